What follows belongs to an exercise in optimizing a design on an open flow for small area; a production flow would make more cautious choices.
Where RTL was checked, it was by simulation tests only, not by an equivalence proof against the original.
Order is by start time. A run may have started before the one above it ended, and the first run may already hold edits.
The series may have gaps, and a smaller design here may also do less where the tests do not look.
The RTL of runs 2 to 4 was laid out without a check of its function.
In runs 5, 6, 9 to 13, 16 to 21 and 23 to 25 the design's own scripts or RTL, not TritonCTS, make the clock network.
The flow treats the clock pin as an ideal source. Dropping or thinning the clock tree relies on that and would not hold on a real chip.
Power is estimated from default activity; no workload was simulated.

[run.sh]
#!/bin/bash
# synth_recipe.tcl (not shown) runs the flow's synth.tcl, then flattens the netlist and writes it again
# the make line also repeats each setting of config.mk as NAME=value (left out here)
make -C /OpenROAD-flow-scripts/flow DESIGN_CONFIG=/design/flow/config.mk WORK_HOME=/design/flow/orfs CLKGATE_MAP_FILE= SYNTH_SCRIPT=/design/flow/synth_recipe.tcl finish
[config.mk]
export PLATFORM = sky130hd
export DESIGN_NAME = odd_detector
export DESIGN_NICKNAME = odd_detector
export VERILOG_FILES = /design/flow/design.v
export SDC_FILE = /design/flow/constraint.sdc
export NUM_CORES = 8
export LEC_CHECK = 0
export CAP_MARGIN = 20
export CORE_MARGIN = 2
export CORE_UTILIZATION = 30
export SLEW_MARGIN = 40
[constraint.sdc]
create_clock -name core_clock -period 10.0 [get_ports {clk}]
set_input_delay 2.0000 -clock core_clock [delete_from_list [all_inputs] [get_ports {clk}]]
set_output_delay 2.0000 -clock core_clock [all_outputs]
set_load 0.01 [all_outputs]
[design.v]
`timescale 1ns / 1ps
module synchronizer #(
    parameter WIDTH = 1
    ) (
    input wire clk,
    input wire [WIDTH-1:0] asynclk,
    output reg [WIDTH-1:0] syn_clk
    );
    reg [WIDTH-1:0] sync1;
always @(posedge clk)
begin
    sync1 <= asynclk;
    syn_clk <= sync1;
end
endmodule
`timescale 1ns / 1ps
module odd_detector(
    input wire clk,
    input wire reset,
    input wire [7:0] integers,
    input wire [7:0] N,
    input wire latch_in,
    output wire [7:0] out_value,
    output wire ready
    );
    wire sync_latch_in;
    wire [7:0] sync_integers;
    wire [7:0] sync_N;
    synchronizer #(.WIDTH(17)) in_sync(
        .clk(clk),
        .asynclk({latch_in, N, integers}),
        .syn_clk({sync_latch_in, sync_N, sync_integers}));
    reg latch_d_reg;         
    reg [7:0] cnt_reg;       
    reg [7:0] xor_reg;       
    wire latch_edge = sync_latch_in & ~latch_d_reg;
    wire first = (cnt_reg == 8'd0);
    wire [7:0] cnt_inc = cnt_reg + 8'd1;
    wire last = (cnt_inc == sync_N);
    assign out_value = (first ? 8'h00 : xor_reg) ^ sync_integers;
    assign ready = latch_edge & last;
    always @(posedge clk)
        latch_d_reg <= sync_latch_in;
    always @(posedge clk)
        if (latch_edge)
            xor_reg <= out_value;
    always @(posedge clk, posedge reset) begin
        if (reset)
            cnt_reg <= 8'd0;
        else if (latch_edge)
            cnt_reg <= last ? 8'd0 : cnt_inc;
    end
endmodule
==> summary.txt, run 1 <==
- The post-detailed-route DRC marker count is 0.
- The post-synthesis net count is 165.
- Across the run, the number of max-cap violations was 0.
- STA puts the critical path data required time at 8.00 ns.
- In this run the tightest slew margin relative to its limit is 0.623.
- In this run the static leakage power is 0.000836 uW.
- The register bit total from synthesis is 51.
- In the finished design, the share of the clock period the worst path needs comes to 0.509.
- The count of nets left with antenna violations once routing finished came out at 0.
- The initial utilization of the core area, before any placement, comes to 0.306.
- The number of synthesis warnings is 2.
- The global-route wire length before repair is 4520 um.
- The power per cell area is 191 nW/um2.
- The top cell types in the final layout, fill and taps aside, are dfxtp_1 (35), clkdlybuf4s50_1 (27), nand2_1 (18).
- Detailed placement finished with a half-perimeter wire length of 1990 um.
- The mapped cell area is 1780 um2.
- The overall track demand over capacity in global routing is 0.0928.
- In this run, synthesis inferred 8 flip-flops with an integrated enable.
- The clock reaches the later pin of the worst-skew pair after 0.30 ns.
- The most common flop cell mapped by yosys is dfxtp_1.
- The run finished with no timing, DRC or antenna violations.
- After clock tree synthesis, the clock-pin slew on the worst setup and hold paths is 0.09 ns.
- The number of antenna repair diodes is 0.
- Post-CTS timing repair inserted 0 buffers for setup.
- The share of total power dissipated in sequential elements is 0.563.
- The final-layout setup total negative slack is 0 ns.
- In this run the power spent charging and discharging nets is 110 uW.
- Between clock sinks in the finished design, the worst skew comes to 0.0116 ns.
- The number of hold buffers added after cts is 0.
- The post-layout net count is 193.
- For this run, the share of the core covered by cells in the final layout is 0.377.
- The maximum clock insertion buffer count is 2.
- The number of hold-slack violations in the final timing report was 0.
- For this run the aggregate overflow at the end of global routing stands at 0.
- Counting distinct cell types in the post-synthesis netlist gives 40.
- The number of buffers created by CTS is 5.
- Port buffering added 27 buffers.
- IR analysis of the VDD net gives a maximum drop of 0.0954 mV.
- The filler cells instantiated in the layout total 591.
- Setup repair after global routing left no endpoint under its margin.
- The I/O pin count is 28.
- Measured along the y axis, the die boundary spans 81.0 um.
- Of the total power, the share spent switching nets is 0.263.
- After detailed routing, the total wire length is 2820 um.
- In this run the clock root is driven by a clkbuf_8.
- After synthesis, the share of flip-flops with an asynchronous set or reset is 0.157.
- For this run, the register share of the synthesized area comes to 0.642.
- The combinational cell fraction of total power is 0.164.
- Once placement completed, the tool counted placed cells totaling 240.
- After the flow finishes, the layout carries non-filler instances totaling 248.
- The first routing iteration left 32 violations.
- The final number of setup-violating endpoints is 0.
- For the pin with the worst max-slew slack, the measured transition is 0.566 ns.
- The die area is 6550 um2.
- The min-delay analysis places its worst path in the category reg -> reg.
- The final max-slew violation count is 0.
- The largest registers in the layout are in_sync.syn_clk: 17 flops, in_sync.sync1: 17 flops.
- The number of levels the H-tree was split into is 2.
- In the routed layout, each cell is associated on average with a via count of 4.23.
- Relative to the synthesized area, the layout overhead comes to 23.5%.
- The worst path needs 5.09 ns of the cycle, external delays included.
- Counting every sink on the clock net gives 51.
- STA puts the critical path data arrival time at 3.09 ns.
- The routed layout has 1050 vias.
- Of the cells placed in the final design, the portion with a size suffix greater than 1 is 0.0925.
- Leaving out fill and tap cells, the most frequent cell in the layout is dfxtp_1.
- The type of origin of the critical path is a register.
- The via count of the first global-routing pass is 978.
- The mean post-synth cell area is 12.3 um2.
- The CTS tree is yes.
- The largest net degree at the start of global routing is 17.
- Synthesis produced a netlist whose cell count is 144.
- For this run, the detailed router's first-pass iteration total came to 4.
- The critical path is of the reg -> out type.
- After detailed routing, the average wire length per cell comes to 11.4 um.
- The horizontal die dimension is 81.0 um.
- The share of total power dissipated in the clock network is 0.273.
- The floorplan step defined a core boundary enclosing 5820 um2.
- The initial antenna violation count is 0.
- The number of gates resized after CTS was 0.
- Along the worst path, the maximum fanout reaches 8.
- Based on the critical path, the design can be clocked at up to 196 MHz.
- The internal power component is 309 uW.
- The weighted congestion at the end of routability-driven global placement is 0.770.
- The standard-cell row count is 28.
- The worst setup path is captured at an output port.
[synth_stat cells, types with 2 or more instances]
cell type	number	area [um2]
or3_1	3	18.8
clkbuf_1	2	7.51
inv_1	4	15.0
edfxtp_1	8	240
dfxtp_1	35	701
nand3_1	5	25.0
ha_1	2	25.0
xor2_1	4	35.0
buf_2	2	10.0
a21o_1	5	37.5
nand2_1	18	67.6
nand2b_1	4	25.0
a21oi_1	4	20.0
dfrtp_1	8	200
xnor2_1	15	131
[per-stage QoR]
step | worst slack (ns) | hold WS [ns] | total power, uW | area, um2
3_3_place_gp | 5.28 | 0.312 | 309 | 2100
3_5_place_dp | 5.24 | 0.314 | 310 | 2100
5_1_grt | 4.75 | 0.336 | 442 | 2190
4_1_cts | 4.87 | 0.327 | 427 | 2190
2_1_floorplan | 5.94 | 0.310 | 287 | 1780
6_report | 4.91 | 0.324 | 420 | 2190
[area by class of cell]
class                           count  area, um2  share of cell area
Timing Repair Buffer               27        270               0.123
Multi-Input combinational cell     82        581               0.265
Inverter                            5       18.8             0.00856
Sequential cell                    51       1140               0.520
Tap cell                           75       93.8              0.0428
Clock buffer                        5       68.8              0.0314
Clock inverter                      3       20.0             0.00913
[path summary, 6_finish.rpt]
path / from / end / slack, ns / cells past startpoint
worst min-delay path: in_sync.sync1[10] / in_sync.syn_clk[10] / 0.32 / 0
worst max register to register: cnt_reg[0] / cnt_reg[7] / 7.56 / 7
min in group asynchronous: reset / cnt_reg[6] / 1.94 / 2
worst max-delay path: cnt_reg[0] / ready / 4.91 / 7
max in group asynchronous: reset / cnt_reg[5] / 7.80 / 2
worst min register to register: in_sync.sync1[10] / in_sync.syn_clk[10] / 0.32 / 0
[critical path, stage by stage (launching register included)]
cell	delay [ns]
dfrtp_1	0.46
ha_1	0.35
a21o_1	0.20
a211o_2	0.32
o311a_1	0.13
a2111oi_4	0.55
and2_4	0.25
clkdlybuf4s50_1	0.53
[power by group through the flow]
stage / combinational, uW / clock (uW) / sequential [uW]
3_5_place_dp: 68.9 / 0 / 241
6_report: 68.7 / 115 / 236
5_1_grt: 75.8 / 127 / 238
4_1_cts: 69.4 / 122 / 236
2_1_floorplan: 50.7 / 0 / 236
3_3_place_gp: 68.7 / 0 / 240
[metal layers]
layer | GRT usage | share of wire | vias to the layer above
met5 | 0 | 0 | -
met3 | 0.0300 | 0.040 | 5
met1 | 0.117 | 0.46 | 484
li1 | - | - | 540
met2 | 0.143 | 0.48 | 21
met4 | 0.0458 | 0.017 | 0
[cell families after synthesis]
| logic type | after synthesis | share of synthesized area |
|---|---|---|
| adders and majority gates | 2 | 0.0141 |
| AOI/OAI and AO/OA | 20 | 0.0965 |
| DFF | 51 | 0.642 |
| and+or+nand+nor | 41 | 0.123 |
| buffers and inverters | 11 | 0.0310 |
| xor gates and xnor gates | 19 | 0.0937 |
==> inputs of run 2 (changes only) <==
--- a/design.v
+++ b/design.v
@@ -34,9 +34,9 @@
     reg [7:0] cnt_reg;       
     reg [7:0] xor_reg;       
     wire latch_edge = sync_latch_in & ~latch_d_reg;
-    wire first = (cnt_reg == 8'd0);
+    wire first = (cnt_reg == 8'd1);
     wire [7:0] cnt_inc = cnt_reg + 8'd1;
-    wire last = (cnt_inc == sync_N);
+    wire last = (cnt_reg == sync_N);
     assign out_value = (first ? 8'h00 : xor_reg) ^ sync_integers;
     assign ready = latch_edge & last;
     always @(posedge clk)
@@ -46,8 +46,8 @@
             xor_reg <= out_value;
     always @(posedge clk, posedge reset) begin
         if (reset)
-            cnt_reg <= 8'd0;
+            cnt_reg <= 8'd1;
         else if (latch_edge)
-            cnt_reg <= last ? 8'd0 : cnt_inc;
+            cnt_reg <= last ? 8'd1 : cnt_inc;
     end
 endmodule
--- a/config.mk
+++ b/config.mk
@@ -5,7 +5,9 @@
 export SDC_FILE = /design/flow/constraint.sdc
 export NUM_CORES = 8
 export LEC_CHECK = 0
+export ABC_AREA = 0
 export CAP_MARGIN = 20
 export CORE_MARGIN = 2
-export CORE_UTILIZATION = 30
+export CORE_UTILIZATION = 70
+export CTS_BUF_LIST = sky130_fd_sc_hd__clkbuf_8
 export SLEW_MARGIN = 40
==> summary.txt, run 2 <==
- The worst voltage drop across the vdd grid is 0.254 mV.
- Including well taps, the total number of placed cells is 175.
- For this design, the CTS-stage hold fixing added 0 buffers.
- In the finished design, the share of the clock period the worst path needs comes to 0.466.
- The post-route standard cell area excluding fillers is 2050 um2.
- The largest registers in the layout are in_sync.syn_clk: 17 flops, in_sync.sync1: 17 flops.
- Clock-pin slew was measured on the worst setup and hold paths at 0.09 ns.
- The global-route wire length before repair is 5630 um.
- The post-detailed-route DRC marker count is 0.
- The final number of setup-violating endpoints is 0.
- CTS placed an instance of clkbuf_8 at the clock tree root.
- The number of nets in the synthesized netlist is 144.
- The fraction of final layout cells sized beyond drive strength 1 is 0.116.
- The register bit total from synthesis is 51.
- In this run the static leakage power is 0.000822 uW.
- For the final routed database, the setup TNS stands at 0 ns.
- The sequential share of the synthesized area is 0.694.
- In this run, distinct cell masters in the synthesized netlist total 25.
- The final global-route overflow total is 0.
- No sink is reached through more buffers than the 2 on the longest clock path.
- The synthesized netlist occupies a cell area of 1650 um2.
- The startpoint of the worst setup timing path is cnt_reg[0].
- The most common flop cell mapped by yosys is dfxtp_1.
- The largest single stage delay on the critical path is 0.63 ns.
- By instance count, the leading cell after synthesis is dfxtp_1.
- The kind of cell adding the most delay to the critical path is simple AND/OR/NAND/NOR gates.
- The initial antenna violation count is 0.
- The first routing iteration left 37 violations.
- Derived from the worst setup path, the maximum achievable clock frequency is 214 MHz.
- Setup repair after global routing left no endpoint under its margin.
- The horizontal die dimension is 52.5 um.
- After layout, the minimum clock period comes to 4.66 ns.
- 0 antenna diodes ended up in the layout.
- The overall track demand over capacity in global routing is 0.316.
- For this run, the post-layout net count is 175.
- For the final database, setup skew stands at 0.00669 ns.
- For flop-to-flop paths, the worst setup slack is 8.06 ns.
- The number of flops mapped to enable cells by yosys is 8.
- The standard-cell row count is 17.
- The cell type of the slowest stage on the worst timing path is dfstp_2.
- For this configuration, the core starts out at a cell density of 0.744.
- Together, buffers and inverters on the worst path number 1.
- The via count of the first global-routing pass is 1088.
- The final max-slew violation count is 0.
- The final-layout worst hold slack is 0.332 ns.
- The via density per instance is 5.60.
- The critical path class is reg -> out.
- The total cell area at the placement stage is 1930 um2.
- The placeable core region is 2210 um2.
- The congestion estimate from routability-driven global placement came to 0.841.
- In this run the post-CTS setup repair buffer count came out at 0.
- Traced cell by cell, the critical path runs through ha_1, nor4b_2, nand2_1, nand2_1, xnor2_1, clkdlybuf4s50_1.
- The die area is 2760 um2.
- The layout overhead on the synthesized area is 24.4%.
- Detailed placement ended at an HPWL of 1940 um.
- The synthesized instance count is 123.
- The number of sinks handled by clock tree synthesis is 51.
- Post-CTS repair changed the size of 0 cells.
- In the layout the commonest cells are dfxtp_1 (35), clkdlybuf4s50_1 (27), xnor2_1 (18).
- The power per cell area is 217 nW/um2.
- The total of buffers placed on input and output ports is 27.
- The H-tree generated during clock tree synthesis spans 2 levels.
- The first-pass detailed-route iteration total is 7.
- The critical path arrival is 2.66 ns.
- The cell with the most instances on the worst path is nand2_1.
- Entering global routing, the biggest net connects 16 pins.
- The CTS tree is yes.
- In the synthesized netlist, the cells that appear most often are dfxtp_1 (35), xnor2_1 (18), nand2_1 (16), nor2_1 (11), edfxtp_1 (8).
- The largest area contributor in the synthesized netlist is dfxtp_1.
- The chip height is 52.5 um.
- The capture point of the worst path is out_value[7].
- The required time reported for the critical path endpoint is 8.00 ns.
- In this run the critical register-to-register path is captured at xor_reg[7].
- For this block, the via count after detailed routing is 1025.
- 28 I/O pins were placed.
- The flow ran to the end and the layout has no timing, DRC or antenna violations.
- Counting cells, the worst reg-to-reg path comes to 5.
- Of the post-synthesis cell area, the dominant cell type holds 0.426.
- For the worst-skew pair, the clock arrives at the later sink with an insertion delay of 0.31 ns.
- The remaining antenna violation count after routing is 0.
- Counting buffers and inverters, the worst setup path is 6 cells deep.
- The kind of capture point of the worst setup path is an output port.
- The mean post-synth cell area is 13.4 um2.
- Summed over all layers, the routed wires come to 3790 um.
- The number of synthesis warnings is 2.
- The commonest non-fill, non-tap cell in the layout is dfxtp_1.
- In the final routed layout, each cell accounts on average for 20.7 um.
- Ranked by total cell area, the synthesized netlist is headed by dfxtp_1 (43%), edfxtp_1 (15%), dfrtp_1 (11%).
- The worst setup path is launched from a register.
- The number of hold-slack violations in the final timing report is 0.
- In this run the critical register-to-register path is launched from cnt_reg[0].
- The number of max-capacitance violations reported is 0.
- For this run, the number of standard cells in the final layout without fillers is 183.
- At the pin with the least slew margin, the transition time is 0.461 ns.
- Of all flip-flops after synthesis, the portion carrying an async set or reset was 0.157.
- The class of the tightest hold or removal check is reg -> reg.
- TritonCTS created 5 clock buffers.
- Measured on the finished design, the core utilization comes to 0.926.
- Along the worst path, the maximum fanout reaches 8.
- The relative slew slack is 0.692.
## run 2: changes by cell type after synthesis, sizes merged, moves of 4 or more
cell   previous run  this run
a21o              5         0
a21oi             4         0
nor2              1        11
or3               4         0
xnor2            15        19
xor2              4         0
## run 2: layout make-up
type                       count  area, um2
sequential                    51       1140
multi-input combinational     66        472
timing repair buffer          27        270
fill                          68        164
clock buffer                   6       82.6
clock inverter                 2       35.0
tap                           28       35.0
inverter                       3       11.3
## run 2: worst min path at each step
stage                                start            endpoint  cells after the start
after floorplan           in_sync.sync1[0]  in_sync.syn_clk[0]                      0
after global routing      in_sync.sync1[6]  in_sync.syn_clk[6]                      0
after detailed placement  in_sync.sync1[8]  in_sync.syn_clk[8]                      0
final                     in_sync.sync1[6]  in_sync.syn_clk[6]                      0
after global placement    in_sync.sync1[2]  in_sync.syn_clk[2]                      0
after CTS                 in_sync.sync1[6]  in_sync.syn_clk[6]                      0
## run 2: logic make-up after synthesis
logic type	count (synthesis)	share of synthesized area
buffers and inverters	6	0.0198
muxes	4	0.0251
and+or+nand+nor	37	0.127
xor gates and xnor gates	19	0.106
DFF	51	0.694
AOI/OAI and AO/OA	4	0.0137
adders and majority gates	2	0.0152
## run 2: layer usage
layer  up-vias  track usage  part of all wire  wire [um]
met1       499        0.341              0.37       1420
met3        13        0.120             0.077        290
met2        56        0.527              0.51       1940
met4         0        0.175             0.036        138
li1        457            -                 -          -
met5         -            0                 0          0
## run 2: power by group
| group | internal [uW] | leakage (uW) | switching [uW] |
|---|---|---|---|
| clock | 81.0 | 0.0000612 | 66.8 |
| combinational | 29.4 | 0.000290 | 27.2 |
| sequential | 225 | 0.000471 | 15.2 |
| total | 335 | 0.000822 | 109 |
## run 2: metrics by stage
| stage | power (uW) | worst slack (ns) |
|---|---|---|
| global placement | 289 | 6.07 |
| global route | 459 | 5.28 |
| finish | 445 | 5.34 |
| floorplan | 270 | 6.69 |
| detailed placement | 293 | 5.90 |
| CTS | 445 | 5.32 |
==> inputs of run 3 (changes only) <==
==> flow/run.sh (new file) <==
#!/bin/bash
# Standard ORFS layout with small port buffers and a lean clock tree.
set -euo pipefail
export BUFFER_PORTS_ARGS="-buffer_cell sky130_fd_sc_hd__buf_1"
export CTS_ARGS="-sink_clustering_enable -repair_clock_nets -dont_use_dummy_load -buf_list sky130_fd_sc_hd__clkbuf_8"
bash standard.sh > standard.log 2>&1
==> standard.sh (new file) <==
#!/bin/bash
# synth_recipe.tcl (not shown) runs the flow's synth.tcl, then flattens the netlist and writes it again
# the make line also repeats each setting of config.mk as NAME=value (left out here)
make -C /OpenROAD-flow-scripts/flow DESIGN_CONFIG=/design/flow/config.mk WORK_HOME=/design/flow/orfs CLKGATE_MAP_FILE= SYNTH_SCRIPT=/design/flow/synth_recipe.tcl "${@:-finish}"
--- a/config.mk
+++ b/config.mk
@@ -5,9 +5,7 @@
 export SDC_FILE = /design/flow/constraint.sdc
 export NUM_CORES = 8
 export LEC_CHECK = 0
-export ABC_AREA = 0
 export CAP_MARGIN = 20
 export CORE_MARGIN = 2
 export CORE_UTILIZATION = 70
-export CTS_BUF_LIST = sky130_fd_sc_hd__clkbuf_8
 export SLEW_MARGIN = 40
removed: run.sh
==> summary.txt, run 3 <==
- The flow ran to the end and the layout has no timing, DRC or antenna violations.
- The synthesized-area fraction occupied by adder cells is 0.0152.
- The placeable core region is 2210 um2.
- The die covers 2760 um2.
- The fraction of power spent switching nets is 0.230.
- Derived from the worst setup path, the maximum achievable clock frequency is 253 MHz.
- The post-synthesis share of cell area spent on and, or, nand and nor gates is 0.127.
- The mapped netlist covers 1650 um2.
- The first-pass detailed-route iteration total is 4.
- The cell type of the slowest stage on the worst timing path is dfstp_2.
- The library cell used most frequently in the layout, excluding fill and tap cells, is dfxtp_1.
- The internal power component is 289 uW.
- The required time reported for the critical path endpoint is 8.00 ns.
- The largest driver fanout on the critical path is 8.
- The number of library cell types mapped by synthesis is 25.
- The footprint of the flip-flops and latches is 1140 um2.
- The sequential share of the synthesized area is 0.694.
- The final-layout setup total negative slack is 0 ns.
- Summed over all layers, the routed wires come to 2190 um.
- In this design, the stage delay of the slowest critical-path cell is 0.60 ns.
- IR analysis of the VDD net gives a maximum drop of 0.193 mV.
- TritonCTS built the clock tree.
- The share of total power dissipated in the clock network is 0.263.
- The mean post-synth cell area is 13.4 um2.
- The final max-slew violation count was 0.
- In this run the power density over the cells is 205 nW/um2.
- The half-perimeter wire length after detailed placement is 1670 um.
- Dividing the detail-routed via count by the number of cells gives 4.99.
- The multi-input gate area in the final layout is 472 um2.
- The weighted congestion at the end of routability-driven global placement is 0.821.
- The number of antenna repair diodes is 0.
- In the detailed route, the total length drawn on met2 is 1070 um.
- The overall track demand over capacity in global routing is 0.181.
- The tree is rooted in a clkbuf_8.
- The largest registers in the layout are in_sync.syn_clk: 17 flops, in_sync.sync1: 17 flops.
- For this design, the CTS-stage hold fixing added 0 buffers.
- Synthesis produced a netlist whose cell count is 123.
- The path class of the tightest hold or removal check is reg -> reg.
- Counting along the longest clock path gives a buffer depth of 2.
- The total of cells resized after clock tree synthesis is 0.
- STA classifies the critical path endpoint as an output port.
- The share of synthesized area in the top cell type comes to 0.426.
- Counting the buffers created by CTS gives 5.
- The most instantiated library cell after synthesis is dfxtp_1.
- By startpoint and endpoint, the worst setup path is classified as reg -> out.
- The most numerous cell type found on the critical path is nand2_1.
- The global-route wire length before repair is 3460 um.
- For the pin with the worst max-slew slack, the measured transition is 0.397 ns.
- At the end of the flow, the number of nets in the layout was 175.
- When the netlist entered floorplanning its net count stood at 144.
- The clock tree skew after final layout is 0.0181 ns.
- For this design the total switching power over the nets is 86.4 uW.
- The clock period minus worst slack is 3.95 ns.
- The critical path goes through ha_1, nor4b_2, nand2_1, nand2_1, xnor2_1, buf_1.
- Setup violations remaining at the end of the flow were counted as 0.
- The number of synthesis warnings is 2.
- In the post-synthesis netlist, the biggest area contributors are dfxtp_1 (43%), edfxtp_1 (15%), dfrtp_1 (11%).
- The initial antenna violation count is 0.
- The number of sinks handled by clock tree synthesis is 51.
- The type of origin of the critical path is a register.
- By area, the combinational part of the netlist is dominated by simple AND/OR/NAND/NOR gates.
- The library cells used most frequently in the layout, excluding fill and tap cells, are dfxtp_1 (35), buf_1 (27), xnor2_1 (18).
- Setup repair after global routing left no endpoint under its margin.
- The number of hold-slack violations in the final timing report was 0.
- The number of flops mapped to enable cells by yosys is 8.
- Measured against the total synthesized area, the mux share comes to 0.0251.
- The compound-cell area share of the yosys netlist is 0.0137.
- In the final routed layout, each cell accounts on average for 12.2 um.
- The number of max-capacitance violations reported is 0.
- The share of async-settable or async-resettable flops after synthesis is 0.157.
- For this run, design rule violations remaining after detail routing come to 0.
- The layout has 133 filler cells.
- The total overflow left after global routing is 0.
- The commonest cells after synthesis are dfxtp_1 (35), xnor2_1 (18), nand2_1 (16), nor2_1 (11), edfxtp_1 (8).
- The horizontal die dimension is 52.5 um.
- The total setup buffers inserted after CTS is 0.
- Clock latency on the worst-skew pair, taken at its later pin, is 0.29 ns.
- The worst pin sits at a relative slew slack of 0.735.
- The via count of the first global-routing pass is 862.
- The initial DRC count is 32.
- The remaining antenna violation count after routing is 0.
- The most common flop cell mapped by yosys is dfxtp_1.
- After clock tree synthesis, the clock-pin slew on the worst setup and hold paths is 0.07 ns.
- The fraction of final layout cells sized beyond drive strength 1 is 0.0987.
- The post-route core utilization is 0.827.
- The I/O pin count is 28.
- The final route contains 898 vias.
- The detailed router put a total of 964 um of wire on met1.
- The area growth from synthesis to layout is 11.2%.
- After floorplanning, the core was divided into 17 placement rows.
- The share of total power dissipated in sequential elements is 0.634.
- The xor/xnor share of the synthesized area is 0.106.
- The cell leakage power is 0.000724 uW.
- In the detailed route, the total length drawn on met3 is 130 um.
- The chip height is 52.5 um.
- The number of levels the H-tree was split into is 2.
- The register bit total from synthesis is 51.
- The share of total power dissipated in combinational logic is 0.103.
- The total of buffers placed on input and output ports is 27.
- The largest area contributor in the synthesized netlist is dfxtp_1.
- The initial standard-cell utilization of the core is 0.744.
- Entering global routing, the biggest net connects 17 pins.
- Data on the critical path arrives at its endpoint at 1.95 ns.
- The post-route fraction of the period consumed by the critical path is 0.395.
- The uppermost layer routed is met4.
-- run 3: metal layers --
layer	global-route usage	vias to the layer above
met5	0	-
met4	0.0897	0
met3	0.0600	5
met2	0.300	30
met1	0.208	409
li1	-	454
-- run 3: per-stage QoR --
stage	hold WS (ns)	setup WS [ns]	total power, uW	cells	area, um2
after floorplan	0.310	6.69	270	123	1650
after global placement	0.310	6.47	279	175	1760
after detailed placement	0.312	6.35	282	175	1760
after CTS	0.330	6.02	378	180	1830
after global routing	0.333	5.88	390	180	1830
final	0.329	6.05	375	180	1830
-- run 3: cell type report --
class,count,area share
repair buffers,27,0.0554
well taps,28,0.0191
multi-input cells,66,0.258
flip-flops and latches,51,0.624
inverters,3,0.00615
clock buffers,5,0.0376
-- run 3: kinds of logic (layout without fill, tap and decap cells) --
family                   count (synthesis)  count (layout)
buffers and inverters                    6              35
XOR/XNOR                                19              19
AO/OA/AOI/OAI                            4               4
multiplexers                             4               4
adder cells (fa/ha/maj)                  2               2
AND/OR/NAND/NOR                         37              37
flip-flops                              51              51
-- run 3: power groups by stage --
stage          combinational [uW]  clock, uW  sequential, uW
2_1_floorplan                32.4          0             237
3_3_place_gp                 37.6          0             242
3_5_place_dp                 39.2          0             242
4_1_cts                      39.3        101             238
5_1_grt                      43.4        107             240
6_report                     38.8       98.8             238
-- run 3: worst paths after layout --
| kind | start | to | slack (ns) | cells past startpoint |
|---|---|---|---|---|
| max | cnt_reg[0] | out_value[5] | 6.05 | 6 |
| min | in_sync.sync1[16] | in_sync.syn_clk[16] | 0.33 | 0 |
| max reg2reg | cnt_reg[0] | xor_reg[4] | 8.33 | 5 |
| min reg2reg | in_sync.sync1[16] | in_sync.syn_clk[16] | 0.33 | 0 |
| max in group asynchronous | reset | cnt_reg[0] | 8.10 | 2 |
| min in group asynchronous | reset | cnt_reg[2] | 1.63 | 2 |
-- run 3: worst max-delay path: cells and delay by family, from the launching register on --
kind                       cells  cell delay (ns)
and+or+nand+nor                3             0.58
DFF                            1             0.60
xor gates and xnor gates       1             0.14
adders and majority gates      1             0.17
buffers and inverters          1             0.18
==> inputs of run 4 (changes only) <==
==> flow/run.sh (replaced) <==
#!/bin/bash
# Standard ORFS layout with small port buffers and a lean clock tree.
set -euo pipefail
export BUFFER_PORTS_ARGS="-buffer_cell sky130_fd_sc_hd__buf_1"
export CTS_ARGS="-sink_clustering_enable -repair_clock_nets -dont_use_dummy_load -buf_list sky130_fd_sc_hd__clkbuf_16 -sink_clustering_size 60 -sink_clustering_max_diameter 200"
bash standard.sh > standard.log 2>&1
==> summary.txt, run 4 <==
- The area share of the largest cell type after synthesis is 0.426.
- Of the available clock period, the critical path in the final layout requires 0.398.
- Of all flip-flops after synthesis, the portion carrying an async set or reset was 0.157.
- The die covers 2760 um2.
- The clock drives 51 sinks.
- At the pin with the least slew margin, the transition time is 0.403 ns.
- After filler insertion, the fill cell instance count of the layout stands at 118.
- Power spread over the standard cell area amounts to 227 nW/um2.
- The final global-route overflow total is 0.
- The number of setup buffers added after CTS is 0.
- For this design the static power due to leakage is 0.000749 uW.
- Measured along the x axis, the die boundary spans 52.5 um.
- The clock period minus worst slack is 3.98 ns.
- On the final layout, the worst clock skew is 0.0154 ns.
- The depth of the most critical reg-to-reg path is 5.
- The most numerous cell type found on the critical path is nand2_1.
- The relative slew slack is 0.731.
- The via count of the first global-routing pass is 921.
- The post-route core utilization is 0.853.
- The initial DRC count is 18.
- The initial utilization of the core area, before any placement, comes to 0.744.
- Summing all flip-flop and latch instances after layout gives 1140 um2.
- The critical path arrival is 1.98 ns.
- The clock tree root driver cell is clkbuf_16.
- The number of stages on the worst hold path is 0.
- The detail route stage leaves a number of antenna-violating nets equal to 0.
- The floorplan step set the die height to 52.5 um.
- The I/O pin count is 28.
- Buffers inserted to repair hold after CTS numbered 0.
- Timing would allow up to 251 MHz.
- After synthesis, the netlist uses 25 different library cells.
- The commonest cells after synthesis are dfxtp_1 (35), xnor2_1 (18), nand2_1 (16), nor2_1 (11), edfxtp_1 (8).
- STA classifies the critical path endpoint as an output port.
- The most instantiated library cell after synthesis is dfxtp_1.
- The number of nets handed over by synthesis was 144.
- The first TritonRoute pass finished after 4 iterations.
- The library cells used most frequently in the layout, excluding fill and tap cells, are dfxtp_1 (35), buf_1 (27), xnor2_1 (18).
- Setup repair after global routing left no endpoint under its margin.
- Data on the critical path is required at its endpoint by 8.00 ns.
- The final layout contains routed wiring with a total length of 2670 um.
- After detailed routing, the average wire length per cell comes to 14.8 um.
- Gates resized during post-CTS repair numbered 0.
- The most common flop cell mapped by yosys is dfxtp_1.
- The flow ran to the end and the layout has no timing, DRC or antenna violations.
- Walking the worst path, the cells encountered are ha_1, nor4b_2, nand2_1, nand2_1, xnor2_1, buf_1.
- The CTS tree is yes.
- Entering global routing, the biggest net connects 17 pins.
- IR analysis of the VDD net gives a maximum drop of 0.215 mV.
- The routed layout has 928 vias.
- At the later pin of the worst-skew pair, clock insertion delay measures 0.28 ns.
- In the final layout, the multi-input gates occupy 472 um2.
- The final number of setup-violating endpoints is 0.
- The number of hold-slack violations in the final timing report is 0.
- The number of antenna repair diodes is 0.
- The initial antenna violation count is 0.
- Averaged over all synthesized cells, the footprint is 13.4 um2.
- In this run the cell area of the synthesized design comes to 1650 um2.
- The largest stage delay on the critical path is 0.59 ns.
- The post-route standard cell area excluding fillers is 1890 um2.
- In the global route stage, overall resource usage came out at 0.225.
- The final max-slew violation count came to 0.
- The largest registers in the layout are in_sync.syn_clk: 17 flops, in_sync.sync1: 17 flops.
- For this run, the register share of the synthesized area comes to 0.694.
- The H-tree generated during clock tree synthesis spans 2 levels.
- The number of synthesis warnings is 2.
- The fraction of final layout cells sized beyond drive strength 1 is 0.0987.
- The synthesized instance count is 123.
- The number of buffers created by CTS is 5.
- The congestion estimate from routability-driven global placement came to 0.821.
- The synthesized design contains 51 register bits.
- The first global-routing pass estimated 4200 um of wire.
- The register clock-pin slew on the reported worst setup and hold paths is 0.06 ns.
- In the routed design, unresolved DRC markers number 0.
- Compared with the post-synthesis result, the final layout area differs by 14.6%.
- The maximum clock insertion buffer count is 2.
- The min-delay analysis places its worst path in the category reg -> reg.
- The final-layout setup total negative slack is 0 ns.
- The commonest non-fill, non-tap cell in the layout is dfxtp_1.
- Max-cap violations in this run came to 0.
- The critical path class is reg -> out.
- In this run the worst path has a maximum fanout of 8.
- The type of origin of the critical path is a register.
- The biggest area contributor in the post-synthesis netlist is dfxtp_1.
- During placement, the flow inserted port buffers numbering 27.
- The half-perimeter wire length after detailed placement is 1670 um.
- The floorplan step defined a core boundary enclosing 2210 um2.
- The total cell area at the placement stage is 1760 um2.
- The initialized floorplan defines 17 standard-cell rows.
- By area the synthesized netlist is led by dfxtp_1 (43%), edfxtp_1 (15%), dfrtp_1 (11%).
- The via density per instance is 5.16.
- The cell type of the slowest stage on the worst timing path is dfstp_2.
- For this run, the post-layout net count is 175.
- Yosys mapped a number of flops with a built-in enable equal to 8.
## run 4: cell counts after synthesis
No cell type changed its count.
## run 4: logic make-up (layout without fill, tap and decap cells)
group	Yosys count	in the layout	share of synthesized area
buf+inv	6	35	0.0198
compound gates	4	4	0.0137
mux	4	4	0.0251
xor+xnor	19	19	0.106
flops	51	51	0.694
simple gates	37	37	0.127
fa+ha+maj	2	2	0.0152
## run 4: path summary, 6_finish.rpt
kind                                   start             endpoint  slack, ns
max                               cnt_reg[0]         out_value[0]       6.02
min                        in_sync.sync1[16]  in_sync.syn_clk[16]       0.33
max reg2reg                       cnt_reg[0]           xor_reg[0]       8.28
min reg2reg                in_sync.sync1[16]  in_sync.syn_clk[16]       0.33
max in group asynchronous              reset           cnt_reg[0]       8.09
min in group asynchronous              reset           cnt_reg[2]       1.64
## run 4: through the flow
stage,power (uW),cells,setup slack (ns),hold slack [ns]
after global routing,443,180,5.87,0.328
final,429,180,6.02,0.325
after global placement,279,175,6.47,0.310
after floorplan,270,123,6.69,0.310
after detailed placement,282,175,6.35,0.312
after CTS,430,180,6.02,0.326
## run 4: per-layer routing
metal  vias up  GRT usage  routed length (um)
li1        454          -                   -
met1       426      0.264                1090
met2        43      0.390                1370
met3         5     0.0600                 159
met4         0     0.0897                  40
met5         -          0                   0
## run 4: power breakdown
part	leakage (uW)	internal, uW	switching [uW]
logic	0.000216	19.0	21.9
clock network	0.0000616	88.2	60.6
registers	0.000471	225	13.4
## run 4: final cells by class
type | count | area share
Inverter | 3 | 0.00597
Clock buffer | 5 | 0.0663
Tap cell | 28 | 0.0186
Multi-Input combinational cell | 66 | 0.250
Timing Repair Buffer | 27 | 0.0537
Sequential cell | 51 | 0.605
## run 4: critical path: cells and delay by family, from the launching register on
family	cells	cell delay (ns)
buf+inv	1	0.19
fa+ha+maj	1	0.17
xor+xnor	1	0.16
flops	1	0.59
simple gates	3	0.60
==> inputs of run 5 (changes only) <==
--- a/design.v
+++ b/design.v
@@ -31,23 +31,24 @@
         .asynclk({latch_in, N, integers}),
         .syn_clk({sync_latch_in, sync_N, sync_integers}));
     reg latch_d_reg;         
-    reg [7:0] cnt_reg;       
+    reg [7:0] left_reg;      
     reg [7:0] xor_reg;       
     wire latch_edge = sync_latch_in & ~latch_d_reg;
-    wire first = (cnt_reg == 8'd1);
-    wire [7:0] cnt_inc = cnt_reg + 8'd1;
-    wire last = (cnt_reg == sync_N);
-    assign out_value = (first ? 8'h00 : xor_reg) ^ sync_integers;
-    assign ready = latch_edge & last;
-    always @(posedge clk)
+    wire idle = (left_reg == 8'd0);
+    wire first = idle & latch_edge;      
+    wire [7:0] left_cur = left_reg | (sync_N & {8{first}});
+    wire [7:0] left_next = left_cur - {7'd0, latch_edge};
+    wire [7:0] xor_next = (xor_reg & ~{8{first}}) ^ (sync_integers & {8{latch_edge}});
+    assign out_value = xor_next;
+    assign ready = latch_edge & (left_cur == 8'd1);
+    always @(posedge clk) begin
         latch_d_reg <= sync_latch_in;
-    always @(posedge clk)
-        if (latch_edge)
-            xor_reg <= out_value;
+        xor_reg <= xor_next;
+    end
     always @(posedge clk, posedge reset) begin
         if (reset)
-            cnt_reg <= 8'd1;
-        else if (latch_edge)
-            cnt_reg <= last ? 8'd1 : cnt_inc;
+            left_reg <= 8'd0;
+        else
+            left_reg <= left_next;
     end
 endmodule
==> flow/run.sh (replaced) <==
#!/bin/bash
# The standard layout (standard.sh) with these changes:
# - synthesis: ABC maps the logic with the area script in area.abc, and Yosys
#   does not extract half/full adders first (ADDER_MAP_FILE empty); the
#   flip-flops are mapped before either step, so they keep the standard
#   synthesis's cells and names;
# - every port gets the smallest buffer, sky130_fd_sc_hd__buf_1;
# - clock_tree.tcl builds the clock tree: the clock port drives four clock
#   buffers, one per group of nearby flip-flops.
# ORFS writes each step's full log to orfs/logs/; make's output goes to standard.log.
set -euo pipefail
work=$PWD
flow=$work/flow
export AREA_ABC_SCRIPT=$flow/area.abc
export FLOW_SYNTH_TCL=$work/synth_recipe.tcl
export BUFFER_PORTS_ARGS="-buffer_cell sky130_fd_sc_hd__buf_1"
export PRE_CTS_TCL=$flow/clock_tree.tcl
export CLOCK_PORT_NAME=clk
export CLOCK_BUFFER_CELL=sky130_fd_sc_hd__clkbuf_4
sed -e "s#SYNTH_SCRIPT=[^ ]*#SYNTH_SCRIPT=$flow/synth.tcl ADDER_MAP_FILE=#" standard.sh > run_standard.sh
grep -q "SYNTH_SCRIPT=$flow/synth.tcl ADDER_MAP_FILE=" run_standard.sh
bash run_standard.sh > standard.log 2>&1
==> flow/area.abc (new file) <==
strash
&get -n
&st
&dch -f
&nf -R 1000
&put
==> flow/clock_tree.tcl (new file) <==
# Sourced by ORFS's cts.tcl before clock_tree_synthesis (PRE_CTS_TCL). Builds a
# one-level clock tree by hand: the flip-flops are split into four groups of
# nearly equal size by position (halves by x, then each half by y), and the
# clock port drives one clock buffer per group, placed at the group's centre.
# clock_tree_synthesis then has nothing left to do and is skipped.
set block [ord::get_db_block]
set clk_net [$block findNet $::env(CLOCK_PORT_NAME)]
set master [[ord::get_db] findMaster $::env(CLOCK_BUFFER_CELL)]

set sinks {}
foreach iterm [$clk_net getITerms] {
  set loc [[$iterm getInst] getLocation]
  lappend sinks [list [lindex $loc 0] [lindex $loc 1] $iterm]
}

proc halves { items key } {
  set items [lsort -integer -index $key $items]
  set mid [expr {([llength $items] + 1) / 2}]
  return [list [lrange $items 0 [expr {$mid - 1}]] [lrange $items $mid end]]
}

set groups {}
foreach half [halves $sinks 0] {
  foreach quarter [halves $half 1] { lappend groups $quarter }
}

set k 0
foreach group $groups {
  set buf [odb::dbInst_create $block $master clkbuf_leaf_$k]
  set net [odb::dbNet_create $block clknet_leaf_$k]
  $net setSigType CLOCK
  set sx 0
  set sy 0
  foreach sink $group {
    set sx [expr {$sx + [lindex $sink 0]}]
    set sy [expr {$sy + [lindex $sink 1]}]
    set iterm [lindex $sink 2]
    $iterm disconnect
    $iterm connect $net
  }
  [$buf findITerm A] connect $clk_net
  [$buf findITerm X] connect $net
  set n [llength $group]
  $buf setLocation [expr {$sx / $n}] [expr {$sy / $n}]
  $buf setPlacementStatus PLACED
  puts "clock tree: $::env(CLOCK_BUFFER_CELL) clkbuf_leaf_$k drives $n clock pins"
  incr k
}

proc clock_tree_synthesis { args } {
  puts "clock_tree_synthesis skipped: the clock tree is already built"
}
==> flow/synth.tcl (new file) <==
# The standard synthesis, with ABC mapping the logic for area with the
# script in area.abc instead of ORFS's speed script. The flip-flops are mapped
# before ABC runs, so they keep the standard synthesis's cells and names.
proc abc {args} {
  set i [lsearch -exact $args -script]
  if { $i >= 0 } { lset args [expr {$i + 1}] $::env(AREA_ABC_SCRIPT) }
  yosys abc {*}$args
}
source $::env(FLOW_SYNTH_TCL)
--- a/config.mk
+++ b/config.mk
@@ -7,5 +7,5 @@
 export LEC_CHECK = 0
 export CAP_MARGIN = 20
 export CORE_MARGIN = 2
-export CORE_UTILIZATION = 70
+export CORE_UTILIZATION = 30
 export SLEW_MARGIN = 40
==> summary.txt, run 5 <==
- The startpoint of the worst setup timing path is in_sync.syn_clk[16].
- The number of cells on the worst reg-to-reg path is 8.
- The count of filler cells inserted in the layout is 444.
- The relative slew slack is 0.692.
- Averaged over all synthesized cells, the footprint is 12.6 um2.
- The die covers 5180 um2.
- Setup violations remaining at the end of the flow were counted as 0.
- The number of nets handed over by synthesis was 129.
- The placeable core region is 4410 um2.
- In the synthesized netlist, the cells that appear most often are dfxtp_1 (43), nand2_1 (21), xor2_1 (10), a21oi_1 (8), dfrtp_1 (8).
- The first-pass detailed-route iteration total is 4.
- The die is 72.0 um wide.
- The initial standard-cell utilization of the core is 0.314.
- The fraction of power spent switching nets is 0.296.
- The combinational cell fraction of total power is 0.227.
- For this design, the CTS-stage hold fixing added 0 buffers.
- The via count of the first global-routing pass is 903.
- The multi-input gate area in the final layout is 320 um2.
- The critical path goes through nor2b_2, and3_1, a21oi_1, nand4_1, nor4_1, buf_1.
- The share of total power dissipated in sequential elements is 0.619.
- The post-detailed-route DRC marker count is 0.
- After detailed routing, the met3 layer carries 112 um of wire.
- After technology mapping, the gate count stands at 110.
- The origin of the critical flop-to-flop path is in_sync.syn_clk[16].
- The critical path ends at ready.
- The number of standard cells in the final layout excluding fillers is 193.
- The global-route wire length before repair is 3780 um.
- The worst voltage drop across the vdd grid is 0.0825 mV.
- After floorplanning, the core was divided into 24 placement rows.
- The remaining antenna violation count after routing is 0.
- The weighted congestion at the end of routability-driven global placement is 0.892.
- The slowest stage of the critical path is the nor4_1 cell.
- The met2 layer wire length in the routed design is 1130 um.
- 28 I/O pins were placed.
- The half-perimeter wire length after detailed placement is 1750 um.
- For the final database, setup skew stands at 0.00996 ns.
- After clock tree synthesis, the clock-pin slew on the worst setup and hold paths is 0.12 ns.
- The total setup buffers inserted after CTS is 0.
- The slew of the pin with the lowest slew margin is 0.460 ns.
- The number of hold-slack violations in the final timing report is 0.
- In the final layout, the registers with the most flip-flops are in_sync.syn_clk: 17 flops, in_sync.sync1: 17 flops.
- The largest single stage delay on the critical path is 0.36 ns.
- In this run the top signal layer used is met4.
- Port buffering added 27 buffers.
- Setup repair after global routing left no endpoint under its margin.
- The via density per instance is 4.35.
- For this run, the total global-route usage over all layers was measured as 0.0878.
- The tool flagged a number of max-cap violations equal to 0.
- The internal power component is 297 uW.
- The number of stages on the worst hold path is 0.
- The reg2reg setup slack is 7.92 ns.
- Of the post-synthesis cell area, the dominant cell type holds 0.621.
- The number of library cell types mapped by synthesis is 17.
- The flow ran to the end and the layout has no timing, DRC or antenna violations.
- In the post-synthesis netlist, the cell with the most instances is dfxtp_1.
- The commonest non-fill, non-tap cell in the layout is dfxtp_1.
- The kind of capture point of the worst setup path is an output port.
- The biggest area contributor in the post-synthesis netlist is dfxtp_1.
- The layout overhead on the synthesized area is 14.4%.
- The largest net degree at the start of global routing is 15.
- The footprint of the flip-flops and latches is 1060 um2.
- The number of flops mapped to enable cells by yosys is 0.
- The analysis attributes to net switching a power of 125 uW.
- In this run the static leakage power is 0.000631 uW.
- In the post-synthesis netlist, the biggest area contributors are dfxtp_1 (62%), dfrtp_1 (14%), xor2_1 (6.3%).
- The final max-slew violation count is 0.
- The class of the tightest hold or removal check is reg -> reg.
- After synthesis the cells add up to 1390 um2.
- The chip height is 72.0 um.
- The maximum operating frequency is 244 MHz.
- The clock power share is 0.154.
- The worst-skew pair later-pin latency is 0.18 ns.
- After detailed routing, the wire length on met1 is 934 um.
- The required time reported for the critical path endpoint is 8.00 ns.
- The most used flip-flop cell after synthesis is dfxtp_1.
- In the final layout, the share of cells above drive strength 1 is 0.0355.
- The wire length reported by the detailed router is 2240 um.
- The worst setup path is of the reg -> out kind.
- The total overflow left after global routing is 0.
- In this run, synthesis produced a sequential element count of 51.
- The clock period minus worst slack is 4.09 ns.
- The total via count in the routed design is 839.
- Summing internal, switching and leakage power gives 422 uW.
- The sequential share of the synthesized area is 0.765.
- STA puts the critical path data arrival time at 2.09 ns.
- Dividing the final minimum period by the clock period gives 0.409.
- The number of antenna repair diodes is 0.
- For the final routed database, the setup TNS stands at 0 ns.
- The total of cells resized after clock tree synthesis is 0.
- After the first detailed-routing iteration, the DRC count stood at 13.
- The number of placed instances with taps included is 189.
- The post-layout net count is 162.
- Power spread over the standard cell area amounts to 266 nW/um2.
- Of all nets on the critical path, the largest fanout is 14.
- Dividing the detail-routed wire length by the instance count gives 11.6 um.
- In this run the critical register-to-register path is captured at left_reg[5].
- STA classifies the critical path startpoint as a register.
- The share of async-settable or async-resettable flops after synthesis is 0.157.
- The number of synthesis warnings is 2.
- In the layout the commonest cells are dfxtp_1 (43), buf_1 (27), nand2_1 (21).
- The initial antenna violation count is 0.
-- run 5: through the flow --
stage | setup slack, ns | utilization | hold slack (ns) | instance area [um2]
floorplan | 6.26 | - | 0.310 | 1390
global placement | 6.07 | 0.352 | 0.312 | 1550
detailed placement | 5.97 | 0.352 | 0.312 | 1550
CTS | 5.97 | 0.359 | 0.312 | 1580
global route | 5.77 | 0.359 | 0.344 | 1590
finish | 5.91 | 0.359 | 0.330 | 1590
-- run 5: worst min path at each step --
| stage | end | startpoint | slack [ns] |
|---|---|---|---|
| detailed placement | in_sync.syn_clk[14] | in_sync.sync1[14] | 0.31 |
| global placement | in_sync.syn_clk[6] | in_sync.sync1[6] | 0.31 |
| global route | in_sync.syn_clk[11] | in_sync.sync1[11] | 0.34 |
| CTS | in_sync.syn_clk[14] | in_sync.sync1[14] | 0.31 |
| finish | in_sync.syn_clk[14] | in_sync.sync1[14] | 0.33 |
| floorplan | in_sync.syn_clk[0] | in_sync.sync1[0] | 0.31 |
-- run 5: cell type report --
class,count,area share
Tap cell,52,0.0410
Multi-Input combinational cell,57,0.202
Buffer,4,0.0189
Timing Repair Buffer,27,0.0639
Sequential cell,51,0.669
Inverter,2,0.00474
-- run 5: logic make-up after synthesis --
kind of cell           after synthesis  synth area share
buffers and inverters                2           0.00542
AO/OA/AOI/OAI                       11            0.0415
AND/OR/NAND/NOR                     33             0.106
XOR/XNOR                            13            0.0821
flip-flops                          51             0.765
-- run 5: metal layers --
metal  global-route usage  vias up
li1                     -      418
met1                0.101      387
met2                0.164       25
met3               0.0153        9
met4               0.0294        0
met5                    0        -
-- run 5: power groups by stage --
stage | sequential, uW | combinational (uW) | clock (uW)
2_1_floorplan | 258 | 68.2 | 0
3_3_place_gp | 264 | 89.3 | 0
3_5_place_dp | 264 | 97.4 | 0
4_1_cts | 266 | 96.2 | 50.1
5_1_grt | 266 | 106 | 75.7
6_report | 262 | 95.8 | 65.0
-- run 5: critical path, delay by kind of cell (launching register included) --
| kind | cells | cell delay [ns] |
|---|---|---|
| buf+inv | 1 | 0.19 |
| flops | 1 | 0.33 |
| compound gates | 1 | 0.35 |
| simple gates | 4 | 1.06 |
==> inputs of run 6 (changes only) <==
--- a/flow/clock_tree.tcl
+++ b/flow/clock_tree.tcl
@@ -50,3 +50,13 @@
 proc clock_tree_synthesis { args } {
   puts "clock_tree_synthesis skipped: the clock tree is already built"
 }
+
+# Estimate each group's clock slew from the placement and print it
+set_propagated_clock [all_clocks]
+estimate_parasitics -placement
+foreach iterm [[$block findNet $::env(CLOCK_PORT_NAME)] getITerms] {
+  set inst [$iterm getInst]
+  set pin [get_pins [$inst getName]/X]
+  puts "clock tree estimate: [$inst getName] [[$inst getMaster] getName] slew [get_property $pin slew_max_rise] [get_property $pin slew_max_fall]"
+}
+unset_propagated_clock [all_clocks]
==> summary.txt, run 6 <==
- The initial standard-cell utilization of the core is 0.314.
- The most instantiated library cell after synthesis is dfxtp_1.
- The mux contribution to synthesized area is 0.
- In the final layout, the registers with the most flip-flops are in_sync.syn_clk: 17 flops, in_sync.sync1: 17 flops.
- Summed over all nets, the switching power comes to 125 uW.
- The post-route worst setup slack is 5.91 ns.
- The worst hold path terminates at in_sync.syn_clk[14].
- The startpoint of the lowest-slack hold path is in_sync.sync1[14].
- The total via count in the routed design is 839.
- The run finished with no timing, DRC or antenna violations.
- The largest family of logic cells by synthesized area is simple AND/OR/NAND/NOR gates.
- The via count of the first global-routing pass is 903.
- For this design, the CTS-stage hold fixing added 0 buffers.
- The share of total power dissipated in combinational logic is 0.227.
- The clock reaches the later pin of the worst-skew pair after 0.18 ns.
- After detailed routing, the total wire length is 2240 um.
- The number of max-capacitance violations reported is 0.
- The placeable core region is 4410 um2.
- The number of setup buffers added after CTS is 0.
- The internal power component is 297 uW.
- For the worst setup path, the data required time is 8.00 ns.
- In this run, the number of DRC markers left after iteration 0 of detailed routing was 13.
- The half-perimeter wire length after detailed placement is 1750 um.
- The worst-case IR drop observed on VDD is 0.0825 mV.
- The worst hold path was traced through 0 stages.
- The worst setup path is launched from a register.
- The first-pass detailed-route iteration total is 4.
- The worst setup path is captured at an output port.
- In the final routed layout, each cell accounts on average for 11.6 um.
- The post-route total power is 422 uW.
- In this run, synthesis inferred 0 flip-flops with an integrated enable.
- The sequential share of the synthesized area is 0.765.
- The largest total area in the synthesized netlist belongs to dfxtp_1.
- 28 I/O pins were placed.
- The worst register-to-register path has a depth of 8.
- Summed over all layers, the global routing overflow is 0.
- The critical path arrival is 2.09 ns.
- The synthesized design contains 51 register bits.
- Of the total synthesized cell area, the portion taken by AND, OR, NAND and NOR gates is 0.106.
- The cell count after synthesis came out at 110.
- The share of async-settable or async-resettable flops after synthesis is 0.157.
- The class of the tightest hold or removal check is reg -> reg.
- Once the clock tree was built, the resizer swapped 0 gates to a different size.
- The number of hold-slack violations in the final timing report was 0.
- The compound-cell area share of the yosys netlist is 0.0415.
- The clock power share is 0.154.
- The slowest stage of the critical path is the nor4_1 cell.
- The maximum operating frequency is 244 MHz.
- The setup check on the worst reg-to-reg path leaves a slack of 7.92 ns.
- The mapped netlist covers 1390 um2.
- Port buffering added 27 buffers.
- The end of the worst register-to-register path is left_reg[5].
- Of the total synthesized cell area, the portion taken by full adders, half adders and majority gates is 0.
- The number of nets handed over by synthesis was 129.
- The overall track demand over capacity in global routing is 0.0878.
- The via density per instance is 4.35.
- The global-route wire length before repair is 3780 um.
- After synthesis, the netlist uses 17 different library cells.
- The area share of the largest cell type after synthesis is 0.621.
- The largest driver fanout on the critical path is 14.
- The register clock-pin slew on the reported worst setup and hold paths is 0.12 ns.
- Among all flip-flop cells after synthesis, the most frequent one is dfxtp_1.
- Of the cells placed in the final design, the portion with a size suffix greater than 1 is 0.0355.
- After routing, the total negative slack on setup checks comes to 0 ns.
- From bottom edge to top edge, the die measures 72.0 um.
- The library cell used most frequently in the layout, excluding fill and tap cells, is dfxtp_1.
- The initial antenna violation count came to 0.
- The slew of the pin with the lowest slew margin is 0.460 ns.
- The clock tree skew after final layout is 0.00996 ns.
- Before CTS, the worst setup slack after placement is 5.97 ns.
- The smallest clock period supported by the final layout is computed as 4.09 ns.
- The count of filler cells inserted in the layout is 444.
- Setup violations remaining at the end of the flow were counted as 0.
- The relative slew slack is 0.692.
- Of the total synthesized cell area, the portion taken by XOR and XNOR cells is 0.0821.
- The origin of the critical flop-to-flop path is in_sync.syn_clk[16].
- The fraction of power spent switching nets is 0.296.
- The final max-slew violation count is 0.
- By count the netlist is led by dfxtp_1 (43), nand2_1 (21), xor2_1 (10), a21oi_1 (8), dfrtp_1 (8).
- The largest net degree at the start of global routing is 15.
- The repair_antennas step left the layout with diodes totalling 0.
- Walking the worst path, the cells encountered are nor2b_2, and3_1, a21oi_1, nand4_1, nor4_1, buf_1.
- The Yosys step of the flow raised 2 warnings.
- At the end of routability-driven placement, the weighted congestion stood at 0.892.
- The die area is 5180 um2.
- The cell leakage power is 0.000631 uW.
- The share of total power dissipated in sequential elements is 0.619.
- Of the available clock period, the critical path in the final layout requires 0.409.
- Counting tap cells, the placed design contains a total of 189 instances.
- The mean post-synth cell area is 12.6 um2.
- The largest stage delay on the critical path is 0.36 ns.
- Setup repair after global routing left no endpoint under its margin.
- The top cell types in the final layout, fill and taps aside, are dfxtp_1 (43), buf_1 (27), nand2_1 (21).
- At the end of the flow, the number of nets in the layout was 162.
- From synthesis to final layout, the design area changed by 14.4%.
- The initialized floorplan defines 24 standard-cell rows.
- The power per cell area is 266 nW/um2.
- The critical path class is reg -> out.
- The number of standard cells in the final layout excluding fillers is 193.
- In the post-synthesis netlist, the biggest area contributors are dfxtp_1 (62%), dfrtp_1 (14%), xor2_1 (6.3%).
- The post-detailed-route DRC marker count is 0.
- The horizontal die dimension is 72.0 um.
- The remaining antenna violation count after routing is 0.
==> run 6: cell counts in the layout (fill, tap and decap cells not counted) <==
Identical to the previous run, type by type.
==> run 6: power groups by stage <==
stage | Sequential [uW] | Clock (uW) | Combinational (uW)
after floorplan | 258 | 0 | 68.2
after global placement | 264 | 0 | 89.3
after detailed placement | 264 | 0 | 97.4
after CTS | 266 | 50.1 | 96.2
after global routing | 266 | 75.7 | 106
final | 262 | 65.0 | 95.8
==> run 6: cell families after synthesis <==
family                 after synthesis
AO/OA/AOI/OAI                       11
XOR/XNOR                            13
flip-flops                          51
buffers and inverters                2
AND/OR/NAND/NOR                     33
==> run 6: critical path: cells and delay by family (launching register included) <==
| kind | cells | cell delay [ns] |
|---|---|---|
| AO/OA/AOI/OAI | 1 | 0.35 |
| buffers and inverters | 1 | 0.19 |
| flip-flops | 1 | 0.33 |
| AND/OR/NAND/NOR | 4 | 1.06 |
==> run 6: worst max path at each step <==
stage / startpoint / to / slack [ns] / cells after the start
after floorplan: in_sync.syn_clk[16] / ready / 6.26 / 4
after global placement: in_sync.syn_clk[16] / ready / 6.07 / 5
after detailed placement: in_sync.syn_clk[16] / ready / 5.97 / 5
after CTS: in_sync.syn_clk[16] / ready / 5.97 / 5
after global routing: in_sync.syn_clk[16] / ready / 5.77 / 6
final: in_sync.syn_clk[16] / ready / 5.91 / 6
==> run 6: stage by stage <==
stage          utilization  area [um2]  hold slack [ns]
6_report             0.359        1590            0.330
5_1_grt              0.359        1590            0.344
4_1_cts              0.359        1580            0.312
3_5_place_dp         0.352        1550            0.312
3_3_place_gp         0.352        1550            0.312
2_1_floorplan            -        1390            0.310
==> run 6: layer usage <==
layer  wire, um  up-vias  GRT usage
li1           -      418          -
met1        934      387      0.101
met2       1130       25      0.164
met3        112        9     0.0153
met4         70        0     0.0294
met5          0        -          0
==> run 6: final cells by class <==
type                            instances  area [um2]  area share
Buffer                                  4        30.0      0.0189
Inverter                                2        7.51     0.00474
Multi-Input combinational cell         57         320       0.202
Sequential cell                        51        1060       0.669
Tap cell                               52        65.1      0.0410
Timing Repair Buffer                   27         101      0.0639
==> inputs of run 7 (changes only) <==
--- a/flow/run.sh
+++ b/flow/run.sh
@@ -16,6 +16,7 @@
 export BUFFER_PORTS_ARGS="-buffer_cell sky130_fd_sc_hd__buf_1"
 export PRE_CTS_TCL=$flow/clock_tree.tcl
 export CLOCK_PORT_NAME=clk
+export IO_CONSTRAINTS=$flow/io.tcl
 export CLOCK_BUFFER_CELL=sky130_fd_sc_hd__clkbuf_4
 sed -e "s#SYNTH_SCRIPT=[^ ]*#SYNTH_SCRIPT=$flow/synth.tcl ADDER_MAP_FILE=#" standard.sh > run_standard.sh
 grep -q "SYNTH_SCRIPT=$flow/synth.tcl ADDER_MAP_FILE=" run_standard.sh
==> flow/io.tcl (new file) <==
# Keep every port together on the middle of one edge, so that the logic, and
# with it the flip-flops each clock buffer drives, is placed close together.
set_io_pin_constraint -region bottom:20-55 -pin_names [get_object_name [all_inputs]]
set_io_pin_constraint -region bottom:20-55 -pin_names [get_object_name [all_outputs]]
--- a/config.mk
+++ b/config.mk
@@ -8,4 +8,5 @@
 export CAP_MARGIN = 20
 export CORE_MARGIN = 2
 export CORE_UTILIZATION = 30
+export PLACE_DENSITY = 0.9
 export SLEW_MARGIN = 40
==> summary.txt, run 7 <==
- The flow did not finish.
- In the post-synthesis netlist, the biggest area contributors are dfxtp_1 (62%), dfrtp_1 (14%), xor2_1 (6.3%).
- The stage where the flow stopped is 2_1_floorplan.
- The share of async-settable or async-resettable flops after synthesis is 0.157.
- In this run, synthesis inferred 0 flip-flops with an integrated enable.
- The register bit total from synthesis is 51.
- The mean post-synth cell area is 12.6 um2.
- In this run the cell area of the synthesized design comes to 1390 um2.
- Synthesis produced a netlist whose cell count is 110.
- The commonest cells after synthesis are dfxtp_1 (43), nand2_1 (21), xor2_1 (10), a21oi_1 (8), dfrtp_1 (8).
- The most instantiated library cell after synthesis is dfxtp_1.
- The number of synthesis warnings is 2.
- The standard-cell row count is 24.
- The initial utilization of the core area, before any placement, comes to 0.314.
- The share of the Yosys chip area taken by registers is 0.765.
- The number of nets in the synthesized netlist is 129.
- The horizontal die dimension is 72.0 um.
- For this run, the leading register cell type out of synthesis is dfxtp_1.
- The tool reported: "Error: floorplan.tcl, 162 invalid command name ”get_object_name”".
- After synthesis, the netlist uses 17 different library cells.
- The die is 72.0 um tall.
- The area share of the largest cell type after synthesis is 0.621.
- The largest area contributor in the synthesized netlist is dfxtp_1.
==> run 7: cell families after synthesis <==
| logic type | after synthesis | share of synthesized area |
|---|---|---|
| buffers and inverters | 2 | 0.00542 |
| AO/OA/AOI/OAI | 11 | 0.0415 |
| AND/OR/NAND/NOR | 33 | 0.106 |
| XOR/XNOR | 13 | 0.0821 |
| flip-flops | 51 | 0.765 |
==> inputs of run 8 (changes only) <==
--- a/config.mk
+++ b/config.mk
@@ -8,5 +8,4 @@
 export CAP_MARGIN = 20
 export CORE_MARGIN = 2
 export CORE_UTILIZATION = 30
-export PLACE_DENSITY = 0.9
 export SLEW_MARGIN = 40
==> summary.txt, run 8 <==
- Of all cell types, the one taking the most synthesized area is dfxtp_1.
- The first error in the log reads "Error: floorplan.tcl, 162 invalid command name ”get_object_name”".
- The post-synthesis net count is 129.
- In this run the cell area of the synthesized design comes to 1390 um2.
- The area share of the largest cell type after synthesis is 0.621.
- The most common flop cell mapped by yosys is dfxtp_1.
- The flow did not finish.
- The Yosys step of the flow raised 2 warnings.
- Of the total synthesized cell area, the portion taken by full adders, half adders and majority gates is 0.
- In the synthesized netlist the async set-or-reset flop fraction comes to 0.157.
- The die is 72.0 um wide.
- The largest family of logic cells by synthesized area is simple AND/OR/NAND/NOR gates.
- Of the total synthesized cell area, the portion taken by AND, OR, NAND and NOR gates is 0.106.
- The number of flops mapped to enable cells by yosys is 0.
- The mean post-synth cell area is 12.6 um2.
- In the synthesized netlist, the number of instances is 110.
- Row generation in the floorplan step produced 24 rows.
- By instance count, the leading cell after synthesis is dfxtp_1.
- The initial utilization of the core area, before any placement, comes to 0.314.
- The die is 72.0 um tall.
- By count the netlist is led by dfxtp_1 (43), nand2_1 (21), xor2_1 (10), a21oi_1 (8), dfrtp_1 (8).
- For this run, the register share of the synthesized area comes to 0.765.
- The register bit total from synthesis is 51.
- The number of different library cells used by synthesis comes to 17.
- Of the total synthesized cell area, the portion taken by XOR and XNOR cells is 0.0821.
- The compound-cell area share of the yosys netlist is 0.0415.
- In the post-synthesis netlist, the biggest area contributors are dfxtp_1 (62%), dfrtp_1 (14%), xor2_1 (6.3%).
- The stage where the flow stopped is 2_1_floorplan.
- The portion of synthesized area spent on multiplexers is 0.
run 8: cell counts after synthesis:
Identical to the previous run, type by type.
run 8: cell families after synthesis:
kind of cell | after synthesis
and+or+nand+nor | 33
DFF | 51
buffers and inverters | 2
AOI/OAI and AO/OA | 11
xor gates and xnor gates | 13
==> inputs of run 9 (changes only) <==
==> flow/io.tcl (replaced) <==
# Keep every port together on the middle of one edge, so that the logic, and
# with it the flip-flops each clock buffer drives, is placed close together.
set io_pins {}
foreach port [concat [all_inputs] [all_outputs]] { lappend io_pins [get_name $port] }
set_io_pin_constraint -region bottom:20-55 -pin_names $io_pins
--- a/config.mk
+++ b/config.mk
@@ -8,4 +8,5 @@
 export CAP_MARGIN = 20
 export CORE_MARGIN = 2
 export CORE_UTILIZATION = 30
+export PLACE_DENSITY = 0.9
 export SLEW_MARGIN = 40
==> summary.txt, run 9 <==
- By count the netlist is led by dfxtp_1 (43), nand2_1 (21), xor2_1 (10), a21oi_1 (8), dfrtp_1 (8).
- The post-layout net count is 162.
- The layout overhead on the synthesized area is 14.4%.
- The critical path arrival is 2.04 ns.
- The type of origin of the critical path is a register.
- The final global-route overflow total is 0.
- The via density per instance is 4.33.
- The first global-routing pass estimated 3720 um of wire.
- The power per cell area is 264 nW/um2.
- Row generation in the floorplan step produced 24 rows.
- The clock arrives with 0.00673 ns of skew.
- In this run the cell area measured after placement is 1550 um2.
- The largest area contributor in the synthesized netlist is dfxtp_1.
- The sequential share of the synthesized area is 0.765.
- 28 I/O pins were placed.
- The largest net degree at the start of global routing is 15.
- For this run, the number of Yosys warnings is 2.
- The number of hold-slack violations in the final timing report is 0.
- Data on the critical path is required at its endpoint by 8.00 ns.
- In this run the power spent charging and discharging nets is 121 uW.
- The most common flop cell mapped by yosys is dfxtp_1.
- From left edge to right edge, the die measures 72.0 um.
- The origin of the critical flop-to-flop path is in_sync.syn_clk[16].
- The fraction of power spent switching nets is 0.289.
- The run finished with no timing, DRC or antenna violations.
- The share of async-settable or async-resettable flops after synthesis is 0.157.
- The largest registers in the layout are in_sync.syn_clk: 17 flops, in_sync.sync1: 17 flops.
- Of the total power, combinational logic draws 0.226.
- The half-perimeter wire length after detailed placement is 1740 um.
- The area share of the largest cell type after synthesis is 0.621.
- dfxtp_1 is the most common cell in the netlist.
- After synthesis, the mean cell area works out to 12.6 um2.
- Setup violations remaining at the end of the flow were counted as 0.
- In this run the most critical hold path is launched from in_sync.sync1[9].
- The via count of the first global-routing pass is 859.
- Leaving out fill and tap cells, the most frequent cells in the layout are dfxtp_1 (43), buf_1 (27), nand2_1 (21).
- Of the cells placed in the final design, the portion with a size suffix greater than 1 is 0.0355.
- The worst path in the final design needs a cycle of 4.04 ns, including I/O delays and setup.
- The worst setup path is captured at an output port.
- Routability-driven placement finished with a final weighted congestion of 0.832.
- For this design, the CTS-stage hold fixing added 0 buffers.
- The mapped cell area is 1390 um2.
- For this configuration, the core starts out at a cell density of 0.314.
- After detailed routing, the average wire length per cell comes to 11.6 um.
- 0 antenna diodes ended up in the layout.
- Max-cap violations in this run came to 0.
- Setup slack on the worst reg-to-reg path comes out at 7.90 ns.
- The register bit total from synthesis is 51.
- Of all nets on the critical path, the largest fanout is 14.
- The synthesized design contains 0 enable-type register cells.
- The proportion of power drawn by flip-flops and latches is 0.620.
- For this run, the top clock speed supported by timing is 248 MHz.
- The clock reaches the later pin of the worst-skew pair after 0.17 ns.
- Setup repair after global routing left no endpoint under its margin.
- The final max-slew violation count is 0.
- Measured along the y axis, the die boundary spans 72.0 um.
- Counting every net in the synthesized netlist gives 129.
- By startpoint and endpoint, the worst setup path is classified as reg -> out.
- The total setup buffers inserted after CTS is 0.
- The post-route standard cell area excluding fillers is 1590 um2.
- The class of the tightest hold or removal check is reg -> reg.
- The worst voltage drop across the vdd grid is 0.0846 mV.
- After detailed routing, the number of remaining DRC violations is 0.
- Summed over all layers, the routed wires come to 2250 um.
- The number of library cell types mapped by synthesis is 17.
- The first-pass detailed-route iteration total is 4.
- The die area is 5180 um2.
- The library cell used most frequently in the layout, excluding fill and tap cells, is dfxtp_1.
- The remaining antenna violation count after routing is 0.
- The routed layout has 836 vias.
- After synthesis, the cell types taking the most area are dfxtp_1 (62%), dfrtp_1 (14%), xor2_1 (6.3%).
- Along the worst hold path, the cell count comes to 0.
- The placeable core region is 4410 um2.
- The final-layout setup total negative slack is 0 ns.
- The clock power share is 0.154.
- The total of buffers placed on input and output ports is 27.
- The sink of the worst hold path is in_sync.syn_clk[9].
- The initial antenna violation count is 0.
- The end of the worst register-to-register path is left_reg[5].
- The register clock-pin slew on the reported worst setup and hold paths is 0.12 ns.
- The post-route fraction of the period consumed by the critical path is 0.404.
- The relative slew slack is 0.679.
- For this run, the total global-route usage over all layers was measured as 0.0870.
- The slew of the pin with the lowest slew margin is 0.479 ns.
- The cell leakage power is 0.000631 uW.
- The initial DRC count is 36.
- The synthesized instance count is 110.
- In this run, post-CTS repair resized a total of 0 instances.
- The depth of the most critical reg-to-reg path is 8.
- The internal portion of the total power is 297 uW.
run 9: cell counts after synthesis:
No cell type changed its count.
run 9: cell families (layout without fill, tap and decap cells):
group                     Yosys count  count (layout)  synth area share
AOI/OAI and AO/OA                  11              11            0.0415
xor gates and xnor gates           13              13            0.0821
buffers and inverters               2              33           0.00542
DFF                                51              51             0.765
and+or+nand+nor                    33              33             0.106
run 9: per-stage QoR:
step	util	hold slack, ns	instances	worst slack, ns	power, uW
global placement	0.352	0.311	189	6.02	353
floorplan	-	0.310	110	6.26	326
global route	0.359	0.345	193	5.78	444
CTS	0.359	0.312	193	6.01	410
finish	0.359	0.338	193	5.96	418
detailed placement	0.352	0.312	189	6.01	359
run 9: worst max-delay path: stages, from the launching register on:
cell and delay, ns:
dfxtp_1 0.33, nor2b_2 0.22, and3_1 0.28, a21oi_1 0.33
nand4_1 0.18, nor4_1 0.32, buf_1 0.19
run 9: worst max-delay path by stage:
| stage | from | slack [ns] | cells past startpoint | endpoint |
|---|---|---|---|---|
| 2_1_floorplan | in_sync.syn_clk[16] | 6.26 | 4 | ready |
| 3_3_place_gp | in_sync.syn_clk[16] | 6.02 | 5 | ready |
| 3_5_place_dp | in_sync.syn_clk[16] | 6.01 | 5 | ready |
| 4_1_cts | in_sync.syn_clk[16] | 6.01 | 5 | ready |
| 5_1_grt | in_sync.syn_clk[16] | 5.78 | 6 | ready |
| 6_report | in_sync.syn_clk[16] | 5.96 | 6 | ready |
run 9: cell type report:
| class | count | area [um2] |
|---|---|---|
| Timing Repair Buffer | 27 | 101 |
| Fill cell | 409 | 2830 |
| Inverter | 2 | 7.51 |
| Sequential cell | 51 | 1060 |
| Multi-Input combinational cell | 57 | 320 |
| Buffer | 4 | 30.0 |
| Tap cell | 52 | 65.1 |
run 9: power by group through the flow:
stage | Clock, uW | Sequential (uW) | Combinational [uW]
final | 64.4 | 259 | 94.6
after global routing | 75.2 | 264 | 106
after CTS | 50.1 | 264 | 95.3
after detailed placement | 0 | 264 | 94.8
after global placement | 0 | 262 | 91.0
after floorplan | 0 | 258 | 68.2
run 9: routing by layer:
metal  up-vias  routed length [um]  GRT usage
met4         0                  28     0.0168
li1        418                   -          -
met1       406                 922      0.104
met2        10                1240      0.172
met5         -                   0          0
met3         2                  57    0.00417
==> inputs of run 10 (changes only) <==
==> flow/run.sh (replaced) <==
#!/bin/bash
# The standard layout (standard.sh) with these changes:
# - synthesis: ABC maps the logic with the area script in area.abc, and Yosys
#   does not extract half/full adders first (ADDER_MAP_FILE empty); the
#   flip-flops are mapped before either step, so they keep the standard
#   synthesis's cells and names;
# - every port gets the smallest buffer, sky130_fd_sc_hd__buf_1;
set -euo pipefail
work=$PWD
flow=$work/flow
export AREA_ABC_SCRIPT=$flow/area.abc
export FLOW_SYNTH_TCL=$work/synth_recipe.tcl
export BUFFER_PORTS_ARGS="-buffer_cell sky130_fd_sc_hd__buf_1"
export PRE_CTS_TCL=$flow/clock_tree.tcl
export CLOCK_PORT_NAME=clk
export CLOCK_BUFFER_CELL=sky130_fd_sc_hd__clkbuf_4
export CLOCK_BUFFER_BIG_CELL=sky130_fd_sc_hd__clkbuf_8
export CLOCK_SLEW_TARGET_NS=0.112
sed -e "s#SYNTH_SCRIPT=[^ ]*#SYNTH_SCRIPT=$flow/synth.tcl ADDER_MAP_FILE=#" standard.sh > run_standard.sh
grep -q "SYNTH_SCRIPT=$flow/synth.tcl ADDER_MAP_FILE=" run_standard.sh
bash run_standard.sh > standard.log 2>&1
--- a/flow/clock_tree.tcl
+++ b/flow/clock_tree.tcl
@@ -51,12 +51,17 @@
   puts "clock_tree_synthesis skipped: the clock tree is already built"
 }
 
-# Estimate each group's clock slew from the placement and print it
 set_propagated_clock [all_clocks]
-estimate_parasitics -placement
 foreach iterm [[$block findNet $::env(CLOCK_PORT_NAME)] getITerms] {
   set inst [$iterm getInst]
   set pin [get_pins [$inst getName]/X]
-  puts "clock tree estimate: [$inst getName] [[$inst getMaster] getName] slew [get_property $pin slew_max_rise] [get_property $pin slew_max_fall]"
+  estimate_parasitics -placement
+  set slew [get_property $pin slew_max_rise]
+  puts "clock tree estimate: [$inst getName] [[$inst getMaster] getName] slew $slew"
+  if { $slew > $::env(CLOCK_SLEW_TARGET_NS) } {
+    $inst swapMaster [[ord::get_db] findMaster $::env(CLOCK_BUFFER_BIG_CELL)]
+    estimate_parasitics -placement
+    puts "clock tree estimate: [$inst getName] [[$inst getMaster] getName] slew [get_property $pin slew_max_rise]"
+  }
 }
 unset_propagated_clock [all_clocks]
--- a/config.mk
+++ b/config.mk
@@ -8,5 +8,4 @@
 export CAP_MARGIN = 20
 export CORE_MARGIN = 2
 export CORE_UTILIZATION = 30
-export PLACE_DENSITY = 0.9
 export SLEW_MARGIN = 40
removed: flow/io.tcl
==> summary.txt, run 10 <==
- The flow ran to the end and the layout has no timing, DRC or antenna violations.
- The initial antenna violation count is 0.
- From bottom edge to top edge, the die measures 72.0 um.
- The cell area that synthesis handed to floorplanning was 1390 um2.
- The clock period minus worst slack is 4.04 ns.
- The total of cells resized after clock tree synthesis is 0.
- Of all flip-flops after synthesis, the portion carrying an async set or reset was 0.157.
- The cell leakage power is 0.000642 uW.
- The wire length reported by the detailed router is 2240 um.
- The filler cells instantiated in the layout total 439.
- The horizontal die dimension is 72.0 um.
- After synthesis, the cell types taking the most area are dfxtp_1 (62%), dfrtp_1 (14%), xor2_1 (6.3%).
- Ranked by instance count, the synthesized netlist is headed by dfxtp_1 (43), nand2_1 (21), xor2_1 (10), a21oi_1 (8), dfrtp_1 (8).
- The detail-routed net length per standard cell is 11.6 um.
- The final max-slew violation count is 0.
- Timing would allow up to 247 MHz.
- The via count of the first global-routing pass is 906.
- The count of cells in the finished layout, fillers not included, comes to 193.
- For this configuration, the core starts out at a cell density of 0.314.
- The number of hold-slack violations in the final timing report is 0.
- In this run the critical register-to-register path is captured at left_reg[5].
- The startpoint of the lowest-slack hold path is in_sync.sync1[14].
- The share of the Yosys chip area taken by registers is 0.765.
- During placement, the flow inserted port buffers numbering 27.
- The critical path arrival is 2.04 ns.
- The reg2reg setup slack is 7.93 ns.
- The completed layout was analyzed and its total power is 439 uW.
- The library cells used most frequently in the layout, excluding fill and tap cells, are dfxtp_1 (43), buf_1 (27), nand2_1 (21).
- Setup repair after global routing left no endpoint under its margin.
- On the final layout, the worst hold slack is 0.323 ns.
- For this run, the total global-route usage over all layers was measured as 0.0875.
- Power spread over the standard cell area amounts to 273 nW/um2.
- The worst-case IR drop observed on VDD is 0.0945 mV.
- The post-route fraction of the period consumed by the critical path is 0.404.
- The total via count in the routed design is 837.
- The layout overhead on the synthesized area is 16.2%.
- Clock-pin slew was measured on the worst setup and hold paths at 0.08 ns.
- The synthesized design contains 0 enable-type register cells.
- The origin of the critical flop-to-flop path is in_sync.syn_clk[16].
- The type of origin of the critical path is a register.
- The congestion estimate from routability-driven global placement came to 0.892.
- The worst hold path terminates at in_sync.syn_clk[14].
- The biggest area contributor in the post-synthesis netlist is dfxtp_1.
- The mean post-synth cell area is 12.6 um2.
- The detail route stage leaves a number of antenna-violating nets equal to 0.
- The area share of the largest cell type after synthesis is 0.621.
- The first-pass detailed-route iteration total is 4.
- The number of cells on the worst reg-to-reg path is 8.
- The global-route wire length before repair is 3770 um.
- Summed over all layers, the global routing overflow is 0.
- The I/O pin count is 28.
- The post-synthesis net count is 129.
- The post-layout net count is 162.
- STA classifies the critical path endpoint as an output port.
- By instance count, the leading cell after synthesis is dfxtp_1.
- The number of hold buffers added after CTS was 0.
- Of all nets on the critical path, the largest fanout is 14.
- The HPWL after detailed placement is 1750 um.
- The number of max-capacitance violations reported is 0.
- The total setup buffers inserted after CTS is 0.
- At the pin with the least slew margin, the transition time is 0.461 ns.
- Leaving out fill and tap cells, the most frequent cell in the layout is dfxtp_1.
- After synthesis the netlist holds a flip-flop and latch count of 51.
- For this run, design rule violations remaining after detail routing come to 0.
- STA puts the critical path data required time at 8.00 ns.
- The most common flop cell mapped by yosys is dfxtp_1.
- The class of the tightest hold or removal check is reg -> reg.
- Including well taps, the total number of placed cells is 189.
- The final number of setup-violating endpoints is 0.
- 0 antenna diodes ended up in the layout.
- The synthesized instance count is 110.
- Entering global routing, the biggest net connects 15 pins.
- In this run the core area contains 24 standard-cell rows.
- The critical path is of the reg -> out type.
- The worst-skew pair later-pin latency is 0.14 ns.
- The largest registers in the layout are in_sync.syn_clk: 17 flops, in_sync.sync1: 17 flops.
- The via density per instance is 4.34.
- The clock tree skew after final layout is 0.00614 ns.
- The number of synthesis warnings is 2.
- The initial DRC count is 12.
- The final-layout setup total negative slack is 0 ns.
- The relative slew slack is 0.691.
- After floorplanning, the core was sized to cover 4410 um2.
- The number of library cell types mapped by synthesis is 17.
- The die covers 5180 um2.
- Once layout is complete, the utilization of the core stands at 0.365.
- The number of stages on the worst hold path is 0.
- Of the cells placed in the final design, the portion with a size suffix greater than 1 is 0.0355.
[run 10: cell counts after synthesis]
No cell type changed its count.
[run 10: area by class of cell]
| class | count | area, um2 | share of cell area |
|---|---|---|---|
| tap | 52 | 65.1 | 0.0404 |
| timing repair buffer | 27 | 101 | 0.0629 |
| buffer | 4 | 55.1 | 0.0342 |
| multi-input combinational | 57 | 320 | 0.199 |
| sequential | 51 | 1060 | 0.659 |
| inverter | 2 | 7.51 | 0.00466 |
[run 10: critical path, cell delays in order, from the launching register on]
cell     delay, ns
dfxtp_1       0.32
nor2b_2       0.22
and3_1        0.28
a21oi_1       0.35
nand4_1       0.19
nor4_1        0.36
buf_1         0.19
[run 10: cell families (layout without fill, tap and decap cells)]
logic type | Yosys count | after routing | synth area share
DFF | 51 | 51 | 0.765
xor gates and xnor gates | 13 | 13 | 0.0821
AOI/OAI and AO/OA | 11 | 11 | 0.0415
buffers and inverters | 2 | 33 | 0.00542
and+or+nand+nor | 33 | 33 | 0.106
[run 10: through the flow]
| stage | setup slack (ns) | area, um2 |
|---|---|---|
| floorplan | 6.26 | 1390 |
| global placement | 6.07 | 1550 |
| detailed placement | 5.97 | 1550 |
| CTS | 5.97 | 1610 |
| global route | 5.83 | 1610 |
| finish | 5.96 | 1610 |
[run 10: per-layer routing]
metal  up-vias  GRT usage  share of wire
li1        416          -              -
met1       387      0.101           0.41
met2        25      0.164           0.51
met3         9     0.0153          0.050
met4         0     0.0273          0.028
met5         -          0              0
[run 10: report_power, final]
part | internal (uW) | total [uW] | switching (uW)
clock | 36.6 | 81.9 | 45.3
combinational | 34.8 | 95.6 | 60.8
sequential | 243 | 262 | 18.3
[run 10: how the worst max path moves through the flow]
| stage | from | endpoint | slack (ns) | cells past startpoint |
|---|---|---|---|---|
| 6_report | in_sync.syn_clk[16] | ready | 5.96 | 6 |
| 5_1_grt | in_sync.syn_clk[16] | ready | 5.83 | 6 |
| 4_1_cts | in_sync.syn_clk[16] | ready | 5.97 | 5 |
| 3_5_place_dp | in_sync.syn_clk[16] | ready | 5.97 | 5 |
| 3_3_place_gp | in_sync.syn_clk[16] | ready | 6.07 | 5 |
| 2_1_floorplan | in_sync.syn_clk[16] | ready | 6.26 | 4 |
==> inputs of run 11 (changes only) <==
--- a/flow/run.sh
+++ b/flow/run.sh
@@ -13,8 +13,8 @@
 export BUFFER_PORTS_ARGS="-buffer_cell sky130_fd_sc_hd__buf_1"
 export PRE_CTS_TCL=$flow/clock_tree.tcl
 export CLOCK_PORT_NAME=clk
-export CLOCK_BUFFER_CELL=sky130_fd_sc_hd__clkbuf_4
-export CLOCK_BUFFER_BIG_CELL=sky130_fd_sc_hd__clkbuf_8
+export CLOCK_BUFFER_CELL=sky130_fd_sc_hd__buf_4
+export CLOCK_BUFFER_BIG_CELL=sky130_fd_sc_hd__buf_6
 export CLOCK_SLEW_TARGET_NS=0.112
 sed -e "s#SYNTH_SCRIPT=[^ ]*#SYNTH_SCRIPT=$flow/synth.tcl ADDER_MAP_FILE=#" standard.sh > run_standard.sh
 grep -q "SYNTH_SCRIPT=$flow/synth.tcl ADDER_MAP_FILE=" run_standard.sh
==> summary.txt, run 11 <==
- The initial standard-cell utilization of the core is 0.314.
- The post-detailed-route DRC marker count is 0.
- The type of origin of the critical path is a register.
- The worst hold path belongs to the class reg -> reg.
- Setup repair after global routing left no endpoint under its margin.
- The biggest area contributor in the post-synthesis netlist is dfxtp_1.
- In this run the mean area of a mapped cell was 12.6 um2.
- In this design, the stage delay of the slowest critical-path cell is 0.35 ns.
- The flow ran to the end and the layout has no timing, DRC or antenna violations.
- The via density per instance is 4.31.
- The maximum operating frequency is 247 MHz.
- Walking the worst path, the cells encountered are nor2b_2, and3_1, a21oi_1, nand4_1, nor4_1, buf_1.
- Once detailed placement completed, the half-perimeter wirelength came to 1750 um.
- Hold timing on the final database bottoms out at a slack of 0.338 ns.
- Of the cells placed in the final design, the portion with a size suffix greater than 1 is 0.0355.
- The number of antenna repair diodes is 0.
- The combinational cell fraction of total power is 0.222.
- In this run the tightest slew margin relative to its limit is 0.691.
- In the synthesized netlist the dominant register cell turns out to be dfxtp_1.
- The initial DRC count is 14.
- The final layout contains 162 nets.
- The standard-cell row count is 24.
- The most instantiated library cell after synthesis is dfxtp_1.
- In the global route stage, met2 resource usage came out at 0.164.
- The via count of the first global-routing pass is 910.
- Of the total power, the clock network draws 0.166.
- Of the post-synthesis cell area, the dominant cell type holds 0.621.
- Setup violations remaining at the end of the flow were counted as 0.
- The total via count in the routed design is 832.
- The power spent charging and discharging nets is 124 uW.
- The analysis attributes to cell leakage a power of 0.000635 uW.
- The number of gates resized after CTS was 0.
- The I/O pin count is 28.
- The largest net degree at the start of global routing is 15.
- The register bit total from synthesis is 51.
- Synthesis produced 110 cells.
- Max-cap violations in this run came to 0.
- The number of library cell types mapped by synthesis is 17.
- The initial antenna violation count was 0.
- The routing usage on met1 is 0.101.
- The congestion estimate from routability-driven global placement came to 0.892.
- The horizontal die dimension is 72.0 um.
- The worst path needs 4.04 ns of the cycle, external delays included.
- For the worst setup path, the data arrival time is 2.04 ns.
- Yosys attributes the largest share of cell area to dfxtp_1 (62%), dfrtp_1 (14%), xor2_1 (6.3%).
- The required time reported for the critical path endpoint is 8.00 ns.
- The sequential share of the synthesized area is 0.765.
- The fraction of power spent switching nets is 0.289.
- The worst-skew pair later-pin latency is 0.14 ns.
- The floorplan step defined a die boundary enclosing 5180 um2.
- The largest registers in the layout are in_sync.syn_clk: 17 flops, in_sync.sync1: 17 flops.
- Among all stages on the critical path, the largest delay is contributed by a21oi_1.
- The global-route wire length before repair is 3770 um.
- Fill cells in the final layout number 442.
- Clock skew on the completed layout was measured at 0.0317 ns.
- In the synthesized netlist, the cells that appear most often are dfxtp_1 (43), nand2_1 (21), xor2_1 (10), a21oi_1 (8), dfrtp_1 (8).
- After global routing, the most crowded layer is met2.
- In the global route stage, met3 resource usage came out at 0.0153.
- The kind of capture point of the worst setup path is an output port.
- The proportion of power drawn by flip-flops and latches is 0.611.
- The final global-route overflow total is 0.
- The chip height is 72.0 um.
- Cell internal power was estimated by the tool at 305 uW.
- The worst-case IR drop observed on VDD is 0.0848 mV.
- The number of stages on the worst hold path is 0.
- The sum of buffers and inverters on the critical path is 1.
- The overall track demand over capacity in global routing is 0.0878.
- The kind of cell adding the most delay to the critical path is simple AND/OR/NAND/NOR gates.
- The number of hold buffers added after cts is 0.
- The commonest non-fill, non-tap cell in the layout is dfxtp_1.
- The mapped cell area is 1390 um2.
- In this run, synthesis inferred 0 flip-flops with an integrated enable.
- Counting every net in the synthesized netlist gives 129.
- After synthesis, the share of flip-flops with an asynchronous set or reset is 0.157.
- Counting cells, the worst reg-to-reg path comes to 8.
- The number of cells on the critical path is 6.
- The layout overhead on the synthesized area is 14.9%.
- Buffers added to address setup during post-CTS repair amount to 0.
- In this run the remaining antenna-violating nets after routing total 0.
- In the layout the commonest cells are dfxtp_1 (43), buf_1 (27), nand2_1 (21).
- The register clock-pin slew on the reported worst setup and hold paths is 0.10 ns.
- The number of hold-slack violations in the final timing report is 0.
- Of the available clock period, the critical path in the final layout requires 0.404.
- Input and output buffers added on the ports amount to 27.
- The setup path with the least slack is of type reg -> out.
- The final-layout setup total negative slack is 0 ns.
- The largest driver fanout on the critical path is 14.
- At the pin with the least slew margin, the transition time is 0.461 ns.
- The pre-antenna-repair detailed-routing pass consisted of 4 iterations.
- The number of synthesis warnings is 2.
- Wires add up to 2230 um.
- Dividing the detail-routed wire length by the instance count gives 11.6 um.
- The final max-slew violation count came to 0.
- The core region is 4410 um2.
- The power per cell area is 269 nW/um2.
==> run 11: cell counts after synthesis <==
No cell type changed its count.
==> run 11: path summary, 6_finish.rpt <==
kind / startpoint / to / slack (ns)
setup / recovery: in_sync.syn_clk[16] / ready / 5.96
hold / removal: in_sync.sync1[7] / in_sync.syn_clk[7] / 0.34
setup reg to reg: in_sync.syn_clk[16] / left_reg[5] / 7.90
hold reg to reg: in_sync.sync1[7] / in_sync.syn_clk[7] / 0.34
max in group asynchronous: reset / left_reg[3] / 8.10
min in group asynchronous: reset / left_reg[6] / 1.74
==> run 11: layout make-up <==
cell class	count	area, um2	area share
inverter	2	7.51	0.00471
sequential	51	1060	0.666
buffer	4	37.5	0.0236
tap	52	65.1	0.0408
timing repair buffer	27	101	0.0636
multi-input combinational	57	320	0.201
==> run 11: metrics by stage <==
| step | total power [uW] | instance area, um2 | util | std cells | setup slack [ns] |
|---|---|---|---|---|---|
| after floorplan | 326 | 1390 | - | 110 | 6.26 |
| after global placement | 353 | 1550 | 0.352 | 189 | 6.07 |
| after detailed placement | 362 | 1550 | 0.352 | 189 | 5.97 |
| after CTS | 420 | 1590 | 0.360 | 193 | 5.97 |
| after global routing | 455 | 1590 | 0.361 | 193 | 5.81 |
| final | 429 | 1590 | 0.361 | 193 | 5.96 |
==> run 11: kinds of logic after synthesis <==
family,Yosys count,synth area share
flip-flops,51,0.765
AND/OR/NAND/NOR,33,0.106
XOR/XNOR,13,0.0821
AO/OA/AOI/OAI,11,0.0415
buffers and inverters,2,0.00542
==> run 11: power groups by stage <==
stage / combinational (uW) / clock, uW / sequential (uW)
2_1_floorplan: 68.2 / 0 / 258
3_3_place_gp: 89.3 / 0 / 264
3_5_place_dp: 97.4 / 0 / 264
4_1_cts: 96.2 / 57.2 / 266
5_1_grt: 106 / 83.2 / 266
6_report: 95.3 / 71.3 / 262
==> run 11: worst reg2reg max path, delay by kind of cell, from the launching register on <==
family / cells / cell delay [ns]
simple gates: 7 / 1.47
flops: 1 / 0.35
compound gates: 1 / 0.15
==> run 11: layer usage <==
layer / part of all wire / up-vias
met1: 0.41 / 383
met3: 0.049 / 11
li1: - / 415
met4: 0.037 / 0
met5: 0 / -
met2: 0.51 / 23
==> inputs of run 12 (changes only) <==
--- a/design.v
+++ b/design.v
@@ -45,7 +45,7 @@
         latch_d_reg <= sync_latch_in;
         xor_reg <= xor_next;
     end
-    always @(posedge clk, posedge reset) begin
+    always @(posedge clk) begin
         if (reset)
             left_reg <= 8'd0;
         else
==> summary.txt, run 12 <==
- STA classifies the critical path startpoint as a register.
- At the later pin of the worst-skew pair, clock insertion delay measures 0.14 ns.
- The post-route core utilization is 0.358.
- The completed layout was analyzed and its total power is 390 uW.
- The initial antenna violation count is 0.
- For this block, the routed nets add up to 1970 um of wire.
- Static timing analysis puts the maximum clock frequency at 250 MHz.
- The total setup buffers inserted after CTS is 0.
- The commonest cells after synthesis are dfxtp_1 (51), nand2_1 (19), a21oi_1 (11), nor2_1 (11), xor2_1 (9).
- Yosys mapped the design onto 15 distinct sky130hd cell types.
- Of all flip-flops after synthesis, the portion carrying an async set or reset was 0.
- Adding up every negative setup slack in the final design gives 0 ns.
- During I/O placement, the number of pins put on the boundary was 28.
- The critical path is of the reg -> out type.
- The slew of the pin with the lowest slew margin is 0.499 ns.
- The number of antenna diodes in the final layout is 0.
- The final max-slew violation count is 0.
- The overall track demand over capacity in global routing is 0.0784.
- Setup repair after global routing left no endpoint under its margin.
- In this run, the number of DRC markers left after iteration 0 of detailed routing was 17.
- Of the available clock period, the critical path in the final layout requires 0.400.
- The half-perimeter wire length after detailed placement is 1480 um.
- In the final layout, the share of cells above drive strength 1 is 0.0338.
- The first global-routing pass estimated 3420 um of wire.
- Yosys attributes the largest share of cell area to dfxtp_1 (75%), xor2_1 (5.8%), nand2_1 (5.2%).
- OpenSTA, run right after detailed placement, puts the worst setup slack at 5.88 ns.
- Counting every net in the synthesized netlist gives 136.
- The initial utilization of the core area, before any placement, comes to 0.312.
- The library cells used most frequently in the layout, excluding fill and tap cells, are dfxtp_1 (51), buf_1 (27), nand2_1 (19).
- The final layout contains 169 nets.
- The via count of the first global-routing pass is 851.
- The worst voltage drop across the vdd grid is 0.113 mV.
- The worst register-to-register path has a setup slack of 7.77 ns.
- The share of synthesized area in the top cell type comes to 0.745.
- Entering global routing, the biggest net connects 15 pins.
- Once routing completed, OpenROAD measured the worst setup slack at 6.00 ns.
- The final-layout worst hold slack is 0.331 ns.
- The tool flagged a number of max-cap violations equal to 0.
- The first-pass detailed-route iteration total is 4.
- The flow ran to the end and the layout has no timing, DRC or antenna violations.
- The most instantiated library cell after synthesis is dfxtp_1.
- The die area is 5120 um2.
- The number of flops mapped to enable cells by yosys is 0.
- Setup violations remaining at the end of the flow were counted as 0.
- The critical path arrival is 2.00 ns.
- The mapped cell area is 1370 um2.
- The cell leakage power is 0.000620 uW.
- The synthesized instance count is 117.
- After global routing the overflow that remains totals 0.
- The number of gates resized after CTS was 0.
- Compared with the post-synthesis result, the final layout area differs by 14.5%.
- The register bit total from synthesis is 51.
- The largest area contributor in the synthesized netlist is dfxtp_1.
- The placeable core region is 4380 um2.
- The number of hold-slack violations in the final timing report is 0.
- The largest driver fanout on the critical path is 14.
- The chip height is 71.6 um.
- The clock period minus worst slack is 4.00 ns.
- The post-detailed-route DRC marker count is 0.
- Routability-driven placement finished with a final weighted congestion of 0.789.
- The class of the tightest hold or removal check is reg -> reg.
- The required time reported for the critical path endpoint is 8.00 ns.
- The most common flop cell mapped by yosys is dfxtp_1.
- The relative slew slack is 0.666.
- The commonest non-fill, non-tap cell in the layout is dfxtp_1.
- After synthesis, the mean cell area works out to 11.7 um2.
- The detail-routed net length per standard cell is 9.85 um.
- The worst setup path is captured at an output port.
- After filler insertion, the fill cell instance count of the layout stands at 460.
- The clock tree skew after final layout is 0.00889 ns.
- The horizontal die dimension is 71.6 um.
- In the final layout, the registers with the most flip-flops are in_sync.syn_clk: 17 flops, in_sync.sync1: 17 flops.
- The register clock-pin slew on the reported worst setup and hold paths is 0.11 ns.
- The remaining antenna violation count after routing is 0.
- Row generation in the floorplan step produced 24 rows.
- The sequential share of the synthesized area is 0.745.
- The power per cell area is 249 nW/um2.
- Input and output buffers added on the ports amount to 27.
- Dividing the detail-routed via count by the number of cells gives 4.18.
- For this run, the number of Yosys warnings is 2.
- The total via count in the routed design is 835.
- After clock tree synthesis, the flow added hold-fix buffers numbering 0.
## run 12: cell types whose count changed after synthesis, moves of 2 or more
cell	before	now
a31oi_1	2	0
clkinv_1	2	0
nand2b_1	0	2
nand2_1	21	19
dfrtp_1	8	0
nand3_1	1	4
nor2_1	2	11
a21oi_1	8	11
dfxtp_1	43	51
or2_0	2	0
## run 12: logic make-up (layout without fill, tap and decap cells)
kind of cell	after synthesis	count (layout)	share of synthesized area
DFF	51	51	0.745
buffers and inverters	0	31	0
xor gates and xnor gates	11	11	0.0703
and+or+nand+nor	43	43	0.139
AOI/OAI and AO/OA	12	12	0.0457
## run 12: final timing paths
| kind | end | startpoint | depth (start not counted) |
|---|---|---|---|
| setup / recovery | ready | in_sync.syn_clk[16] | 6 |
| setup reg to reg | left_reg[7] | in_sync.syn_clk[16] | 9 |
| hold / removal | in_sync.syn_clk[10] | in_sync.sync1[10] | 0 |
| hold reg to reg | in_sync.syn_clk[10] | in_sync.sync1[10] | 0 |
## run 12: worst max-delay path, cell delays in order (launching register included)
cell and delay, ns:
dfxtp_1 0.33, nor2b_2 0.45, and3_1 0.40, a21oi_1 0.14, nand4b_1 0.18, nor3_1 0.18, buf_1 0.18
## run 12: where the power goes
group	leakage, uW	internal, uW	switching [uW]
Sequential	0.000428	233	9.15
Clock	0.0000192	21.1	43.9
Combinational	0.000173	30.8	51.9
## run 12: routing by layer
layer / track usage / part of all wire / up-vias
li1: - / - / 438
met1: 0.0911 / 0.44 / 370
met2: 0.149 / 0.49 / 27
met3: 0.0141 / 0.075 / 0
met4: 0.0168 / 0 / 0
met5: 0 / 0 / -
## run 12: layout make-up
cell class | instances | area, um2 | share of cell area
Sequential cell | 51 | 1020 | 0.651
Tap cell | 52 | 65.1 | 0.0415
Buffer | 4 | 30.0 | 0.0191
Timing Repair Buffer | 27 | 101 | 0.0646
Multi-Input combinational cell | 66 | 352 | 0.224
## run 12: stage by stage
stage | cells | instance area, um2
after floorplan | 117 | 1370
after global placement | 196 | 1540
after detailed placement | 196 | 1540
after CTS | 200 | 1570
after global routing | 200 | 1570
final | 200 | 1570
==> inputs of run 13 (changes only) <==
==> flow/area.abc (replaced) <==
strash
&get -n
&st
&dc2
&dc2
&dch -f
&nf -R 1000
&put
==> summary.txt, run 13 <==
- The flow ran to the end and the layout has no timing, DRC or antenna violations.
- For this design, the CTS-stage hold fixing added 0 buffers.
- The post-synthesis net count is 135.
- The total of buffers placed on input and output ports is 27.
- The final max-slew violation count is 0.
- The tool flagged a number of max-cap violations equal to 0.
- The die is 71.4 um wide.
- The power per cell area is 257 nW/um2.
- The required time reported for the critical path endpoint is 8.00 ns.
- In this run the static leakage power is 0.000619 uW.
- The setup path with the least slack is of type reg -> out.
- The via count of the first global-routing pass is 830.
- Setup repair after global routing left no endpoint under its margin.
- Counting cells, the worst reg-to-reg path comes to 9.
- The detail-routed net length per standard cell is 10.9 um.
- The reg2reg setup slack is 7.80 ns.
- The largest registers in the layout are in_sync.syn_clk: 17 flops, in_sync.sync1: 17 flops.
- After synthesis, the cell types taking the most area are dfxtp_1 (75%), xor2_1 (5.8%), nand2_1 (5.5%).
- Using the TritonRoute via totals, the vias-per-cell ratio works out to 4.26.
- The worst-skew pair later-pin latency is 0.12 ns.
- The worst setup path is captured at an output port.
- The clock period minus worst slack is 3.95 ns.
- After floorplanning, the core was sized to cover 4350 um2.
- Once detailed placement completed, the half-perimeter wirelength came to 1610 um.
- The sink of the worst hold path is in_sync.syn_clk[10].
- The mean post-synth cell area is 11.8 um2.
- The standard-cell row count is 24.
- In this run, synthesis inferred 0 flip-flops with an integrated enable.
- The post-detailed-route DRC marker count is 0.
- Counting flops and latches in the post-synthesis netlist gives 51.
- Among all stages on the critical path, the largest delay is contributed by nor2b_2.
- The xor/xnor share of the synthesized area is 0.0706.
- The initial antenna violation count came to 0.
- Counting the fill cells in the layout gives 452.
- In the synthesized netlist the dominant register cell turns out to be dfxtp_1.
- The share of synthesized area in the top cell type comes to 0.749.
- The synthesized instance count is 116.
- Relative to the synthesized area, the layout overhead comes to 15.7%.
- STA classifies the critical path startpoint as a register.
- Of the cells placed in the final design, the portion with a size suffix greater than 1 is 0.0340.
- After synthesis the cells add up to 1360 um2.
- The register clock-pin slew on the reported worst setup and hold paths is 0.08 ns.
- Counting instances, the worst hold path has a depth of 0.
- The initial DRC count is 35.
- The compound-cell area share of the yosys netlist came to 0.0477.
- dfxtp_1 is the most common cell in the netlist.
- At the worst endpoint, the arrival time is 1.95 ns.
- The chip height is 71.4 um.
- The largest net degree at the start of global routing is 15.
- The mux contribution to synthesized area is 0.
- The final route contains 847 vias.
- VDD sags by at most 0.0953 mV.
- The critical path goes through nor2b_2, and3_1, a21oi_1, nor4_1, buf_1.
- The startpoint identified for the worst register-to-register timing path is in_sync.syn_clk[16].
- Leaving out fill and tap cells, the most frequent cell in the layout is dfxtp_1.
- The post-route fraction of the period consumed by the critical path is 0.395.
- The number of hold-slack violations in the final timing report came to 0.
- The number of gates resized after CTS was 0.
- In this run the tightest slew margin relative to its limit is 0.673.
- The startpoint of the lowest-slack hold path is in_sync.sync1[10].
- By area, the combinational part of the netlist is dominated by simple AND/OR/NAND/NOR gates.
- In the layout the commonest cells are dfxtp_1 (51), buf_1 (27), nand2_1 (20).
- In this design, the stage delay of the slowest critical-path cell is 0.44 ns.
- The wire length reported by the detailed router is 2180 um.
- The end of the worst register-to-register path is left_reg[5].
- The commonest cells after synthesis are dfxtp_1 (51), nand2_1 (20), a21oi_1 (13), xor2_1 (9), nor2_1 (8).
- Once detail routing completed, the nets flagged for antenna violations numbered 0.
- The die covers 5100 um2.
- The sequential share of the synthesized area is 0.749.
- The number of buffers and inverters on the critical path is 1.
- In the global route stage, overall resource usage came out at 0.0831.
- Once layout is complete, the utilization of the core stands at 0.362.
- For this configuration, the core starts out at a cell density of 0.313.
- The largest driver fanout on the critical path is 14.
- For this run, the detailed router's first-pass iteration total came to 4.
- The number of synthesis warnings is 2.
- The final global-route overflow total is 0.
- Of all cell types, the one taking the most synthesized area is dfxtp_1.
- The total setup buffers inserted after CTS is 0.
- Pin placement for this block handled 28 I/O pins.
- Grouping stages by cell kind, the critical path spends the most delay in simple AND/OR/NAND/NOR gates.
- At the pin with the least slew margin, the transition time is 0.488 ns.
- The final number of setup-violating endpoints is 0.
- The number of library cell types mapped by synthesis is 14.
- The final-layout setup total negative slack is 0 ns.
- The maximum operating frequency is 253 MHz.
- The clock tree skew after final layout is 0.00795 ns.
- Of the total synthesized cell area, the portion taken by AND, OR, NAND and NOR gates is 0.130.
- The synthesized-area fraction occupied by adder cells is 0.
- The first global-routing pass estimated 3550 um of wire.
- The share of async-settable or async-resettable flops after synthesis is 0.
- The worst hold path belongs to the class reg -> reg.
- The post-layout net count is 168.
- The repair_antennas step left the layout with diodes totalling 0.
- Routability-driven placement finished with a final weighted congestion of 0.813.
run 13: worst max path at each step:
stage	slack [ns]	cells past startpoint	end	from
2_1_floorplan	6.27	4	ready	in_sync.syn_clk[16]
3_3_place_gp	5.94	5	ready	in_sync.syn_clk[16]
3_5_place_dp	5.89	5	ready	in_sync.syn_clk[16]
4_1_cts	5.89	5	ready	in_sync.syn_clk[16]
5_1_grt	5.87	5	ready	in_sync.syn_clk[16]
6_report	6.05	5	ready	in_sync.syn_clk[16]
run 13: through the flow:
step                      hold WS, ns  area [um2]  cells  total power [uW]  worst slack, ns
after floorplan                 0.310        1360    116               304             6.27
after global placement          0.310        1530    195               328             5.94
after detailed placement        0.313        1530    195               332             5.89
after CTS                       0.313        1580    199               396             5.89
after global routing            0.336        1580    199               430             5.87
final                           0.331        1580    199               405             6.05
run 13: per-layer routing:
metal	vias up	global-route usage	share of wire	wire (um)
met5	-	0	0	0
met4	0	0.0168	0.025	55
met3	6	0.0127	0.076	165
met2	30	0.142	0.45	991
met1	376	0.112	0.44	966
li1	435	-	-	-
run 13: cell type report:
class | instances | area (um2) | share of cell area
Sequential cell | 51 | 1020 | 0.647
Multi-Input combinational cell | 64 | 342 | 0.216
Inverter | 1 | 3.75 | 0.00238
Tap cell | 52 | 65.1 | 0.0412
Timing Repair Buffer | 27 | 101 | 0.0642
Buffer | 4 | 45.0 | 0.0285
run 13: power breakdown:
part | internal [uW] | switching (uW) | total [uW] | leakage (uW)
registers | 234 | 10.1 | 244 | 0.000428
logic | 30.6 | 52.5 | 83.1 | 0.000166
clock network | 31.9 | 46.5 | 78.4 | 0.0000242
total | 296 | 109 | 405 | 0.000619
run 13: cell families after synthesis:
family / Yosys count
AO/OA/AOI/OAI: 13
buffers and inverters: 1
flip-flops: 51
XOR/XNOR: 11
AND/OR/NAND/NOR: 40
==> inputs of run 14 (changes only) <==
--- a/flow/run.sh
+++ b/flow/run.sh
@@ -11,7 +11,9 @@
 export AREA_ABC_SCRIPT=$flow/area.abc
 export FLOW_SYNTH_TCL=$work/synth_recipe.tcl
 export BUFFER_PORTS_ARGS="-buffer_cell sky130_fd_sc_hd__buf_1"
-export PRE_CTS_TCL=$flow/clock_tree.tcl
+export CLOCK_TREE_TCL=$flow/clock_tree.tcl
+export POST_GLOBAL_PLACE_TCL=$flow/post_gpl.tcl
+export PRE_CTS_TCL=$flow/pre_cts.tcl
 export CLOCK_PORT_NAME=clk
 export CLOCK_BUFFER_CELL=sky130_fd_sc_hd__buf_4
 export CLOCK_BUFFER_BIG_CELL=sky130_fd_sc_hd__buf_6
==> flow/area.abc (replaced) <==
strash
&get -n
&st
&dch -f
&nf -R 1000
&put
==> flow/clock_tree.tcl (replaced) <==

proc clock_tree_build {} {
  set block [ord::get_db_block]
  set clk_net [$block findNet $::env(CLOCK_PORT_NAME)]
  set master [[ord::get_db] findMaster $::env(CLOCK_BUFFER_CELL)]

  set sinks {}
  foreach iterm [$clk_net getITerms] {
    set loc [[$iterm getInst] getLocation]
    lappend sinks [list [lindex $loc 0] [lindex $loc 1] $iterm]
  }

  set groups {}
  foreach half [clock_tree_halves $sinks 0] {
    foreach quarter [clock_tree_halves $half 1] { lappend groups $quarter }
  }

  set k 0
  foreach group $groups {
    set buf [odb::dbInst_create $block $master clkbuf_leaf_$k]
    set net [odb::dbNet_create $block clknet_leaf_$k]
    $net setSigType CLOCK
    set sx 0
    set sy 0
    foreach sink $group {
      set sx [expr {$sx + [lindex $sink 0]}]
      set sy [expr {$sy + [lindex $sink 1]}]
      set iterm [lindex $sink 2]
      $iterm disconnect
      $iterm connect $net
    }
    [$buf findITerm A] connect $clk_net
    [$buf findITerm X] connect $net
    set n [llength $group]
    $buf setLocation [expr {$sx / $n}] [expr {$sy / $n}]
    $buf setPlacementStatus PLACED
    puts "clock tree: $::env(CLOCK_BUFFER_CELL) clkbuf_leaf_$k drives $n clock pins"
    incr k
  }
}

proc clock_tree_halves { items key } {
  set items [lsort -integer -index $key $items]
  set mid [expr {([llength $items] + 1) / 2}]
  return [list [lrange $items 0 [expr {$mid - 1}]] [lrange $items $mid end]]
}

proc clock_tree_size {} {
  set block [ord::get_db_block]
  set_propagated_clock [all_clocks]
  foreach iterm [[$block findNet $::env(CLOCK_PORT_NAME)] getITerms] {
    set inst [$iterm getInst]
    set pin [get_pins [$inst getName]/X]
    estimate_parasitics -placement
    set slew [get_property $pin slew_max_rise]
    puts "clock tree estimate: [$inst getName] [[$inst getMaster] getName] slew $slew"
    if { $slew > $::env(CLOCK_SLEW_TARGET_NS) } {
      $inst swapMaster [[ord::get_db] findMaster $::env(CLOCK_BUFFER_BIG_CELL)]
      estimate_parasitics -placement
      puts "clock tree estimate: [$inst getName] [[$inst getMaster] getName] slew [get_property $pin slew_max_rise]"
    }
  }
  unset_propagated_clock [all_clocks]
}

if { $::env(CLOCK_TREE_STEP) eq "build" } {
  clock_tree_build
  do_placement $global_placement_args
} else {
  clock_tree_size
  proc clock_tree_synthesis { args } {
    puts "clock_tree_synthesis skipped: the clock tree is already built"
  }
}
==> flow/post_gpl.tcl (new file) <==
set ::env(CLOCK_TREE_STEP) build
source $::env(CLOCK_TREE_TCL)
==> flow/pre_cts.tcl (new file) <==
set ::env(CLOCK_TREE_STEP) size
source $::env(CLOCK_TREE_TCL)
==> summary.txt, run 14 <==
- The flow did not finish.
- The flow halted during 3_3_place_gp.
- The first error in the log reads "Error: global_place.tcl, 78 can't read ”global_placement_args”: no such variable".
- The biggest area contributor in the post-synthesis netlist is dfxtp_1.
- The synthesized-area fraction occupied by adder cells is 0.
- The compound-cell area share of the yosys netlist is 0.0457.
- 28 I/O pins were placed.
- The average instance in the mapped netlist occupies 11.7 um2.
- Synthesis handed over a netlist of 117 instances.
- The share of async-settable or async-resettable flops after synthesis is 0.
- The initial utilization of the core area, before any placement, comes to 0.312.
- The most common cell in the synthesized netlist is dfxtp_1.
- The floorplan has 24 rows.
- The horizontal die dimension is 71.6 um.
- Sorting the synthesized cells by area gives the leading types as dfxtp_1 (75%), xor2_1 (5.8%), nand2_1 (5.2%).
- The die is 71.6 um tall.
- The total of buffers placed on input and output ports is 27.
- Sorting the synthesized cells by how often they occur yields dfxtp_1 (51), nand2_1 (19), a21oi_1 (11), nor2_1 (11), xor2_1 (9).
- The number of library cell types mapped by synthesis is 15.
- The post-synthesis net count is 136.
- The xor/xnor share of the synthesized area is 0.0703.
- The largest family of logic cells by synthesized area is simple AND/OR/NAND/NOR gates.
- The area share of the largest cell type after synthesis is 0.745.
- Yosys mapped a number of flops with a built-in enable equal to 0.
- The portion of synthesized area spent on multiplexers is 0.
- The most common flop cell mapped by yosys is dfxtp_1.
- The number of synthesis warnings is 2.
- For this run, the register share of the synthesized area comes to 0.745.
- The post-synthesis share of cell area spent on and, or, nand and nor gates is 0.139.
- Synthesis inferred 51 register bits.
- In this run the cell area of the synthesized design comes to 1370 um2.
-- run 14: kinds of logic after synthesis --
| logic type | count (synthesis) |
|---|---|
| XOR/XNOR | 11 |
| flip-flops | 51 |
| AO/OA/AOI/OAI | 12 |
| AND/OR/NAND/NOR | 43 |
==> inputs of run 15 (changes only) <==
--- a/flow/clock_tree.tcl
+++ b/flow/clock_tree.tcl
@@ -65,7 +65,7 @@
 
 if { $::env(CLOCK_TREE_STEP) eq "build" } {
   clock_tree_build
-  do_placement $global_placement_args
+  do_placement $::global_placement_args
 } else {
   clock_tree_size
   proc clock_tree_synthesis { args } {
==> summary.txt, run 15 <==
- The run stopped with a tool error.
- The stage where the flow stopped is 3_3_place_gp.
- The tool reported: "[ERROR EST-0104] inconsistent parasitics state".
- The post-synthesis share of cell area spent on and, or, nand and nor gates is 0.139.
- The number of nets handed over by synthesis was 136.
- The number of flops mapped to enable cells by yosys is 0.
- The largest family of logic cells by synthesized area is simple AND/OR/NAND/NOR gates.
- The sequential share of the synthesized area is 0.745.
- After synthesis, the most frequently instantiated cells are dfxtp_1 (51), nand2_1 (19), a21oi_1 (11), nor2_1 (11), xor2_1 (9).
- The synthesized-area fraction occupied by adder cells is 0.
- The compound-cell area share of the yosys netlist is 0.0457.
- The initialized floorplan defines 24 standard-cell rows.
- Of all cell types, the one taking the most synthesized area is dfxtp_1.
- The area share of the largest cell type after synthesis is 0.745.
- The mapped cell area is 1370 um2.
- The mux contribution to synthesized area is 0.
- The number of library cell types mapped by synthesis is 15.
- Yosys printed 2 warnings.
- For this configuration, the core starts out at a cell density of 0.312.
- The total of buffers placed on input and output ports is 27.
- Of all flip-flops after synthesis, the portion carrying an async set or reset was 0.
- 28 I/O pins were placed.
- After synthesis, the cell types taking the most area are dfxtp_1 (75%), xor2_1 (5.8%), nand2_1 (5.2%).
- The horizontal die dimension is 71.6 um.
- The most common flop cell mapped by yosys is dfxtp_1.
- Synthesis inferred 51 register bits.
- The chip height is 71.6 um.
- Synthesis handed over a netlist of 117 instances.
- The xor/xnor share of the synthesized area is 0.0703.
- The most instantiated library cell after synthesis is dfxtp_1.
- The mean post-synth cell area is 11.7 um2.
## run 15: cell counts after synthesis
No cell type changed its count.
## run 15: logic make-up after synthesis
group and Yosys count:
AO/OA/AOI/OAI 12, XOR/XNOR 11, flip-flops 51, AND/OR/NAND/NOR 43
==> inputs of run 16 (changes only) <==
--- a/flow/clock_tree.tcl
+++ b/flow/clock_tree.tcl
@@ -65,7 +65,9 @@
 
 if { $::env(CLOCK_TREE_STEP) eq "build" } {
   clock_tree_build
+  estimate_parasitics -placement
   do_placement $::global_placement_args
+  estimate_parasitics -placement
 } else {
   clock_tree_size
   proc clock_tree_synthesis { args } {
==> summary.txt, run 16 <==
- The post-synthesis net count is 136.
- In this run, post-CTS hold repair placed 0 buffers.
- The critical path class is reg -> out.
- The final number of setup-violating endpoints is 0.
- The register clock-pin slew on the reported worst setup and hold paths is 0.10 ns.
- The worst hold path terminates at in_sync.syn_clk[15].
- The sequential cells in the finished layout cover a total of 1020 um2.
- The library cells used most frequently in the layout, excluding fill and tap cells, are dfxtp_1 (51), buf_1 (27), nand2_1 (19).
- For this run the aggregate overflow at the end of global routing stands at 0.
- Counting the fill cells in the layout gives 462.
- The end of the worst register-to-register path is left_reg[7].
- The initial DRC count is 27.
- The clock arrives with 0.0297 ns of skew.
- After synthesis, the most frequently instantiated cells are dfxtp_1 (51), nand2_1 (19), a21oi_1 (11), nor2_1 (11), xor2_1 (9).
- The total of buffers placed on input and output ports is 27.
- At the worst endpoint, the required time is 8.00 ns.
- The half-perimeter wire length after detailed placement is 1620 um.
- The critical path arrival is 2.02 ns.
- Averaged over all synthesized cells, the footprint is 11.7 um2.
- Dividing the detail-routed wire length by the instance count gives 9.95 um.
- The final-layout setup total negative slack is 0 ns.
- In the finished design, the share of the clock period the worst path needs comes to 0.402.
- Setup repair after global routing left no endpoint under its margin.
- The standard-cell row count is 24.
- Once the clock tree was built, the setup fixing pass inserted 0 buffers.
- The maximum operating frequency is 249 MHz.
- The chip height is 71.6 um.
- The number of antenna repair diodes is 0.
- The largest net degree at the start of global routing is 15.
- In the routed layout, each cell is associated on average with a via count of 4.23.
- Of the cells placed in the final design, the portion with a size suffix greater than 1 is 0.0338.
- The Yosys step of the flow raised 2 warnings.
- The total of cells resized after clock tree synthesis is 0.
- The routed layout has 845 vias.
- Counting flops with an async set or reset pin after synthesis yields a share of 0.
- The number of stages on the worst hold path is 0.
- Summing all placed instances gives a cell area of 1570 um2.
- Once layout is done, the placed cells without fillers occupy 1580 um2.
- The relative slew slack is 0.658.
- The multi-input gate area in the final layout is 352 um2.
- After synthesis, the netlist uses 15 different library cells.
- 28 I/O pins were placed.
- The area share of the largest cell type after synthesis is 0.745.
- The via count of the first global-routing pass is 845.
- The met2 layer wire length in the routed design is 980 um.
- The initial antenna violation count was 0.
- The commonest non-fill, non-tap cell in the layout is dfxtp_1.
- The first detailed-routing pass took 4 iterations.
- The origin of the critical flop-to-flop path is in_sync.syn_clk[16].
- The class of the tightest hold or removal check is reg -> reg.
- The die area is 5120 um2.
- The synthesized instance count is 117.
- The most used flip-flop cell after synthesis is dfxtp_1.
- The uppermost layer routed is met4.
- The horizontal die dimension is 71.6 um.
- The register bit total from synthesis is 51.
- In this run the static leakage power is 0.000623 uW.
- The worst voltage drop across the vdd grid is 0.115 mV.
- The power per cell area is 252 nW/um2.
- The initial utilization of the core area, before any placement, comes to 0.312.
- The largest area contributor in the synthesized netlist is dfxtp_1.
- The depth of the most critical reg-to-reg path is 9.
- By instance count, the leading cell after synthesis is dfxtp_1.
- The layout overhead on the synthesized area is 15.1%.
- Counting I/O delays and the setup requirement, the final critical path takes 4.02 ns.
- The placeable core region is 4380 um2.
- The largest registers in the layout are in_sync.syn_clk: 17 flops, in_sync.sync1: 17 flops.
- The wire length reported by the detailed router is 1990 um.
- Across all register-to-register paths, the minimum setup slack is 7.71 ns.
- At the pin with the least slew margin, the transition time is 0.510 ns.
- The final max-slew violation count is 0.
- By area the synthesized netlist is led by dfxtp_1 (75%), xor2_1 (5.8%), nand2_1 (5.2%).
- In this run, synthesis inferred 0 flip-flops with an integrated enable.
- The startpoint of the lowest-slack hold path is in_sync.sync1[15].
- The largest driver fanout on the critical path is 14.
- STA classifies the critical path endpoint as an output port.
- Clock latency on the worst-skew pair, taken at its later pin, is 0.14 ns.
- The run finished with no timing, DRC or antenna violations.
- The count of nets left with antenna violations once routing finished came out at 0.
- The mapped cell area is 1370 um2.
- For this run, design rule violations remaining after detail routing come to 0.
- The worst setup path is launched from a register.
- The met1 layer wirelength in the final routing is 874 um.
- In the global route stage, overall resource usage came out at 0.0792.
- The routed length on met3 is 128 um.
- For this run, the post-layout net count is 169.
- The first global-routing pass estimated 3480 um of wire.
- The sequential share of the synthesized area is 0.745.
- Across the run, the number of max-cap violations was 0.
- The number of hold-slack violations in the final timing report came to 0.
==> run 16: cell counts after synthesis <==
Identical to the previous run, type by type.
==> run 16: worst max-delay path, cell delays in order, from the launching register on <==
cell	delay, ns
dfxtp_1	0.33
nor2b_2	0.45
and3_1	0.41
a21oi_1	0.16
nand4b_1	0.19
nor3_1	0.15
buf_1	0.18
==> run 16: routing by layer <==
metal  GRT usage  vias up
met1      0.0979      377
met3      0.0127        2
met4      0.0126        0
li1            -      442
met5           0        -
met2       0.147       24
==> run 16: how the worst max path moves through the flow <==
| stage | cells past startpoint | endpoint | startpoint |
|---|---|---|---|
| after floorplan | 5 | ready | in_sync.syn_clk[16] |
| after global placement | 6 | ready | in_sync.syn_clk[16] |
| after detailed placement | 5 | out_value[7] | in_sync.syn_clk[16] |
| after CTS | 6 | ready | in_sync.syn_clk[16] |
| after global routing | 6 | ready | in_sync.syn_clk[16] |
| final | 6 | ready | in_sync.syn_clk[16] |
==> run 16: cells by family (layout without fill, tap and decap cells) <==
group           count (synthesis)  count (layout)  share of synthesized area
flops                          51              51                      0.745
buf+inv                         0              31                          0
compound gates                 12              12                     0.0457
simple gates                   43              43                      0.139
xor+xnor                       11              11                     0.0703
==> run 16: report_power, final <==
group	leakage, uW	switching (uW)	total, uW	internal (uW)
Combinational	0.000173	52.8	83.6	30.8
Sequential	0.000428	9.27	243	233
Clock	0.0000217	44.9	71.4	26.5
Total	0.000623	107	398	291
==> run 16: layout make-up <==
cell class                      instances  share of cell area
Buffer                                  4              0.0238
Multi-Input combinational cell         66               0.223
Sequential cell                        51               0.648
Tap cell                               52              0.0413
Timing Repair Buffer                   27              0.0643
==> run 16: stage by stage <==
stage,worst slack [ns],hold WS (ns),util,total power (uW),cells
after floorplan,6.28,0.310,-,304,117
after global placement,5.91,0.310,0.350,329,196
after detailed placement,5.86,0.312,0.357,384,200
after CTS,5.85,0.312,0.359,391,200
after global routing,5.76,0.303,0.360,425,200
final,5.98,0.305,0.360,398,200
==> inputs of run 17 (changes only) <==
--- a/flow/run.sh
+++ b/flow/run.sh
@@ -17,7 +17,7 @@
 export CLOCK_PORT_NAME=clk
 export CLOCK_BUFFER_CELL=sky130_fd_sc_hd__buf_4
 export CLOCK_BUFFER_BIG_CELL=sky130_fd_sc_hd__buf_6
-export CLOCK_SLEW_TARGET_NS=0.112
+export CLOCK_SLEW_TARGET_NS=0.118
 sed -e "s#SYNTH_SCRIPT=[^ ]*#SYNTH_SCRIPT=$flow/synth.tcl ADDER_MAP_FILE=#" standard.sh > run_standard.sh
 grep -q "SYNTH_SCRIPT=$flow/synth.tcl ADDER_MAP_FILE=" run_standard.sh
 bash run_standard.sh > standard.log 2>&1
==> summary.txt, run 17 <==
- The reg2reg setup slack is 7.75 ns.
- The area share of the largest cell type after synthesis is 0.745.
- The via count of the first global-routing pass is 833.
- The post-synthesis net count is 136.
- The number of synthesis warnings is 2.
- The commonest non-fill, non-tap cell in the layout is dfxtp_1.
- The largest registers in the layout are in_sync.syn_clk: 17 flops, in_sync.sync1: 17 flops.
- The initial standard-cell utilization of the core is 0.312.
- The share of async-settable or async-resettable flops after synthesis is 0.
- The remaining antenna violation count after routing is 0.
- The die covers 5120 um2.
- For this block, the initial DRC count from the detailed router was 14.
- The share of total power dissipated in sequential elements is 0.620.
- The path class of the tightest hold or removal check is reg -> reg.
- Sorting the synthesized cells by area gives the leading types as dfxtp_1 (75%), xor2_1 (5.8%), nand2_1 (5.2%).
- The total via count in the routed design is 841.
- The chip height is 71.6 um.
- Based on the critical path, the design can be clocked at up to 249 MHz.
- Headroom to the max-slew limit came out at 0.660.
- In this run the worst path has a maximum fanout of 14.
- The fraction of final layout cells sized beyond drive strength 1 is 0.0338.
- Of the total power, the share spent switching nets is 0.272.
- At the worst endpoint, the arrival time is 2.01 ns.
- STA classifies the critical path startpoint as a register.
- The global-route wire length before repair is 3450 um.
- The critical path in this run is classified as reg -> out.
- The initial antenna violation count is 0.
- After synthesis the cells add up to 1370 um2.
- Buffers placed on the I/O ports in this run total 27.
- For the pin with the worst max-slew slack, the measured transition is 0.508 ns.
- The most common cell in the synthesized netlist is dfxtp_1.
- The number of antenna repair diodes is 0.
- The clock period minus worst slack is 4.01 ns.
- Setup repair after global routing left no endpoint under its margin.
- The worst register-to-register path begins at in_sync.syn_clk[16].
- Hold is met by 0.337 ns.
- The region available for standard cell placement spans 4380 um2.
- In the layout the commonest cells are dfxtp_1 (51), buf_1 (27), nand2_1 (19).
- The startpoint of the lowest-slack hold path is in_sync.sync1[13].
- The flow ran to the end and the layout has no timing, DRC or antenna violations.
- The largest area contributor in the synthesized netlist is dfxtp_1.
- The final max-slew violation count is 0.
- The combinational cell fraction of total power is 0.214.
- The standard-cell row count is 24.
- The post-layout net count is 169.
- The share of the Yosys chip area taken by registers is 0.745.
- Dividing the synthesized area by the synthesized cell count gives 11.7 um2.
- The number of hold-slack violations in the final timing report was 0.
- The synthesized instance count is 117.
- The synthesized design contains 51 register bits.
- The horizontal die dimension is 71.6 um.
- Detailed placement ended at an HPWL of 1620 um.
- The end of the worst register-to-register path is left_reg[7].
- The detail-routed net length per standard cell is 9.92 um.
- In this run, synthesis inferred 0 flip-flops with an integrated enable.
- In the routed design, unresolved DRC markers number 0.
- The number of hold buffers added after cts is 0.
- The kind of capture point of the worst setup path is an output port.
- Dividing the final minimum period by the clock period gives 0.401.
- The worst hold path terminates at in_sync.syn_clk[13].
- The final number of setup-violating endpoints is 0.
- The internal power of the cells totals 285 uW.
- In this run the power density over the cells is 250 nW/um2.
- Once the clock tree was built, the resizer swapped 0 gates to a different size.
- The register clock-pin slew on the reported worst setup and hold paths is 0.10 ns.
- The clock power share is 0.167.
- The final global-route overflow total is 0.
- The number of stages on the worst hold path is 0.
- The total setup buffers inserted after CTS is 0.
- Counting the fill cells in the layout gives 458.
- For this design the total switching power over the nets is 106 uW.
- Using the TritonRoute via totals, the vias-per-cell ratio works out to 4.21.
- Relative to the synthesized area, the layout overhead comes to 14.5%.
- For this block, the routed nets add up to 1980 um of wire.
- For the worst-skew pair, the clock arrives at the later sink with an insertion delay of 0.14 ns.
- The overall track demand over capacity in global routing is 0.0783.
- At the worst endpoint, the required time is 8.00 ns.
- For this run, the leading register cell type out of synthesis is dfxtp_1.
- The cell leakage power is 0.000620 uW.
- The first-pass detailed-route iteration total is 4.
- Yosys mapped the design onto 15 distinct sky130hd cell types.
- The clock tree skew after final layout is 0.00619 ns.
- The I/O pin count is 28.
- After synthesis, the most frequently instantiated cells are dfxtp_1 (51), nand2_1 (19), a21oi_1 (11), nor2_1 (11), xor2_1 (9).
- The final-layout setup total negative slack is 0 ns.
- The largest net degree at the start of global routing is 15.
- The worst voltage drop across the vdd grid is 0.105 mV.
- Max-cap violations in this run came to 0.
- The depth of the most critical reg-to-reg path is 9.
run 17: cell counts after synthesis:
Identical to the previous run, type by type.
run 17: routing by layer:
metal	global-route usage	wire length, um	part of all wire	vias up
met1	0.0970	880	0.44	374
met3	0.0113	128	0.065	2
met5	0	0	0	-
li1	-	-	-	441
met4	0.0126	5	0.0025	0
met2	0.146	969	0.49	24
run 17: metrics by stage:
stage | worst slack, ns | total power (uW) | std cells | instance area (um2) | util
floorplan | 6.28 | 304 | 117 | 1370 | -
global placement | 5.91 | 329 | 196 | 1540 | 0.350
detailed placement | 5.86 | 384 | 200 | 1570 | 0.357
CTS | 5.85 | 385 | 200 | 1570 | 0.357
global route | 5.77 | 419 | 200 | 1570 | 0.358
finish | 5.99 | 391 | 200 | 1570 | 0.358
run 17: worst max-delay path by stage:
stage / from / end / slack (ns) / cells after the start
global placement: in_sync.syn_clk[16] / ready / 5.91 / 6
finish: in_sync.syn_clk[16] / ready / 5.99 / 6
CTS: in_sync.syn_clk[16] / ready / 5.85 / 6
detailed placement: in_sync.syn_clk[16] / out_value[7] / 5.86 / 5
floorplan: in_sync.syn_clk[16] / ready / 6.28 / 5
global route: in_sync.syn_clk[16] / ready / 5.77 / 6
run 17: final cells by class:
cell class,count,area (um2),area share
Multi-Input combinational cell,66,352,0.224
Sequential cell,51,1020,0.651
Tap cell,52,65.1,0.0415
Timing Repair Buffer,27,101,0.0646
Buffer,4,30.0,0.0191
run 17: cells by family after synthesis:
group | Yosys count | share of synthesized area
AO/OA/AOI/OAI | 12 | 0.0457
XOR/XNOR | 11 | 0.0703
AND/OR/NAND/NOR | 43 | 0.139
flip-flops | 51 | 0.745
run 17: power by group through the flow:
stage	clock, uW	sequential [uW]	combinational, uW
after floorplan	0	244	59.9
after global placement	0	247	81.9
after detailed placement	51.9	247	85.4
after CTS	51.9	248	85.6
after global routing	76.8	245	96.7
final	65.4	243	83.6
run 17: worst max-delay path, cell delays in order (launching register included):
cell and delay, ns:
dfxtp_1 0.33, nor2b_2 0.45, and3_1 0.41, a21oi_1 0.16, nand4b_1 0.19, nor3_1 0.15, buf_1 0.18
==> inputs of run 18 (changes only) <==
--- a/config.mk
+++ b/config.mk
@@ -8,4 +8,5 @@
 export CAP_MARGIN = 20
 export CORE_MARGIN = 2
 export CORE_UTILIZATION = 30
+export PLACE_DENSITY = 0.8
 export SLEW_MARGIN = 40
==> summary.txt, run 18 <==
- The run finished with no timing, DRC or antenna violations.
- The library cells used most frequently in the layout, excluding fill and tap cells, are dfxtp_1 (51), buf_1 (27), nand2_1 (19).
- In the final routed layout, each cell accounts on average for 10.2 um.
- The highest metal layer carrying signal wires in the routed design is met4.
- In this run, synthesis inferred 0 flip-flops with an integrated enable.
- The internal portion of the total power is 285 uW.
- The largest area contributor in the synthesized netlist is dfxtp_1.
- Input and output buffers added on the ports amount to 27.
- The clock power share is 0.170.
- The met1 layer wirelength in the final routing is 945 um.
- The number of library cell types mapped by synthesis is 15.
- The fraction of final layout cells sized beyond drive strength 1 is 0.0338.
- The layout overhead on the synthesized area is 14.5%.
- The first detailed-routing pass took 4 iterations.
- dfxtp_1 is the most common cell in the netlist.
- On the critical path, the stage with the largest delay is an instance of nor2b_2.
- The worst hold path belongs to the class reg -> reg.
- The fraction of power spent switching nets is 0.272.
- The analysis attributes to cell leakage a power of 0.000620 uW.
- The post-route fraction of the period consumed by the critical path is 0.405.
- The worst path in the final design needs a cycle of 4.05 ns, including I/O delays and setup.
- The total cell area at the placement stage is 1570 um2.
- In this run the tightest slew margin relative to its limit is 0.669.
- The worst-skew pair later-pin latency is 0.15 ns.
- The largest net degree at the start of global routing is 15.
- For this configuration, the core starts out at a cell density of 0.312.
- After detailed routing, the number of vias per cell comes to 4.26.
- In the routed design, unresolved DRC markers number 0.
- The number of hold buffers added after CTS was 0.
- The power spent charging and discharging nets is 107 uW.
- The Yosys step of the flow raised 2 warnings.
- The die area is 5120 um2.
- Buffers added to address setup during post-CTS repair amount to 0.
- The signal on the critical path passes through nor2b_2, and3_1, a21oi_1, nand4b_1, nor3_1, buf_1.
- Setup repair after global routing left no endpoint under its margin.
- The final global-route overflow total is 0.
- The routed design uses 138 um of met3 wire.
- STA classifies the critical path endpoint as an output port.
- In this design, the stage delay of the slowest critical-path cell is 0.44 ns.
- After routing the design area is 1570 um2.
- The number of hold-slack violations in the final timing report is 0.
- The I/O pin count is 28.
- STA puts the critical path data required time at 8.00 ns.
- After synthesis, the most frequently instantiated cells are dfxtp_1 (51), nand2_1 (19), a21oi_1 (11), nor2_1 (11), xor2_1 (9).
- The via count of the first global-routing pass came to 826.
- The final-layout setup total negative slack is 0 ns.
- For the pin with the worst max-slew slack, the measured transition is 0.495 ns.
- The initial antenna violation count is 0.
- The final max-slew violation count is 0.
- Across every metal layer, demand over resource in global routing totals 0.0789.
- The horizontal die dimension is 71.6 um.
- Hold timing on the final database bottoms out at a slack of 0.335 ns.
- The remaining antenna violation count after routing is 0.
- The sequential share of the synthesized area is 0.745.
- The critical path arrival is 2.05 ns.
- The proportion of power drawn by flip-flops and latches is 0.620.
- The multi-input gate area in the final layout is 352 um2.
- The register bit total from synthesis is 51.
- By area the synthesized netlist is led by dfxtp_1 (75%), xor2_1 (5.8%), nand2_1 (5.2%).
- The chip height is 71.6 um.
- The share of total power dissipated in combinational logic is 0.210.
- The critical path is of the reg -> out type.
- After clock tree synthesis, the clock-pin slew on the worst setup and hold paths is 0.10 ns.
- The sum of buffers and inverters on the critical path is 1.
- The area share of the largest cell type after synthesis is 0.745.
- Summed over all nets, wire length on met2 after detailed routing comes to 914 um.
- Gates resized during post-CTS repair numbered 0.
- The wire length reported by the detailed router is 2040 um.
- The kind of cell adding the most delay to the critical path is simple AND/OR/NAND/NOR gates.
- The half-perimeter wire length after detailed placement is 1640 um.
- The total via count in the routed design is 851.
- Dividing total power by cell area gives a power density of 250 nW/um2.
- The clock arrives with 0.00913 ns of skew.
- The total area inside the core boundary comes to 4380 um2.
- The share of async-settable or async-resettable flops after synthesis is 0.
- In the synthesized netlist, the number of instances is 117.
- The largest driver fanout on the critical path is 14.
- The most used flip-flop cell after synthesis is dfxtp_1.
- When the netlist entered floorplanning its net count stood at 136.
- Summing every instance area after synthesis gives 1370 um2.
- The maximum operating frequency is 247 MHz.
- Leaving out fill and tap cells, the most frequent cell in the layout is dfxtp_1.
- The mean post-synth cell area is 11.7 um2.
- The global-route wire length before repair is 3440 um.
- The worst voltage drop across the vdd grid is 0.101 mV.
- The detailed router finished its first iteration with 26 violations.
- The final number of setup-violating endpoints is 0.
- The largest registers in the layout are in_sync.syn_clk: 17 flops, in_sync.sync1: 17 flops.
- For this run, the post-layout net count is 169.
- After filler insertion, the fill cell instance count of the layout stands at 446.
- The initialized floorplan defines 24 standard-cell rows.
- The number of max-capacitance violations reported is 0.
- Across the whole layout, storage elements account for 1020 um2.
- The number of antenna repair diodes is 0.
- The post-route total power is 392 uW.
- The worst setup path is launched from a register.
[run 18: cell counts after synthesis]
No cell type changed its count.
[run 18: metal layers]
layer,track usage,vias up
met1,0.103,384
met2,0.137,25
met4,0.0168,0
li1,-,438
met5,0,-
met3,0.0141,4
[run 18: layout make-up]
class / count / share of cell area
flip-flops and latches: 51 / 0.651
multi-input cells: 66 / 0.224
repair buffers: 27 / 0.0646
well taps: 52 / 0.0415
plain buffers: 4 / 0.0191
[run 18: worst register-to-register path: stages (launching register included)]
cell     delay, ns
dfxtp_1       0.33
nor2b_2       0.44
and3_1        0.41
a21oi_1       0.15
nand2_1       0.15
nor2_1        0.09
and2_0        0.22
nand3_1       0.15
xnor2_1       0.13
nor2_1        0.05
[run 18: kinds of logic after synthesis]
| group | share of synthesized area |
|---|---|
| flops | 0.745 |
| simple gates | 0.139 |
| compound gates | 0.0457 |
| xor+xnor | 0.0703 |
[run 18: stage by stage]
| stage | setup slack, ns | instances | util |
|---|---|---|---|
| after floorplan | 6.28 | 117 | - |
| after global placement | 5.92 | 196 | 0.350 |
| after detailed placement | 5.84 | 200 | 0.357 |
| after CTS | 5.85 | 200 | 0.357 |
| after global routing | 5.76 | 200 | 0.358 |
| final | 5.95 | 200 | 0.358 |
[run 18: power by group through the flow]
stage / logic (uW) / clock network [uW] / registers, uW
2_1_floorplan: 59.9 / 0 / 244
3_3_place_gp: 81.5 / 0 / 247
3_5_place_dp: 83.7 / 51.9 / 248
4_1_cts: 83.7 / 51.9 / 248
5_1_grt: 93.7 / 79.6 / 246
6_report: 82.2 / 66.7 / 243
[run 18: path summary, 6_finish.rpt]
check	cells past startpoint	endpoint	from	slack, ns
worst min register to register	0	in_sync.syn_clk[7]	in_sync.sync1[7]	0.33
worst max register to register	9	left_reg[7]	in_sync.syn_clk[16]	7.78
worst max-delay path	6	ready	in_sync.syn_clk[16]	5.95
worst min-delay path	0	in_sync.syn_clk[7]	in_sync.sync1[7]	0.33
==> inputs of run 19 (changes only) <==
==> flow/area.abc (replaced) <==
strash
&get -n
&st
&dc2
&dc2
&dch -f
&nf -R 1000
&put
--- a/config.mk
+++ b/config.mk
@@ -8,5 +8,4 @@
 export CAP_MARGIN = 20
 export CORE_MARGIN = 2
 export CORE_UTILIZATION = 30
-export PLACE_DENSITY = 0.8
 export SLEW_MARGIN = 40
==> summary.txt, run 19 <==
- The run finished with no timing, DRC or antenna violations.
- The share of synthesized area in the top cell type comes to 0.749.
- The initial DRC count is 18.
- Across every metal layer, demand over resource in global routing totals 0.0777.
- Measured along the x axis, the die boundary spans 71.4 um.
- Counting every instance in the synthesized netlist gives 116.
- The remaining antenna violation count after routing is 0.
- The uppermost layer routed is met4.
- The register bit total from synthesis is 51.
- The detail-routed net length per standard cell is 10.4 um.
- The relative slew slack is 0.669.
- The slew of the pin with the lowest slew margin is 0.495 ns.
- The kind of capture point of the worst setup path is an output port.
- For this run, the number of Yosys warnings is 2.
- The number of placed instances with taps included is 199.
- The repair_antennas step left the layout with diodes totalling 0.
- For this run, the register share of the synthesized area comes to 0.749.
- The core region is 4350 um2.
- The total of buffers placed on input and output ports is 27.
- The post-detailed-route DRC marker count is 0.
- The final number of setup-violating endpoints is 0.
- The critical path class is reg -> out.
- The number of setup buffers added after CTS is 0.
- The cell area that synthesis handed to floorplanning was 1360 um2.
- The number of hold-slack violations in the final timing report was 0.
- The type of origin of the critical path is a register.
- The initial antenna violation count was 0.
- The top cell types in the final layout, fill and taps aside, are dfxtp_1 (51), buf_1 (27), nand2_1 (20).
- For the final routed database, the setup TNS stands at 0 ns.
- Setup repair after global routing left no endpoint under its margin.
- 28 I/O pins were placed.
- The via count of the first global-routing pass was 850.
- The class of the tightest hold or removal check is reg -> reg.
- The post-route total power is 395 uW.
- Synthesis produced a netlist with a net count of 135.
- The standard-cell row count is 24.
- Sorting the synthesized cells by area gives the leading types as dfxtp_1 (75%), xor2_1 (5.8%), nand2_1 (5.5%).
- The post-route fraction of the period consumed by the critical path is 0.398.
- For this block, the via count after detailed routing is 852.
- The final global-route overflow total is 0.
- The commonest cells after synthesis are dfxtp_1 (51), nand2_1 (20), a21oi_1 (13), xor2_1 (9), nor2_1 (8).
- The number of hold buffers added after cts is 0.
- From synthesis to final layout, the design area changed by 14.9%.
- The largest net degree at the start of global routing is 15.
- The largest registers in the layout are in_sync.syn_clk: 17 flops, in_sync.sync1: 17 flops.
- The via density per instance is 4.28.
- The half-perimeter wire length after detailed placement is 1700 um.
- For this run, the leading register cell type out of synthesis is dfxtp_1.
- For the worst setup path, the data required time is 8.00 ns.
- The worst voltage drop across the vdd grid is 0.135 mV.
- The register clock-pin slew on the reported worst setup and hold paths is 0.10 ns.
- The commonest non-fill, non-tap cell in the layout is dfxtp_1.
- The die area is 5100 um2.
- Counting distinct cell types in the post-synthesis netlist gives 14.
- On the final layout, the worst hold slack is 0.307 ns.
- The worst-skew pair later-pin latency is 0.14 ns.
- The most instantiated library cell after synthesis is dfxtp_1.
- The met1 layer wirelength in the final routing is 934 um.
- The largest driver fanout on the critical path is 14.
- The final max-slew violation count was 0.
- The clock period minus worst slack is 3.98 ns.
- The total of cells resized after clock tree synthesis is 0.
- The largest area contributor in the synthesized netlist is dfxtp_1.
- The number of flops mapped to enable cells by yosys is 0.
- The first global-routing pass estimated 3440 um of wire.
- The maximum operating frequency is 251 MHz.
- Counting flops with an async set or reset pin after synthesis yields a share of 0.
- Of the cells placed in the final design, the portion with a size suffix greater than 1 is 0.0340.
- The number of max-capacitance violations reported is 0.
- The power per cell area is 252 nW/um2.
- After detailed routing, the total wire length is 2060 um.
- The post-route core utilization is 0.360.
- Across the routed clock network, the largest skew measured is 0.0285 ns.
- The chip height is 71.4 um.
- The first-pass detailed-route iteration total is 4.
- The mean post-synth cell area is 11.8 um2.
- The initial standard-cell utilization of the core is 0.313.
- Wire segments on met3 add up to 140 um in the final route.
- After filler insertion, the fill cell instance count of the layout stands at 442.
- Once layout is complete, the cells apart from fillers number 199.
- Summed over all nets, wire length on met2 after detailed routing comes to 978 um.
- Summed over all cells, the static leakage comes to 0.000615 uW.
- At the end of the flow, the number of nets in the layout was 168.
- The critical path arrival is 1.98 ns.
[run 19: path summary, 6_finish.rpt]
check | cells past startpoint | endpoint | start | slack (ns)
setup / recovery | 6 | ready | in_sync.syn_clk[16] | 6.02
hold / removal | 0 | in_sync.syn_clk[6] | in_sync.sync1[6] | 0.31
setup reg to reg | 9 | left_reg[5] | in_sync.syn_clk[16] | 7.77
hold reg to reg | 0 | in_sync.syn_clk[6] | in_sync.sync1[6] | 0.31
[run 19: metal layers]
layer,GRT usage,up-vias
met2,0.148,27
met5,0,-
met4,0.00839,0
li1,-,436
met3,0.0127,2
met1,0.0942,387
[run 19: report_power, final]
part	internal [uW]	leakage [uW]	switching (uW)	total (uW)
Combinational	30.6	0.000166	51.9	82.5
Clock	23.8	0.0000205	45.4	69.2
Sequential	233	0.000428	9.64	243
Total	288	0.000615	107	395
[run 19: cell type report]
class / count / area [um2] / area share
Multi-Input combinational cell: 64 / 342 / 0.218
Buffer: 4 / 33.8 / 0.0216
Timing Repair Buffer: 27 / 101 / 0.0647
Inverter: 1 / 3.75 / 0.00240
Sequential cell: 51 / 1020 / 0.652
Tap cell: 52 / 65.1 / 0.0415
[run 19: cells by family (layout without fill, tap and decap cells)]
family,Yosys count,after routing,share of synthesized area
AND/OR/NAND/NOR,40,40,0.130
XOR/XNOR,11,11,0.0706
AO/OA/AOI/OAI,13,13,0.0477
flip-flops,51,51,0.749
buffers and inverters,1,32,0.00275
[run 19: critical path, stage by stage, from the launching register on]
cell and delay, ns:
dfxtp_1 0.32, nor2b_2 0.23, and3_1 0.26, a21oi_1 0.33
nand4_1 0.17, nor4_1 0.35, buf_1 0.19
[run 19: stage by stage]
| stage | area, um2 | setup slack [ns] |
|---|---|---|
| floorplan | 1360 | 6.27 |
| global placement | 1530 | 5.94 |
| detailed placement | 1560 | 5.87 |
| CTS | 1560 | 5.87 |
| global route | 1570 | 5.82 |
| finish | 1570 | 6.02 |
==> inputs of run 20 (changes only) <==
--- a/flow/clock_tree.tcl
+++ b/flow/clock_tree.tcl
@@ -10,9 +10,21 @@
     lappend sinks [list [lindex $loc 0] [lindex $loc 1] $iterm]
   }
 
+  # split by x then y, or by y then x: whichever gives the groups the
+  # smaller total bounding box half-perimeter
   set groups {}
-  foreach half [clock_tree_halves $sinks 0] {
-    foreach quarter [clock_tree_halves $half 1] { lappend groups $quarter }
+  set best_hpwl -1
+  foreach {first second} {0 1 1 0} {
+    set candidate {}
+    foreach half [clock_tree_halves $sinks $first] {
+      foreach quarter [clock_tree_halves $half $second] { lappend candidate $quarter }
+    }
+    set hpwl 0
+    foreach group $candidate { set hpwl [expr {$hpwl + [clock_tree_hpwl $group]}] }
+    if { $best_hpwl < 0 || $hpwl < $best_hpwl } {
+      set best_hpwl $hpwl
+      set groups $candidate
+    }
   }
 
   set k 0
@@ -45,6 +57,12 @@
   return [list [lrange $items 0 [expr {$mid - 1}]] [lrange $items $mid end]]
 }
 
+proc clock_tree_hpwl { group } {
+  set xs [lsort -integer [lmap sink $group { lindex $sink 0 }]]
+  set ys [lsort -integer [lmap sink $group { lindex $sink 1 }]]
+  return [expr {[lindex $xs end] - [lindex $xs 0] + [lindex $ys end] - [lindex $ys 0]}]
+}
+
 proc clock_tree_size {} {
   set block [ord::get_db_block]
   set_propagated_clock [all_clocks]
==> summary.txt, run 20 <==
- The run finished with no timing, DRC or antenna violations.
- The first-pass detailed-route iteration total is 4.
- The met2 usage in global routing is 0.150.
- The power per cell area is 253 nW/um2.
- The largest driver fanout on the critical path is 14.
- The worst voltage drop across the vdd grid is 0.154 mV.
- During I/O placement, the number of pins put on the boundary was 28.
- The layer flagged by global routing as most heavily used is met2.
- For this run, the number of Yosys warnings is 2.
- The path class of the tightest hold or removal check is reg -> reg.
- The placeable core region is 4350 um2.
- The critical path goes through nor2b_2, and3_1, a21oi_1, nor4_1, buf_1.
- After detailed routing, the number of vias per cell comes to 4.31.
- The mapped cell area is 1360 um2.
- Port buffering added 27 buffers.
- The most instantiated library cell after synthesis is dfxtp_1.
- For this run, the register share of the synthesized area comes to 0.749.
- In this run the static leakage power is 0.000615 uW.
- From left edge to right edge, the die measures 71.4 um.
- The number of gates resized after CTS was 0.
- The share of synthesized area in the top cell type comes to 0.749.
- The largest registers in the layout are in_sync.syn_clk: 17 flops, in_sync.sync1: 17 flops.
- In this run, synthesis produced a sequential element count of 51.
- Measured on the finished design, the core utilization comes to 0.360.
- The clock power share is 0.173.
- The commonest cells after synthesis are dfxtp_1 (51), nand2_1 (20), a21oi_1 (13), xor2_1 (9), nor2_1 (8).
- The critical path class is reg -> out.
- The die covers 5100 um2.
- The final number of setup-violating endpoints is 0.
- In the layout the commonest cells are dfxtp_1 (51), buf_1 (27), nand2_1 (20).
- In the post-route analysis, the smallest setup slack over all paths is 6.02 ns.
- For this block, the initial DRC count from the detailed router was 25.
- The area growth from synthesis to layout is 14.9%.
- The largest net degree at the start of global routing is 15.
- The kind of capture point of the worst setup path is an output port.
- The largest area contributor in the synthesized netlist is dfxtp_1.
- The initial antenna violation count is 0.
- After synthesis, the cell types taking the most area are dfxtp_1 (75%), xor2_1 (5.8%), nand2_1 (5.5%).
- After legalization and detailed placement, the total HPWL measured 1760 um.
- The tool flagged a number of max-cap violations equal to 0.
- The power spent charging and discharging nets is 109 uW.
- After floorplanning, the core was divided into 24 placement rows.
- The most common flop cell mapped by yosys is dfxtp_1.
- The required time reported for the critical path endpoint is 8.00 ns.
- Of the total power, combinational logic draws 0.213.
- The remaining antenna violation count after routing is 0.
- Setup repair after global routing left no endpoint under its margin.
- For this configuration, the core starts out at a cell density of 0.313.
- The cell family contributing the most delay on the critical path is simple AND/OR/NAND/NOR gates.
- Headroom to the max-slew limit came out at 0.669.
- The clock tree skew after final layout is 0.0279 ns.
- The slew of the pin with the lowest slew margin is 0.494 ns.
- The final route contains 858 vias.
- The post-detailed-route DRC marker count is 0.
- The largest stage delay on the critical path is 0.44 ns.
- The post-layout net count is 168.
- The chip height is 71.4 um.
- For this run, global-route usage on met1 was measured as 0.111.
- The number of flops mapped to enable cells by yosys is 0.
- The fraction of power spent switching nets is 0.274.
- The global-route wire length before repair is 3580 um.
- The final max-slew violation count is 0.
- The final layout contains routed wiring with a total length of 2090 um.
- The via count of the first global-routing pass was 839.
- The number of hold-slack violations in the final timing report is 0.
- The count of filler cells inserted in the layout is 424.
- After routing, the total negative slack on setup checks comes to 0 ns.
- The routed design could run at a clock period as short as 3.98 ns.
- The number of antenna repair diodes is 0.
- The maximum operating frequency is 251 MHz.
- Data arrives at the worst endpoint at 1.98 ns.
- Synthesis produced 116 cells.
- The mean post-synth cell area is 11.8 um2.
- For this run, asynchronously set or reset flops after synthesis account for 0.
- The proportion of power drawn by flip-flops and latches is 0.614.
- Cell internal power was estimated by the tool at 288 uW.
- The post-synthesis net count is 135.
- Together, buffers and inverters on the worst path number 1.
- The final global-route overflow total is 0.
- The total setup buffers inserted after CTS is 0.
- Hold repair after CTS inserted 0 buffers.
- At the later pin of the worst-skew pair, clock insertion delay measures 0.14 ns.
- Clock-pin slew was measured on the worst setup and hold paths at 0.10 ns.
- Prior to clock tree synthesis, the placed netlist has a worst setup slack of 5.90 ns.
- For met3 alone, demand over resource in global routing was 0.00703.
- The type of origin of the critical path is a register.
- Dividing the detail-routed wire length by the instance count gives 10.5 um.
- After synthesis, the netlist uses 14 different library cells.
- On the critical path, the stage with the largest delay is an instance of nor2b_2.
- The library cell used most frequently in the layout, excluding fill and tap cells, is dfxtp_1.
- The post-route fraction of the period consumed by the critical path is 0.398.
- The multi-input gate area in the final layout is 342 um2.
- The fraction of final layout cells sized beyond drive strength 1 is 0.0340.
- Summing all flip-flop and latch instances after layout gives 1020 um2.
- The overall track demand over capacity in global routing is 0.0822.
[run 20: cell counts in the layout (fill, tap and decap cells not counted)]
No cell type changed its count.
[run 20: cell type report]
| type | instances | share of cell area |
|---|---|---|
| plain buffers | 4 | 0.0216 |
| flip-flops and latches | 51 | 0.652 |
| repair buffers | 27 | 0.0647 |
| inverters | 1 | 0.00240 |
| multi-input cells | 64 | 0.218 |
| well taps | 52 | 0.0415 |
[run 20: power groups by stage]
stage | registers, uW | clock network, uW | logic, uW
global route | 246 | 81.1 | 95.9
finish | 243 | 68.8 | 84.5
CTS | 248 | 54.6 | 85.8
detailed placement | 248 | 51.9 | 85.1
floorplan | 244 | 0 | 59.5
global placement | 247 | 0 | 80.7
[run 20: metrics by stage]
stage	instances	power, uW	hold WS (ns)	instance area (um2)
final	199	397	0.302	1570
after detailed placement	199	385	0.312	1560
after global routing	199	423	0.322	1570
after floorplan	116	304	0.310	1360
after CTS	199	389	0.312	1560
after global placement	195	328	0.310	1530
[run 20: cells by family (layout without fill, tap and decap cells)]
| family | Yosys count | in the layout | share of synthesized area |
|---|---|---|---|
| xor gates and xnor gates | 11 | 11 | 0.0706 |
| DFF | 51 | 51 | 0.749 |
| and+or+nand+nor | 40 | 40 | 0.130 |
| AOI/OAI and AO/OA | 13 | 13 | 0.0477 |
| buffers and inverters | 1 | 32 | 0.00275 |
[run 20: worst paths after layout]
check	startpoint	to	slack, ns	cells past startpoint
worst max-delay path	in_sync.syn_clk[16]	ready	6.02	5
worst min register to register	in_sync.sync1[9]	in_sync.syn_clk[9]	0.30	0
worst min-delay path	in_sync.sync1[9]	in_sync.syn_clk[9]	0.30	0
worst max register to register	in_sync.syn_clk[16]	left_reg[5]	7.75	9
[run 20: metal layers]
| layer | part of all wire | vias to the layer above |
|---|---|---|
| met2 | 0.48 | 34 |
| met1 | 0.45 | 389 |
| met4 | 0 | 0 |
| met3 | 0.066 | 0 |
| li1 | - | 435 |
| met5 | 0 | - |
==> inputs of run 21 (changes only) <==
==> flow/area.abc (replaced) <==
strash
&get -n
&st
&dc2
&dc2
&dch -f
&nf -R 1000
&put
strash
&get -n
&st
&dc2
&dc2
&dch -f
&nf -R 1000
&put
==> summary.txt, run 21 <==
- In this run the worst setup path begins at in_sync.syn_clk[16].
- The most used flip-flop cell after synthesis is dfxtp_1.
- The flow ran to the end and the layout has no timing, DRC or antenna violations.
- The total via count in the routed design is 853.
- The critical path arrival is 2.26 ns.
- The pre-antenna-repair detailed-routing pass consisted of 4 iterations.
- Summed over all layers, the routed wires come to 2150 um.
- For flop-to-flop paths, the worst setup slack is 7.49 ns.
- The mean post-synth cell area is 11.8 um2.
- The largest registers in the layout are in_sync.syn_clk: 17 flops, in_sync.sync1: 17 flops.
- By area the synthesized netlist is led by dfxtp_1 (75%), xor2_1 (5.8%), nand2_1 (4.7%).
- The area growth from synthesis to layout is 14.7%.
- The clock period minus worst slack is 4.26 ns.
- The capture point of the worst path is ready.
- The synthesized-area fraction occupied by adder cells is 0.
- The initial utilization of the core area, before any placement, comes to 0.313.
- The first global-routing pass estimated 3570 um of wire.
- Setup violations remaining at the end of the flow were counted as 0.
- The number of antenna repair diodes is 0.
- The final-layout setup total negative slack is 0 ns.
- The final global-route overflow total is 0.
- The number of hold buffers added after cts is 0.
- Across every metal layer, demand over resource in global routing totals 0.0819.
- The critical path class is reg -> out.
- Summed over all cells, the static leakage comes to 0.000612 uW.
- The path class of the tightest hold or removal check is reg -> reg.
- Fill cells in the final layout number 413.
- The share of async-settable or async-resettable flops after synthesis is 0.
- The total of buffers placed on input and output ports is 27.
- The most instantiated library cell after synthesis is dfxtp_1.
- Synthesis inferred 51 register bits.
- The post-route fraction of the period consumed by the critical path is 0.426.
- Power spread over the standard cell area amounts to 253 nW/um2.
- The initial DRC count is 13.
- The chip height is 71.4 um.
- After clock tree synthesis, the clock-pin slew on the worst setup and hold paths is 0.11 ns.
- The relative slew slack is 0.478.
- The synthesized instance count is 115.
- The post-route core utilization is 0.359.
- The compound-cell area share of the yosys netlist is 0.0496.
- The via count of the first global-routing pass is 900.
- Max-cap violations in this run came to 0.
- The initial antenna violation count came to 0.
- The final max-slew violation count is 0.
- Of the cells placed in the final design, the portion with a size suffix greater than 1 is 0.0274.
- Of the total synthesized cell area, the portion taken by AND, OR, NAND and NOR gates is 0.127.
- Setup repair after global routing left no endpoint under its margin.
- The area share of the largest cell type after synthesis is 0.750.
- The largest area contributor in the synthesized netlist is dfxtp_1.
- The post-detailed-route DRC marker count is 0.
- Of the total synthesized cell area, the portion taken by XOR and XNOR cells is 0.0708.
- STA classifies the critical path endpoint as an output port.
- The type of origin of the critical path is a register.
- The total of cells resized after clock tree synthesis is 0.
- At the pin with the least slew margin, the transition time is 0.781 ns.
- The horizontal die dimension is 71.4 um.
- The total setup buffers inserted after CTS is 0.
- The top cell types in the final layout, fill and taps aside, are dfxtp_1 (51), buf_1 (27), nand2_1 (17).
- The largest family of logic cells by synthesized area is simple AND/OR/NAND/NOR gates.
- The commonest non-fill, non-tap cell in the layout is dfxtp_1.
- Along the worst path, the maximum fanout reaches 14.
- In this run the remaining antenna-violating nets after routing total 0.
- 28 I/O pins were placed.
- Synthesis produced a netlist with a net count of 134.
- The number of flops mapped to enable cells by yosys is 0.
- Summing every instance area after synthesis gives 1360 um2.
- The initialized floorplan defines 24 standard-cell rows.
- The clock reaches the later pin of the worst-skew pair after 0.15 ns.
- The half-perimeter wire length after detailed placement is 1820 um.
- After detailed routing, the number of vias per cell comes to 4.31.
- The origin of the critical flop-to-flop path is in_sync.syn_clk[16].
- The clock tree skew after final layout is 0.0300 ns.
- The largest net degree at the start of global routing is 15.
- The number of cells on the worst reg-to-reg path is 9.
- The share of the Yosys chip area taken by registers is 0.750.
- The number of hold-slack violations in the final timing report was 0.
- After synthesis, the most frequently instantiated cells are dfxtp_1 (51), nand2_1 (17), a21oi_1 (12), nor2_1 (10), xor2_1 (9).
- The required time reported for the critical path endpoint is 8.00 ns.
- In the final routed layout, each cell accounts on average for 10.9 um.
- The worst voltage drop across the vdd grid is 0.0657 mV.
- The endpoint identified for the worst register-to-register timing path is left_reg[5].
- The floorplan step defined a die boundary enclosing 5090 um2.
- Counting distinct cell types in the post-synthesis netlist gives 15.
- During synthesis, Yosys emitted a total of 2 warnings.
- Timing would allow up to 235 MHz.
- The post-layout net count is 167.
- Measured against the total synthesized area, the mux share comes to 0.
- The placeable core region is 4350 um2.
[run 21: per-layer routing]
layer	part of all wire	GRT usage	vias up
met5	0	0	-
met4	0.028	0.0377	0
met3	0.046	0.0141	7
met2	0.51	0.159	29
met1	0.41	0.0838	381
li1	-	-	436
[run 21: final cells by class]
class,instances,area [um2],share of cell area
Timing Repair Buffer,27,101,0.0649
Tap cell,52,65.1,0.0417
Buffer,4,33.8,0.0216
Multi-Input combinational cell,63,337,0.216
Inverter,1,3.75,0.00240
Sequential cell,51,1020,0.654
[run 21: report_power, final]
| group | internal [uW] | switching, uW | total [uW] |
|---|---|---|---|
| sequential | 233 | 9.45 | 243 |
| clock | 23.8 | 46.2 | 70.1 |
| combinational | 29.3 | 52.6 | 81.9 |
[run 21: worst min-delay path by stage]
stage                                 start             endpoint  cells past startpoint
after floorplan            in_sync.sync1[0]   in_sync.syn_clk[0]                      0
after global placement     in_sync.sync1[3]   in_sync.syn_clk[3]                      0
after detailed placement  in_sync.sync1[13]  in_sync.syn_clk[13]                      0
after CTS                 in_sync.sync1[13]  in_sync.syn_clk[13]                      0
after global routing      in_sync.sync1[16]  in_sync.syn_clk[16]                      0
final                     in_sync.sync1[11]  in_sync.syn_clk[11]                      0
[run 21: kinds of logic (layout without fill, tap and decap cells)]
group           count (synthesis)  after routing
flops                          51             51
xor+xnor                       11             11
buf+inv                         1             32
simple gates                   39             39
compound gates                 13             13
[run 21: worst max-delay path: stages (launching register included)]
cell     delay [ns]
dfxtp_1        0.33
nor2b_1        0.63
and3_1         0.43
a21oi_1        0.16
nor2b_1        0.17
nand4_1        0.10
nor2_1         0.12
buf_1          0.17
[run 21: per-stage QoR]
stage | power [uW] | hold slack, ns | std cells | setup WS, ns | cell area, um2
floorplan | 301 | 0.310 | 115 | 6.32 | 1360
global placement | 325 | 0.313 | 194 | 6.04 | 1530
detailed placement | 381 | 0.312 | 198 | 5.95 | 1560
CTS | 385 | 0.312 | 198 | 5.94 | 1560
global route | 415 | 0.348 | 198 | 5.48 | 1560
finish | 395 | 0.330 | 198 | 5.74 | 1560
==> inputs of run 22 (changes only) <==
--- a/flow/run.sh
+++ b/flow/run.sh
@@ -15,6 +15,7 @@
 export POST_GLOBAL_PLACE_TCL=$flow/post_gpl.tcl
 export PRE_CTS_TCL=$flow/pre_cts.tcl
 export CLOCK_PORT_NAME=clk
+export IO_CONSTRAINTS=$flow/io.tcl
 export CLOCK_BUFFER_CELL=sky130_fd_sc_hd__buf_4
 export CLOCK_BUFFER_BIG_CELL=sky130_fd_sc_hd__buf_6
 export CLOCK_SLEW_TARGET_NS=0.118
==> flow/io.tcl (new file) <==
# Keep every port together on the middle of one edge, so that the logic, and
# with it the flip-flops each clock buffer drives, is placed close together.
set io_pins {}
foreach port [concat [all_inputs] [all_outputs]] { lappend io_pins [get_name $port] }
set_io_pin_constraint -region bottom:30-45 -pin_names $io_pins
--- a/config.mk
+++ b/config.mk
@@ -8,4 +8,5 @@
 export CAP_MARGIN = 20
 export CORE_MARGIN = 2
 export CORE_UTILIZATION = 30
+export PLACE_DENSITY = 0.9
 export SLEW_MARGIN = 40
==> summary.txt, run 22 <==
- The flow did not finish.
- The flow halted during 3_2_place_iop.
- The tool reported: "[ERROR PPL-0111] 1 constraint(s) does not have available slots for the pins".
- The sequential share of the synthesized area is 0.750.
- The most instantiated library cell after synthesis is dfxtp_1.
- Summing every instance area after synthesis gives 1360 um2.
- Sorting the synthesized cells by how often they occur yields dfxtp_1 (51), nand2_1 (17), a21oi_1 (12), nor2_1 (10), xor2_1 (9).
- The synthesized design contains 51 register bits.
- The number of library cell types mapped by synthesis is 15.
- Among all flip-flop cells after synthesis, the most frequent one is dfxtp_1.
- The initial standard-cell utilization of the core is 0.313.
- The synthesized instance count is 115.
- Dividing the synthesized area by the synthesized cell count gives 11.8 um2.
- Ranked by total cell area, the synthesized netlist is headed by dfxtp_1 (75%), xor2_1 (5.8%), nand2_1 (4.7%).
- For this run, the number of Yosys warnings is 2.
- The number of flops mapped to enable cells by yosys is 0.
- Of the post-synthesis cell area, the dominant cell type holds 0.750.
- The standard-cell row count is 24.
- The horizontal die dimension is 71.4 um.
- The share of async-settable or async-resettable flops after synthesis is 0.
- The largest area contributor in the synthesized netlist is dfxtp_1.
- The chip height is 71.4 um.
- The number of nets in the synthesized netlist is 134.
## run 22: cell counts after synthesis
No cell type changed its count.
## run 22: kinds of logic after synthesis
| family | count (synthesis) | share of synthesized area |
|---|---|---|
| AND/OR/NAND/NOR | 39 | 0.127 |
| buffers and inverters | 1 | 0.00275 |
| flip-flops | 51 | 0.750 |
| XOR/XNOR | 11 | 0.0708 |
| AO/OA/AOI/OAI | 13 | 0.0496 |
==> inputs of run 23 (changes only) <==
==> flow/io.tcl (replaced) <==
# Keep every port together on the middle of one edge, so that the logic, and
# with it the flip-flops each clock buffer drives, is placed close together.
set io_pins {}
foreach port [concat [all_inputs] [all_outputs]] { lappend io_pins [get_name $port] }
set_io_pin_constraint -region bottom:20-55 -pin_names $io_pins
==> summary.txt, run 23 <==
- The global-route wire length before repair is 3710 um.
- The cell family contributing the most delay on the critical path is simple AND/OR/NAND/NOR gates.
- Setup violations remaining at the end of the flow were counted as 0.
- After synthesis, the cell types taking the most area are dfxtp_1 (75%), xor2_1 (5.8%), nand2_1 (4.7%).
- The sum of buffers and inverters on the critical path is 1.
- Summed over all layers, the routed wires come to 2350 um.
- The flow ran to the end and the layout has no timing, DRC or antenna violations.
- In the synthesized netlist, the cells that appear most often are dfxtp_1 (51), nand2_1 (17), a21oi_1 (12), nor2_1 (10), xor2_1 (9).
- The post-synthesis share of cell area spent on and, or, nand and nor gates is 0.127.
- The power spent charging and discharging nets is 113 uW.
- The largest net degree at the start of global routing is 15.
- The via count of the first global-routing pass is 859.
- The remaining antenna violation count after routing is 0.
- The mean post-synth cell area is 11.8 um2.
- The footprint of the flip-flops and latches is 1020 um2.
- For the worst setup path, the data arrival time is 2.01 ns.
- VDD sags by at most 0.123 mV.
- Counting flops and latches in the post-synthesis netlist gives 51.
- The mux contribution to synthesized area is 0.
- The final layout contains 167 nets.
- The number of synthesis warnings is 2.
- The end of the worst register-to-register path is left_reg[5].
- The depth of the most critical reg-to-reg path is 9.
- Leaving out fill and tap cells, the most frequent cell in the layout is dfxtp_1.
- The power per cell area is 256 nW/um2.
- In the layout the commonest cells are dfxtp_1 (51), buf_1 (27), nand2_1 (17).
- The critical path class is reg -> out.
- The number of hold buffers added after cts is 0.
- The total setup buffers inserted after CTS is 0.
- Summed over all layers, the global routing overflow is 0.
- The maximum operating frequency is 249 MHz.
- The synthesized netlist occupies a cell area of 1360 um2.
- The initial antenna violation count came to 0.
- The worst hold path begins at in_sync.sync1[7].
- The largest driver fanout on the critical path is 14.
- Of the synthesized area, sequential elements account for 0.750.
- The total via count in the routed design is 835.
- Of the total synthesized cell area, the portion taken by XOR and XNOR cells is 0.0708.
- Yosys mapped the design onto 15 distinct sky130hd cell types.
- The initial DRC count is 14.
- The share of async-settable or async-resettable flops after synthesis is 0.
- Input and output buffers added on the ports amount to 27.
- The fraction of power spent switching nets is 0.280.
- The required time reported for the critical path endpoint is 8.00 ns.
- In the final layout, the registers with the most flip-flops are in_sync.syn_clk: 17 flops, in_sync.sync1: 17 flops.
- The internal power component is 289 uW.
- Synthesis handed over a netlist of 115 instances.
- The type of origin of the critical path is a register.
- Of the total synthesized cell area, the portion taken by full adders, half adders and majority gates is 0.
- The final-layout setup total negative slack is 0 ns.
- Measured on the finished design, the core utilization comes to 0.360.
- The proportion of power drawn by flip-flops and latches is 0.605.
- After synthesis, the largest family of logic cells by area is simple AND/OR/NAND/NOR gates.
- Clock skew on the completed layout was measured at 0.0267 ns.
- The worst setup path is captured at an output port.
- From synthesis to final layout, the design area changed by 15.2%.
- The clock power share is 0.190.
- The later pin in the worst-skew pair is clocked with a latency of 0.14 ns.
- The class of the tightest hold or removal check is reg -> reg.
- The I/O pin count is 28.
- The die area is 5090 um2.
- The standard-cell row count is 24.
- Gates resized during post-CTS repair numbered 0.
- The multi-input gate area in the final layout is 339 um2.
- The final max-slew violation count came to 0.
- The relative slew slack is 0.650.
- The fraction of final layout cells sized beyond drive strength 1 is 0.0342.
- The clock period minus worst slack is 4.01 ns.
- The number of flops mapped to enable cells by yosys is 0.
- The post-detailed-route DRC marker count is 0.
- The initial standard-cell utilization of the core is 0.313.
- At the pin with the least slew margin, the transition time is 0.522 ns.
- The most instantiated library cell after synthesis is dfxtp_1.
- When the netlist entered floorplanning its net count stood at 134.
- The chip height is 71.4 um.
- In the global route stage, overall resource usage came out at 0.0862.
- The number of antenna repair diodes is 0.
- The region available for standard cell placement spans 4350 um2.
- The count of filler cells inserted in the layout is 423.
- The register clock-pin slew on the reported worst setup and hold paths is 0.10 ns.
- For this run, the leading register cell type out of synthesis is dfxtp_1.
- In this run the horizontal extent of the chip is 71.4 um.
- The largest stage delay on the critical path is 0.46 ns.
- Setup slack on the worst reg-to-reg path comes out at 7.74 ns.
- Setup repair after global routing left no endpoint under its margin.
- The largest area contributor in the synthesized netlist is dfxtp_1.
- The area share of the largest cell type after synthesis is 0.750.
- The worst hold path terminates at in_sync.syn_clk[7].
- The wire-length estimate of the detail-placed layout is 1900 um.
- The number of hold-slack violations in the final timing report is 0.
- The largest individual stage delay along the critical path comes from the cell nor2b_2.
- The number of stages on the worst hold path is 0.
- Across all hold checks on the routed design, the worst slack comes to 0.333 ns.
- The tool flagged a number of max-cap violations equal to 0.
- The first TritonRoute pass finished after 4 iterations.
- The cell leakage power is 0.000614 uW.
- In the routed layout, each cell is associated on average with a via count of 4.22.
- The origin of the critical flop-to-flop path is in_sync.syn_clk[16].
- The critical path goes through nor2b_2, and3_1, a21oi_1, nor2b_1, nand4_1, nor2_1, buf_1.
- The combinational cell fraction of total power is 0.205.
- In the final routed layout, each cell accounts on average for 11.9 um.
- Of the available clock period, the critical path in the final layout requires 0.401.
- The compound-cell area share of the yosys netlist is 0.0496.
[run 23: cell counts after synthesis]
Identical to the previous run, type by type.
[run 23: area by class of cell]
type | instances | area share
plain buffers | 4 | 0.0239
flip-flops and latches | 51 | 0.651
well taps | 52 | 0.0415
repair buffers | 27 | 0.0646
inverters | 1 | 0.00239
multi-input cells | 63 | 0.216
[run 23: routing by layer]
metal / vias to the layer above / track usage / wire, um
li1: 433 / - / -
met1: 390 / 0.104 / 1030
met2: 10 / 0.171 / 1280
met3: 2 / 0.00281 / 17
met4: 0 / 0.0147 / 17
met5: - / 0 / 0
[run 23: how the worst max path moves through the flow]
stage	from	endpoint	slack [ns]	cells after the start
after floorplan	in_sync.syn_clk[16]	ready	6.32	6
after global placement	in_sync.syn_clk[16]	ready	6.02	7
final	in_sync.syn_clk[16]	ready	5.99	7
after global routing	in_sync.syn_clk[16]	ready	5.81	7
after detailed placement	in_sync.syn_clk[16]	out_value[2]	5.92	5
after CTS	in_sync.syn_clk[16]	out_value[2]	5.92	5
[run 23: cell families (layout without fill, tap and decap cells)]
group,Yosys count,after routing
flops,51,51
simple gates,39,39
compound gates,13,13
xor+xnor,11,11
buf+inv,1,32
[run 23: stage by stage]
stage / area [um2] / power, uW / setup slack [ns] / cells
final: 1570 / 402 / 5.99 / 198
after global routing: 1570 / 421 / 5.81 / 198
after CTS: 1570 / 388 / 5.92 / 198
after detailed placement: 1560 / 382 / 5.92 / 198
after global placement: 1530 / 325 / 6.02 / 194
after floorplan: 1360 / 301 / 6.32 / 115
[run 23: worst reg2reg max path, cell delays in order, from the launching register on]
cell and delay [ns]:
dfxtp_1 0.34, nor2b_2 0.46, and3_1 0.39, a21oi_1 0.15, nand3_1 0.21, clkinv_1 0.11
and3_1 0.22, a21oi_1 0.15, nor2_1 0.05, nor2_1 0.08
[run 23: power by group through the flow]
stage	registers [uW]	logic, uW	clock network (uW)
floorplan	244	56.9	0
global placement	246	79.1	0
detailed placement	248	82.4	51.9
CTS	248	83.3	57.3
global route	245	92.0	83.7
finish	243	82.3	76.2
==> inputs of run 24 (changes only) <==
--- a/flow/run.sh
+++ b/flow/run.sh
@@ -15,7 +15,6 @@
 export POST_GLOBAL_PLACE_TCL=$flow/post_gpl.tcl
 export PRE_CTS_TCL=$flow/pre_cts.tcl
 export CLOCK_PORT_NAME=clk
-export IO_CONSTRAINTS=$flow/io.tcl
 export CLOCK_BUFFER_CELL=sky130_fd_sc_hd__buf_4
 export CLOCK_BUFFER_BIG_CELL=sky130_fd_sc_hd__buf_6
 export CLOCK_SLEW_TARGET_NS=0.118
--- a/config.mk
+++ b/config.mk
@@ -7,6 +7,6 @@
 export LEC_CHECK = 0
 export CAP_MARGIN = 20
 export CORE_MARGIN = 2
-export CORE_UTILIZATION = 30
-export PLACE_DENSITY = 0.9
+export CORE_UTILIZATION = 35
+export PLACE_DENSITY = 0.8
 export SLEW_MARGIN = 40
removed: flow/io.tcl
==> summary.txt, run 24 <==
- Measured in cells, the most critical reg-to-reg path has a length of 9.
- The initial standard-cell utilization of the core is 0.369.
- The combinational cell fraction of total power is 0.206.
- The internal power of the cells totals 283 uW.
- The number of library cell types mapped by synthesis is 15.
- The first global-routing pass estimated 3270 um of wire.
- Of all flip-flops after synthesis, the portion carrying an async set or reset was 0.
- The first-pass detailed-route iteration total is 4.
- In this run the vertical extent of the chip is 66.4 um.
- In this run the static leakage power is 0.000611 uW.
- The net count of the finished layout is 167.
- After routing, the total negative slack on setup checks comes to 0 ns.
- The tool flagged a number of max-cap violations equal to 0.
- After synthesis the cells add up to 1360 um2.
- The post-synthesis net count is 134.
- The total via count in the routed design is 820.
- The register clock-pin slew on the reported worst setup and hold paths is 0.11 ns.
- The critical path class is reg -> out.
- The run finished with no timing, DRC or antenna violations.
- The number of antenna repair diodes is 0.
- The half-perimeter wire length after detailed placement is 1580 um.
- Across the VDD grid, the largest voltage drop is 0.118 mV.
- For this design the ratio of total power to cell area is 249 nW/um2.
- Setup violations remaining at the end of the flow were counted as 0.
- The area share of the largest cell type after synthesis is 0.750.
- The worst setup path is launched from a register.
- Setup repair after global routing left no endpoint under its margin.
- The kind of capture point of the worst setup path is an output port.
- The largest net degree at the start of global routing is 15.
- For the worst-skew pair, the clock arrives at the later sink with an insertion delay of 0.14 ns.
- The via density per instance is 4.23.
- Together, buffers and inverters on the worst path number 1.
- The largest driver fanout on the critical path is 14.
- The largest area contributor in the synthesized netlist is dfxtp_1.
- The tightest min-delay check is of the reg -> reg type.
- The post-route total power is 387 uW.
- The required time reported for the critical path endpoint is 8.00 ns.
- For this run, the total global-route usage over all layers was measured as 0.0915.
- The register bit total from synthesis is 51.
- The horizontal die dimension is 66.4 um.
- On the critical path the largest part of the delay comes from simple AND/OR/NAND/NOR gates.
- By count the netlist is led by dfxtp_1 (51), nand2_1 (17), a21oi_1 (12), nor2_1 (10), xor2_1 (9).
- The number of stages on the worst hold path is 0.
- Of the total power, registers draw 0.627.
- The largest stage delay on the critical path is 0.42 ns.
- The maximum operating frequency is 250 MHz.
- The clock period minus worst slack is 4.00 ns.
- The critical path arrival is 2.00 ns.
- The initial antenna violation count was 0.
- The detailed router finished its first iteration with 16 violations.
- Yosys mapped a number of flops with a built-in enable equal to 0.
- The fraction of final layout cells sized beyond drive strength 1 is 0.0342.
- The floorplan step defined a core boundary enclosing 3690 um2.
- After detailed routing, the average wire length per cell comes to 9.77 um.
- For this run, design rule violations remaining after detail routing come to 0.
- The critical path goes through nor2b_2, and3_1, a21oi_1, nor2b_1, nand4_1, nor2_1, buf_1.
- The slew of the pin with the lowest slew margin is 0.456 ns.
- The sequential share of the synthesized area is 0.750.
- The slowest stage of the critical path belongs to the cell nor2b_2.
- The area growth from synthesis to layout is 14.2%.
- The clock tree skew after final layout is 0.00899 ns.
- Of the total power, the share spent switching nets is 0.267.
- The standard-cell row count is 22.
- The number of hold-slack violations in the final timing report was 0.
- The clock power share is 0.167.
- The commonest non-fill, non-tap cell in the layout is dfxtp_1.
- In this run the tool buffered the top-level ports with 27 buffer cells.
- After global routing the overflow that remains totals 0.
- The die area is 4400 um2.
- For this run, the number of Yosys warnings is 2.
- The number of gates resized after CTS was 0.
- For this run, the leading register cell type out of synthesis is dfxtp_1.
- The I/O pin count is 28.
- The number of hold buffers added after cts is 0.
- The final max-slew violation count was 0.
- Counting buffers and inverters, the worst setup path is 7 cells deep.
- The total setup buffers inserted after CTS is 0.
- In the layout the commonest cells are dfxtp_1 (51), buf_1 (27), nand2_1 (17).
- The power spent charging and discharging nets is 103 uW.
- The remaining antenna violation count after routing is 0.
- In this run the tightest slew margin relative to its limit is 0.695.
- The synthesized instance count is 115.
- After detailed routing, the total wire length is 1900 um.
- The post-route fraction of the period consumed by the critical path is 0.400.
- The most instantiated library cell after synthesis is dfxtp_1.
- Dividing the synthesized area by the synthesized cell count gives 11.8 um2.
- The via count of the first global-routing pass is 766.
- The largest registers in the layout are in_sync.syn_clk: 17 flops, in_sync.sync1: 17 flops.
- After synthesis, the cell types taking the most area are dfxtp_1 (75%), xor2_1 (5.8%), nand2_1 (4.7%).
==> run 24: logic make-up (layout without fill, tap and decap cells) <==
kind of cell | after synthesis | after routing | share of synthesized area
XOR/XNOR | 11 | 11 | 0.0708
AO/OA/AOI/OAI | 13 | 13 | 0.0496
flip-flops | 51 | 51 | 0.750
AND/OR/NAND/NOR | 39 | 39 | 0.127
buffers and inverters | 1 | 32 | 0.00275
==> run 24: metal layers <==
layer,vias to the layer above,track usage,routed length (um)
li1,433,-,-
met1,372,0.125,866
met2,13,0.156,935
met3,2,0.00852,63
met4,0,0.0204,29
met5,-,0,0
==> run 24: path summary, 6_finish.rpt <==
path                       start            endpoint  slack [ns]
min             in_sync.sync1[2]  in_sync.syn_clk[2]        0.33
min reg2reg     in_sync.sync1[2]  in_sync.syn_clk[2]        0.33
max reg2reg  in_sync.syn_clk[16]         left_reg[5]        7.82
max          in_sync.syn_clk[16]               ready        6.00
==> run 24: power groups by stage <==
stage,clock network (uW),logic [uW],registers [uW]
6_report,64.7,79.6,242
5_1_grt,77.4,89.4,246
4_1_cts,51.9,80.5,247
3_5_place_dp,51.9,80.4,247
3_3_place_gp,0,78.3,246
2_1_floorplan,0,56.9,244
==> run 24: through the flow <==
stage	worst slack, ns	util	std cells	cell area (um2)	hold slack (ns)
after global routing	5.74	0.422	194	1560	0.338
after floorplan	6.32	-	115	1360	0.310
after CTS	5.94	0.421	194	1550	0.312
final	6.00	0.422	194	1560	0.326
after global placement	6.05	0.413	190	1520	0.310
after detailed placement	5.95	0.421	194	1550	0.312
==> run 24: area by class of cell <==
class | instances | area [um2]
plain buffers | 4 | 30.0
fillers | 365 | 2130
inverters | 1 | 3.75
multi-input cells | 63 | 339
flip-flops and latches | 51 | 1020
well taps | 48 | 60.1
repair buffers | 27 | 101
==> inputs of run 25 (changes only) <==
--- a/config.mk
+++ b/config.mk
@@ -7,6 +7,6 @@
 export LEC_CHECK = 0
 export CAP_MARGIN = 20
 export CORE_MARGIN = 2
-export CORE_UTILIZATION = 35
-export PLACE_DENSITY = 0.8
+export CORE_UTILIZATION = 30
+export PLACE_DENSITY = 0.95
 export SLEW_MARGIN = 40
==> summary.txt, run 25 <==
- On the worst path, the slowest cell contributes a delay of 0.44 ns.
- The register clock-pin slew on the reported worst setup and hold paths is 0.11 ns.
- The power per cell area is 249 nW/um2.
- The worst path needs 4.05 ns of the cycle, external delays included.
- At the pin with the least slew margin, the transition time is 0.494 ns.
- Of the synthesized area, sequential elements account for 0.750.
- After technology mapping, the gate count stands at 115.
- The layout overhead on the synthesized area is 14.6%.
- Of the cells placed in the final design, the portion with a size suffix greater than 1 is 0.0342.
- The largest net degree at the start of global routing is 15.
- The critical path class is reg -> out.
- The area share of the largest cell type after synthesis is 0.750.
- The share of total power dissipated in sequential elements is 0.624.
- In the final layout, the registers with the most flip-flops are in_sync.syn_clk: 17 flops, in_sync.sync1: 17 flops.
- The cell leakage power is 0.000611 uW.
- The post-synthesis net count is 134.
- Yosys instantiated no cell more often than dfxtp_1.
- The worst-skew pair later-pin latency is 0.14 ns.
- The number of hold-slack violations in the final timing report is 0.
- The internal power component is 283 uW.
- The floorplan step defined a die boundary enclosing 5090 um2.
- By area the synthesized netlist is led by dfxtp_1 (75%), xor2_1 (5.8%), nand2_1 (4.7%).
- Before antenna repair, the detailed router went through 4 iterations.
- At the worst endpoint, the required time is 8.00 ns.
- Setup violations remaining at the end of the flow were counted as 0.
- In the final routed layout, each cell accounts on average for 10.4 um.
- The relative slew slack is 0.669.
- Setup repair after global routing left no endpoint under its margin.
- During I/O placement, the number of pins put on the boundary was 28.
- The share of total power dissipated in combinational logic is 0.206.
- The number of max-capacitance violations reported is 0.
- The via density per instance is 4.22.
- The total of cells resized after clock tree synthesis is 0.
- The count of nets left with antenna violations once routing finished came out at 0.
- The most common flop cell mapped by yosys is dfxtp_1.
- The wire length reported by the detailed router is 2050 um.
- The final-layout worst hold slack is 0.334 ns.
- The half-perimeter wire length after detailed placement is 1710 um.
- The final-layout setup total negative slack is 0 ns.
- The post-detailed-route DRC marker count is 0.
- Ranked by instance count, the synthesized netlist is headed by dfxtp_1 (51), nand2_1 (17), a21oi_1 (12), nor2_1 (10), xor2_1 (9).
- 0 antenna diodes ended up in the layout.
- The final global-route overflow total is 0.
- The kind of capture point of the worst setup path is an output port.
- The final max-slew violation count is 0.
- The share of total power dissipated in the clock network is 0.170.
- For this configuration, the core starts out at a cell density of 0.313.
- The library cell used most frequently in the layout, excluding fill and tap cells, is dfxtp_1.
- After clock tree synthesis, the flow added hold-fix buffers numbering 0.
- The first global-routing pass estimated 3320 um of wire.
- The fraction of power spent switching nets is 0.272.
- The worst hold path belongs to the class reg -> reg.
- The number of flops mapped to enable cells by yosys is 0.
- The standard-cell row count is 24.
- The largest driver fanout on the critical path is 14.
- After filler insertion, the fill cell instance count of the layout stands at 432.
- The count of buffers added on input and output ports is 27.
- For this run, the top clock speed supported by timing is 247 MHz.
- The post-route total power is 389 uW.
- The type of origin of the critical path is a register.
- Of all cell types, the one taking the most synthesized area is dfxtp_1.
- The reg2reg setup slack is 7.79 ns.
- The critical path arrival is 2.05 ns.
- The number of library cell types mapped by synthesis is 15.
- The total via count in the routed design is 835.
- The total setup buffers inserted after CTS is 0.
- After synthesis, the mean cell area works out to 11.8 um2.
- The overall track demand over capacity in global routing is 0.0759.
- The top cell types in the final layout, fill and taps aside, are dfxtp_1 (51), buf_1 (27), nand2_1 (17).
- Counting flops and latches in the post-synthesis netlist gives 51.
- The post-route fraction of the period consumed by the critical path is 0.405.
- The core region is 4350 um2.
- The post-layout net count is 167.
- The initial antenna violation count came to 0.
- From bottom edge to top edge, the die measures 71.4 um.
- For the final database, setup skew stands at 0.00467 ns.
- The largest individual stage delay along the critical path comes from the cell nor2b_2.
- Yosys printed 2 warnings.
- The worst voltage drop across the vdd grid is 0.0777 mV.
- The mapped cell area is 1360 um2.
- Summed over all nets, the switching power comes to 106 uW.
- Traced cell by cell, the critical path runs through nor2b_2, and3_1, a21oi_1, nor2b_1, nand4_1, nor2_1, buf_1.
- The share of async-settable or async-resettable flops after synthesis is 0.
- The horizontal die dimension is 71.4 um.
- The via count of the first global-routing pass is 799.
- The flow ran to the end and the layout has no timing, DRC or antenna violations.
- The detailed router finished its first iteration with 22 violations.
run 25: per-stage QoR:
stage	setup slack, ns	instance area (um2)	cells	utilization
6_report	5.95	1560	198	0.358
5_1_grt	5.65	1560	198	0.358
4_1_cts	5.87	1560	198	0.358
3_5_place_dp	5.86	1560	198	0.358
3_3_place_gp	5.94	1530	194	0.351
2_1_floorplan	6.32	1360	115	-
run 25: cells by family (layout without fill, tap and decap cells):
logic type             after synthesis  after routing  synth area share
flip-flops                          51             51             0.750
buffers and inverters                1             32           0.00275
AND/OR/NAND/NOR                     39             39             0.127
XOR/XNOR                            11             11            0.0708
AO/OA/AOI/OAI                       13             13            0.0496
run 25: worst paths after layout:
| check | startpoint | to | cells past startpoint |
|---|---|---|---|
| hold reg to reg | in_sync.sync1[5] | in_sync.syn_clk[5] | 0 |
| setup / recovery | in_sync.syn_clk[16] | ready | 7 |
| hold / removal | in_sync.sync1[5] | in_sync.syn_clk[5] | 0 |
| setup reg to reg | in_sync.syn_clk[16] | left_reg[5] | 9 |
run 25: worst max-delay path: cells and delay by family (launching register included):
| family | cells | cell delay, ns |
|---|---|---|
| simple gates | 5 | 1.24 |
| compound gates | 1 | 0.16 |
| buf+inv | 1 | 0.17 |
| flops | 1 | 0.33 |
run 25: cell type report:
class | count | area (um2) | share of cell area
plain buffers | 4 | 30.0 | 0.0192
inverters | 1 | 3.75 | 0.00241
multi-input cells | 63 | 339 | 0.217
flip-flops and latches | 51 | 1020 | 0.654
well taps | 52 | 65.1 | 0.0417
repair buffers | 27 | 101 | 0.0650
run 25: power by group through the flow:
| stage | clock network [uW] | registers, uW | logic (uW) |
|---|---|---|---|
| floorplan | 0 | 244 | 56.9 |
| CTS | 51.9 | 248 | 81.8 |
| global placement | 0 | 246 | 77.9 |
| global route | 77.0 | 245 | 90.1 |
| detailed placement | 51.9 | 248 | 81.7 |
| finish | 66.1 | 243 | 80.3 |
run 25: metal layers:
metal / global-route usage / wire length [um] / vias to the layer above
li1: - / - / 435
met1: 0.0887 / 874 / 373
met2: 0.141 / 984 / 22
met3: 0.0127 / 142 / 5
met4: 0.0231 / 53 / 0
met5: 0 / 0 / -

[static timing again, ports no longer ideal]
The results above use ideal ports. As a check the final layouts listed here were re-extracted and re-timed, cells and wires unchanged.
Step 1 sets driving cells, clkbuf_16 on the clock port and buf_2 on the other inputs (assumed; they add their load-dependent delay and slew).
Step 2 times the ports against the registers' clock, not the clock port: input delays grow and output delays shrink by t, the midpoint of the rising clock arrivals with the driver on.
Slacks: ideal / step 1 / step 2; pairs: ideal / step 1.
run	shift t [ns]	setup WS [ns]	clock arrival spread, ns	slew at the worst register clock pin (ns)	worst data-port slew with drivers (ns)
run 1	0.321	4.911 / 4.887 / 5.208	0.011 / 0.012	0.09 / 0.09	0.04
run 2	0.328	5.337 / 5.311 / 5.639	0.007 / 0.007	0.09 / 0.09	0.04
run 3	0.306	6.051 / 6.028 / 6.335	0.018 / 0.019	0.09 / 0.09	0.03
run 4	0.304	6.021 / 5.994 / 6.298	0.015 / 0.016	0.06 / 0.06	0.03
run 5	0.213	5.905 / 5.865 / 6.078	0.010 / 0.010	0.12 / 0.12	0.03
run 6	0.213	5.905 / 5.865 / 6.078	0.010 / 0.010	0.12 / 0.12	0.03
run 9	0.212	5.963 / 5.922 / 6.135	0.007 / 0.007	0.12 / 0.12	0.05
run 10	0.187	5.958 / 5.908 / 6.095	0.006 / 0.006	0.08 / 0.08	0.03
run 11	0.173	5.957 / 5.909 / 6.082	0.032 / 0.032	0.10 / 0.10	0.03
run 12	0.182	5.996 / 5.954 / 6.137	0.009 / 0.009	0.11 / 0.11	0.03
run 13	0.167	6.048 / 5.994 / 6.161	0.009 / 0.009	0.09 / 0.09	0.03
run 16	0.165	5.982 / 5.943 / 6.108	0.030 / 0.030	0.10 / 0.10	0.03
run 17	0.174	5.988 / 5.954 / 6.129	0.007 / 0.007	0.11 / 0.11	0.03
run 18	0.179	5.946 / 5.909 / 6.088	0.009 / 0.009	0.11 / 0.11	0.03
run 19	0.165	6.016 / 5.979 / 6.144	0.029 / 0.030	0.11 / 0.11	0.04
run 20	0.162	6.020 / 5.985 / 6.147	0.028 / 0.028	0.10 / 0.10	0.03
run 21	0.170	5.741 / 5.703 / 5.873	0.030 / 0.030	0.11 / 0.11	0.03
run 23	0.165	5.986 / 5.952 / 6.117	0.028 / 0.029	0.11 / 0.11	0.04
run 24	0.176	5.995 / 5.959 / 6.135	0.009 / 0.009	0.11 / 0.11	0.03
run 25	0.181	5.954 / 5.914 / 6.095	0.005 / 0.005	0.11 / 0.11	0.03
After both steps setup and hold are still met in every run listed.
